This is an optimization exercise on Yosys and OpenROAD, whose aim is small area and a short achievable clock period, not a production implementation.
RTL that was checked went through simulation tests only; none was proved equivalent to the original.
The runs stand in the order in which they began. Some may have run side by side, so a run need not build on the results above it, and the first need not be the original design.
The series may have gaps, and a smaller design here may also do less where the tests do not look.
No functional check of the RTL was part of runs 2 to 10.

`flow/config.mk`:
```
export PLATFORM = sky130hd
export DESIGN_NAME = FIR
export DESIGN_NICKNAME = FIR
export VERILOG_FILES = /design/flow/design.v
export SDC_FILE = /design/flow/constraint.sdc
export NUM_CORES = 4
export LEC_CHECK = 0
export CAP_MARGIN = 20
export CORE_MARGIN = 2
export CORE_UTILIZATION = 40
export SLEW_MARGIN = 20
```
`flow/constraint.sdc`:
```
create_clock -name core_clock -period 19.0 [get_ports {clk}]
set_input_delay 3.8000 -clock core_clock [delete_from_list [all_inputs] [get_ports {clk}]]
set_output_delay 3.8000 -clock core_clock [all_outputs]
set_load 0.01 [all_outputs]
```
`flow/design.v`:
```
module FIR(
input clk, 
input reset_p, 
input  [9:0]data_in, 
output [9:0]fir_data 
);
wire [31:0] mul_data_1;
wire [31:0] mul_data_2;
wire [31:0] mul_data_3;
wire [31:0] mul_data_4;
wire [31:0]add_data;
reg  [9:0] shift_data_0;
reg  [9:0] shift_data_1;
reg  [9:0] shift_data_2;
reg  [9:0] shift_data_3;
reg  [9:0] shift_data_4;
reg  [9:0] shift_data_5;
reg  [9:0] shift_data_6;
reg  [9:0] shift_data_7;
assign mul_data_1=9*(shift_data_0+shift_data_7); 
assign mul_data_2=48*(shift_data_1+shift_data_6);
assign mul_data_3=164*(shift_data_2+shift_data_5);
assign mul_data_4=279*(shift_data_3+shift_data_4); 
assign add_data=(mul_data_1+mul_data_2+mul_data_3+mul_data_4)/1000; 
assign fir_data=add_data[9:0]; 
always @(posedge clk or posedge reset_p)
    begin
        if(reset_p)
        begin
            shift_data_0<=10'd0;
            shift_data_1<=10'd0;
            shift_data_2<=10'd0;
            shift_data_3<=10'd0;
            shift_data_4<=10'd0;
            shift_data_5<=10'd0;
            shift_data_6<=10'd0;
            shift_data_7<=10'd0;
        end
        else
        begin
			shift_data_0<=data_in;
            shift_data_1<=shift_data_0;
            shift_data_2<=shift_data_1;
            shift_data_3<=shift_data_2;
            shift_data_4<=shift_data_3;
            shift_data_5<=shift_data_4;
            shift_data_6<=shift_data_5;
            shift_data_7<=shift_data_6;
        end
    end
endmodule
```
`flow/run.sh`:
```
#!/bin/bash
# synth_recipe.tcl (not shown) runs the flow's synth.tcl, then flattens the netlist and writes it again
# the make line also repeats each setting of config.mk as NAME=value (left out here)
make -C /OpenROAD-flow-scripts/flow DESIGN_CONFIG=/design/flow/config.mk WORK_HOME=/design/flow/orfs CLKGATE_MAP_FILE= SYNTH_SCRIPT=/design/flow/synth_recipe.tcl finish
```
==> results of run 1 <==
-- layer usage --
layer	up-vias	GRT usage, %
li1	4892	-
met1	4825	24.6
met2	156	31.7
met3	21	1.34
met4	0	2.97
met5	-	0
-- state kept, by name (all words and copies together) (netlist names) --
signal and flops:
shift_data_5 10, shift_data_4 10, shift_data_7 10, shift_data_6 10, shift_data_3 10, shift_data_1 10, shift_data_2 10, shift_data_0 10
-- what timing repair did --
item	4_1_cts	5_1_grt
endpoints found under the hold margin	0	0
cloned	0	1
pin swaps	13	107
gates resized for setup	28	154
setup buffers	6	43
endpoints found under the setup margin	2	3
-- logic make-up (layout without fill, tap and decap cells) --
family | count (synthesis) | count (layout)
AOI/OAI and AO/OA | 357 | 357
adders and majority gates | 256 | 256
and+or+nand+nor | 250 | 251
buffers and inverters | 201 | 454
DFF | 80 | 80
xor gates and xnor gates | 79 | 79
muxes | 12 | 12
-- layout make-up --
| class | count | area (um2) | area share, % |
|---|---|---|---|
| clock buffers | 11 | 243 | 1.62 |
| inverters | 183 | 691 | 4.61 |
| well taps | 378 | 473 | 3.16 |
| repair buffers | 255 | 1980 | 13.2 |
| multi-input cells | 955 | 9540 | 63.7 |
| clock inverters | 5 | 56.3 | 0.376 |
| flip-flops and latches | 80 | 2000 | 13.4 |
-- worst min path at each step --
stage | from | slack (ns) | to
2_1_floorplan | shift_data_4[0] | 0.36 | shift_data_5[0]
3_3_place_gp | shift_data_4[5] | 0.36 | shift_data_5[5]
3_5_place_dp | shift_data_4[6] | 0.36 | shift_data_5[6]
4_1_cts | shift_data_1[2] | 0.37 | shift_data_2[2]
5_1_grt | shift_data_1[2] | 0.39 | shift_data_2[2]
6_report | shift_data_1[2] | 0.37 | shift_data_2[2]
-- placed cells by master, fill, tap and decap left out, types with 38 or more instances in the layout --
| master | synthesis | routed |
|---|---|---|
| nor2_1 | 57 | 52 |
| buf_4 | 2 | 229 |
| inv_1 | 180 | 170 |
| nand2_1 | 66 | 57 |
| o21bai_1 | 39 | 38 |
| ha_1 | 171 | 153 |
| a21oi_1 | 84 | 62 |
| xnor2_1 | 67 | 59 |
| fa_1 | 83 | 78 |
| dfrtp_1 | 80 | 80 |
-- stage by stage --
step           instance area, um2  worst slack [ns]  utilization, %
3_5_place_dp                13400           -0.0992            48.0
3_3_place_gp                13400            0.0553            48.0
6_report                    15000             0.520            53.5
2_1_floorplan               11500             0.993               -
4_1_cts                     13900           0.00428            49.6
5_1_grt                     15000            -0.168            53.5
==> results.toml, run 1 <==
[sta]
tns_ns = 0
fin_worst_hold_slack_ns = 0.374
final.period_utilization_pct = 97.3
timing.final.crit_period_ns = 18.48
slew_headroom_pct = 37.1
final_hold_viol_count = 0
clock-skew-final_ns = 0.00592
setup_viol = 0
worst_slew_pin_slew_ns = 0.943
drv_slew = 0
clock.fmax_ghz = 0.0541

[synth]
adder_cell_area_share_of_the_yosys_netlist_pct = 33.3
number_of_flops_mapped_to_enable_cells_by_yosys = 0
yosys.cell_count.top_type = "inv_1"
leading_cell_types_by_total_area_after_synthesis = "ha_1 (19%), dfrtp_1 (17%), fa_1 (14%), inv_1 (5.9%), xnor2_1 (5.1%)"
synth_fp_nets = 1501
synth_area_leader_cell = "ha_1"
synth_top_area_share_pct = 18.7
post_synth_mux_area_share_pct = 1.15
netlist_instances = 1235
synth_top_family_by_area = "adder cells"
synth_compound_gate_area_share_pct = 23.7
synth_xor_xnor_area_share_pct = 6.17
synth_warnings = 1
synthDistinctLibCells = 103
postSynthRegisterBits = 80
synth-seq-area-share_pct = 17.5
asyncSetResetFlopFracSynth_pct = 100
netlist_area_mm2 = 0.0115
synth-main-ff-cell = "dfrtp_1"
yosys.area_share.simple_pct = 11.2
synth.top_cells.by_count = "inv_1 (180), ha_1 (171), a21oi_1 (84), fa_1 (83), dfrtp_1 (80)"
post_synth.cell_area_avg_um2 = 9.28

[worst_setup_path]
kind_of_end_point_of_the_critical_path = "output port"
worst_path_max_delay_cell = "fa_1"
worst_path_dominant_cell_family = "compound AO/OA/AOI/OAI gates"
cp.arrival_ns = 14.68
critical_path.max_fanout = 6
critical_path.startpoint = "shift_data_2[0]"
setup.worst_path.start_class = "register"
crit_path_end = "fir_data[0]"
reg2regPathDepth = 0
slowest_delay_ns = 0.53
r2r-start = "shift_data_2[1]"
worstPathBufferInverterCount = 14
critical_path.reg2reg.endpoint = "shift_data_3[1]"
crit_path_depth = 63
timing.reg2reg.setup_slack_ns = 18.42
path_common_cell = "fa_1"
cp_data_required_time_ns = 15.20
criticalPathCategory = "register to output port"

[placement]
place_congestion = 0.854
io_buffer_count = 21
placed_cells_incl_taps = 1802
post-dp-hpwl_mm = 22.8

[cells_and_area]
final_nets = 1750
antennaDiodeCount = 0
final_layout_size_suffix_gt1_share_pct = 30.0
layout.cells.non_filler = 1867
area_growth_syn_to_layout_pct = 30.7
filler_cell_count = 2520

[global_routing]
grt_max_degree = 81
number_of_antenna_violations_at_the_first_check_in_global_routing = 0
global_route_wire_length_before_repair_mm = 45.8
grt_util_all_layers_pct = 18.0
globalRoute.totalOverflow = 0
first_global_vias = 9661

[cts]
cts.htree.levels = 3
clock_insertion_delay_worst_skew_ns = 0.33
tritoncts_clock_tree = "built"
cts_hold_fix_bufs = 0
cts.clk_slew.worst_paths_ns = 0.06
cts_buffers = 9
cts_buffer_depth = 2
cts_root_buffer = "clkbuf_16"
cts.sinks = 80

[route]
firstDrtPassIters = 5
remaining_drc_errors = 0
average_vias_per_placed_instance = 5.30
met3_length_um = 689
route.layer.met1.wl_mm = 13.5
wl_per_cell_um = 15.4
drtAntennaViolNets = 0
routed_wl_mm = 28.7
detail_route.iter0.violations = 429
met2_length_mm = 14.3
num_vias = 9894
dr.max_layer_used = "met4"

[die]
chipHeight_um = 173
initial_cell_density_of_the_core_pct = 40.9
std_cell_rows = 61
core_area_mm2 = 0.0280
area_of_the_die_mm2 = 0.0300
die-width_um = 173
io_pins = 22

[flow_run]
max-cap-violations = 0

[status]
outcome = "finished clean"

[min_path]
holdPathStages = 0
holdCritPathClass = "register to register"
Power of run 1 is left out: the tool's default activity adds up to more than one toggle a clock period on the data nets, which glitch-free logic cannot reach.
==> run 2, diff against run 1 <==
==> flow/design.v (replaced) <==
module FIR(
input clk,
input reset_p,
input  [9:0]data_in,
output [9:0]fir_data
);
reg  [9:0] x1, x2, x3, x4, x5, x6, x7;
reg  [9:0] y;
wire [10:0] p1 = x1 + x6;
wire [10:0] p2 = x2 + x5;
wire [10:0] p3 = x3 + x4;
wire [19:0] s  = 48*p1 + 164*p2 + 279*p3 + 9*x7;
wire [9:0]  h  = s[19:10];
wire [14:0] t  = 24*h + s[9:0];
wire [4:0]  h2 = t[14:10];
wire [9:0]  q0 = h + h2;
wire [10:0] r0 = 24*h2 + t[9:0];
wire [13:0] v  = r0 + 9*data_in;
wire [3:0]  inc = (v >= 14'd10000) ? 4'd10 :
                  (v >= 14'd9000)  ? 4'd9  :
                  (v >= 14'd8000)  ? 4'd8  :
                  (v >= 14'd7000)  ? 4'd7  :
                  (v >= 14'd6000)  ? 4'd6  :
                  (v >= 14'd5000)  ? 4'd5  :
                  (v >= 14'd4000)  ? 4'd4  :
                  (v >= 14'd3000)  ? 4'd3  :
                  (v >= 14'd2000)  ? 4'd2  :
                  (v >= 14'd1000)  ? 4'd1  : 4'd0;
assign fir_data = y;
always @(posedge clk or posedge reset_p)
    begin
        if(reset_p)
        begin
            x1 <= 10'd0;
            x2 <= 10'd0;
            x3 <= 10'd0;
            x4 <= 10'd0;
            x5 <= 10'd0;
            x6 <= 10'd0;
            x7 <= 10'd0;
            y  <= 10'd0;
        end
        else
        begin
            x1 <= data_in;
            x2 <= x1;
            x3 <= x2;
            x4 <= x3;
            x5 <= x4;
            x6 <= x5;
            x7 <= x6;
            y  <= q0 + inc;
        end
    end
endmodule
==> results.toml, run 2 <==
[global_routing]
first_global_vias = 7574
grt_max_degree = 54
number_of_antenna_violations_at_the_first_check_in_global_routing = 0
global_route_wire_length_before_repair_mm = 37.7
globalRoute.totalOverflow = 0
grt_util_all_layers_pct = 17.0

[worst_setup_path]
slowest_delay_ns = 0.57
timing.reg2reg.setup_slack_ns = 1.81
critical_path.startpoint = "x2[0]"
r2r-start = "x2[0]"
cp.arrival_ns = 17.45
criticalPathCategory = "register to register"
path_common_cell = "fa_1"
cp_data_required_time_ns = 19.26
worst_path_max_delay_cell = "o31ai_1"
critical_path.max_fanout = 7
setup.worst_path.start_class = "register"
kind_of_end_point_of_the_critical_path = "register"

[cells_and_area]
final_layout_size_suffix_gt1_share_pct = 2.90
antennaDiodeCount = 0
final_nets = 1424
area_growth_syn_to_layout_pct = 8.92
filler_cell_count = 2482
final_cell_mix = "inv_1 (251), ha_1 (210), fa_1 (102)"
most_common_library_cell_in_the_layout_ignoring_fill_and_taps = "inv_1"
layout.core_utilization_pct = 44.0

[route]
routed_wl_mm = 21.9
remaining_drc_errors = 0
wl_per_cell_um = 15.2
firstDrtPassIters = 4
drtAntennaViolNets = 0
num_vias = 7122
average_vias_per_placed_instance = 4.95
detail_route.iter0.violations = 230

[sta]
slew_headroom_pct = 43.0
tns_ns = 0
fin_worst_hold_slack_ns = 0.379
clock.fmax_ghz = 0.0582
final_hold_viol_count = 0
setup_viol = 0
clock-skew-final_ns = 0.00812
drv_slew = 0
rsz_0062_raised_after_global_routing = "no"
timing.final.crit_period_ns = 17.19
worst_slew_pin_slew_ns = 0.849
final.period_utilization_pct = 90.5

[cts]
cts.clk_slew.worst_paths_ns = 0.07
clock_insertion_delay_worst_skew_ns = 0.34
post_cts_resize_count = 0
cts_buffer_depth = 2
cts.htree.levels = 3
cts.sinks = 80
tritoncts_clock_tree = "built"
postCtsSetupBuffers = 0
cts_root_buffer = "clkbuf_16"
cts_hold_fix_bufs = 0
cts_buffers = 9

[synth]
number_of_flops_mapped_to_enable_cells_by_yosys = 0
netlist_instances = 1071
synth-seq-area-share_pct = 19.1
yosys.area_share.simple_pct = 6.81
asyncSetResetFlopFracSynth_pct = 100
synth_top_area_share_pct = 25.1
yosys.cell_count.top_type = "inv_1"
synth-main-ff-cell = "dfrtp_1"
synth_xor_xnor_area_share_pct = 8.31
post_synth_mux_area_share_pct = 0.191
synth_area_leader_cell = "ha_1"
synth_fp_nets = 1395
synth_compound_gate_area_share_pct = 11.6
adder_cell_area_share_of_the_yosys_netlist_pct = 44.8
synth_top_family_by_area = "adder cells"
post_synth.cell_area_avg_um2 = 9.78
synth.top_cells.by_count = "inv_1 (252), ha_1 (210), fa_1 (102), dfrtp_1 (80), xnor2_1 (66)"
synthDistinctLibCells = 64
leading_cell_types_by_total_area_after_synthesis = "ha_1 (25%), fa_1 (19%), dfrtp_1 (19%), inv_1 (9.0%), xnor2_1 (5.5%)"
netlist_area_mm2 = 0.0105
synth_warnings = 1
postSynthRegisterBits = 80

[placement]
io_buffer_count = 21
place_congestion = 0.879
post-dp-hpwl_mm = 19.2

[die]
io_pins = 22
core_area_mm2 = 0.0259
die-width_um = 166
area_of_the_die_mm2 = 0.0275
chipHeight_um = 166
initial_cell_density_of_the_core_pct = 40.4
std_cell_rows = 59

[flow_run]
max-cap-violations = 0

[min_path]
hp-start = "x4[2]"
holdCritPathClass = "register to register"

[status]
outcome = "finished clean"
==> run 2: changes by cell type after synthesis, sizes merged, moves of 13 or more <==
cell / delta
buf: -15
xor2: +14
inv: +69
nor2: -13
ha: +39
o21bai: -16
fa: +19
a211oi: -15
o211ai: -18
a21oi: -25
nand2: -42
==> run 2: logic make-up (layout without fill, tap and decap cells) <==
family,Yosys count,after routing
adders and majority gates,314,314
buffers and inverters,256,290
AOI/OAI and AO/OA,184,184
and+or+nand+nor,141,141
xor gates and xnor gates,94,94
DFF,80,80
muxes,2,2
==> run 2: final cells by class <==
cell class / count / area (um2) / area share (%)
timing repair buffer: 22 / 218 / 1.91
sequential: 80 / 2000 / 17.5
clock buffer: 10 / 239 / 2.09
multi-input combinational: 735 / 7510 / 65.8
inverter: 252 / 947 / 8.30
tap: 335 / 419 / 3.67
clock inverter: 6 / 76.3 / 0.669
==> run 2: worst paths after layout <==
path,cells past startpoint,endpoint
min in group asynchronous,2,x1[2]
setup reg to reg,65,y[9]
hold reg to reg,0,x5[2]
setup / recovery,65,y[9]
hold / removal,0,x5[2]
max in group asynchronous,3,y[9]
==> run 2: metrics by stage <==
stage / instance area (um2) / cells / setup WS (ns)
global placement: 11100 / 1424 / 1.93
CTS: 11400 / 1440 / 1.66
detailed placement: 11100 / 1424 / 1.70
finish: 11400 / 1440 / 1.81
global route: 11400 / 1440 / 0.357
floorplan: 10500 / 1071 / 3.26
==> run 2: metal layers <==
metal / wire length, um / track usage (%)
met2: 10500 / 28.6
met5: 0 / 0
met3: 736 / 2.43
met4: 199 / 2.61
met1: 10500 / 24.0
==> run 2: critical path, delay by kind of cell (launching register included) <==
family / cells / cell delay [ns]
compound gates: 17 / 3.63
xor+xnor: 7 / 1.65
fa+ha+maj: 25 / 9.96
buf+inv: 6 / 0.30
flops: 1 / 0.38
simple gates: 10 / 1.18
Power of run 2 is left out for the same reason.
==> run 3, diff against run 2 <==
==> flow/design.v (replaced) <==
module FIR(
input clk,
input reset_p,
input  [9:0]data_in,
output [9:0]fir_data
);
reg  [9:0] x1, x2, x3, x4, x5, x6, x7;
reg  [9:0] y;
wire n1 = x1[0] ^ x6[0];
wire n2 = x1[0] & x6[0];
wire n3 = x1[1] ^ x6[1] ^ n2;
wire n4 = (x1[1] & x6[1]) | (x1[1] & n2) | (x6[1] & n2);
wire n5 = x1[2] ^ x6[2] ^ n4;
wire n6 = (x1[2] & x6[2]) | (x1[2] & n4) | (x6[2] & n4);
wire n7 = x1[3] ^ x6[3] ^ n6;
wire n8 = (x1[3] & x6[3]) | (x1[3] & n6) | (x6[3] & n6);
wire n9 = x1[4] ^ x6[4] ^ n8;
wire n10 = (x1[4] & x6[4]) | (x1[4] & n8) | (x6[4] & n8);
wire n11 = x1[5] ^ x6[5] ^ n10;
wire n12 = (x1[5] & x6[5]) | (x1[5] & n10) | (x6[5] & n10);
wire n13 = x1[6] ^ x6[6] ^ n12;
wire n14 = (x1[6] & x6[6]) | (x1[6] & n12) | (x6[6] & n12);
wire n15 = x1[7] ^ x6[7] ^ n14;
wire n16 = (x1[7] & x6[7]) | (x1[7] & n14) | (x6[7] & n14);
wire n17 = x1[8] ^ x6[8] ^ n16;
wire n18 = (x1[8] & x6[8]) | (x1[8] & n16) | (x6[8] & n16);
wire n19 = x1[9] ^ x6[9] ^ n18;
wire n20 = (x1[9] & x6[9]) | (x1[9] & n18) | (x6[9] & n18);
wire n21 = x2[0] ^ x5[0];
wire n22 = x2[0] & x5[0];
wire n23 = x2[1] ^ x5[1] ^ n22;
wire n24 = (x2[1] & x5[1]) | (x2[1] & n22) | (x5[1] & n22);
wire n25 = x2[2] ^ x5[2] ^ n24;
wire n26 = (x2[2] & x5[2]) | (x2[2] & n24) | (x5[2] & n24);
wire n27 = x2[3] ^ x5[3] ^ n26;
wire n28 = (x2[3] & x5[3]) | (x2[3] & n26) | (x5[3] & n26);
wire n29 = x2[4] ^ x5[4] ^ n28;
wire n30 = (x2[4] & x5[4]) | (x2[4] & n28) | (x5[4] & n28);
wire n31 = x2[5] ^ x5[5] ^ n30;
wire n32 = (x2[5] & x5[5]) | (x2[5] & n30) | (x5[5] & n30);
wire n33 = x2[6] ^ x5[6] ^ n32;
wire n34 = (x2[6] & x5[6]) | (x2[6] & n32) | (x5[6] & n32);
wire n35 = x2[7] ^ x5[7] ^ n34;
wire n36 = (x2[7] & x5[7]) | (x2[7] & n34) | (x5[7] & n34);
wire n37 = x2[8] ^ x5[8] ^ n36;
wire n38 = (x2[8] & x5[8]) | (x2[8] & n36) | (x5[8] & n36);
wire n39 = x2[9] ^ x5[9] ^ n38;
wire n40 = (x2[9] & x5[9]) | (x2[9] & n38) | (x5[9] & n38);
wire n41 = x3[0] ^ x4[0];
wire n42 = x3[0] & x4[0];
wire n43 = x3[1] ^ x4[1] ^ n42;
wire n44 = (x3[1] & x4[1]) | (x3[1] & n42) | (x4[1] & n42);
wire n45 = x3[2] ^ x4[2] ^ n44;
wire n46 = (x3[2] & x4[2]) | (x3[2] & n44) | (x4[2] & n44);
wire n47 = x3[3] ^ x4[3] ^ n46;
wire n48 = (x3[3] & x4[3]) | (x3[3] & n46) | (x4[3] & n46);
wire n49 = x3[4] ^ x4[4] ^ n48;
wire n50 = (x3[4] & x4[4]) | (x3[4] & n48) | (x4[4] & n48);
wire n51 = x3[5] ^ x4[5] ^ n50;
wire n52 = (x3[5] & x4[5]) | (x3[5] & n50) | (x4[5] & n50);
wire n53 = x3[6] ^ x4[6] ^ n52;
wire n54 = (x3[6] & x4[6]) | (x3[6] & n52) | (x4[6] & n52);
wire n55 = x3[7] ^ x4[7] ^ n54;
wire n56 = (x3[7] & x4[7]) | (x3[7] & n54) | (x4[7] & n54);
wire n57 = x3[8] ^ x4[8] ^ n56;
wire n58 = (x3[8] & x4[8]) | (x3[8] & n56) | (x4[8] & n56);
wire n59 = x3[9] ^ x4[9] ^ n58;
wire n60 = (x3[9] & x4[9]) | (x3[9] & n58) | (x4[9] & n58);
wire n61 = x7[0] ^ n41;
wire n62 = x7[0] & n41;
wire n63 = x7[1] ^ n41 ^ n62;
wire n64 = (x7[1] & n41) | (x7[1] & n62) | (n41 & n62);
wire n65 = n43 ^ n63;
wire n66 = n43 & n63;
wire n67 = x7[2] ^ n21 ^ n41;
wire n68 = (x7[2] & n21) | (x7[2] & n41) | (n21 & n41);
wire n69 = n43 ^ n67 ^ n64;
wire n70 = (n43 & n67) | (n43 & n64) | (n67 & n64);
wire n71 = n45 ^ n66 ^ n69;
wire n72 = (n45 & n66) | (n45 & n69) | (n66 & n69);
wire n73 = x7[3] ^ x7[0] ^ n68;
wire n74 = (x7[3] & x7[0]) | (x7[3] & n68) | (x7[0] & n68);
wire n75 = n23 ^ n43 ^ n45;
wire n76 = (n23 & n43) | (n23 & n45) | (n43 & n45);
wire n77 = n73 ^ n70 ^ n47;
wire n78 = (n73 & n70) | (n73 & n47) | (n70 & n47);
wire n79 = n75 ^ n72 ^ n77;
wire n80 = (n75 & n72) | (n75 & n77) | (n72 & n77);
wire n81 = x7[4] ^ x7[1] ^ n1;
wire n82 = (x7[4] & x7[1]) | (x7[4] & n1) | (x7[1] & n1);
wire n83 = n41 ^ n81 ^ n74;
wire n84 = (n41 & n81) | (n41 & n74) | (n81 & n74);
wire n85 = n25 ^ n45 ^ n47;
wire n86 = (n25 & n45) | (n25 & n47) | (n45 & n47);
wire n87 = n83 ^ n76 ^ n49;
wire n88 = (n83 & n76) | (n83 & n49) | (n76 & n49);
wire n89 = n78 ^ n85 ^ n80;
wire n90 = (n78 & n85) | (n78 & n80) | (n85 & n80);
wire n91 = n87 ^ n89;
wire n92 = n87 & n89;
wire n93 = x7[5] ^ x7[2] ^ n1;
wire n94 = (x7[5] & x7[2]) | (x7[5] & n1) | (x7[2] & n1);
wire n95 = n21 ^ n82 ^ n3;
wire n96 = (n21 & n82) | (n21 & n3) | (n82 & n3);
wire n97 = n43 ^ n93 ^ n95;
wire n98 = (n43 & n93) | (n43 & n95) | (n93 & n95);
wire n99 = n84 ^ n27 ^ n47;
wire n100 = (n84 & n27) | (n84 & n47) | (n27 & n47);
wire n101 = n97 ^ n49 ^ n86;
wire n102 = (n97 & n49) | (n97 & n86) | (n49 & n86);
wire n103 = n99 ^ n51 ^ n88;
wire n104 = (n99 & n51) | (n99 & n88) | (n51 & n88);
wire n105 = n101 ^ n90 ^ n103;
wire n106 = (n101 & n90) | (n101 & n103) | (n90 & n103);
wire n107 = n92 ^ n105;
wire n108 = n92 & n105;
wire n109 = x7[6] ^ x7[3] ^ n94;
wire n110 = (x7[6] & x7[3]) | (x7[6] & n94) | (x7[3] & n94);
wire n111 = n3 ^ n23 ^ n5;
wire n112 = (n3 & n23) | (n3 & n5) | (n23 & n5);
wire n113 = n45 ^ n109 ^ n96;
wire n114 = (n45 & n109) | (n45 & n96) | (n109 & n96);
wire n115 = n98 ^ n111 ^ n113;
wire n116 = (n98 & n111) | (n98 & n113) | (n111 & n113);
wire n117 = n29 ^ n49 ^ n100;
wire n118 = (n29 & n49) | (n29 & n100) | (n49 & n100);
wire n119 = n115 ^ n51 ^ n102;
wire n120 = (n115 & n51) | (n115 & n102) | (n51 & n102);
wire n121 = n117 ^ n53 ^ n104;
wire n122 = (n117 & n53) | (n117 & n104) | (n53 & n104);
wire n123 = n119 ^ n106 ^ n121;
wire n124 = (n119 & n106) | (n119 & n121) | (n106 & n121);
wire n125 = n108 ^ n123;
wire n126 = n108 & n123;
wire n127 = x7[7] ^ x7[4] ^ n21;
wire n128 = (x7[7] & x7[4]) | (x7[7] & n21) | (x7[4] & n21);
wire n129 = n127 ^ n110 ^ n5;
wire n130 = (n127 & n110) | (n127 & n5) | (n110 & n5);
wire n131 = n25 ^ n7 ^ n47;
wire n132 = (n25 & n7) | (n25 & n47) | (n7 & n47);
wire n133 = n112 ^ n114 ^ n129;
wire n134 = (n112 & n114) | (n112 & n129) | (n114 & n129);
wire n135 = n131 ^ n116 ^ n133;
wire n136 = (n131 & n116) | (n131 & n133) | (n116 & n133);
wire n137 = n31 ^ n51 ^ n118;
wire n138 = (n31 & n51) | (n31 & n118) | (n51 & n118);
wire n139 = n135 ^ n53 ^ n120;
wire n140 = (n135 & n53) | (n135 & n120) | (n53 & n120);
wire n141 = n137 ^ n55 ^ n122;
wire n142 = (n137 & n55) | (n137 & n122) | (n55 & n122);
wire n143 = n139 ^ n124 ^ n141;
wire n144 = (n139 & n124) | (n139 & n141) | (n124 & n141);
wire n145 = n126 ^ n143;
wire n146 = n126 & n143;
wire n147 = x7[8] ^ x7[5] ^ n41;
wire n148 = (x7[8] & x7[5]) | (x7[8] & n41) | (x7[5] & n41);
wire n149 = n128 ^ n23 ^ n147;
wire n150 = (n128 & n23) | (n128 & n147) | (n23 & n147);
wire n151 = n149 ^ n7 ^ n27;
wire n152 = (n149 & n7) | (n149 & n27) | (n7 & n27);
wire n153 = n130 ^ n9 ^ n49;
wire n154 = (n130 & n9) | (n130 & n49) | (n9 & n49);
wire n155 = n132 ^ n134 ^ n151;
wire n156 = (n132 & n134) | (n132 & n151) | (n134 & n151);
wire n157 = n153 ^ n136 ^ n155;
wire n158 = (n153 & n136) | (n153 & n155) | (n136 & n155);
wire n159 = n33 ^ n53 ^ n138;
wire n160 = (n33 & n53) | (n33 & n138) | (n53 & n138);
wire n161 = n157 ^ n55 ^ n140;
wire n162 = (n157 & n55) | (n157 & n140) | (n55 & n140);
wire n163 = n159 ^ n57 ^ n142;
wire n164 = (n159 & n57) | (n159 & n142) | (n57 & n142);
wire n165 = n161 ^ n144 ^ n163;
wire n166 = (n161 & n144) | (n161 & n163) | (n144 & n163);
wire n167 = n146 ^ n165;
wire n168 = n146 & n165;
wire n169 = x7[9] ^ x7[6] ^ n148;
wire n170 = (x7[9] & x7[6]) | (x7[9] & n148) | (x7[6] & n148);
wire n171 = n43 ^ n25 ^ n169;
wire n172 = (n43 & n25) | (n43 & n169) | (n25 & n169);
wire n173 = n150 ^ n171 ^ n9;
wire n174 = (n150 & n171) | (n150 & n9) | (n171 & n9);
wire n175 = n29 ^ n152 ^ n11;
wire n176 = (n29 & n152) | (n29 & n11) | (n152 & n11);
wire n177 = n51 ^ n154 ^ n156;
wire n178 = (n51 & n154) | (n51 & n156) | (n154 & n156);
wire n179 = n173 ^ n175 ^ n158;
wire n180 = (n173 & n175) | (n173 & n158) | (n175 & n158);
wire n181 = n177 ^ n35 ^ n55;
wire n182 = (n177 & n35) | (n177 & n55) | (n35 & n55);
wire n183 = n160 ^ n179 ^ n57;
wire n184 = (n160 & n179) | (n160 & n57) | (n179 & n57);
wire n185 = n162 ^ n181 ^ n59;
wire n186 = (n162 & n181) | (n162 & n59) | (n181 & n59);
wire n187 = n164 ^ n183 ^ n185;
wire n188 = (n164 & n183) | (n164 & n185) | (n183 & n185);
wire n189 = n166 ^ n168 ^ n187;
wire n190 = (n166 & n168) | (n166 & n187) | (n168 & n187);
wire n191 = x7[7] ^ n170 ^ n45;
wire n192 = (x7[7] & n170) | (x7[7] & n45) | (n170 & n45);
wire n193 = n27 ^ n172 ^ n191;
wire n194 = (n27 & n172) | (n27 & n191) | (n172 & n191);
wire n195 = n193 ^ n11 ^ n31;
wire n196 = (n193 & n11) | (n193 & n31) | (n11 & n31);
wire n197 = n174 ^ n13 ^ n53;
wire n198 = (n174 & n13) | (n174 & n53) | (n13 & n53);
wire n199 = n176 ^ n178 ^ n195;
wire n200 = (n176 & n178) | (n176 & n195) | (n178 & n195);
wire n201 = n197 ^ n180 ^ n199;
wire n202 = (n197 & n180) | (n197 & n199) | (n180 & n199);
wire n203 = n37 ^ n57 ^ n182;
wire n204 = (n37 & n57) | (n37 & n182) | (n57 & n182);
wire n205 = n201 ^ n60 ^ n59;
wire n206 = (n201 & n60) | (n201 & n59) | (n60 & n59);
wire n207 = n184 ^ n203 ^ n186;
wire n208 = (n184 & n203) | (n184 & n186) | (n203 & n186);
wire n209 = n205 ^ n188 ^ n207;
wire n210 = (n205 & n188) | (n205 & n207) | (n188 & n207);
wire n211 = n190 ^ n209;
wire n212 = n190 & n209;
wire n213 = x7[8] ^ n47 ^ n192;
wire n214 = (x7[8] & n47) | (x7[8] & n192) | (n47 & n192);
wire n215 = n29 ^ n194 ^ n213;
wire n216 = (n29 & n194) | (n29 & n213) | (n194 & n213);
wire n217 = n215 ^ n13 ^ n33;
wire n218 = (n215 & n13) | (n215 & n33) | (n13 & n33);
wire n219 = n196 ^ n15 ^ n55;
wire n220 = (n196 & n15) | (n196 & n55) | (n15 & n55);
wire n221 = n198 ^ n200 ^ n217;
wire n222 = (n198 & n200) | (n198 & n217) | (n200 & n217);
wire n223 = n219 ^ n202 ^ n221;
wire n224 = (n219 & n202) | (n219 & n221) | (n202 & n221);
wire n225 = n60 ^ n39 ^ n59;
wire n226 = (n60 & n39) | (n60 & n59) | (n39 & n59);
wire n227 = n204 ^ n223 ^ n206;
wire n228 = (n204 & n223) | (n204 & n206) | (n223 & n206);
wire n229 = n225 ^ n208 ^ n227;
wire n230 = (n225 & n208) | (n225 & n227) | (n208 & n227);
wire n231 = n210 ^ n229 ^ n212;
wire n232 = (n210 & n229) | (n210 & n212) | (n229 & n212);
wire n233 = x7[9] ^ n49 ^ n214;
wire n234 = (x7[9] & n49) | (x7[9] & n214) | (n49 & n214);
wire n235 = n31 ^ n216 ^ n233;
wire n236 = (n31 & n216) | (n31 & n233) | (n216 & n233);
wire n237 = n235 ^ n15 ^ n35;
wire n238 = (n235 & n15) | (n235 & n35) | (n15 & n35);
wire n239 = n218 ^ n17 ^ n57;
wire n240 = (n218 & n17) | (n218 & n57) | (n17 & n57);
wire n241 = n220 ^ n222 ^ n237;
wire n242 = (n220 & n222) | (n220 & n237) | (n222 & n237);
wire n243 = n40 ^ n60 ^ n239;
wire n244 = (n40 & n60) | (n40 & n239) | (n60 & n239);
wire n245 = n241 ^ n224 ^ n226;
wire n246 = (n241 & n224) | (n241 & n226) | (n224 & n226);
wire n247 = n243 ^ n228 ^ n245;
wire n248 = (n243 & n228) | (n243 & n245) | (n228 & n245);
wire n249 = n230 ^ n247 ^ n232;
wire n250 = (n230 & n247) | (n230 & n232) | (n247 & n232);
wire n251 = n51 ^ n234 ^ n33;
wire n252 = (n51 & n234) | (n51 & n33) | (n234 & n33);
wire n253 = n236 ^ n251 ^ n17;
wire n254 = (n236 & n251) | (n236 & n17) | (n251 & n17);
wire n255 = n37 ^ n238 ^ n19;
wire n256 = (n37 & n238) | (n37 & n19) | (n238 & n19);
wire n257 = n59 ^ n240 ^ n242;
wire n258 = (n59 & n240) | (n59 & n242) | (n240 & n242);
wire n259 = n253 ^ n255 ^ n244;
wire n260 = (n253 & n255) | (n253 & n244) | (n255 & n244);
wire n261 = n257 ^ n246 ^ n259;
wire n262 = (n257 & n246) | (n257 & n259) | (n246 & n259);
wire n263 = n248 ^ n261 ^ n250;
wire n264 = (n248 & n261) | (n248 & n250) | (n261 & n250);
wire n265 = n53 ^ n35 ^ n252;
wire n266 = (n53 & n35) | (n53 & n252) | (n35 & n252);
wire n267 = n265 ^ n20 ^ n60;
wire n268 = (n265 & n20) | (n265 & n60) | (n20 & n60);
wire n269 = n19 ^ n39 ^ n254;
wire n270 = (n19 & n39) | (n19 & n254) | (n39 & n254);
wire n271 = n256 ^ n267 ^ n258;
wire n272 = (n256 & n267) | (n256 & n258) | (n267 & n258);
wire n273 = n269 ^ n260 ^ n271;
wire n274 = (n269 & n260) | (n269 & n271) | (n260 & n271);
wire n275 = n262 ^ n273 ^ n264;
wire n276 = (n262 & n273) | (n262 & n264) | (n273 & n264);
wire n277 = n55 ^ n37 ^ n266;
wire n278 = (n55 & n37) | (n55 & n266) | (n37 & n266);
wire n279 = n20 ^ n40 ^ n277;
wire n280 = (n20 & n40) | (n20 & n277) | (n40 & n277);
wire n281 = n268 ^ n270 ^ n279;
wire n282 = (n268 & n270) | (n268 & n279) | (n270 & n279);
wire n283 = n272 ^ n281 ^ n274;
wire n284 = (n272 & n281) | (n272 & n274) | (n281 & n274);
wire n285 = n283 ^ n276;
wire n286 = n283 & n276;
wire n287 = n57 ^ n39 ^ n278;
wire n288 = (n57 & n39) | (n57 & n278) | (n39 & n278);
wire n289 = n280 ^ n287 ^ n282;
wire n290 = (n280 & n287) | (n280 & n282) | (n287 & n282);
wire n291 = n289 ^ n284 ^ n286;
wire n292 = (n289 & n284) | (n289 & n286) | (n284 & n286);
wire n293 = n40 ^ n59 ^ n288;
wire n294 = (n40 & n59) | (n40 & n288) | (n59 & n288);
wire n295 = n293 ^ n290 ^ n292;
wire n296 = (n293 & n290) | (n293 & n292) | (n290 & n292);
wire n297 = n60 ^ n294 ^ n296;
wire n298 = (n60 & n294) | (n60 & n296) | (n294 & n296);
wire n299 = n79 ^ n211;
wire n300 = n79 & n211;
wire n301 = n91 ^ n211 ^ n300;
wire n302 = (n91 & n211) | (n91 & n300) | (n211 & n300);
wire n303 = n231 ^ n301;
wire n304 = n231 & n301;
wire n305 = n107 ^ n231 ^ n302;
wire n306 = (n107 & n231) | (n107 & n302) | (n231 & n302);
wire n307 = n249 ^ n304 ^ n305;
wire n308 = (n249 & n304) | (n249 & n305) | (n304 & n305);
wire n309 = n125 ^ n249 ^ n306;
wire n310 = (n125 & n249) | (n125 & n306) | (n249 & n306);
wire n311 = n263 ^ n308 ^ n309;
wire n312 = (n263 & n308) | (n263 & n309) | (n308 & n309);
wire n313 = n145 ^ n263 ^ n310;
wire n314 = (n145 & n263) | (n145 & n310) | (n263 & n310);
wire n315 = n275 ^ n312 ^ n313;
wire n316 = (n275 & n312) | (n275 & n313) | (n312 & n313);
wire n317 = n167 ^ n275 ^ n285;
wire n318 = (n167 & n275) | (n167 & n285) | (n275 & n285);
wire n319 = n314 ^ n316 ^ n317;
wire n320 = (n314 & n316) | (n314 & n317) | (n316 & n317);
wire n321 = n189 ^ n285 ^ n318;
wire n322 = (n189 & n285) | (n189 & n318) | (n285 & n318);
wire n323 = n291 ^ n321 ^ n320;
wire n324 = (n291 & n321) | (n291 & n320) | (n321 & n320);
wire n325 = n291 ^ n322 ^ n295;
wire n326 = (n291 & n322) | (n291 & n295) | (n322 & n295);
wire n327 = n324 ^ n325;
wire n328 = n324 & n325;
wire n329 = n295 ^ n297 ^ n326;
wire n330 = (n295 & n297) | (n295 & n326) | (n297 & n326);
wire n331 = n328 ^ n329;
wire n332 = n328 & n329;
wire n333 = n298 ^ n297 ^ n330;
wire n334 = (n298 & n297) | (n298 & n330) | (n297 & n330);
wire n335 = n332 ^ n333;
wire n336 = n332 & n333;
wire n337 = n298 ^ n334 ^ n336;
wire n338 = (n298 & n334) | (n298 & n336) | (n334 & n336);
wire n339 = n211 ^ n327;
wire n340 = n211 & n327;
wire n341 = n231 ^ n340 ^ n331;
wire n342 = (n231 & n340) | (n231 & n331) | (n340 & n331);
wire n343 = n249 ^ n335 ^ n342;
wire n344 = (n249 & n335) | (n249 & n342) | (n335 & n342);
wire n345 = n263 ^ n344 ^ n337;
wire n346 = (n263 & n344) | (n263 & n337) | (n344 & n337);
wire n347 = n275 ^ n338 ^ n346;
wire n348 = (n275 & n338) | (n275 & n346) | (n338 & n346);
wire n349 = n285 ^ n348;
wire n350 = n285 & n348;
wire n351 = n291 ^ n350;
wire n352 = n291 & n350;
wire n353 = n295 ^ n352;
wire n354 = n295 & n352;
wire n355 = n297 ^ n354;
wire n356 = n297 & n354;
wire n357 = n298 ^ n356;
wire n358 = n298 & n356;
wire n359 = n299 ^ n327;
wire n360 = n299 & n327;
wire n361 = n303 ^ n327 ^ n360;
wire n362 = (n303 & n327) | (n303 & n360) | (n327 & n360);
wire n363 = n331 ^ n361;
wire n364 = n331 & n361;
wire n365 = n307 ^ n331 ^ n362;
wire n366 = (n307 & n331) | (n307 & n362) | (n331 & n362);
wire n367 = n335 ^ n364 ^ n365;
wire n368 = (n335 & n364) | (n335 & n365) | (n364 & n365);
wire n369 = n311 ^ n335 ^ n366;
wire n370 = (n311 & n335) | (n311 & n366) | (n335 & n366);
wire n371 = n337 ^ n368 ^ n369;
wire n372 = (n337 & n368) | (n337 & n369) | (n368 & n369);
wire n373 = n315 ^ n338 ^ n337;
wire n374 = (n315 & n338) | (n315 & n337) | (n338 & n337);
wire n375 = n370 ^ n373 ^ n372;
wire n376 = (n370 & n373) | (n370 & n372) | (n373 & n372);
wire n377 = n319 ^ n338 ^ n374;
wire n378 = (n319 & n338) | (n319 & n374) | (n338 & n374);
wire n379 = n377 ^ n376;
wire n380 = n377 & n376;
wire n381 = n323 ^ n378 ^ n380;
wire n382 = (n323 & n378) | (n323 & n380) | (n378 & n380);
wire [9:0] q0 = {n357, n355, n353, n351, n349, n347, n345, n343, n341, n339};
wire [10:0] r0 = {n382, n381, n379, n375, n371, n367, n363, n359, n71, n65, n61};
wire [13:0] v = r0 + 9*data_in;
wire [3:0]  inc = (v >= 14'd10000) ? 4'd10 :
                  (v >= 14'd9000)  ? 4'd9  :
                  (v >= 14'd8000)  ? 4'd8  :
                  (v >= 14'd7000)  ? 4'd7  :
                  (v >= 14'd6000)  ? 4'd6  :
                  (v >= 14'd5000)  ? 4'd5  :
                  (v >= 14'd4000)  ? 4'd4  :
                  (v >= 14'd3000)  ? 4'd3  :
                  (v >= 14'd2000)  ? 4'd2  :
                  (v >= 14'd1000)  ? 4'd1  : 4'd0;
wire [9:0] y_next = q0 + inc;
assign fir_data = y;
always @(posedge clk or posedge reset_p)
    begin
        if(reset_p)
        begin
            x1 <= 10'd0;
            x2 <= 10'd0;
            x3 <= 10'd0;
            x4 <= 10'd0;
            x5 <= 10'd0;
            x6 <= 10'd0;
            x7 <= 10'd0;
            y  <= 10'd0;
        end
        else
        begin
            x1 <= data_in;
            x2 <= x1;
            x3 <= x2;
            x4 <= x3;
            x5 <= x4;
            x6 <= x5;
            x7 <= x6;
            y  <= y_next;
        end
    end
endmodule
==> results.toml, run 3 <==
[worst_setup_path]
critical_path.reg2reg.endpoint = "y[7]"
cp.arrival_ns = 16.44
critical_path.max_fanout = 9
slowest_delay_ns = 0.58
kind_of_end_point_of_the_critical_path = "register"
reg2regPathDepth = 65
path_common_cell = "fa_1"
worst_path_dominant_cell_family = "adder cells"
worstPathBufferInverterCount = 19
cp_data_required_time_ns = 19.20
setup.worst_path.start_class = "register"
r2r-start = "x3[0]"
criticalPathCategory = "register to register"
worst_path_max_delay_cell = "fa_1"
timing.reg2reg.setup_slack_ns = 2.76

[cells_and_area]
final_layout_size_suffix_gt1_share_pct = 4.13
antennaDiodeCount = 0
area_growth_syn_to_layout_pct = 10.3
final_nets = 982
most_common_library_cell_in_the_layout_ignoring_fill_and_taps = "inv_1"
layout.cells.non_filler = 1020
final_cell_mix = "inv_1 (243), fa_1 (169), dfrtp_1 (80)"
filler_cell_count = 1925

[global_routing]
top_usage_layer = "met2"
grt_util_all_layers_pct = 16.5
global_route_wire_length_before_repair_mm = 27.4
met2_layer_usage_reported_by_global_route_pct = 27.9
met1_usage_pct = 22.5
number_of_antenna_violations_at_the_first_check_in_global_routing = 0
grt_max_degree = 81
globalRouteMet3Util_pct = 2.52
globalRoute.totalOverflow = 0
first_global_vias = 5395

[synth]
synth.top_cells.by_count = "inv_1 (244), fa_1 (169), dfrtp_1 (80), ha_1 (56), nor2_1 (22)"
yosys.cell_count.top_type = "inv_1"
netlist_area_mm2 = 0.00822
leading_cell_types_by_total_area_after_synthesis = "fa_1 (41%), dfrtp_1 (24%), inv_1 (11%), ha_1 (8.5%), xor2_1 (1.2%)"
netlist_instances = 719
synth_xor_xnor_area_share_pct = 1.90
asyncSetResetFlopFracSynth_pct = 100
synth_top_family_by_area = "adder cells"
number_of_flops_mapped_to_enable_cells_by_yosys = 0
synth_top_area_share_pct = 41.2
synth_compound_gate_area_share_pct = 7.08
adder_cell_area_share_of_the_yosys_netlist_pct = 49.8
yosys.area_share.simple_pct = 4.84
synth_fp_nets = 956
synth_warnings = 1
synth-main-ff-cell = "dfrtp_1"
synth-seq-area-share_pct = 24.4
post_synth_mux_area_share_pct = 0.244
synthDistinctLibCells = 64
postSynthRegisterBits = 80
post_synth.cell_area_avg_um2 = 11.4
synth_area_leader_cell = "fa_1"

[route]
average_vias_per_placed_instance = 4.58
drtAntennaViolNets = 0
wl_per_cell_um = 15.3
num_vias = 4673
routed_wl_mm = 15.6
remaining_drc_errors = 0
detail_route.iter0.violations = 155
firstDrtPassIters = 4

[cts]
tritoncts_clock_tree = "built"
clock_insertion_delay_worst_skew_ns = 0.35
cts.htree.levels = 3
cts_hold_fix_bufs = 0
cts.sinks = 80
post_cts_resize_count = 0
cts_root_buffer = "clkbuf_16"
postCtsSetupBuffers = 0
cts.clk_slew.worst_paths_ns = 0.07
cts_buffer_depth = 2
cts_buffers = 9

[sta]
drv_slew = 0
post-route-worst-setup-slack_ns = 2.76
final.period_utilization_pct = 85.5
final_hold_viol_count = 0
setup_viol = 0
rsz_0062_raised_after_global_routing = "no"
worst_slew_pin_slew_ns = 0.735
clock.fmax_ghz = 0.0616
clock-skew-final_ns = 0.0138
fin_worst_hold_slack_ns = 0.365
timing.final.crit_period_ns = 16.24
slew_headroom_pct = 51.0
tns_ns = 0

[placement]
placed_cells_incl_taps = 1004
post-dp-hpwl_mm = 13.7
place_congestion = 0.850
io_buffer_count = 21
place_worst_setup_slack_ns = 2.74

[die]
std_cell_rows = 52
area_of_the_die_mm2 = 0.0217
io_pins = 22
chipHeight_um = 147
core_area_mm2 = 0.0202
initial_cell_density_of_the_core_pct = 40.7
die-width_um = 147

[min_path]
holdPathStages = 0
min_delay_worst_endpoint = "x4[2]"
holdCritPathClass = "register to register"
hp-start = "x3[2]"

[flow_run]
max-cap-violations = 0

[status]
outcome = "finished clean"
run 3: cell count changes in the layout (fill, tap and decap cells not counted), moves of 21 or more:
cell      before  now
xnor2_1       66    5
a21o_1        28    3
nor2_1        45   22
o21bai_1      23    2
a21oi_1       63   14
fa_1         102  169
ha_1         210   56
run 3: through the flow:
| step | instance area, um2 | util, % |
|---|---|---|
| finish | 9060 | 44.9 |
| global route | 9060 | 44.9 |
| CTS | 9060 | 44.9 |
| detailed placement | 8720 | 43.3 |
| global placement | 8720 | 43.3 |
| floorplan | 8220 | - |
run 3: logic make-up after synthesis:
kind of cell / Yosys count
adders and majority gates: 226
buffers and inverters: 251
muxes: 2
AOI/OAI and AO/OA: 75
xor gates and xnor gates: 17
and+or+nand+nor: 68
DFF: 80
run 3: area by class of cell:
class / instances / area, um2 / share of cell area [%]
clock buffers: 9 / 225 / 2.49
well taps: 270 / 338 / 3.73
clock inverters: 7 / 106 / 1.17
flip-flops and latches: 80 / 2000 / 22.1
inverters: 244 / 917 / 10.1
repair buffers: 22 / 221 / 2.44
multi-input cells: 388 / 5250 / 57.9
run 3: how the worst max path moves through the flow:
stage           from    to  slack, ns  depth (start not counted)
2_1_floorplan  x3[0]  y[7]       3.61                         65
3_3_place_gp   x3[0]  y[8]       2.83                         64
3_5_place_dp   x1[0]  y[7]       2.74                         61
4_1_cts        x3[0]  y[7]       2.65                         63
5_1_grt        x3[0]  y[7]       1.85                         65
6_report       x3[0]  y[7]       2.76                         65
run 3: layer usage:
layer / vias up / part of all wire (%)
met5: - / 0
met4: 0 / 1.6
met3: 15 / 2.0
met2: 46 / 50
met1: 2416 / 47
li1: 2196 / -
Power of run 3 is left out for the same reason.
==> run 4, diff against run 3 <==
==> flow/design.v (replaced) <==
module FIR(
input clk,
input reset_p,
input  [9:0]data_in,
output [9:0]fir_data
);
reg  [9:0] x1, x2, x3, x4, x5;
reg  [11:0] t3;
reg  [10:0] qp;
reg  [19:0] b;
reg  [9:0] qa;
reg  [14:0] ra;
reg  [9:0] q;
reg  [3:0] i;
wire n1, n2;
fir_ha u_n1 (.a(data_in[1]), .b(data_in[0]), .s(n1), .co(n2));
wire n3, n4;
fir_ha u_n3 (.a(data_in[2]), .b(data_in[1]), .s(n3), .co(n4));
wire n5, n6;
fir_ha u_n5 (.a(data_in[3]), .b(data_in[2]), .s(n5), .co(n6));
wire n7, n8;
fir_ha u_n7 (.a(data_in[4]), .b(data_in[3]), .s(n7), .co(n8));
wire n9, n10;
fir_ha u_n9 (.a(data_in[5]), .b(data_in[4]), .s(n9), .co(n10));
wire n11, n12;
fir_ha u_n11 (.a(data_in[6]), .b(data_in[5]), .s(n11), .co(n12));
wire n13, n14;
fir_ha u_n13 (.a(data_in[7]), .b(data_in[6]), .s(n13), .co(n14));
wire n15, n16;
fir_ha u_n15 (.a(data_in[8]), .b(data_in[7]), .s(n15), .co(n16));
wire n17, n18;
fir_ha u_n17 (.a(data_in[9]), .b(data_in[8]), .s(n17), .co(n18));
wire n19 = n1 & data_in[0];
wire n20 = n6 | (n5 & n4);
wire n21 = n5 & n3;
wire n22 = n10 | (n9 & n8);
wire n23 = n9 & n7;
wire n24 = n14 | (n13 & n12);
wire n25 = n13 & n11;
wire n26 = n18 | (n17 & n16);
wire n27 = n17 & n15;
wire n28 = n4 | (n3 & n2);
wire n29 = n3 & n19;
wire n30 = n20 | (n21 & n2);
wire n31 = n21 & n19;
wire n32 = n12 | (n11 & n22);
wire n33 = n11 & n23;
wire n34 = n24 | (n25 & n22);
wire n35 = n25 & n23;
wire n36 = data_in[9] & n26;
wire n37 = data_in[9] & n27;
wire n38 = n8 | (n7 & n30);
wire n39 = n7 & n31;
wire n40 = n22 | (n23 & n30);
wire n41 = n23 & n31;
wire n42 = n32 | (n33 & n30);
wire n43 = n33 & n31;
wire n44 = n34 | (n35 & n30);
wire n45 = n35 & n31;
wire n46 = n16 | (n15 & n44);
wire n47 = n15 & n45;
wire n48 = n26 | (n27 & n44);
wire n49 = n27 & n45;
wire n50 = n36 | (n37 & n44);
wire n51 = n37 & n45;
wire n52 = n3 ^ n2;
wire n53 = n5 ^ n28;
wire n54 = n7 ^ n30;
wire n55 = n9 ^ n38;
wire n56 = n11 ^ n40;
wire n57 = n13 ^ n42;
wire n58 = n15 ^ n44;
wire n59 = n17 ^ n46;
wire n60 = data_in[9] ^ n48;
wire [11:0] t3_next = {n50, n60, n59, n58, n57, n56, n55, n54, n53, n52, n1, data_in[0]};
wire n61, n62;
fir_ha u_n61 (.a(x3[0]), .b(data_in[0]), .s(n61), .co(n62));
wire n63, n64;
fir_ha u_n63 (.a(x3[1]), .b(data_in[1]), .s(n63), .co(n64));
wire n65, n66;
fir_ha u_n65 (.a(x3[2]), .b(data_in[2]), .s(n65), .co(n66));
wire n67, n68;
fir_ha u_n67 (.a(x3[3]), .b(data_in[3]), .s(n67), .co(n68));
wire n69, n70;
fir_ha u_n69 (.a(x3[4]), .b(data_in[4]), .s(n69), .co(n70));
wire n71, n72;
fir_ha u_n71 (.a(x3[5]), .b(data_in[5]), .s(n71), .co(n72));
wire n73, n74;
fir_ha u_n73 (.a(x3[6]), .b(data_in[6]), .s(n73), .co(n74));
wire n75, n76;
fir_ha u_n75 (.a(x3[7]), .b(data_in[7]), .s(n75), .co(n76));
wire n77, n78;
fir_ha u_n77 (.a(x3[8]), .b(data_in[8]), .s(n77), .co(n78));
wire n79, n80;
fir_ha u_n79 (.a(x3[9]), .b(data_in[9]), .s(n79), .co(n80));
wire n81 = n64 | (n63 & n62);
wire n82 = n63 & n61;
wire n83 = n68 | (n67 & n66);
wire n84 = n67 & n65;
wire n85 = n72 | (n71 & n70);
wire n86 = n71 & n69;
wire n87 = n76 | (n75 & n74);
wire n88 = n75 & n73;
wire n89 = n80 | (n79 & n78);
wire n90 = n79 & n77;
wire n91 = n66 | (n65 & n81);
wire n92 = n65 & n82;
wire n93 = n83 | (n84 & n81);
wire n94 = n84 & n82;
wire n95 = n74 | (n73 & n85);
wire n96 = n73 & n86;
wire n97 = n87 | (n88 & n85);
wire n98 = n88 & n86;
wire n99 = n70 | (n69 & n93);
wire n100 = n69 & n94;
wire n101 = n85 | (n86 & n93);
wire n102 = n86 & n94;
wire n103 = n95 | (n96 & n93);
wire n104 = n96 & n94;
wire n105 = n97 | (n98 & n93);
wire n106 = n98 & n94;
wire n107 = n78 | (n77 & n105);
wire n108 = n77 & n106;
wire n109 = n89 | (n90 & n105);
wire n110 = n90 & n106;
wire n111 = n63 ^ n62;
wire n112 = n65 ^ n81;
wire n113 = n67 ^ n91;
wire n114 = n69 ^ n93;
wire n115 = n71 ^ n99;
wire n116 = n73 ^ n101;
wire n117 = n75 ^ n103;
wire n118 = n77 ^ n105;
wire n119 = n79 ^ n107;
wire [10:0] qp_next = {n109, n119, n118, n117, n116, n115, n114, n113, n112, n111, n61};
wire n120, n121;
fir_ha u_n120 (.a(x1[0]), .b(x2[0]), .s(n120), .co(n121));
wire n122, n123;
fir_ha u_n122 (.a(x1[1]), .b(x2[1]), .s(n122), .co(n123));
wire n124, n125;
fir_ha u_n124 (.a(x1[2]), .b(x2[2]), .s(n124), .co(n125));
wire n126, n127;
fir_ha u_n126 (.a(x1[3]), .b(x2[3]), .s(n126), .co(n127));
wire n128, n129;
fir_ha u_n128 (.a(x1[4]), .b(x2[4]), .s(n128), .co(n129));
wire n130, n131;
fir_ha u_n130 (.a(x1[5]), .b(x2[5]), .s(n130), .co(n131));
wire n132, n133;
fir_ha u_n132 (.a(x1[6]), .b(x2[6]), .s(n132), .co(n133));
wire n134, n135;
fir_ha u_n134 (.a(x1[7]), .b(x2[7]), .s(n134), .co(n135));
wire n136, n137;
fir_ha u_n136 (.a(x1[8]), .b(x2[8]), .s(n136), .co(n137));
wire n138, n139;
fir_ha u_n138 (.a(x1[9]), .b(x2[9]), .s(n138), .co(n139));
wire n140 = n123 | (n122 & n121);
wire n141 = n122 & n120;
wire n142 = n127 | (n126 & n125);
wire n143 = n126 & n124;
wire n144 = n131 | (n130 & n129);
wire n145 = n130 & n128;
wire n146 = n135 | (n134 & n133);
wire n147 = n134 & n132;
wire n148 = n139 | (n138 & n137);
wire n149 = n138 & n136;
wire n150 = n125 | (n124 & n140);
wire n151 = n124 & n141;
wire n152 = n142 | (n143 & n140);
wire n153 = n143 & n141;
wire n154 = n133 | (n132 & n144);
wire n155 = n132 & n145;
wire n156 = n146 | (n147 & n144);
wire n157 = n147 & n145;
wire n158 = n129 | (n128 & n152);
wire n159 = n128 & n153;
wire n160 = n144 | (n145 & n152);
wire n161 = n145 & n153;
wire n162 = n154 | (n155 & n152);
wire n163 = n155 & n153;
wire n164 = n156 | (n157 & n152);
wire n165 = n157 & n153;
wire n166 = n137 | (n136 & n164);
wire n167 = n136 & n165;
wire n168 = n148 | (n149 & n164);
wire n169 = n149 & n165;
wire n170 = n122 ^ n121;
wire n171 = n124 ^ n140;
wire n172 = n126 ^ n150;
wire n173 = n128 ^ n152;
wire n174 = n130 ^ n158;
wire n175 = n132 ^ n160;
wire n176 = n134 ^ n162;
wire n177 = n136 ^ n164;
wire n178 = n138 ^ n166;
wire n179, n180;
fir_fa u_n179 (.a(x5[1]), .b(n120), .c(n170), .s(n179), .co(n180));
wire n181, n182;
fir_fa u_n181 (.a(x5[2]), .b(n120), .c(n170), .s(n181), .co(n182));
wire n183, n184;
fir_fa u_n183 (.a(n171), .b(n180), .c(n181), .s(n183), .co(n184));
wire n185, n186;
fir_fa u_n185 (.a(x5[3]), .b(x5[0]), .c(n170), .s(n185), .co(n186));
wire n187, n188;
fir_fa u_n187 (.a(n171), .b(n172), .c(n182), .s(n187), .co(n188));
wire n189, n190;
fir_fa u_n189 (.a(n185), .b(n184), .c(n187), .s(n189), .co(n190));
wire n191, n192;
fir_fa u_n191 (.a(x4[0]), .b(x5[4]), .c(x5[1]), .s(n191), .co(n192));
wire n193, n194;
fir_fa u_n193 (.a(n120), .b(n191), .c(n171), .s(n193), .co(n194));
wire n195, n196;
fir_fa u_n195 (.a(n173), .b(n172), .c(n186), .s(n195), .co(n196));
wire n197, n198;
fir_fa u_n197 (.a(n193), .b(n188), .c(n195), .s(n197), .co(n198));
wire n199, n200;
fir_fa u_n199 (.a(x4[1]), .b(x4[0]), .c(x5[5]), .s(n199), .co(n200));
wire n201, n202;
fir_fa u_n201 (.a(x5[2]), .b(n192), .c(n199), .s(n201), .co(n202));
wire n203, n204;
fir_fa u_n203 (.a(n170), .b(n173), .c(n172), .s(n203), .co(n204));
wire n205, n206;
fir_fa u_n205 (.a(n201), .b(n174), .c(n194), .s(n205), .co(n206));
wire n207, n208;
fir_fa u_n207 (.a(n196), .b(n203), .c(n205), .s(n207), .co(n208));
wire n209, n210;
fir_fa u_n209 (.a(x4[2]), .b(x4[1]), .c(x5[6]), .s(n209), .co(n210));
wire n211, n212;
fir_fa u_n211 (.a(x5[3]), .b(n200), .c(n209), .s(n211), .co(n212));
wire n213, n214;
fir_fa u_n213 (.a(n171), .b(n173), .c(n202), .s(n213), .co(n214));
wire n215, n216;
fir_fa u_n215 (.a(n211), .b(n175), .c(n174), .s(n215), .co(n216));
wire n217, n218;
fir_fa u_n217 (.a(n204), .b(n213), .c(n206), .s(n217), .co(n218));
wire n219, n220;
fir_fa u_n219 (.a(n215), .b(n208), .c(n217), .s(n219), .co(n220));
wire n221, n222;
fir_fa u_n221 (.a(x4[3]), .b(x4[2]), .c(x5[7]), .s(n221), .co(n222));
wire n223, n224;
fir_fa u_n223 (.a(x5[4]), .b(n210), .c(n221), .s(n223), .co(n224));
wire n225, n226;
fir_fa u_n225 (.a(n172), .b(n212), .c(n223), .s(n225), .co(n226));
wire n227, n228;
fir_fa u_n227 (.a(n176), .b(n175), .c(n174), .s(n227), .co(n228));
wire n229, n230;
fir_fa u_n229 (.a(n214), .b(n216), .c(n225), .s(n229), .co(n230));
wire n231, n232;
fir_fa u_n231 (.a(n227), .b(n218), .c(n229), .s(n231), .co(n232));
wire n233, n234;
fir_fa u_n233 (.a(x4[4]), .b(x4[3]), .c(x5[8]), .s(n233), .co(n234));
wire n235, n236;
fir_fa u_n235 (.a(x5[5]), .b(n120), .c(n222), .s(n235), .co(n236));
wire n237, n238;
fir_fa u_n237 (.a(n233), .b(n173), .c(n224), .s(n237), .co(n238));
wire n239, n240;
fir_fa u_n239 (.a(n235), .b(n177), .c(n176), .s(n239), .co(n240));
wire n241, n242;
fir_fa u_n241 (.a(n175), .b(n226), .c(n237), .s(n241), .co(n242));
wire n243, n244;
fir_fa u_n243 (.a(n228), .b(n239), .c(n230), .s(n243), .co(n244));
wire n245, n246;
fir_fa u_n245 (.a(n241), .b(n232), .c(n243), .s(n245), .co(n246));
wire n247, n248;
fir_fa u_n247 (.a(x4[5]), .b(x4[4]), .c(x5[9]), .s(n247), .co(n248));
wire n249, n250;
fir_fa u_n249 (.a(x5[6]), .b(n234), .c(n247), .s(n249), .co(n250));
wire n251, n252;
fir_fa u_n251 (.a(n170), .b(n236), .c(n249), .s(n251), .co(n252));
wire n253, n254;
fir_fa u_n253 (.a(n177), .b(n176), .c(n174), .s(n253), .co(n254));
wire n255, n256;
fir_fa u_n255 (.a(n178), .b(n238), .c(n240), .s(n255), .co(n256));
wire n257, n258;
fir_fa u_n257 (.a(n251), .b(n253), .c(n242), .s(n257), .co(n258));
wire n259, n260;
fir_fa u_n259 (.a(n255), .b(n244), .c(n257), .s(n259), .co(n260));
wire n261, n262;
fir_fa u_n261 (.a(x4[6]), .b(x4[5]), .c(x5[7]), .s(n261), .co(n262));
wire n263, n264;
fir_fa u_n263 (.a(n248), .b(n261), .c(n171), .s(n263), .co(n264));
wire n265, n266;
fir_fa u_n265 (.a(n250), .b(n168), .c(n177), .s(n265), .co(n266));
wire n267, n268;
fir_fa u_n267 (.a(n175), .b(n263), .c(n178), .s(n267), .co(n268));
wire n269, n270;
fir_fa u_n269 (.a(n252), .b(n254), .c(n265), .s(n269), .co(n270));
wire n271, n272;
fir_fa u_n271 (.a(n267), .b(n256), .c(n269), .s(n271), .co(n272));
wire n273, n274;
fir_fa u_n273 (.a(n258), .b(n271), .c(n260), .s(n273), .co(n274));
wire n275, n276;
fir_fa u_n275 (.a(x4[7]), .b(x4[6]), .c(x5[8]), .s(n275), .co(n276));
wire n277, n278;
fir_fa u_n277 (.a(n262), .b(n275), .c(n172), .s(n277), .co(n278));
wire n279, n280;
fir_fa u_n279 (.a(n168), .b(n176), .c(n264), .s(n279), .co(n280));
wire n281, n282;
fir_fa u_n281 (.a(n178), .b(n277), .c(n266), .s(n281), .co(n282));
wire n283, n284;
fir_fa u_n283 (.a(n279), .b(n268), .c(n270), .s(n283), .co(n284));
wire n285, n286;
fir_fa u_n285 (.a(n281), .b(n272), .c(n283), .s(n285), .co(n286));
wire n287, n288;
fir_fa u_n287 (.a(x4[8]), .b(x4[7]), .c(x5[9]), .s(n287), .co(n288));
wire n289, n290;
fir_fa u_n289 (.a(n276), .b(n287), .c(n173), .s(n289), .co(n290));
wire n291, n292;
fir_fa u_n291 (.a(n168), .b(n177), .c(n278), .s(n291), .co(n292));
wire n293, n294;
fir_fa u_n293 (.a(n289), .b(n280), .c(n291), .s(n293), .co(n294));
wire n295, n296;
fir_fa u_n295 (.a(n282), .b(n293), .c(n284), .s(n295), .co(n296));
wire n297, n298;
fir_fa u_n297 (.a(x4[9]), .b(x4[8]), .c(n288), .s(n297), .co(n298));
wire n299, n300;
fir_fa u_n299 (.a(n297), .b(n174), .c(n178), .s(n299), .co(n300));
wire n301, n302;
fir_fa u_n301 (.a(n290), .b(n292), .c(n299), .s(n301), .co(n302));
wire n303, n304;
fir_fa u_n303 (.a(n294), .b(n301), .c(n296), .s(n303), .co(n304));
wire n305, n306;
fir_fa u_n305 (.a(x4[9]), .b(n298), .c(n168), .s(n305), .co(n306));
wire n307, n308;
fir_fa u_n307 (.a(n175), .b(n305), .c(n300), .s(n307), .co(n308));
wire n309, n310;
fir_fa u_n309 (.a(n302), .b(n307), .c(n304), .s(n309), .co(n310));
wire n311, n312;
fir_fa u_n311 (.a(n176), .b(n306), .c(n308), .s(n311), .co(n312));
wire n313, n314;
fir_ha u_n313 (.a(x5[0]), .b(n120), .s(n313), .co(n314));
wire n315, n316;
fir_ha u_n315 (.a(n190), .b(n197), .s(n315), .co(n316));
wire n317, n318;
fir_ha u_n317 (.a(n198), .b(n207), .s(n317), .co(n318));
wire n319, n320;
fir_ha u_n319 (.a(n220), .b(n231), .s(n319), .co(n320));
wire n321, n322;
fir_ha u_n321 (.a(n246), .b(n259), .s(n321), .co(n322));
wire n323, n324;
fir_ha u_n323 (.a(n274), .b(n285), .s(n323), .co(n324));
wire n325, n326;
fir_ha u_n325 (.a(n286), .b(n295), .s(n325), .co(n326));
wire n327, n328;
fir_ha u_n327 (.a(n310), .b(n311), .s(n327), .co(n328));
wire n329, n330;
fir_ha u_n329 (.a(n177), .b(n312), .s(n329), .co(n330));
wire n331 = n179 & n314;
wire n332 = n179 & n313;
wire n333 = n189 & n183;
wire n334 = n318 | (n317 & n316);
wire n335 = n317 & n315;
wire n336 = n319 & n219;
wire n337 = n321 & n245;
wire n338 = n323 & n273;
wire n339 = n303 & n326;
wire n340 = n303 & n325;
wire n341 = n327 & n309;
wire n342 = n178 & n330;
wire n343 = n178 & n329;
wire n344 = n183 & n331;
wire n345 = n183 & n332;
wire n346 = n333 & n331;
wire n347 = n333 & n332;
wire n348 = n219 & n334;
wire n349 = n219 & n335;
wire n350 = n320 | (n336 & n334);
wire n351 = n336 & n335;
wire n352 = n273 & n322;
wire n353 = n273 & n337;
wire n354 = n324 | (n338 & n322);
wire n355 = n338 & n337;
wire n356 = n309 & n339;
wire n357 = n309 & n340;
wire n358 = n328 | (n341 & n339);
wire n359 = n341 & n340;
wire n360 = n168 & n342;
wire n361 = n168 & n343;
wire n362 = n316 | (n315 & n346);
wire n363 = n315 & n347;
wire n364 = n334 | (n335 & n346);
wire n365 = n335 & n347;
wire n366 = n348 | (n349 & n346);
wire n367 = n349 & n347;
wire n368 = n350 | (n351 & n346);
wire n369 = n351 & n347;
wire n370 = n326 | (n325 & n354);
wire n371 = n325 & n355;
wire n372 = n339 | (n340 & n354);
wire n373 = n340 & n355;
wire n374 = n356 | (n357 & n354);
wire n375 = n357 & n355;
wire n376 = n358 | (n359 & n354);
wire n377 = n359 & n355;
wire n378 = n245 & n368;
wire n379 = n245 & n369;
wire n380 = n322 | (n337 & n368);
wire n381 = n337 & n369;
wire n382 = n352 | (n353 & n368);
wire n383 = n353 & n369;
wire n384 = n354 | (n355 & n368);
wire n385 = n355 & n369;
wire n386 = n370 | (n371 & n368);
wire n387 = n371 & n369;
wire n388 = n372 | (n373 & n368);
wire n389 = n373 & n369;
wire n390 = n374 | (n375 & n368);
wire n391 = n375 & n369;
wire n392 = n376 | (n377 & n368);
wire n393 = n377 & n369;
wire n394 = n330 | (n329 & n392);
wire n395 = n329 & n393;
wire n396 = n342 | (n343 & n392);
wire n397 = n343 & n393;
wire n398 = n360 | (n361 & n392);
wire n399 = n361 & n393;
wire n400 = n179 ^ n314;
wire n401 = n183 ^ n331;
wire n402 = n189 ^ n344;
wire n403 = n315 ^ n346;
wire n404 = n317 ^ n362;
wire n405 = n219 ^ n364;
wire n406 = n319 ^ n366;
wire n407 = n245 ^ n368;
wire n408 = n321 ^ n378;
wire n409 = n273 ^ n380;
wire n410 = n323 ^ n382;
wire n411 = n325 ^ n384;
wire n412 = n303 ^ n386;
wire n413 = n309 ^ n388;
wire n414 = n327 ^ n390;
wire n415 = n329 ^ n392;
wire n416 = n178 ^ n394;
wire n417 = n168 ^ n396;
wire [19:0] b_next = {n398, n417, n416, n415, n414, n413, n412, n411, n410, n409, n408, n407, n406, n405, n404, n403, n402, n401, n400, n313};
wire n418, n419;
fir_fa u_n418 (.a(b[5]), .b(qp[3]), .c(qp[0]), .s(n418), .co(n419));
wire n420, n421;
fir_fa u_n420 (.a(b[6]), .b(qp[4]), .c(qp[1]), .s(n420), .co(n421));
wire n422, n423;
fir_fa u_n422 (.a(b[7]), .b(qp[5]), .c(qp[2]), .s(n422), .co(n423));
wire n424, n425;
fir_fa u_n424 (.a(qp[0]), .b(n421), .c(n422), .s(n424), .co(n425));
wire n426, n427;
fir_fa u_n426 (.a(b[8]), .b(qp[6]), .c(qp[3]), .s(n426), .co(n427));
wire n428, n429;
fir_fa u_n428 (.a(qp[1]), .b(n423), .c(n426), .s(n428), .co(n429));
wire n430, n431;
fir_fa u_n430 (.a(b[9]), .b(qp[7]), .c(qp[4]), .s(n430), .co(n431));
wire n432, n433;
fir_fa u_n432 (.a(qp[2]), .b(n427), .c(n430), .s(n432), .co(n433));
wire n434, n435;
fir_fa u_n434 (.a(b[10]), .b(qp[8]), .c(qp[5]), .s(n434), .co(n435));
wire n436, n437;
fir_fa u_n436 (.a(qp[3]), .b(n431), .c(n434), .s(n436), .co(n437));
wire n438, n439;
fir_fa u_n438 (.a(b[11]), .b(qp[9]), .c(qp[6]), .s(n438), .co(n439));
wire n440, n441;
fir_fa u_n440 (.a(qp[4]), .b(n435), .c(n438), .s(n440), .co(n441));
wire n442, n443;
fir_fa u_n442 (.a(b[12]), .b(qp[10]), .c(qp[7]), .s(n442), .co(n443));
wire n444, n445;
fir_fa u_n444 (.a(qp[5]), .b(n439), .c(n442), .s(n444), .co(n445));
wire n446, n447;
fir_fa u_n446 (.a(b[13]), .b(qp[8]), .c(qp[6]), .s(n446), .co(n447));
wire n448, n449;
fir_fa u_n448 (.a(n443), .b(n446), .c(n445), .s(n448), .co(n449));
wire n450, n451;
fir_fa u_n450 (.a(b[14]), .b(qp[9]), .c(qp[7]), .s(n450), .co(n451));
wire n452, n453;
fir_fa u_n452 (.a(n447), .b(n450), .c(n449), .s(n452), .co(n453));
wire n454, n455;
fir_fa u_n454 (.a(b[15]), .b(qp[10]), .c(qp[8]), .s(n454), .co(n455));
wire n456, n457;
fir_fa u_n456 (.a(n451), .b(n454), .c(n453), .s(n456), .co(n457));
wire n458, n459;
fir_fa u_n458 (.a(b[16]), .b(qp[9]), .c(n455), .s(n458), .co(n459));
wire n460, n461;
fir_fa u_n460 (.a(b[17]), .b(qp[10]), .c(n459), .s(n460), .co(n461));
wire n462, n463;
fir_ha u_n462 (.a(b[2]), .b(qp[0]), .s(n462), .co(n463));
wire n464, n465;
fir_ha u_n464 (.a(b[3]), .b(qp[1]), .s(n464), .co(n465));
wire n466, n467;
fir_ha u_n466 (.a(b[4]), .b(qp[2]), .s(n466), .co(n467));
wire n468, n469;
fir_ha u_n468 (.a(n419), .b(n420), .s(n468), .co(n469));
wire n470, n471;
fir_ha u_n470 (.a(n425), .b(n428), .s(n470), .co(n471));
wire n472, n473;
fir_ha u_n472 (.a(n429), .b(n432), .s(n472), .co(n473));
wire n474, n475;
fir_ha u_n474 (.a(n433), .b(n436), .s(n474), .co(n475));
wire n476, n477;
fir_ha u_n476 (.a(n437), .b(n440), .s(n476), .co(n477));
wire n478, n479;
fir_ha u_n478 (.a(n441), .b(n444), .s(n478), .co(n479));
wire n480, n481;
fir_ha u_n480 (.a(n457), .b(n458), .s(n480), .co(n481));
wire n482, n483;
fir_ha u_n482 (.a(b[18]), .b(n461), .s(n482), .co(n483));
wire n484 = b[1] & b[0];
wire n485 = n465 | (n464 & n463);
wire n486 = n464 & n462;
wire n487 = n418 & n467;
wire n488 = n418 & n466;
wire n489 = n424 & n469;
wire n490 = n424 & n468;
wire n491 = n473 | (n472 & n471);
wire n492 = n472 & n470;
wire n493 = n477 | (n476 & n475);
wire n494 = n476 & n474;
wire n495 = n448 & n479;
wire n496 = n448 & n478;
wire n497 = n456 & n452;
wire n498 = n460 & n481;
wire n499 = n460 & n480;
wire n500 = b[19] & n483;
wire n501 = b[19] & n482;
wire n502 = n462 & n484;
wire n503 = n486 & n484;
wire n504 = n469 | (n468 & n487);
wire n505 = n468 & n488;
wire n506 = n489 | (n490 & n487);
wire n507 = n490 & n488;
wire n508 = n475 | (n474 & n491);
wire n509 = n474 & n492;
wire n510 = n493 | (n494 & n491);
wire n511 = n494 & n492;
wire n512 = n452 & n495;
wire n513 = n452 & n496;
wire n514 = n497 & n495;
wire n515 = n497 & n496;
wire n516 = n483 | (n482 & n498);
wire n517 = n482 & n499;
wire n518 = n500 | (n501 & n498);
wire n519 = n501 & n499;
wire n520 = n467 | (n466 & n485);
wire n521 = n466 & n503;
wire n522 = n487 | (n488 & n485);
wire n523 = n488 & n503;
wire n524 = n504 | (n505 & n485);
wire n525 = n505 & n503;
wire n526 = n506 | (n507 & n485);
wire n527 = n507 & n503;
wire n528 = n479 | (n478 & n510);
wire n529 = n478 & n511;
wire n530 = n495 | (n496 & n510);
wire n531 = n496 & n511;
wire n532 = n512 | (n513 & n510);
wire n533 = n513 & n511;
wire n534 = n514 | (n515 & n510);
wire n535 = n515 & n511;
wire n536 = n471 | (n470 & n526);
wire n537 = n470 & n527;
wire n538 = n491 | (n492 & n526);
wire n539 = n492 & n527;
wire n540 = n508 | (n509 & n526);
wire n541 = n509 & n527;
wire n542 = n510 | (n511 & n526);
wire n543 = n511 & n527;
wire n544 = n528 | (n529 & n526);
wire n545 = n529 & n527;
wire n546 = n530 | (n531 & n526);
wire n547 = n531 & n527;
wire n548 = n532 | (n533 & n526);
wire n549 = n533 & n527;
wire n550 = n534 | (n535 & n526);
wire n551 = n535 & n527;
wire n552 = n481 | (n480 & n550);
wire n553 = n480 & n551;
wire n554 = n498 | (n499 & n550);
wire n555 = n499 & n551;
wire n556 = n516 | (n517 & n550);
wire n557 = n517 & n551;
wire n558 = n518 | (n519 & n550);
wire n559 = n519 & n551;
wire n560 = n464 ^ n463;
wire n561 = n466 ^ n485;
wire n562 = n418 ^ n520;
wire n563 = n468 ^ n522;
wire n564 = n424 ^ n524;
wire n565 = n470 ^ n526;
wire n566 = n472 ^ n536;
wire n567 = n474 ^ n538;
wire n568 = n476 ^ n540;
wire n569 = n478 ^ n542;
wire n570 = n448 ^ n544;
wire n571 = n452 ^ n546;
wire n572 = n456 ^ n548;
wire n573 = n480 ^ n550;
wire n574 = n460 ^ n552;
wire n575 = n482 ^ n554;
wire n576 = b[19] ^ n556;
wire n577, n578;
fir_fa u_n577 (.a(n561), .b(n567), .c(n568), .s(n577), .co(n578));
wire n579, n580;
fir_fa u_n579 (.a(n562), .b(n569), .c(n568), .s(n579), .co(n580));
wire n581, n582;
fir_fa u_n581 (.a(n563), .b(n569), .c(n570), .s(n581), .co(n582));
wire n583, n584;
fir_fa u_n583 (.a(n564), .b(n571), .c(n570), .s(n583), .co(n584));
wire n585, n586;
fir_fa u_n585 (.a(n565), .b(n571), .c(n572), .s(n585), .co(n586));
wire n587, n588;
fir_fa u_n587 (.a(n566), .b(n572), .c(n586), .s(n587), .co(n588));
wire n589, n590;
fir_fa u_n589 (.a(n573), .b(n574), .c(n588), .s(n589), .co(n590));
wire n591, n592;
fir_fa u_n591 (.a(n575), .b(n574), .c(n590), .s(n591), .co(n592));
wire n593, n594;
fir_fa u_n593 (.a(n576), .b(n575), .c(n592), .s(n593), .co(n594));
wire n595, n596;
fir_ha u_n595 (.a(n560), .b(n567), .s(n595), .co(n596));
wire n597, n598;
fir_ha u_n597 (.a(n578), .b(n579), .s(n597), .co(n598));
wire n599, n600;
fir_ha u_n599 (.a(n580), .b(n581), .s(n599), .co(n600));
wire n601, n602;
fir_ha u_n601 (.a(n582), .b(n583), .s(n601), .co(n602));
wire n603, n604;
fir_ha u_n603 (.a(n584), .b(n585), .s(n603), .co(n604));
wire n605, n606;
fir_ha u_n605 (.a(n573), .b(n587), .s(n605), .co(n606));
wire n607, n608;
fir_ha u_n607 (.a(n576), .b(n594), .s(n607), .co(n608));
wire n609 = b[1] & b[0];
wire n610 = n595 & n462;
wire n611 = n597 & n577;
wire n612 = n602 | (n601 & n600);
wire n613 = n601 & n599;
wire n614 = n606 | (n605 & n604);
wire n615 = n605 & n603;
wire n616 = n591 & n589;
wire n617 = n607 & n593;
wire n618 = n462 & n609;
wire n619 = n610 & n609;
wire n620 = n600 | (n599 & n598);
wire n621 = n599 & n611;
wire n622 = n612 | (n613 & n598);
wire n623 = n613 & n611;
wire n624 = n589 & n614;
wire n625 = n589 & n615;
wire n626 = n616 & n614;
wire n627 = n616 & n615;
wire n628 = n577 & n596;
wire n629 = n577 & n619;
wire n630 = n598 | (n611 & n596);
wire n631 = n611 & n619;
wire n632 = n620 | (n621 & n596);
wire n633 = n621 & n619;
wire n634 = n622 | (n623 & n596);
wire n635 = n623 & n619;
wire n636 = n593 & n626;
wire n637 = n593 & n627;
wire n638 = n608 | (n617 & n626);
wire n639 = n617 & n627;
wire n640 = n604 | (n603 & n634);
wire n641 = n603 & n635;
wire n642 = n614 | (n615 & n634);
wire n643 = n615 & n635;
wire n644 = n624 | (n625 & n634);
wire n645 = n625 & n635;
wire n646 = n626 | (n627 & n634);
wire n647 = n627 & n635;
wire n648 = n636 | (n637 & n634);
wire n649 = n637 & n635;
wire n650 = n638 | (n639 & n634);
wire n651 = n639 & n635;
wire n652 = n577 ^ n596;
wire n653 = n597 ^ n628;
wire n654 = n599 ^ n630;
wire n655 = n601 ^ n632;
wire n656 = n603 ^ n634;
wire n657 = n605 ^ n640;
wire n658 = n589 ^ n642;
wire n659 = n591 ^ n644;
wire n660 = n593 ^ n646;
wire n661 = n607 ^ n648;
wire [9:0] qa_next = {n576, n575, n574, n573, n572, n571, n570, n569, n568, n567};
wire [14:0] ra_next = {n650, n661, n660, n659, n658, n657, n656, n655, n654, n653, n652, n595, n462, b[1], b[0]};
wire n662, n663;
fir_fa u_n662 (.a(ra[3]), .b(ra[10]), .c(t3[6]), .s(n662), .co(n663));
wire n664, n665;
fir_fa u_n664 (.a(ra[4]), .b(ra[11]), .c(ra[10]), .s(n664), .co(n665));
wire n666, n667;
fir_fa u_n666 (.a(t3[0]), .b(t3[7]), .c(t3[6]), .s(n666), .co(n667));
wire n668, n669;
fir_fa u_n668 (.a(n663), .b(n664), .c(n666), .s(n668), .co(n669));
wire n670, n671;
fir_fa u_n670 (.a(ra[5]), .b(ra[12]), .c(ra[11]), .s(n670), .co(n671));
wire n672, n673;
fir_fa u_n672 (.a(t3[1]), .b(t3[8]), .c(t3[7]), .s(n672), .co(n673));
wire n674, n675;
fir_fa u_n674 (.a(n665), .b(n667), .c(n670), .s(n674), .co(n675));
wire n676, n677;
fir_fa u_n676 (.a(n672), .b(n669), .c(n674), .s(n676), .co(n677));
wire n678, n679;
fir_fa u_n678 (.a(ra[6]), .b(ra[13]), .c(ra[12]), .s(n678), .co(n679));
wire n680, n681;
fir_fa u_n680 (.a(t3[2]), .b(t3[9]), .c(t3[8]), .s(n680), .co(n681));
wire n682, n683;
fir_fa u_n682 (.a(n671), .b(n673), .c(n678), .s(n682), .co(n683));
wire n684, n685;
fir_fa u_n684 (.a(n680), .b(n675), .c(n682), .s(n684), .co(n685));
wire n686, n687;
fir_fa u_n686 (.a(ra[7]), .b(ra[14]), .c(ra[13]), .s(n686), .co(n687));
wire n688, n689;
fir_fa u_n688 (.a(t3[3]), .b(t3[10]), .c(t3[9]), .s(n688), .co(n689));
wire n690, n691;
fir_fa u_n690 (.a(n679), .b(n681), .c(n686), .s(n690), .co(n691));
wire n692, n693;
fir_fa u_n692 (.a(n688), .b(n683), .c(n690), .s(n692), .co(n693));
wire n694, n695;
fir_fa u_n694 (.a(ra[8]), .b(ra[14]), .c(t3[4]), .s(n694), .co(n695));
wire n696, n697;
fir_fa u_n696 (.a(t3[11]), .b(t3[10]), .c(n687), .s(n696), .co(n697));
wire n698, n699;
fir_fa u_n698 (.a(n689), .b(n694), .c(n691), .s(n698), .co(n699));
wire n700, n701;
fir_fa u_n700 (.a(n696), .b(n693), .c(n698), .s(n700), .co(n701));
wire n702, n703;
fir_fa u_n702 (.a(ra[9]), .b(t3[5]), .c(t3[11]), .s(n702), .co(n703));
wire n704, n705;
fir_fa u_n704 (.a(n695), .b(n702), .c(n697), .s(n704), .co(n705));
wire n706, n707;
fir_fa u_n706 (.a(n699), .b(n704), .c(n701), .s(n706), .co(n707));
wire n708, n709;
fir_fa u_n708 (.a(n703), .b(n705), .c(n707), .s(n708), .co(n709));
wire n710, n711;
fir_ha u_n710 (.a(n677), .b(n684), .s(n710), .co(n711));
wire n712, n713;
fir_ha u_n712 (.a(n685), .b(n692), .s(n712), .co(n713));
wire n714 = ra[1] & ra[0];
wire n715 = n662 & ra[2];
wire n716 = n676 & n668;
wire n717 = n713 | (n712 & n711);
wire n718 = n712 & n710;
wire n719 = n706 & n700;
wire n720 = n709 & n708;
wire n721 = ra[2] & n714;
wire n722 = n715 & n714;
wire n723 = n710 & n716;
wire n724 = n718 & n716;
wire n725 = n708 & n719;
wire n726 = n720 & n719;
wire n727 = n668 & n722;
wire n728 = n716 & n722;
wire n729 = n723 & n722;
wire n730 = n724 & n722;
wire n731 = n700 & n717;
wire n732 = n700 & n730;
wire n733 = n719 & n717;
wire n734 = n719 & n730;
wire n735 = n725 & n717;
wire n736 = n725 & n730;
wire n737 = n726 & n717;
wire n738 = n726 & n730;
wire n739 = n712 ^ n711;
wire n740 = n700 ^ n717;
wire n741 = n706 ^ n731;
wire n742 = n708 ^ n733;
wire n743 = n709 ^ n735;
wire n744, n745;
fir_fa u_n744 (.a(qa[0]), .b(ra[10]), .c(t3[6]), .s(n744), .co(n745));
wire n746, n747;
fir_fa u_n746 (.a(qa[1]), .b(ra[11]), .c(t3[7]), .s(n746), .co(n747));
wire n748, n749;
fir_ha u_n748 (.a(n745), .b(n746), .s(n748), .co(n749));
wire n750, n751;
fir_fa u_n750 (.a(qa[2]), .b(ra[12]), .c(t3[8]), .s(n750), .co(n751));
wire n752, n753;
fir_fa u_n752 (.a(n747), .b(n750), .c(n749), .s(n752), .co(n753));
wire n754, n755;
fir_fa u_n754 (.a(qa[3]), .b(ra[13]), .c(t3[9]), .s(n754), .co(n755));
wire n756, n757;
fir_fa u_n756 (.a(n751), .b(n754), .c(n753), .s(n756), .co(n757));
wire n758, n759;
fir_fa u_n758 (.a(qa[4]), .b(ra[14]), .c(t3[10]), .s(n758), .co(n759));
wire n760, n761;
fir_fa u_n760 (.a(n755), .b(n758), .c(n757), .s(n760), .co(n761));
wire n762, n763;
fir_fa u_n762 (.a(qa[5]), .b(t3[11]), .c(n759), .s(n762), .co(n763));
wire n764, n765;
fir_ha u_n764 (.a(n761), .b(n762), .s(n764), .co(n765));
wire n766, n767;
fir_fa u_n766 (.a(qa[6]), .b(n763), .c(n765), .s(n766), .co(n767));
wire n768, n769;
fir_ha u_n768 (.a(qa[7]), .b(n767), .s(n768), .co(n769));
wire n770, n771;
fir_ha u_n770 (.a(qa[8]), .b(n769), .s(n770), .co(n771));
wire n772, n773;
fir_ha u_n772 (.a(qa[9]), .b(n771), .s(n772), .co(n773));
wire [9:0] q_next = {n772, n770, n768, n766, n764, n760, n756, n752, n748, n744};
wire n774, n775;
fir_fa u_n774 (.a(n662), .b(data_in[3]), .c(data_in[0]), .s(n774), .co(n775));
wire n776, n777;
fir_fa u_n776 (.a(n668), .b(data_in[4]), .c(data_in[1]), .s(n776), .co(n777));
wire n778, n779;
fir_fa u_n778 (.a(n676), .b(data_in[5]), .c(data_in[2]), .s(n778), .co(n779));
wire n780, n781;
fir_fa u_n780 (.a(n710), .b(data_in[6]), .c(data_in[3]), .s(n780), .co(n781));
wire n782, n783;
fir_fa u_n782 (.a(n739), .b(data_in[7]), .c(data_in[4]), .s(n782), .co(n783));
wire n784, n785;
fir_fa u_n784 (.a(n740), .b(data_in[8]), .c(data_in[5]), .s(n784), .co(n785));
wire n786, n787;
fir_fa u_n786 (.a(n741), .b(data_in[9]), .c(data_in[6]), .s(n786), .co(n787));
wire n788, n789;
fir_fa u_n788 (.a(n742), .b(data_in[7]), .c(n787), .s(n788), .co(n789));
wire n790, n791;
fir_fa u_n790 (.a(n743), .b(data_in[8]), .c(n789), .s(n790), .co(n791));
wire n792, n793;
fir_ha u_n792 (.a(ra[0]), .b(data_in[0]), .s(n792), .co(n793));
wire n794, n795;
fir_ha u_n794 (.a(ra[1]), .b(data_in[1]), .s(n794), .co(n795));
wire n796, n797;
fir_ha u_n796 (.a(ra[2]), .b(data_in[2]), .s(n796), .co(n797));
wire n798, n799;
fir_ha u_n798 (.a(n775), .b(n776), .s(n798), .co(n799));
wire n800, n801;
fir_ha u_n800 (.a(n777), .b(n778), .s(n800), .co(n801));
wire n802, n803;
fir_ha u_n802 (.a(n779), .b(n780), .s(n802), .co(n803));
wire n804, n805;
fir_ha u_n804 (.a(n781), .b(n782), .s(n804), .co(n805));
wire n806, n807;
fir_ha u_n806 (.a(n783), .b(n784), .s(n806), .co(n807));
wire n808, n809;
fir_ha u_n808 (.a(n785), .b(n786), .s(n808), .co(n809));
wire n810, n811;
fir_ha u_n810 (.a(data_in[9]), .b(n791), .s(n810), .co(n811));
wire n812 = n795 | (n794 & n793);
wire n813 = n794 & n792;
wire n814 = n774 & n797;
wire n815 = n774 & n796;
wire n816 = n801 | (n800 & n799);
wire n817 = n800 & n798;
wire n818 = n805 | (n804 & n803);
wire n819 = n804 & n802;
wire n820 = n809 | (n808 & n807);
wire n821 = n808 & n806;
wire n822 = n790 & n788;
wire n823 = n797 | (n796 & n812);
wire n824 = n796 & n813;
wire n825 = n814 | (n815 & n812);
wire n826 = n815 & n813;
wire n827 = n803 | (n802 & n816);
wire n828 = n802 & n817;
wire n829 = n818 | (n819 & n816);
wire n830 = n819 & n817;
wire n831 = n788 & n820;
wire n832 = n788 & n821;
wire n833 = n822 & n820;
wire n834 = n822 & n821;
wire n835 = n799 | (n798 & n825);
wire n836 = n798 & n826;
wire n837 = n816 | (n817 & n825);
wire n838 = n817 & n826;
wire n839 = n827 | (n828 & n825);
wire n840 = n828 & n826;
wire n841 = n829 | (n830 & n825);
wire n842 = n830 & n826;
wire n843 = n811 | (n810 & n833);
wire n844 = n810 & n834;
wire n845 = n807 | (n806 & n841);
wire n846 = n806 & n842;
wire n847 = n820 | (n821 & n841);
wire n848 = n821 & n842;
wire n849 = n831 | (n832 & n841);
wire n850 = n832 & n842;
wire n851 = n833 | (n834 & n841);
wire n852 = n834 & n842;
wire n853 = n843 | (n844 & n841);
wire n854 = n844 & n842;
wire n855 = n794 ^ n793;
wire n856 = n796 ^ n812;
wire n857 = n774 ^ n823;
wire n858 = n798 ^ n825;
wire n859 = n800 ^ n835;
wire n860 = n802 ^ n837;
wire n861 = n804 ^ n839;
wire n862 = n806 ^ n841;
wire n863 = n808 ^ n845;
wire n864 = n788 ^ n847;
wire n865 = n790 ^ n849;
wire n866 = n810 ^ n851;
wire [13:0] v = {n853, n866, n865, n864, n863, n862, n861, n860, n859, n858, n857, n856, n855, n792};
wire n867, n868;
fir_ha u_n867 (.a(q[0]), .b(i[0]), .s(n867), .co(n868));
wire n869, n870;
fir_ha u_n869 (.a(q[1]), .b(i[1]), .s(n869), .co(n870));
wire n871, n872;
fir_ha u_n871 (.a(q[2]), .b(i[2]), .s(n871), .co(n872));
wire n873, n874;
fir_ha u_n873 (.a(q[3]), .b(i[3]), .s(n873), .co(n874));
wire n875 = n870 | (n869 & n868);
wire n876 = n869 & n867;
wire n877 = n874 | (n873 & n872);
wire n878 = n873 & n871;
wire n879 = q[5] & q[4];
wire n880 = q[7] & q[6];
wire n881 = q[9] & q[8];
wire n882 = n872 | (n871 & n875);
wire n883 = n871 & n876;
wire n884 = n877 | (n878 & n875);
wire n885 = n878 & n876;
wire n886 = q[6] & n879;
wire n887 = n880 & n879;
wire n888 = q[4] & n884;
wire n889 = q[4] & n885;
wire n890 = n879 & n884;
wire n891 = n879 & n885;
wire n892 = n886 & n884;
wire n893 = n886 & n885;
wire n894 = n887 & n884;
wire n895 = n887 & n885;
wire n896 = q[8] & n894;
wire n897 = q[8] & n895;
wire n898 = n881 & n894;
wire n899 = n881 & n895;
wire n900 = n869 ^ n868;
wire n901 = n871 ^ n875;
wire n902 = n873 ^ n882;
wire n903 = q[4] ^ n884;
wire n904 = q[5] ^ n888;
wire n905 = q[6] ^ n890;
wire n906 = q[7] ^ n892;
wire n907 = q[8] ^ n894;
wire n908 = q[9] ^ n896;
wire [9:0] y = {n908, n907, n906, n905, n904, n903, n902, n901, n900, n867};
wire t1 = v >= 14'd1000;
wire t2 = v >= 14'd2000;
wire t3_ = v >= 14'd3000;
wire t4 = v >= 14'd4000;
wire t5 = v >= 14'd5000;
wire t6 = v >= 14'd6000;
wire t7 = v >= 14'd7000;
wire t8 = v >= 14'd8000;
wire t9 = v >= 14'd9000;
wire t10 = v >= 14'd10000;
wire t11 = v >= 14'd11000;
wire t12 = v >= 14'd12000;
wire [3:0] i_next;
assign i_next[3] = t8;
assign i_next[2] = (t4 & ~t8) | t12;
assign i_next[1] = (t2 & ~t4) | (t6 & ~t8) | (t10 & ~t12);
assign i_next[0] = (t1 & ~t2) | (t3_ & ~t4) | (t5 & ~t6) | (t7 & ~t8) | (t9 & ~t10) | (t11 & ~t12);
assign fir_data = y;
always @(posedge clk or posedge reset_p)
    begin
        if(reset_p)
        begin
            x1 <= 10'd0;
            x2 <= 10'd0;
            x3 <= 10'd0;
            x4 <= 10'd0;
            x5 <= 10'd0;
            t3 <= 12'd0;
            qp <= 11'd0;
            b  <= 20'd0;
            qa <= 10'd0;
            ra <= 15'd0;
            q  <= 10'd0;
            i  <= 4'd0;
        end
        else
        begin
            x1 <= data_in;
            x2 <= x1;
            x3 <= x2;
            x4 <= x3;
            x5 <= x4;
            t3 <= t3_next;
            qp <= qp_next;
            b  <= b_next;
            qa <= qa_next;
            ra <= ra_next;
            q  <= q_next;
            i  <= i_next;
        end
    end
endmodule
module fir_fa(input a, input b, input c, output s, output co);
assign s = a ^ b ^ c;
assign co = (a & b) | (a & c) | (b & c);
endmodule
module fir_ha(input a, input b, output s, output co);
assign s = a ^ b;
assign co = a & b;
endmodule
--- a/flow/config.mk
+++ b/flow/config.mk
@@ -10,2 +10,3 @@
 export CORE_UTILIZATION = 40
 export SLEW_MARGIN = 20
+export SYNTH_HIERARCHICAL = 1
==> results.toml, run 4 <==
[cells_and_area]
final-seq-area_mm2 = 0.00328
final_design_area_no_fill_mm2 = 0.0107
antennaDiodeCount = 0
most_common_library_cell_in_the_layout_ignoring_fill_and_taps = "fa_1"
largest_reg_flops = 20
final_layout_size_suffix_gt1_share_pct = 6.80
final_nets = 999
final_cell_mix = "fa_1 (141), dfrtp_1 (131), ha_1 (109)"
largest_register = "b"
area_growth_syn_to_layout_pct = 11.5
biggestRegsByFlops = "b: 20 flops, ra: 15 flops, t3: 12 flops"
filler_cell_count = 2077
multi_input_area_mm2 = 0.00613

[synth]
asyncSetResetFlopFracSynth_pct = 100
synth.top_cells.by_count = "fa_1 (141), dfrtp_1 (131), ha_1 (109), nor2_1 (49), xnor2_1 (37)"
yosys.cell_count.top_type = "fa_1"
synth_fp_nets = 974
synth_area_leader_cell = "dfrtp_1"
synth_warnings = 7
number_of_flops_mapped_to_enable_cells_by_yosys = 0
synth-seq-area-share_pct = 34.3
synth_top_area_share_pct = 34.3
netlist_area_mm2 = 0.00957
synth-main-ff-cell = "dfrtp_1"
leading_cell_types_by_total_area_after_synthesis = "dfrtp_1 (34%), fa_1 (29%), ha_1 (14%), xnor2_1 (3.4%), nor2_1 (1.9%)"
postSynthRegisterBits = 131
netlist_instances = 712
post_synth.cell_area_avg_um2 = 13.4
synthDistinctLibCells = 62

[worst_setup_path]
cp.arrival_ns = 8.01
setup.worst_path.start_class = "input pin"
cp_data_required_time_ns = 19.31
critical_path.max_fanout = 12
criticalPathCategory = "input pin to register"
reg2regPathDepth = 24
kind_of_end_point_of_the_critical_path = "register"

[cts]
post_cts_resize_count = 0
cts.htree.levels = 4
tritoncts_clock_tree = "built"
cts.clk_slew.worst_paths_ns = 0.06
cts_root_buffer = "clkbuf_16"
cts_buffer_depth = 2
cts_hold_fix_bufs = 0
cts_buffers = 17
postCtsSetupBuffers = 0
cts.sinks = 131
clock_insertion_delay_worst_skew_ns = 0.42

[global_routing]
global_route_wire_length_before_repair_mm = 31.6
grt_util_all_layers_pct = 16.7
first_global_vias = 6262
grt_max_degree = 76
number_of_antenna_violations_at_the_first_check_in_global_routing = 0
globalRoute.totalOverflow = 0

[die]
core_area_mm2 = 0.0235
die-width_um = 159
initial_cell_density_of_the_core_pct = 40.8
io_pins = 22
area_of_the_die_mm2 = 0.0252
std_cell_rows = 56
chipHeight_um = 159

[route]
routed_wl_mm = 18.9
detail_route.iter0.violations = 212
wl_per_cell_um = 17.7
num_vias = 5540
average_vias_per_placed_instance = 5.18
firstDrtPassIters = 6
remaining_drc_errors = 0
drtAntennaViolNets = 0

[sta]
drv_slew = 0
worst_slew_pin_slew_ns = 0.974
tns_ns = 0
setup_viol = 0
rsz_0062_raised_after_global_routing = "no"
final.period_utilization_pct = 40.5
timing.final.crit_period_ns = 7.70
final_hold_viol_count = 0
slew_headroom_pct = 34.6
clock-skew-final_ns = 0.00730
clock.fmax_ghz = 0.130

[status]
outcome = "finished clean"

[placement]
place_congestion = 0.808
post-dp-hpwl_mm = 15.3
io_buffer_count = 21
post_dp_cell_area_mm2 = 0.0101

[min_path]
holdPathStages = 0
holdCritPathClass = "register to register"

[flow_run]
max-cap-violations = 0
## run 4: cell count changes in the layout (fill, tap and decap cells not counted), moves of 27 or more
cell and change:
dfrtp_1 +51, fa_1 -28, ha_1 +53, inv_1 -230, nor2_1 +27, xnor2_1 +32
## run 4: final cells by class
| type | instances | share of cell area (%) |
|---|---|---|
| multi-input cells | 550 | 57.5 |
| flip-flops and latches | 131 | 30.7 |
| clock buffers | 20 | 4.28 |
| well taps | 319 | 3.74 |
| repair buffers | 23 | 2.11 |
| clock inverters | 12 | 1.14 |
| inverters | 14 | 0.516 |
## run 4: kinds of logic after synthesis
| group | synth area share (%) |
|---|---|
| xor+xnor | 5.03 |
| fa+ha+maj | 43.9 |
| compound gates | 8.24 |
| buf+inv | 1.67 |
| flops | 34.3 |
| simple gates | 6.62 |
| mux | 0.327 |
## run 4: path summary, 6_finish.rpt
kind,start,to,slack [ns]
worst max-delay path,data_in[4],i[1],11.30
worst min-delay path,b[1],ra[1],0.36
worst max register to register,t3[0],b[17],12.27
worst min register to register,b[1],ra[1],0.36
max in group asynchronous,reset_p,x4[3],13.74
min in group asynchronous,reset_p,q[8],3.85
## run 4: stage by stage
step           hold WS (ns)  setup WS (ns)  instances  util (%)
2_1_floorplan         0.331          11.70        712         -
3_3_place_gp          0.344          11.02       1037      43.0
6_report              0.357          11.30       1069      45.5
3_5_place_dp          0.343          10.90       1037      43.0
4_1_cts               0.358          11.38       1069      45.4
5_1_grt               0.365          11.05       1069      45.5
## run 4: critical path, cell delays in order
cell,delay [ns]
clkdlybuf4s50_1,0.74
fa_1,0.50
ha_1,0.23
or4_4,0.56
nand4_1,0.23
nand2_1,0.09
ha_1,0.18
nor2_1,0.11
xnor2_1,0.17
nand2_1,0.32
nor3_1,0.39
maj3_1,0.24
a21oi_1,0.08
a221o_1,0.35
## run 4: Yosys stat by module, one instance, submodules excluded
module	flip-flops and latches	copies in the design	cells	area (um2)
FIR	131	1	494	5780
fir_ha	0	77	1	12.5
fir_fa	0	141	1	20.0
## run 4: metal layers
layer	track usage, %	part of all wire, %
met3	4.27	3.3
met5	0	0
met4	5.28	2.4
met2	29.2	52
met1	20.2	42
Power of run 4 is left out for the same reason.
==> run 5, diff against run 4 <==
--- a/flow/design.v
+++ b/flow/design.v
@@ -12,5 +12,5 @@
 reg  [14:0] ra;
 reg  [9:0] q;
-reg  [3:0] i;
+reg  [13:0] vr;
 wire n1, n2;
 fir_ha u_n1 (.a(data_in[1]), .b(data_in[0]), .s(n1), .co(n2));
@@ -886,65 +886,23 @@
 wire n866 = n810 ^ n851;
 wire [13:0] v = {n853, n866, n865, n864, n863, n862, n861, n860, n859, n858, n857, n856, n855, n792};
-wire n867, n868;
-fir_ha u_n867 (.a(q[0]), .b(i[0]), .s(n867), .co(n868));
-wire n869, n870;
-fir_ha u_n869 (.a(q[1]), .b(i[1]), .s(n869), .co(n870));
-wire n871, n872;
-fir_ha u_n871 (.a(q[2]), .b(i[2]), .s(n871), .co(n872));
-wire n873, n874;
-fir_ha u_n873 (.a(q[3]), .b(i[3]), .s(n873), .co(n874));
-wire n875 = n870 | (n869 & n868);
-wire n876 = n869 & n867;
-wire n877 = n874 | (n873 & n872);
-wire n878 = n873 & n871;
-wire n879 = q[5] & q[4];
-wire n880 = q[7] & q[6];
-wire n881 = q[9] & q[8];
-wire n882 = n872 | (n871 & n875);
-wire n883 = n871 & n876;
-wire n884 = n877 | (n878 & n875);
-wire n885 = n878 & n876;
-wire n886 = q[6] & n879;
-wire n887 = n880 & n879;
-wire n888 = q[4] & n884;
-wire n889 = q[4] & n885;
-wire n890 = n879 & n884;
-wire n891 = n879 & n885;
-wire n892 = n886 & n884;
-wire n893 = n886 & n885;
-wire n894 = n887 & n884;
-wire n895 = n887 & n885;
-wire n896 = q[8] & n894;
-wire n897 = q[8] & n895;
-wire n898 = n881 & n894;
-wire n899 = n881 & n895;
-wire n900 = n869 ^ n868;
-wire n901 = n871 ^ n875;
-wire n902 = n873 ^ n882;
-wire n903 = q[4] ^ n884;
-wire n904 = q[5] ^ n888;
-wire n905 = q[6] ^ n890;
-wire n906 = q[7] ^ n892;
-wire n907 = q[8] ^ n894;
-wire n908 = q[9] ^ n896;
-wire [9:0] y = {n908, n907, n906, n905, n904, n903, n902, n901, n900, n867};
-wire t1 = v >= 14'd1000;
-wire t2 = v >= 14'd2000;
-wire t3_ = v >= 14'd3000;
-wire t4 = v >= 14'd4000;
-wire t5 = v >= 14'd5000;
-wire t6 = v >= 14'd6000;
-wire t7 = v >= 14'd7000;
-wire t8 = v >= 14'd8000;
-wire t9 = v >= 14'd9000;
-wire t10 = v >= 14'd10000;
-wire t11 = v >= 14'd11000;
-wire t12 = v >= 14'd12000;
-wire [3:0] i_next;
-assign i_next[3] = t8;
-assign i_next[2] = (t4 & ~t8) | t12;
-assign i_next[1] = (t2 & ~t4) | (t6 & ~t8) | (t10 & ~t12);
-assign i_next[0] = (t1 & ~t2) | (t3_ & ~t4) | (t5 & ~t6) | (t7 & ~t8) | (t9 & ~t10) | (t11 & ~t12);
-assign fir_data = y;
+wire [12:1] tk;
+assign tk[1]  = vr >= 14'd1000;
+assign tk[2]  = vr >= 14'd2000;
+assign tk[3]  = vr >= 14'd3000;
+assign tk[4]  = vr >= 14'd4000;
+assign tk[5]  = vr >= 14'd5000;
+assign tk[6]  = vr >= 14'd6000;
+assign tk[7]  = vr >= 14'd7000;
+assign tk[8]  = vr >= 14'd8000;
+assign tk[9]  = vr >= 14'd9000;
+assign tk[10] = vr >= 14'd10000;
+assign tk[11] = vr >= 14'd11000;
+assign tk[12] = vr >= 14'd12000;
+wire [3:0] i_enc;
+assign i_enc[3] = tk[8];
+assign i_enc[2] = (tk[4] & ~tk[8]) | tk[12];
+assign i_enc[1] = (tk[2] & ~tk[4]) | (tk[6] & ~tk[8]) | (tk[10] & ~tk[12]);
+assign i_enc[0] = (tk[1] & ~tk[2]) | (tk[3] & ~tk[4]) | (tk[5] & ~tk[6]) | (tk[7] & ~tk[8]) | (tk[9] & ~tk[10]) | (tk[11] & ~tk[12]);
+assign fir_data = q + i_enc;
 always @(posedge clk or posedge reset_p)
     begin
@@ -962,5 +920,5 @@
             ra <= 15'd0;
             q  <= 10'd0;
-            i  <= 4'd0;
+            vr <= 14'd0;
         end
         else
@@ -977,5 +935,5 @@
             ra <= ra_next;
             q  <= q_next;
-            i  <= i_next;
+            vr <= v;
         end
     end
==> results.toml, run 5 <==
[worst_setup_path]
timing.reg2reg.setup_slack_ns = 12.92
reg2regPathDepth = 20
criticalPathCategory = "register to output port"
slowest_delay_ns = 0.56
critical_path.max_fanout = 6
worst_path_max_delay_cell = "clkdlybuf4s50_1"
worstPathBufferInverterCount = 1
kind_of_end_point_of_the_critical_path = "output port"
timing.critical_path.cells = "o21ai_0, a21oi_1, mux4_1, a31oi_1, o221a_1, a21oi_1, ha_1, fa_1, a21o_1, a21oi_1, nor2b_1, nand4_1, xnor2_1, clkdlybuf4s50_1"
worst_path_dominant_cell_family = "compound AO/OA/AOI/OAI gates"
path_common_cell = "a21oi_1"
cp.arrival_ns = 4.28
cp_data_required_time_ns = 15.20
setup.worst_path.start_class = "register"
crit_path_depth = 14

[synth]
synth_top_area_share_pct = 36.0
number_of_flops_mapped_to_enable_cells_by_yosys = 0
synth_top_family_by_area = "adder cells"
adder_cell_area_share_of_the_yosys_netlist_pct = 43.3
postSynthRegisterBits = 138
synth_fp_nets = 954
synth.top_cells.by_count = "fa_1 (142), dfrtp_1 (138), ha_1 (105), xnor2_1 (48), nor2_1 (46)"
synthDistinctLibCells = 51
synth_compound_gate_area_share_pct = 7.76
synth_area_leader_cell = "dfrtp_1"
asyncSetResetFlopFracSynth_pct = 100
yosys.cell_count.top_type = "fa_1"
leading_cell_types_by_total_area_after_synthesis = "dfrtp_1 (36%), fa_1 (30%), ha_1 (14%), xnor2_1 (4.4%), nor2_1 (1.8%)"
yosys.area_share.simple_pct = 5.96
post_synth_mux_area_share_pct = 0.274
post_synth.cell_area_avg_um2 = 13.8
netlist_instances = 695
synth-main-ff-cell = "dfrtp_1"
synth-seq-area-share_pct = 36.0
netlist_area_mm2 = 0.00959
synth_xor_xnor_area_share_pct = 5.66
synth_warnings = 7

[cts]
cts.clk_slew.worst_paths_ns = 0.06
cts.sinks = 138
postCtsSetupBuffers = 0
cts_root_buffer = "clkbuf_16"
cts_buffer_depth = 2
clock_insertion_delay_worst_skew_ns = 0.43
cts_hold_fix_bufs = 0
post_cts_resize_count = 0
cts_buffers = 17
cts.htree.levels = 4
tritoncts_clock_tree = "built"

[placement]
post-dp-hpwl_mm = 15.1
place_congestion = 0.896
io_buffer_count = 21
place_worst_setup_slack_ns = 11.44

[die]
area_of_the_die_mm2 = 0.0252
initial_cell_density_of_the_core_pct = 40.8
chipHeight_um = 159
core_area_mm2 = 0.0235
std_cell_rows = 56
die-width_um = 159
io_pins = 22

[sta]
post-route-worst-setup-slack_ns = 10.92
drv_slew = 0
fin_worst_hold_slack_ns = 0.355
clock.fmax_ghz = 0.124
final.period_utilization_pct = 42.5
slew_headroom_pct = 37.6
worst_slew_pin_slew_ns = 0.937
setup_viol = 0
clock-skew-final_ns = 0.0104
final_hold_viol_count = 0
timing.final.crit_period_ns = 8.08
tns_ns = 0
rsz_0062_raised_after_global_routing = "no"

[global_routing]
global_route_wire_length_before_repair_mm = 31.3
first_global_vias = 6142
grt_util_all_layers_pct = 16.0
number_of_antenna_violations_at_the_first_check_in_global_routing = 0
grt_max_degree = 78
globalRoute.totalOverflow = 0

[status]
outcome = "finished clean"

[route]
dr.max_layer_used = "met4"
route.layer.met1.wl_mm = 7.95
firstDrtPassIters = 6
average_vias_per_placed_instance = 5.12
drtAntennaViolNets = 0
met2_length_mm = 9.52
routed_wl_mm = 18.4
met3_length_um = 446
remaining_drc_errors = 0
detail_route.iter0.violations = 394
wl_per_cell_um = 17.3
num_vias = 5456

[cells_and_area]
biggestRegsByFlops = "b: 20 flops, ra: 15 flops, t3: 12 flops"
filler_cell_count = 2086
final_nets = 992
largest_reg_flops = 20
most_common_library_cell_in_the_layout_ignoring_fill_and_taps = "fa_1"
final_cell_mix = "fa_1 (142), dfrtp_1 (138), ha_1 (105)"
largest_register = "b"
antennaDiodeCount = 0
area_growth_syn_to_layout_pct = 12.3
layout.core_utilization_pct = 45.8
final_layout_size_suffix_gt1_share_pct = 6.03

[flow_run]
max-cap-violations = 0

[min_path]
holdPathStages = 0
holdCritPathClass = "register to register"
==> run 5: layer usage <==
| metal | global-route usage, % | vias up |
|---|---|---|
| li1 | - | 2481 |
| met1 | 20.2 | 2814 |
| met2 | 27.5 | 121 |
| met3 | 2.72 | 40 |
| met4 | 5.99 | 0 |
| met5 | 0 | - |
==> run 5: path summary, 6_finish.rpt <==
kind | from | to
setup / recovery | vr[4] | fir_data[8]
hold / removal | b[0] | ra[0]
setup reg to reg | x1[1] | b[17]
hold reg to reg | b[0] | ra[0]
max in group asynchronous | reset_p | x3[1]
min in group asynchronous | reset_p | q[7]
==> run 5: metrics by stage <==
step	std cells	instance area [um2]
after floorplan	695	9590
after global placement	1033	10200
after detailed placement	1033	10200
after CTS	1065	10800
after global routing	1065	10800
final	1065	10800
==> run 5: cell type report <==
class	count	area, um2	share of cell area (%)
multi-input combinational	538	6040	56.1
sequential	138	3450	32.0
tap	319	399	3.70
timing repair buffer	24	233	2.16
clock buffer	17	425	3.95
inverter	14	57.6	0.534
clock inverter	15	165	1.53
==> run 5: per-module statistics from Yosys, one instance, submodules excluded <==
| module | flops+latches | area, um2 | copies in the design | cells inside |
|---|---|---|---|---|
| fir_ha | 0 | 12.5 | 73 | 1 |
| fir_fa | 0 | 20.0 | 141 | 1 |
| FIR | 138 | 5860 | 1 | 481 |
==> run 5: logic make-up after synthesis <==
kind of cell | after synthesis
adder cells (fa/ha/maj) | 247
AO/OA/AOI/OAI | 108
AND/OR/NAND/NOR | 120
flip-flops | 138
XOR/XNOR | 62
multiplexers | 1
buffers and inverters | 19
==> run 5: worst register-to-register path, stage by stage (launching register included) <==
cell and delay (ns):
dfrtp_1 0.38, ha_1 0.30, ha_1 0.19, o21a_1 0.19, o211ai_1 0.17, a21boi_1 0.19
o31ai_1 0.39, a21boi_1 0.76, fa_1 0.57, fa_1 0.51, fa_1 0.40, fa_1 0.37
ha_1 0.34, a31oi_1 0.23, nor2b_1 0.07, nor2_1 0.13, a21oi_1 0.13, a21o_1 0.21
ha_1 0.17, nor2_1 0.11, xnor2_1 0.16
Power of run 5 is left out for the same reason.
==> run 6, diff against run 5 <==
==> flow/flow/run.sh (new file) <==
#!/bin/bash
# Standard layout flow, with port buffers of a faster cell than the
# default (every input and output port still gets its own buffer).
set -o pipefail
export BUFFER_PORTS_ARGS="-buffer_cell sky130_fd_sc_hd__buf_2"
echo "BUFFER_PORTS_ARGS=$BUFFER_PORTS_ARGS" > run.log
bash standard.sh > standard.log 2>&1
rc=$?
echo "standard.sh exit $rc" >> run.log
exit $rc
==> flow/standard.sh (new file) <==
#!/bin/bash
# synth_recipe.tcl (not shown) runs the flow's synth.tcl, then flattens the netlist and writes it again
# the make line also repeats each setting of config.mk as NAME=value (left out here)
make -C /OpenROAD-flow-scripts/flow DESIGN_CONFIG=/design/flow/config.mk WORK_HOME=/design/flow/orfs CLKGATE_MAP_FILE= SYNTH_SCRIPT=/design/flow/synth_recipe.tcl "${@:-finish}"
removed: flow/run.sh
==> results.toml, run 6 <==
[cells_and_area]
layout.core_utilization_pct = 45.3
area_growth_syn_to_layout_pct = 11.2
largest_register = "b"
final_cell_mix = "fa_1 (142), dfrtp_1 (138), ha_1 (105)"
final_nets = 992
most_common_library_cell_in_the_layout_ignoring_fill_and_taps = "fa_1"
final_layout_size_suffix_gt1_share_pct = 8.85
largest_reg_flops = 20
antennaDiodeCount = 0
biggestRegsByFlops = "b: 20 flops, ra: 15 flops, t3: 12 flops"

[cts]
clock_insertion_delay_worst_skew_ns = 0.41
cts_buffers = 17
cts_root_buffer = "clkbuf_16"
cts.clk_slew.worst_paths_ns = 0.06
cts_hold_fix_bufs = 0
cts.sinks = 138
cts.htree.levels = 4
postCtsSetupBuffers = 0
post_cts_resize_count = 0
cts_buffer_depth = 2
tritoncts_clock_tree = "built"

[synth]
synth-seq-area-share_pct = 36.0
synth_fp_nets = 954
synth.top_cells.by_count = "fa_1 (142), dfrtp_1 (138), ha_1 (105), xnor2_1 (48), nor2_1 (46)"
postSynthRegisterBits = 138
synth_warnings = 7
asyncSetResetFlopFracSynth_pct = 100
netlist_instances = 695
synthDistinctLibCells = 51
leading_cell_types_by_total_area_after_synthesis = "dfrtp_1 (36%), fa_1 (30%), ha_1 (14%), xnor2_1 (4.4%), nor2_1 (1.8%)"
synth_area_leader_cell = "dfrtp_1"
number_of_flops_mapped_to_enable_cells_by_yosys = 0
post_synth.cell_area_avg_um2 = 13.8
synth_top_area_share_pct = 36.0
synth-main-ff-cell = "dfrtp_1"
netlist_area_mm2 = 0.00959
yosys.cell_count.top_type = "fa_1"

[sta]
final.period_utilization_pct = 40.1
timing.final.crit_period_ns = 7.63
slew_headroom_pct = 35.5
setup_viol = 0
tns_ns = 0
rsz_0062_raised_after_global_routing = "no"
clock-skew-final_ns = 0.0135
drv_slew = 0
worst_slew_pin_slew_ns = 0.968
clock.fmax_ghz = 0.131
final_hold_viol_count = 0

[global_routing]
grt_max_degree = 78
globalRoute.totalOverflow = 0
number_of_antenna_violations_at_the_first_check_in_global_routing = 0
first_global_vias = 6044
global_route_wire_length_before_repair_mm = 30.6
grt_util_all_layers_pct = 15.6

[die]
chipHeight_um = 159
core_area_mm2 = 0.0235
std_cell_rows = 56
io_pins = 22
initial_cell_density_of_the_core_pct = 40.8
area_of_the_die_mm2 = 0.0252
die-width_um = 159

[worst_setup_path]
setup.worst_path.start_class = "register"
critical_path.reg2reg.endpoint = "b[17]"
timing.reg2reg.setup_slack_ns = 12.88
r2r-start = "x2[1]"
crit_path_end = "fir_data[8]"
criticalPathCategory = "register to output port"
reg2regPathDepth = 19
critical_path.startpoint = "vr[6]"
cp.arrival_ns = 3.83
critical_path.max_fanout = 9
cp_data_required_time_ns = 15.20
kind_of_end_point_of_the_critical_path = "output port"

[min_path]
holdCritPathClass = "register to register"
hp-start = "b[1]"

[route]
drtAntennaViolNets = 0
wl_per_cell_um = 17.4
firstDrtPassIters = 6
remaining_drc_errors = 0
routed_wl_mm = 18.5
detail_route.iter0.violations = 349
num_vias = 5411
average_vias_per_placed_instance = 5.08

[placement]
io_buffer_count = 21
place_congestion = 0.896
post-dp-hpwl_mm = 15.2

[status]
outcome = "finished clean"

[flow_run]
max-cap-violations = 0
==> run 6: cell counts after synthesis <==
Identical to the previous run, type by type.
==> run 6: how the worst min path moves through the flow <==
stage	end	slack [ns]	depth (start not counted)
after floorplan	ra[0]	0.33	0
after global placement	ra[0]	0.34	0
after detailed placement	ra[1]	0.34	0
after CTS	ra[1]	0.36	0
after global routing	ra[1]	0.36	0
final	ra[1]	0.35	0
==> run 6: critical path: stages, from the launching register on <==
cell	delay (ns)
dfrtp_1	0.52
nand4_1	0.17
and2_1	0.20
mux4_1	0.47
a31oi_1	0.30
o221a_1	0.23
a21oi_1	0.05
ha_1	0.23
fa_1	0.40
a21o_1	0.17
a21oi_1	0.21
nor2b_1	0.10
nand4_1	0.11
xnor2_1	0.11
buf_2	0.14
==> run 6: modules after synthesis, one instance, submodules excluded <==
module,area [um2],copies in the design,flops+latches,cells inside
FIR,5860,1,138,481
fir_fa,20.0,141,0,1
fir_ha,12.5,73,0,1
==> run 6: cell type report <==
class                           instances  area, um2
Inverter                               14       57.6
Timing Repair Buffer                   24        128
Sequential cell                       138       3450
Tap cell                              319        399
Fill cell                            2114      12900
Clock inverter                         15        164
Clock buffer                           17        425
Multi-Input combinational cell        538       6040
==> run 6: through the flow <==
stage / setup slack, ns / instances / hold WS (ns) / instance area, um2
floorplan: 11.50 / 695 / 0.331 / 9590
global placement: 12.02 / 1033 / 0.336 / 10100
detailed placement: 11.90 / 1033 / 0.342 / 10100
CTS: 11.45 / 1065 / 0.356 / 10700
global route: 11.19 / 1065 / 0.357 / 10700
finish: 11.37 / 1065 / 0.354 / 10700
==> run 6: per-layer routing <==
metal / wire (um) / global-route usage (%)
met1: 7910 / 19.2
met2: 9910 / 27.9
met3: 399 / 2.46
met4: 264 / 5.25
met5: 0 / 0
==> run 6: kinds of logic (layout without fill, tap and decap cells) <==
kind of cell	Yosys count	in the layout	share of synthesized area (%)
AND/OR/NAND/NOR	120	120	5.96
buffers and inverters	19	70	1.03
multiplexers	1	1	0.274
XOR/XNOR	62	62	5.66
flip-flops	138	138	36.0
adder cells (fa/ha/maj)	247	247	43.3
AO/OA/AOI/OAI	108	108	7.76
Power of run 6 is left out for the same reason.
==> run 7, diff against run 6 <==
--- a/flow/design.v
+++ b/flow/design.v
@@ -8,4 +8,5 @@
 reg  [11:0] t3;
 reg  [10:0] qp;
+reg  [10:0] pp;
 reg  [19:0] b;
 reg  [9:0] qa;
@@ -135,23 +136,23 @@
 wire [10:0] qp_next = {n109, n119, n118, n117, n116, n115, n114, n113, n112, n111, n61};
 wire n120, n121;
-fir_ha u_n120 (.a(x1[0]), .b(x2[0]), .s(n120), .co(n121));
+fir_ha u_n120 (.a(x1[0]), .b(data_in[0]), .s(n120), .co(n121));
 wire n122, n123;
-fir_ha u_n122 (.a(x1[1]), .b(x2[1]), .s(n122), .co(n123));
+fir_ha u_n122 (.a(x1[1]), .b(data_in[1]), .s(n122), .co(n123));
 wire n124, n125;
-fir_ha u_n124 (.a(x1[2]), .b(x2[2]), .s(n124), .co(n125));
+fir_ha u_n124 (.a(x1[2]), .b(data_in[2]), .s(n124), .co(n125));
 wire n126, n127;
-fir_ha u_n126 (.a(x1[3]), .b(x2[3]), .s(n126), .co(n127));
+fir_ha u_n126 (.a(x1[3]), .b(data_in[3]), .s(n126), .co(n127));
 wire n128, n129;
-fir_ha u_n128 (.a(x1[4]), .b(x2[4]), .s(n128), .co(n129));
+fir_ha u_n128 (.a(x1[4]), .b(data_in[4]), .s(n128), .co(n129));
 wire n130, n131;
-fir_ha u_n130 (.a(x1[5]), .b(x2[5]), .s(n130), .co(n131));
+fir_ha u_n130 (.a(x1[5]), .b(data_in[5]), .s(n130), .co(n131));
 wire n132, n133;
-fir_ha u_n132 (.a(x1[6]), .b(x2[6]), .s(n132), .co(n133));
+fir_ha u_n132 (.a(x1[6]), .b(data_in[6]), .s(n132), .co(n133));
 wire n134, n135;
-fir_ha u_n134 (.a(x1[7]), .b(x2[7]), .s(n134), .co(n135));
+fir_ha u_n134 (.a(x1[7]), .b(data_in[7]), .s(n134), .co(n135));
 wire n136, n137;
-fir_ha u_n136 (.a(x1[8]), .b(x2[8]), .s(n136), .co(n137));
+fir_ha u_n136 (.a(x1[8]), .b(data_in[8]), .s(n136), .co(n137));
 wire n138, n139;
-fir_ha u_n138 (.a(x1[9]), .b(x2[9]), .s(n138), .co(n139));
+fir_ha u_n138 (.a(x1[9]), .b(data_in[9]), .s(n138), .co(n139));
 wire n140 = n123 | (n122 & n121);
 wire n141 = n122 & n120;
@@ -193,54 +194,55 @@
 wire n177 = n136 ^ n164;
 wire n178 = n138 ^ n166;
+wire [10:0] pp_next = {n168, n178, n177, n176, n175, n174, n173, n172, n171, n170, n120};
 wire n179, n180;
-fir_fa u_n179 (.a(x5[1]), .b(n120), .c(n170), .s(n179), .co(n180));
+fir_fa u_n179 (.a(pp[1]), .b(pp[0]), .c(x5[1]), .s(n179), .co(n180));
 wire n181, n182;
-fir_fa u_n181 (.a(x5[2]), .b(n120), .c(n170), .s(n181), .co(n182));
+fir_fa u_n181 (.a(pp[2]), .b(pp[1]), .c(pp[0]), .s(n181), .co(n182));
 wire n183, n184;
-fir_fa u_n183 (.a(n171), .b(n180), .c(n181), .s(n183), .co(n184));
+fir_fa u_n183 (.a(x5[2]), .b(n180), .c(n181), .s(n183), .co(n184));
 wire n185, n186;
-fir_fa u_n185 (.a(x5[3]), .b(x5[0]), .c(n170), .s(n185), .co(n186));
+fir_fa u_n185 (.a(pp[3]), .b(pp[2]), .c(pp[1]), .s(n185), .co(n186));
 wire n187, n188;
-fir_fa u_n187 (.a(n171), .b(n172), .c(n182), .s(n187), .co(n188));
+fir_fa u_n187 (.a(x5[3]), .b(x5[0]), .c(n182), .s(n187), .co(n188));
 wire n189, n190;
 fir_fa u_n189 (.a(n185), .b(n184), .c(n187), .s(n189), .co(n190));
 wire n191, n192;
-fir_fa u_n191 (.a(x4[0]), .b(x5[4]), .c(x5[1]), .s(n191), .co(n192));
+fir_fa u_n191 (.a(pp[4]), .b(pp[3]), .c(pp[2]), .s(n191), .co(n192));
 wire n193, n194;
-fir_fa u_n193 (.a(n120), .b(n191), .c(n171), .s(n193), .co(n194));
+fir_fa u_n193 (.a(pp[0]), .b(x4[0]), .c(x5[4]), .s(n193), .co(n194));
 wire n195, n196;
-fir_fa u_n195 (.a(n173), .b(n172), .c(n186), .s(n195), .co(n196));
+fir_fa u_n195 (.a(x5[1]), .b(n186), .c(n191), .s(n195), .co(n196));
 wire n197, n198;
 fir_fa u_n197 (.a(n193), .b(n188), .c(n195), .s(n197), .co(n198));
 wire n199, n200;
-fir_fa u_n199 (.a(x4[1]), .b(x4[0]), .c(x5[5]), .s(n199), .co(n200));
+fir_fa u_n199 (.a(pp[5]), .b(pp[4]), .c(pp[3]), .s(n199), .co(n200));
 wire n201, n202;
-fir_fa u_n201 (.a(x5[2]), .b(n192), .c(n199), .s(n201), .co(n202));
+fir_fa u_n201 (.a(pp[1]), .b(x4[1]), .c(x4[0]), .s(n201), .co(n202));
 wire n203, n204;
-fir_fa u_n203 (.a(n170), .b(n173), .c(n172), .s(n203), .co(n204));
+fir_fa u_n203 (.a(x5[5]), .b(x5[2]), .c(n192), .s(n203), .co(n204));
 wire n205, n206;
-fir_fa u_n205 (.a(n201), .b(n174), .c(n194), .s(n205), .co(n206));
+fir_fa u_n205 (.a(n194), .b(n199), .c(n201), .s(n205), .co(n206));
 wire n207, n208;
 fir_fa u_n207 (.a(n196), .b(n203), .c(n205), .s(n207), .co(n208));
 wire n209, n210;
-fir_fa u_n209 (.a(x4[2]), .b(x4[1]), .c(x5[6]), .s(n209), .co(n210));
+fir_fa u_n209 (.a(pp[6]), .b(pp[5]), .c(pp[4]), .s(n209), .co(n210));
 wire n211, n212;
-fir_fa u_n211 (.a(x5[3]), .b(n200), .c(n209), .s(n211), .co(n212));
+fir_fa u_n211 (.a(pp[2]), .b(x4[2]), .c(x4[1]), .s(n211), .co(n212));
 wire n213, n214;
-fir_fa u_n213 (.a(n171), .b(n173), .c(n202), .s(n213), .co(n214));
+fir_fa u_n213 (.a(x5[6]), .b(x5[3]), .c(n200), .s(n213), .co(n214));
 wire n215, n216;
-fir_fa u_n215 (.a(n211), .b(n175), .c(n174), .s(n215), .co(n216));
+fir_fa u_n215 (.a(n202), .b(n209), .c(n211), .s(n215), .co(n216));
 wire n217, n218;
-fir_fa u_n217 (.a(n204), .b(n213), .c(n206), .s(n217), .co(n218));
+fir_fa u_n217 (.a(n204), .b(n206), .c(n213), .s(n217), .co(n218));
 wire n219, n220;
 fir_fa u_n219 (.a(n215), .b(n208), .c(n217), .s(n219), .co(n220));
 wire n221, n222;
-fir_fa u_n221 (.a(x4[3]), .b(x4[2]), .c(x5[7]), .s(n221), .co(n222));
+fir_fa u_n221 (.a(pp[7]), .b(pp[6]), .c(pp[5]), .s(n221), .co(n222));
 wire n223, n224;
-fir_fa u_n223 (.a(x5[4]), .b(n210), .c(n221), .s(n223), .co(n224));
+fir_fa u_n223 (.a(pp[3]), .b(x4[3]), .c(x4[2]), .s(n223), .co(n224));
 wire n225, n226;
-fir_fa u_n225 (.a(n172), .b(n212), .c(n223), .s(n225), .co(n226));
+fir_fa u_n225 (.a(x5[7]), .b(x5[4]), .c(n210), .s(n225), .co(n226));
 wire n227, n228;
-fir_fa u_n227 (.a(n176), .b(n175), .c(n174), .s(n227), .co(n228));
+fir_fa u_n227 (.a(n212), .b(n221), .c(n223), .s(n227), .co(n228));
 wire n229, n230;
 fir_fa u_n229 (.a(n214), .b(n216), .c(n225), .s(n229), .co(n230));
@@ -248,13 +250,13 @@
 fir_fa u_n231 (.a(n227), .b(n218), .c(n229), .s(n231), .co(n232));
 wire n233, n234;
-fir_fa u_n233 (.a(x4[4]), .b(x4[3]), .c(x5[8]), .s(n233), .co(n234));
+fir_fa u_n233 (.a(pp[8]), .b(pp[7]), .c(pp[6]), .s(n233), .co(n234));
 wire n235, n236;
-fir_fa u_n235 (.a(x5[5]), .b(n120), .c(n222), .s(n235), .co(n236));
+fir_fa u_n235 (.a(pp[4]), .b(pp[0]), .c(x4[4]), .s(n235), .co(n236));
 wire n237, n238;
-fir_fa u_n237 (.a(n233), .b(n173), .c(n224), .s(n237), .co(n238));
+fir_fa u_n237 (.a(x4[3]), .b(x5[8]), .c(x5[5]), .s(n237), .co(n238));
 wire n239, n240;
-fir_fa u_n239 (.a(n235), .b(n177), .c(n176), .s(n239), .co(n240));
+fir_fa u_n239 (.a(n222), .b(n224), .c(n233), .s(n239), .co(n240));
 wire n241, n242;
-fir_fa u_n241 (.a(n175), .b(n226), .c(n237), .s(n241), .co(n242));
+fir_fa u_n241 (.a(n235), .b(n237), .c(n226), .s(n241), .co(n242));
 wire n243, n244;
 fir_fa u_n243 (.a(n228), .b(n239), .c(n230), .s(n243), .co(n244));
@@ -262,49 +264,49 @@
 fir_fa u_n245 (.a(n241), .b(n232), .c(n243), .s(n245), .co(n246));
 wire n247, n248;
-fir_fa u_n247 (.a(x4[5]), .b(x4[4]), .c(x5[9]), .s(n247), .co(n248));
+fir_fa u_n247 (.a(pp[9]), .b(pp[8]), .c(pp[7]), .s(n247), .co(n248));
 wire n249, n250;
-fir_fa u_n249 (.a(x5[6]), .b(n234), .c(n247), .s(n249), .co(n250));
+fir_fa u_n249 (.a(pp[5]), .b(pp[1]), .c(x4[5]), .s(n249), .co(n250));
 wire n251, n252;
-fir_fa u_n251 (.a(n170), .b(n236), .c(n249), .s(n251), .co(n252));
+fir_fa u_n251 (.a(x4[4]), .b(x5[9]), .c(x5[6]), .s(n251), .co(n252));
 wire n253, n254;
-fir_fa u_n253 (.a(n177), .b(n176), .c(n174), .s(n253), .co(n254));
+fir_fa u_n253 (.a(n234), .b(n236), .c(n238), .s(n253), .co(n254));
 wire n255, n256;
-fir_fa u_n255 (.a(n178), .b(n238), .c(n240), .s(n255), .co(n256));
+fir_fa u_n255 (.a(n247), .b(n249), .c(n251), .s(n255), .co(n256));
 wire n257, n258;
-fir_fa u_n257 (.a(n251), .b(n253), .c(n242), .s(n257), .co(n258));
+fir_fa u_n257 (.a(n240), .b(n253), .c(n255), .s(n257), .co(n258));
 wire n259, n260;
-fir_fa u_n259 (.a(n255), .b(n244), .c(n257), .s(n259), .co(n260));
+fir_fa u_n259 (.a(n242), .b(n257), .c(n244), .s(n259), .co(n260));
 wire n261, n262;
-fir_fa u_n261 (.a(x4[6]), .b(x4[5]), .c(x5[7]), .s(n261), .co(n262));
+fir_fa u_n261 (.a(pp[10]), .b(pp[9]), .c(pp[8]), .s(n261), .co(n262));
 wire n263, n264;
-fir_fa u_n263 (.a(n248), .b(n261), .c(n171), .s(n263), .co(n264));
+fir_fa u_n263 (.a(pp[6]), .b(pp[2]), .c(x4[6]), .s(n263), .co(n264));
 wire n265, n266;
-fir_fa u_n265 (.a(n250), .b(n168), .c(n177), .s(n265), .co(n266));
+fir_fa u_n265 (.a(x4[5]), .b(x5[7]), .c(n248), .s(n265), .co(n266));
 wire n267, n268;
-fir_fa u_n267 (.a(n175), .b(n263), .c(n178), .s(n267), .co(n268));
+fir_fa u_n267 (.a(n250), .b(n252), .c(n261), .s(n267), .co(n268));
 wire n269, n270;
-fir_fa u_n269 (.a(n252), .b(n254), .c(n265), .s(n269), .co(n270));
+fir_fa u_n269 (.a(n263), .b(n254), .c(n256), .s(n269), .co(n270));
 wire n271, n272;
-fir_fa u_n271 (.a(n267), .b(n256), .c(n269), .s(n271), .co(n272));
+fir_fa u_n271 (.a(n265), .b(n267), .c(n258), .s(n271), .co(n272));
 wire n273, n274;
-fir_fa u_n273 (.a(n258), .b(n271), .c(n260), .s(n273), .co(n274));
+fir_fa u_n273 (.a(n269), .b(n271), .c(n260), .s(n273), .co(n274));
 wire n275, n276;
-fir_fa u_n275 (.a(x4[7]), .b(x4[6]), .c(x5[8]), .s(n275), .co(n276));
+fir_fa u_n275 (.a(pp[10]), .b(pp[9]), .c(pp[7]), .s(n275), .co(n276));
 wire n277, n278;
-fir_fa u_n277 (.a(n262), .b(n275), .c(n172), .s(n277), .co(n278));
+fir_fa u_n277 (.a(pp[3]), .b(x4[7]), .c(x4[6]), .s(n277), .co(n278));
 wire n279, n280;
-fir_fa u_n279 (.a(n168), .b(n176), .c(n264), .s(n279), .co(n280));
+fir_fa u_n279 (.a(x5[8]), .b(n262), .c(n264), .s(n279), .co(n280));
 wire n281, n282;
-fir_fa u_n281 (.a(n178), .b(n277), .c(n266), .s(n281), .co(n282));
+fir_fa u_n281 (.a(n275), .b(n277), .c(n266), .s(n281), .co(n282));
 wire n283, n284;
-fir_fa u_n283 (.a(n279), .b(n268), .c(n270), .s(n283), .co(n284));
+fir_fa u_n283 (.a(n268), .b(n279), .c(n270), .s(n283), .co(n284));
 wire n285, n286;
 fir_fa u_n285 (.a(n281), .b(n272), .c(n283), .s(n285), .co(n286));
 wire n287, n288;
-fir_fa u_n287 (.a(x4[8]), .b(x4[7]), .c(x5[9]), .s(n287), .co(n288));
+fir_fa u_n287 (.a(pp[10]), .b(pp[8]), .c(pp[4]), .s(n287), .co(n288));
 wire n289, n290;
-fir_fa u_n289 (.a(n276), .b(n287), .c(n173), .s(n289), .co(n290));
+fir_fa u_n289 (.a(x4[8]), .b(x4[7]), .c(x5[9]), .s(n289), .co(n290));
 wire n291, n292;
-fir_fa u_n291 (.a(n168), .b(n177), .c(n278), .s(n291), .co(n292));
+fir_fa u_n291 (.a(n276), .b(n278), .c(n287), .s(n291), .co(n292));
 wire n293, n294;
 fir_fa u_n293 (.a(n289), .b(n280), .c(n291), .s(n293), .co(n294));
@@ -312,21 +314,21 @@
 fir_fa u_n295 (.a(n282), .b(n293), .c(n284), .s(n295), .co(n296));
 wire n297, n298;
-fir_fa u_n297 (.a(x4[9]), .b(x4[8]), .c(n288), .s(n297), .co(n298));
+fir_fa u_n297 (.a(pp[9]), .b(pp[5]), .c(x4[9]), .s(n297), .co(n298));
 wire n299, n300;
-fir_fa u_n299 (.a(n297), .b(n174), .c(n178), .s(n299), .co(n300));
+fir_fa u_n299 (.a(x4[8]), .b(n288), .c(n290), .s(n299), .co(n300));
 wire n301, n302;
-fir_fa u_n301 (.a(n290), .b(n292), .c(n299), .s(n301), .co(n302));
+fir_fa u_n301 (.a(n297), .b(n292), .c(n299), .s(n301), .co(n302));
 wire n303, n304;
 fir_fa u_n303 (.a(n294), .b(n301), .c(n296), .s(n303), .co(n304));
 wire n305, n306;
-fir_fa u_n305 (.a(x4[9]), .b(n298), .c(n168), .s(n305), .co(n306));
+fir_fa u_n305 (.a(pp[10]), .b(pp[6]), .c(x4[9]), .s(n305), .co(n306));
 wire n307, n308;
-fir_fa u_n307 (.a(n175), .b(n305), .c(n300), .s(n307), .co(n308));
+fir_fa u_n307 (.a(n298), .b(n305), .c(n300), .s(n307), .co(n308));
 wire n309, n310;
 fir_fa u_n309 (.a(n302), .b(n307), .c(n304), .s(n309), .co(n310));
 wire n311, n312;
-fir_fa u_n311 (.a(n176), .b(n306), .c(n308), .s(n311), .co(n312));
+fir_fa u_n311 (.a(pp[7]), .b(n306), .c(n308), .s(n311), .co(n312));
 wire n313, n314;
-fir_ha u_n313 (.a(x5[0]), .b(n120), .s(n313), .co(n314));
+fir_ha u_n313 (.a(pp[0]), .b(x5[0]), .s(n313), .co(n314));
 wire n315, n316;
 fir_ha u_n315 (.a(n190), .b(n197), .s(n315), .co(n316));
@@ -344,5 +346,5 @@
 fir_ha u_n327 (.a(n310), .b(n311), .s(n327), .co(n328));
 wire n329, n330;
-fir_ha u_n329 (.a(n177), .b(n312), .s(n329), .co(n330));
+fir_ha u_n329 (.a(pp[8]), .b(n312), .s(n329), .co(n330));
 wire n331 = n179 & n314;
 wire n332 = n179 & n313;
@@ -356,6 +358,6 @@
 wire n340 = n303 & n325;
 wire n341 = n327 & n309;
-wire n342 = n178 & n330;
-wire n343 = n178 & n329;
+wire n342 = pp[9] & n330;
+wire n343 = pp[9] & n329;
 wire n344 = n183 & n331;
 wire n345 = n183 & n332;
@@ -374,6 +376,6 @@
 wire n358 = n328 | (n341 & n339);
 wire n359 = n341 & n340;
-wire n360 = n168 & n342;
-wire n361 = n168 & n343;
+wire n360 = pp[10] & n342;
+wire n361 = pp[10] & n343;
 wire n362 = n316 | (n315 & n346);
 wire n363 = n315 & n347;
@@ -430,6 +432,6 @@
 wire n414 = n327 ^ n390;
 wire n415 = n329 ^ n392;
-wire n416 = n178 ^ n394;
-wire n417 = n168 ^ n396;
+wire n416 = pp[9] ^ n394;
+wire n417 = pp[10] ^ n396;
 wire [19:0] b_next = {n398, n417, n416, n415, n414, n413, n412, n411, n410, n409, n408, n407, n406, n405, n404, n403, n402, n401, n400, n313};
 wire n418, n419;
@@ -904,5 +906,7 @@
 assign i_enc[1] = (tk[2] & ~tk[4]) | (tk[6] & ~tk[8]) | (tk[10] & ~tk[12]);
 assign i_enc[0] = (tk[1] & ~tk[2]) | (tk[3] & ~tk[4]) | (tk[5] & ~tk[6]) | (tk[7] & ~tk[8]) | (tk[9] & ~tk[10]) | (tk[11] & ~tk[12]);
-assign fir_data = q + i_enc;
+wire [4:0] y_lo = q[3:0] + i_enc;
+wire [5:0] q_hi1 = q[9:4] + 6'd1;
+assign fir_data = {y_lo[4] ? q_hi1 : q[9:4], y_lo[3:0]};
 always @(posedge clk or posedge reset_p)
     begin
@@ -916,4 +920,5 @@
             t3 <= 12'd0;
             qp <= 11'd0;
+            pp <= 11'd0;
             b  <= 20'd0;
             qa <= 10'd0;
@@ -931,4 +936,5 @@
             t3 <= t3_next;
             qp <= qp_next;
+            pp <= pp_next;
             b  <= b_next;
             qa <= qa_next;
==> results.toml, run 7 <==
[synth]
asyncSetResetFlopFracSynth_pct = 100
synthDistinctLibCells = 53
netlist_area_mm2 = 0.00986
synth_area_leader_cell = "dfrtp_1"
synth-main-ff-cell = "dfrtp_1"
synth-seq-area-share_pct = 37.8
synth_warnings = 7
netlist_instances = 703
post_synth.cell_area_avg_um2 = 14.0
synth_fp_nets = 963
number_of_flops_mapped_to_enable_cells_by_yosys = 0
synth.top_cells.by_count = "dfrtp_1 (149), fa_1 (142), ha_1 (106), xnor2_1 (45), nor2_1 (38)"
postSynthRegisterBits = 149
leading_cell_types_by_total_area_after_synthesis = "dfrtp_1 (38%), fa_1 (29%), ha_1 (13%), xnor2_1 (4.0%), nor2_1 (1.4%)"
synth_top_area_share_pct = 37.8
yosys.cell_count.top_type = "dfrtp_1"

[cts]
cts.clk_slew.worst_paths_ns = 0.07
cts_buffers = 17
postCtsSetupBuffers = 0
cts_hold_fix_bufs = 0
post_cts_resize_count = 0
cts.sinks = 149
cts_root_buffer = "clkbuf_16"
tritoncts_clock_tree = "built"
cts.htree.levels = 4
clock_insertion_delay_worst_skew_ns = 0.43
cts_buffer_depth = 2

[cells_and_area]
final_cell_mix = "dfrtp_1 (149), fa_1 (142), ha_1 (106)"
layout.core_utilization_pct = 45.2
most_common_library_cell_in_the_layout_ignoring_fill_and_taps = "dfrtp_1"
final_layout_size_suffix_gt1_share_pct = 9.30
largest_register = "b"
area_growth_syn_to_layout_pct = 11.3
largest_reg_flops = 20
biggestRegsByFlops = "b: 20 flops, ra: 15 flops, t3: 12 flops"
final_nets = 1000
filler_cell_count = 2202

[sta]
timing.final.crit_period_ns = 7.73
clock.fmax_ghz = 0.129
drv_slew = 0
rsz_0062_raised_after_global_routing = "no"
slew_headroom_pct = 41.5
tns_ns = 0
final_hold_viol_count = 0
final.period_utilization_pct = 40.7
clock-skew-final_ns = 0.0104
setup_viol = 0
worst_slew_pin_slew_ns = 0.878

[die]
std_cell_rows = 57
io_pins = 22
initial_cell_density_of_the_core_pct = 40.6
chipHeight_um = 161
area_of_the_die_mm2 = 0.0259
die-width_um = 161
core_area_mm2 = 0.0242

[status]
outcome = "finished clean"

[worst_setup_path]
kind_of_end_point_of_the_critical_path = "output port"
criticalPathCategory = "register to output port"
cp.arrival_ns = 3.93
critical_path.startpoint = "vr[10]"
critical_path.max_fanout = 10
setup.worst_path.start_class = "register"
r2r-start = "qp[7]"
cp_data_required_time_ns = 15.20

[route]
num_vias = 5416
average_vias_per_placed_instance = 5.02
routed_wl_mm = 18.6
remaining_drc_errors = 0
wl_per_cell_um = 17.2
firstDrtPassIters = 6
detail_route.iter0.violations = 238
drtAntennaViolNets = 0

[min_path]
hp-start = "x2[9]"
holdCritPathClass = "register to register"

[placement]
place_congestion = 0.858
io_buffer_count = 21
post-dp-hpwl_mm = 15.3

[global_routing]
grt_util_all_layers_pct = 16.3
number_of_antenna_violations_at_the_first_check_in_global_routing = 0
grt_max_degree = 80
globalRoute.totalOverflow = 0
global_route_wire_length_before_repair_mm = 32.1
first_global_vias = 6174

[flow_run]
max-cap-violations = 0
## run 7: layout make-up
type	count	area, um2	share of cell area [%]
diodes	1	2.50	0.0228
clock buffers	17	425	3.88
clock inverters	15	180	1.64
inverters	11	46.3	0.422
multi-input cells	539	6070	55.3
flip-flops and latches	149	3730	34.0
well taps	324	405	3.70
repair buffers	22	113	1.03
## run 7: kinds of logic after synthesis
| group | after synthesis | synth area share, % |
|---|---|---|
| compound gates | 103 | 7.36 |
| buf+inv | 15 | 0.609 |
| flops | 149 | 37.8 |
| mux | 2 | 0.216 |
| fa+ha+maj | 248 | 42.3 |
| xor+xnor | 60 | 5.33 |
| simple gates | 126 | 6.35 |
## run 7: metal layers
metal	global-route usage, %	up-vias	part of all wire (%)
met2	27.1	70	50
met3	2.70	27	2.2
met5	0	-	0
met1	21.8	2780	46
met4	5.60	0	2.0
li1	-	2539	-
## run 7: Yosys stat by module (local to each module, per instance)
module	times used	cells inside	flip-flops and latches
FIR	1	489	149
fir_fa	141	1	0
fir_ha	73	1	0
## run 7: stage by stage
stage          hold slack, ns  instance area [um2]  worst slack [ns]  cells
2_1_floorplan           0.331                 9860             11.19    703
3_3_place_gp            0.331                10400             11.86   1045
5_1_grt                 0.351                11000             10.97   1077
4_1_cts                 0.349                11000             11.29   1077
3_5_place_dp            0.335                10400             11.77   1045
6_report                0.350                11000             11.27   1078
## run 7: final timing paths
kind                          endpoint  slack, ns  cells after the start
min in group asynchronous        qa[7]       3.49                      2
hold reg to reg                  x3[9]       0.35                      0
max in group asynchronous        x5[5]      14.17                      3
hold / removal                   x3[9]       0.35                      0
setup reg to reg                ra[14]      13.39                     16
setup / recovery           fir_data[5]      11.27                     10
## run 7: critical path, stage by stage (launching register included)
cell and delay (ns):
dfrtp_1 0.52, nand3_1 0.16, o311ai_0 0.62, nand2_1 0.10, a2111o_1 0.44, ha_1 0.22
fa_1 0.41, a21o_1 0.18, a21oi_1 0.34, mux2_2 0.38, buf_2 0.14
Power of run 7 is left out for the same reason.
==> run 8, diff against run 7 <==
--- a/flow/design.v
+++ b/flow/design.v
@@ -888,25 +888,67 @@
 wire n866 = n810 ^ n851;
 wire [13:0] v = {n853, n866, n865, n864, n863, n862, n861, n860, n859, n858, n857, n856, n855, n792};
-wire [12:1] tk;
-assign tk[1]  = vr >= 14'd1000;
-assign tk[2]  = vr >= 14'd2000;
-assign tk[3]  = vr >= 14'd3000;
-assign tk[4]  = vr >= 14'd4000;
-assign tk[5]  = vr >= 14'd5000;
-assign tk[6]  = vr >= 14'd6000;
-assign tk[7]  = vr >= 14'd7000;
-assign tk[8]  = vr >= 14'd8000;
-assign tk[9]  = vr >= 14'd9000;
-assign tk[10] = vr >= 14'd10000;
-assign tk[11] = vr >= 14'd11000;
-assign tk[12] = vr >= 14'd12000;
-wire [3:0] i_enc;
-assign i_enc[3] = tk[8];
-assign i_enc[2] = (tk[4] & ~tk[8]) | tk[12];
-assign i_enc[1] = (tk[2] & ~tk[4]) | (tk[6] & ~tk[8]) | (tk[10] & ~tk[12]);
-assign i_enc[0] = (tk[1] & ~tk[2]) | (tk[3] & ~tk[4]) | (tk[5] & ~tk[6]) | (tk[7] & ~tk[8]) | (tk[9] & ~tk[10]) | (tk[11] & ~tk[12]);
-wire [4:0] y_lo = q[3:0] + i_enc;
-wire [5:0] q_hi1 = q[9:4] + 6'd1;
-assign fir_data = {y_lo[4] ? q_hi1 : q[9:4], y_lo[3:0]};
+wire n867, n868;
+fir_ha u_n867 (.a(q[0]), .b(vr[10]), .s(n867), .co(n868));
+wire n869, n870;
+fir_ha u_n869 (.a(q[1]), .b(vr[11]), .s(n869), .co(n870));
+wire n871, n872;
+fir_ha u_n871 (.a(q[2]), .b(vr[12]), .s(n871), .co(n872));
+wire n873, n874;
+fir_ha u_n873 (.a(q[3]), .b(vr[13]), .s(n873), .co(n874));
+wire n875 = n870 | (n869 & n868);
+wire n876 = n869 & n867;
+wire n877 = n874 | (n873 & n872);
+wire n878 = n873 & n871;
+wire n879 = q[5] & q[4];
+wire n880 = q[7] & q[6];
+wire n881 = q[9] & q[8];
+wire n882 = n872 | (n871 & n875);
+wire n883 = n871 & n876;
+wire n884 = n877 | (n878 & n875);
+wire n885 = n878 & n876;
+wire n886 = q[6] & n879;
+wire n887 = n880 & n879;
+wire n888 = q[4] & n884;
+wire n889 = q[4] & n885;
+wire n890 = n879 & n884;
+wire n891 = n879 & n885;
+wire n892 = n886 & n884;
+wire n893 = n886 & n885;
+wire n894 = n887 & n884;
+wire n895 = n887 & n885;
+wire n896 = q[8] & n894;
+wire n897 = q[8] & n895;
+wire n898 = n881 & n894;
+wire n899 = n881 & n895;
+wire n900 = n867 ^ c_out;
+wire n901 = n868 | (n867 & c_out);
+wire n902 = n869 ^ n901;
+wire n903 = n875 | (n876 & c_out);
+wire n904 = n871 ^ n903;
+wire n905 = n882 | (n883 & c_out);
+wire n906 = n873 ^ n905;
+wire n907 = n884 | (n885 & c_out);
+wire n908 = q[4] ^ n907;
+wire n909 = n888 | (n889 & c_out);
+wire n910 = q[5] ^ n909;
+wire n911 = n890 | (n891 & c_out);
+wire n912 = q[6] ^ n911;
+wire n913 = n892 | (n893 & c_out);
+wire n914 = q[7] ^ n913;
+wire n915 = n894 | (n895 & c_out);
+wire n916 = q[8] ^ n915;
+wire n917 = n896 | (n897 & c_out);
+wire n918 = q[9] ^ n917;
+wire [9:0] y = {n918, n916, n914, n912, n910, n908, n906, n904, n902, n900};
+wire [3:0] jv = vr[13:10];
+wire [9:0] lo = vr[9:0];
+wire c_out = (jv == 4'd0  & lo >= 10'd1000) | (jv == 4'd1  & lo >= 10'd976) |
+             (jv == 4'd2  & lo >= 10'd952)  | (jv == 4'd3  & lo >= 10'd928) |
+             (jv == 4'd4  & lo >= 10'd904)  | (jv == 4'd5  & lo >= 10'd880) |
+             (jv == 4'd6  & lo >= 10'd856)  | (jv == 4'd7  & lo >= 10'd832) |
+             (jv == 4'd8  & lo >= 10'd808)  | (jv == 4'd9  & lo >= 10'd784) |
+             (jv == 4'd10 & lo >= 10'd760)  | (jv == 4'd11 & lo >= 10'd736) |
+             (jv == 4'd12 & lo >= 10'd712);
+assign fir_data = y;
 always @(posedge clk or posedge reset_p)
     begin
==> results.toml, run 8 <==
[status]
outcome = "finished clean"

[global_routing]
first_global_vias = 6259
grt_util_all_layers_pct = 16.5
globalRoute.totalOverflow = 0
number_of_antenna_violations_at_the_first_check_in_global_routing = 0
grt_max_degree = 87
global_route_wire_length_before_repair_mm = 32.8

[cts]
cts_buffers = 17
cts_root_buffer = "clkbuf_16"
cts.clk_slew.worst_paths_ns = 0.07
cts.htree.levels = 4
tritoncts_clock_tree = "built"
cts_buffer_depth = 2
cts_hold_fix_bufs = 0
post_cts_resize_count = 0
clock_insertion_delay_worst_skew_ns = 0.43
cts.sinks = 149
postCtsSetupBuffers = 0

[min_path]
holdPathStages = 0
min_delay_worst_endpoint = "ra[0]"
holdCritPathClass = "register to register"
hp-start = "b[0]"

[placement]
io_buffer_count = 21
post-dp-hpwl_mm = 15.0
place_worst_setup_slack_ns = 12.52
place_congestion = 0.813

[synth]
post_synth.cell_area_avg_um2 = 14.1
leading_cell_types_by_total_area_after_synthesis = "dfrtp_1 (38%), fa_1 (29%), ha_1 (13%), xnor2_1 (3.9%), xor2_1 (1.8%)"
netlist_area_mm2 = 0.00984
asyncSetResetFlopFracSynth_pct = 100
synth.top_cells.by_count = "dfrtp_1 (149), fa_1 (141), ha_1 (106), nor2_1 (44), xnor2_1 (44)"
postSynthRegisterBits = 149
synth_warnings = 7
synth_area_leader_cell = "dfrtp_1"
synth-main-ff-cell = "dfrtp_1"
synth_fp_nets = 955
synth-seq-area-share_pct = 37.9
number_of_flops_mapped_to_enable_cells_by_yosys = 0
netlist_instances = 696
yosys.cell_count.top_type = "dfrtp_1"
synthDistinctLibCells = 51
synth_top_area_share_pct = 37.9

[cells_and_area]
final_cell_mix = "dfrtp_1 (149), fa_1 (141), ha_1 (106)"
area_growth_syn_to_layout_pct = 10.7
filler_cell_count = 2167
final_nets = 984
largest_reg_flops = 20
biggestRegsByFlops = "b: 20 flops, ra: 15 flops, t3: 12 flops"
largest_register = "b"
most_common_library_cell_in_the_layout_ignoring_fill_and_taps = "dfrtp_1"
final_layout_size_suffix_gt1_share_pct = 9.49
antennaDiodeCount = 0

[worst_setup_path]
cp.arrival_ns = 2.72
kind_of_end_point_of_the_critical_path = "output port"
reg2regPathDepth = 13
setup.worst_path.start_class = "register"
cp_data_required_time_ns = 15.20
timing.reg2reg.setup_slack_ns = 13.44
critical_path.reg2reg.endpoint = "ra[13]"
criticalPathCategory = "register to output port"
r2r-start = "qp[10]"
critical_path.max_fanout = 8

[sta]
final_hold_viol_count = 0
slew_headroom_pct = 49.2
clock.fmax_ghz = 0.153
worst_slew_pin_slew_ns = 0.762
drv_slew = 0
final.period_utilization_pct = 34.3
setup_viol = 0
rsz_0062_raised_after_global_routing = "no"
post-route-worst-setup-slack_ns = 12.48
clock-skew-final_ns = 0.00962
tns_ns = 0
timing.final.crit_period_ns = 6.52

[route]
detail_route.iter0.violations = 313
routed_wl_mm = 18.7
wl_per_cell_um = 17.6
firstDrtPassIters = 4
remaining_drc_errors = 0
drtAntennaViolNets = 0
average_vias_per_placed_instance = 5.03
num_vias = 5338

[die]
area_of_the_die_mm2 = 0.0259
chipHeight_um = 161
std_cell_rows = 57
core_area_mm2 = 0.0242
initial_cell_density_of_the_core_pct = 40.6
io_pins = 22
die-width_um = 161

[flow_run]
max-cap-violations = 0
-- run 8: changes by cell type in the layout (fill, tap and decap cells not counted), sizes merged, moves of 4 or more --
| cell | delta |
|---|---|
| clkinv | +4 |
| nor2 | +6 |
| nor2b | +5 |
| o21bai | -7 |
| a21oi | -14 |
| o31ai | -4 |
| nor3 | +4 |
| xor2 | +5 |
| and2 | -4 |
-- run 8: logic make-up (layout without fill, tap and decap cells) --
| logic type | after synthesis | count (layout) | synth area share, % |
|---|---|---|---|
| buffers and inverters | 23 | 65 | 1.35 |
| adder cells (fa/ha/maj) | 247 | 247 | 42.2 |
| AO/OA/AOI/OAI | 83 | 83 | 6.42 |
| flip-flops | 149 | 149 | 37.9 |
| AND/OR/NAND/NOR | 130 | 130 | 6.45 |
| XOR/XNOR | 64 | 64 | 5.70 |
-- run 8: worst max-delay path, stage by stage (launching register included) --
cell       delay [ns]
dfrtp_1          0.46
o21ai_0          0.32
a2111oi_2        0.15
a2111oi_2        0.39
nand4_2          0.20
a31oi_4          0.34
nor2_1           0.10
xor2_1           0.16
buf_2            0.16
-- run 8: per-module statistics from Yosys, one instance, submodules excluded --
module | cell area [um2] | copies in the design
fir_fa | 20.0 | 141
fir_ha | 12.5 | 77
FIR | 6050 | 1
-- run 8: worst max-delay path by stage --
stage,startpoint,endpoint,slack [ns],depth (start not counted)
after floorplan,reset_p,b[0],11.19,1
after global placement,data_in[1],pp[9],12.52,13
after detailed placement,data_in[1],pp[9],12.52,13
after CTS,vr[4],fir_data[9],12.47,8
after global routing,vr[13],fir_data[9],12.28,8
final,vr[4],fir_data[7],12.48,8
-- run 8: cell type report --
cell class	count	area [um2]	area share (%)
inverter	11	46.3	0.425
multi-input combinational	524	5980	54.9
clock inverter	15	194	1.78
tap	324	405	3.72
sequential	149	3730	34.2
clock buffer	17	425	3.91
timing repair buffer	22	116	1.07
-- run 8: metrics by stage --
step | std cells | utilization (%) | area [um2] | hold slack [ns]
after floorplan | 696 | - | 9840 | 0.331
after global placement | 1030 | 42.3 | 10300 | 0.332
after detailed placement | 1030 | 42.3 | 10300 | 0.336
after CTS | 1062 | 44.9 | 10900 | 0.353
after global routing | 1062 | 44.9 | 10900 | 0.361
final | 1062 | 44.9 | 10900 | 0.351
-- run 8: routing by layer --
metal  vias up  GRT usage, %  wire length [um]
li1       2437             -                 -
met1      2814          21.4              8210
met2        63          28.5              9730
met3        24          3.62               544
met4         0          3.69               251
met5         -             0                 0
Power of run 8 is left out for the same reason.
==> run 9, diff against run 8 <==
--- a/flow/config.mk
+++ b/flow/config.mk
@@ -9,4 +9,5 @@
 export CORE_MARGIN = 2
 export CORE_UTILIZATION = 40
+export CTS_BUF_LIST = sky130_fd_sc_hd__clkbuf_4 sky130_fd_sc_hd__clkbuf_8
 export SLEW_MARGIN = 20
 export SYNTH_HIERARCHICAL = 1
==> results.toml, run 9 <==
[synth]
yosys.cell_count.top_type = "dfrtp_1"
synth_area_leader_cell = "dfrtp_1"
post_synth.cell_area_avg_um2 = 14.1
synthDistinctLibCells = 51
netlist_instances = 696
postSynthRegisterBits = 149
synth.top_cells.by_count = "dfrtp_1 (149), fa_1 (141), ha_1 (106), nor2_1 (44), xnor2_1 (44)"
synth_fp_nets = 955
number_of_flops_mapped_to_enable_cells_by_yosys = 0
synth_warnings = 7
asyncSetResetFlopFracSynth_pct = 100
synth-main-ff-cell = "dfrtp_1"
synth-seq-area-share_pct = 37.9
synth_top_area_share_pct = 37.9
netlist_area_mm2 = 0.00984
leading_cell_types_by_total_area_after_synthesis = "dfrtp_1 (38%), fa_1 (29%), ha_1 (13%), xnor2_1 (3.9%), xor2_1 (1.8%)"

[placement]
io_buffer_count = 21
place_congestion = 0.813
post_dp_cell_area_mm2 = 0.0103
post-dp-hpwl_mm = 15.0

[cells_and_area]
final_design_area_no_fill_mm2 = 0.0107
largest_reg_flops = 20
filler_cell_count = 2193
layout.core_utilization_pct = 44.1
final_layout_size_suffix_gt1_share_pct = 9.49
final_nets = 984
most_common_library_cell_in_the_layout_ignoring_fill_and_taps = "dfrtp_1"
area_growth_syn_to_layout_pct = 8.78
largest_register = "b"
biggestRegsByFlops = "b: 20 flops, ra: 15 flops, t3: 12 flops"
antennaDiodeCount = 0
final_cell_mix = "dfrtp_1 (149), fa_1 (141), ha_1 (106)"

[worst_setup_path]
slowest_delay_ns = 0.47
timing.reg2reg.setup_slack_ns = 13.44
setup.worst_path.start_class = "register"
criticalPathCategory = "register to output port"
cp.arrival_ns = 2.74
kind_of_end_point_of_the_critical_path = "output port"
critical_path.reg2reg.endpoint = "ra[13]"
critical_path.max_fanout = 8
r2r-start = "qp[10]"
reg2regPathDepth = 13
critical_path.startpoint = "vr[4]"
worst_path_max_delay_cell = "dfrtp_1"
cp_data_required_time_ns = 15.20
timing.critical_path.cells = "o21ai_0, a2111oi_2, a2111oi_2, nand4_2, a31oi_4, nor2_1, xor2_1, buf_2"
path_common_cell = "a2111oi_2"
crit_path_end = "fir_data[7]"

[global_routing]
globalRoute.totalOverflow = 0
number_of_antenna_violations_at_the_first_check_in_global_routing = 0
globalRouteMet3Util_pct = 2.87
grt_util_all_layers_pct = 16.3
met1_usage_pct = 21.4
grt_max_degree = 87
met2_layer_usage_reported_by_global_route_pct = 28.1
top_usage_layer = "met2"
global_route_wire_length_before_repair_mm = 32.5
first_global_vias = 6237

[route]
detail_route.iter0.violations = 318
remaining_drc_errors = 0
drtAntennaViolNets = 0
num_vias = 5382
firstDrtPassIters = 7
average_vias_per_placed_instance = 5.07
routed_wl_mm = 18.5
wl_per_cell_um = 17.5

[cts]
cts.sinks = 149
cts_buffer_depth = 2
clock_insertion_delay_worst_skew_ns = 0.47
post_cts_resize_count = 0
cts_root_buffer = "clkbuf_8"
cts_hold_fix_bufs = 0
tritoncts_clock_tree = "built"
cts_buffers = 17
cts.htree.levels = 4
postCtsSetupBuffers = 0
cts.clk_slew.worst_paths_ns = 0.10

[sta]
tns_ns = 0
drv_slew = 0
slew_headroom_pct = 49.0
final.period_utilization_pct = 34.4
timing.final.crit_period_ns = 6.54
clock.fmax_ghz = 0.153
worst_slew_pin_slew_ns = 0.765
final_hold_viol_count = 0
clock-skew-final_ns = 0.0192
rsz_0062_raised_after_global_routing = "no"
setup_viol = 0

[die]
core_area_mm2 = 0.0242
die-width_um = 161
chipHeight_um = 161
initial_cell_density_of_the_core_pct = 40.6
io_pins = 22
area_of_the_die_mm2 = 0.0259
std_cell_rows = 57

[flow_run]
max-cap-violations = 0

[min_path]
holdCritPathClass = "register to register"

[status]
outcome = "finished clean"
[run 9: cell families (layout without fill, tap and decap cells)]
group	after synthesis	in the layout	share of synthesized area (%)
adders and majority gates	247	247	42.2
DFF	149	149	37.9
buffers and inverters	23	65	1.35
and+or+nand+nor	130	130	6.45
xor gates and xnor gates	64	64	5.70
AOI/OAI and AO/OA	83	83	6.42
[run 9: Yosys stat by module, one instance, submodules excluded]
module,copies in the design,flops+latches
fir_ha,77,0
FIR,1,149
fir_fa,141,0
[run 9: layer usage]
layer	vias to the layer above	routed length [um]
li1	2428	-
met1	2833	8150
met2	92	9550
met3	29	538
met4	0	303
met5	-	0
[run 9: layout make-up]
cell class,instances,area [um2],share of cell area [%]
Sequential cell,149,3730,34.8
Inverter,11,46.3,0.433
Multi-Input combinational cell,524,5980,55.8
Tap cell,324,405,3.79
Timing Repair Buffer,22,116,1.09
Clock buffer,17,234,2.19
Clock inverter,15,194,1.81
[run 9: critical path: cells and delay by family, from the launching register on]
family,cells,cell delay [ns]
AOI/OAI and AO/OA,4,1.19
DFF,1,0.47
and+or+nand+nor,2,0.30
xor gates and xnor gates,1,0.16
buffers and inverters,1,0.16
[run 9: worst min-delay path by stage]
stage / startpoint / endpoint / cells after the start
finish: x2[4] / x3[4] / 0
global route: x2[4] / x3[4] / 0
CTS: x2[4] / x3[4] / 0
detailed placement: b[0] / ra[0] / 0
global placement: x2[8] / x3[8] / 0
floorplan: b[0] / ra[0] / 0
[run 9: per-stage QoR]
stage	hold WS (ns)	cells	worst slack, ns
2_1_floorplan	0.331	696	11.19
3_3_place_gp	0.332	1030	12.52
3_5_place_dp	0.336	1030	12.52
4_1_cts	0.360	1062	12.41
5_1_grt	0.366	1062	12.23
6_report	0.357	1062	12.46
Power of run 9 is left out for the same reason.
==> run 10, diff against run 9 <==
--- a/flow/config.mk
+++ b/flow/config.mk
@@ -8,6 +8,5 @@
 export CAP_MARGIN = 20
 export CORE_MARGIN = 2
-export CORE_UTILIZATION = 40
-export CTS_BUF_LIST = sky130_fd_sc_hd__clkbuf_4 sky130_fd_sc_hd__clkbuf_8
+export CORE_UTILIZATION = 65
 export SLEW_MARGIN = 20
 export SYNTH_HIERARCHICAL = 1
==> results.toml, run 10 <==
[synth]
yosys.cell_count.top_type = "dfrtp_1"
netlist_instances = 696
synth.top_cells.by_count = "dfrtp_1 (149), fa_1 (141), ha_1 (106), nor2_1 (44), xnor2_1 (44)"
number_of_flops_mapped_to_enable_cells_by_yosys = 0
netlist_area_mm2 = 0.00984
synth-seq-area-share_pct = 37.9
synth_top_family_by_area = "adder cells"
synth_fp_nets = 955
postSynthRegisterBits = 149
post_synth_mux_area_share_pct = 0
yosys.area_share.simple_pct = 6.45
synth-main-ff-cell = "dfrtp_1"
synthDistinctLibCells = 51
asyncSetResetFlopFracSynth_pct = 100
leading_cell_types_by_total_area_after_synthesis = "dfrtp_1 (38%), fa_1 (29%), ha_1 (13%), xnor2_1 (3.9%), xor2_1 (1.8%)"
post_synth.cell_area_avg_um2 = 14.1
adder_cell_area_share_of_the_yosys_netlist_pct = 42.2
synth_area_leader_cell = "dfrtp_1"
synth_compound_gate_area_share_pct = 6.42
synth_xor_xnor_area_share_pct = 5.70
synth_top_area_share_pct = 37.9
synth_warnings = 7

[die]
std_cell_rows = 44
io_pins = 22
die-width_um = 127
core_area_mm2 = 0.0146
chipHeight_um = 127
area_of_the_die_mm2 = 0.0161
initial_cell_density_of_the_core_pct = 67.2

[placement]
place_congestion = 0.847
io_buffer_count = 21
place_worst_setup_slack_ns = 12.70
post-dp-hpwl_mm = 14.5

[cts]
clock_insertion_delay_worst_skew_ns = 0.42
cts.clk_slew.worst_paths_ns = 0.06
post_cts_resize_count = 0
cts_buffers = 17
postCtsSetupBuffers = 0
cts_buffer_depth = 2
tritoncts_clock_tree = "built"
cts.htree.levels = 4
cts_hold_fix_bufs = 0
cts_root_buffer = "clkbuf_16"
cts.sinks = 149

[worst_setup_path]
crit_path_depth = 8
critical_path.reg2reg.endpoint = "ra[13]"
reg2regPathDepth = 16
critical_path.startpoint = "vr[10]"
kind_of_end_point_of_the_critical_path = "output port"
worst_path_max_delay_cell = "dfrtp_1"
crit_path_end = "fir_data[9]"
setup.worst_path.start_class = "register"
timing.reg2reg.setup_slack_ns = 13.49
path_common_cell = "a2111oi_2"
slowest_delay_ns = 0.57
critical_path.max_fanout = 10
timing.critical_path.cells = "o21ai_0, a2111oi_2, a2111oi_2, nand4_2, a31oi_4, nor3_2, xor2_1, buf_2"
r2r-start = "qp[7]"
cp_data_required_time_ns = 15.20
worstPathBufferInverterCount = 1
criticalPathCategory = "register to output port"
cp.arrival_ns = 2.64
worst_path_dominant_cell_family = "compound AO/OA/AOI/OAI gates"

[cells_and_area]
layout.core_utilization_pct = 72.8
antennaDiodeCount = 0
final_cell_mix = "dfrtp_1 (149), fa_1 (141), ha_1 (106)"
area_growth_syn_to_layout_pct = 8.41
final_layout_size_suffix_gt1_share_pct = 9.21
biggestRegsByFlops = "b: 20 flops, ra: 15 flops, t3: 12 flops"
largest_reg_flops = 20
filler_cell_count = 974
final_nets = 984
most_common_library_cell_in_the_layout_ignoring_fill_and_taps = "dfrtp_1"
largest_register = "b"

[route]
num_vias = 5372
detail_route.iter0.violations = 257
wl_per_cell_um = 19.7
drtAntennaViolNets = 0
firstDrtPassIters = 4
routed_wl_mm = 18.2
remaining_drc_errors = 0
average_vias_per_placed_instance = 5.83

[sta]
clock-skew-final_ns = 0.00919
setup_viol = 0
drv_slew = 0
tns_ns = 0
worst_slew_pin_slew_ns = 0.795
clock.fmax_ghz = 0.155
final.period_utilization_pct = 33.9
fin_worst_hold_slack_ns = 0.351
post-route-worst-setup-slack_ns = 12.56
slew_headroom_pct = 47.0
final_hold_viol_count = 0
timing.final.crit_period_ns = 6.44
rsz_0062_raised_after_global_routing = "no"

[global_routing]
grt_max_degree = 87
grt_util_all_layers_pct = 26.5
global_route_wire_length_before_repair_mm = 32.0
first_global_vias = 6083
globalRoute.totalOverflow = 0
number_of_antenna_violations_at_the_first_check_in_global_routing = 0

[min_path]
holdCritPathClass = "register to register"
holdPathStages = 0

[flow_run]
max-cap-violations = 0

[status]
outcome = "finished clean"
[run 10: cell count changes in the layout (fill, tap and decap cells not counted)]
cell / previous run / this run
buf_4: 0 / 1
buf_6: 1 / 0
bufinv_16: 0 / 1
clkbuf_1: 0 / 2
clkbuf_16: 0 / 17
clkbuf_8: 17 / 1
clkinv_2: 0 / 1
clkinv_4: 1 / 6
clkinv_8: 5 / 0
clkinvlp_4: 0 / 1
inv_12: 2 / 0
inv_6: 4 / 3
inv_8: 4 / 1
[run 10: layer usage]
| layer | global-route usage (%) | vias to the layer above | wire [um] | share of wire, % |
|---|---|---|---|---|
| met1 | 39.3 | 2829 | 8400 | 46 |
| li1 | - | 2426 | - | - |
| met4 | 6.40 | 0 | 231 | 1.3 |
| met2 | 41.8 | 96 | 8950 | 49 |
| met5 | 0 | - | 0 | 0 |
| met3 | 4.65 | 21 | 613 | 3.4 |
[run 10: modules after synthesis, one instance, submodules excluded]
module,cells,flops+latches,copies in the design
FIR,478,149,1
fir_fa,1,0,141
fir_ha,1,0,77
[run 10: final cells by class]
cell class / count / area [um2] / area share (%)
multi-input combinational: 524 / 5980 / 56.0
timing repair buffer: 22 / 113 / 1.06
inverter: 11 / 46.3 / 0.434
tap: 184 / 230 / 2.16
clock buffer: 20 / 447 / 4.19
sequential: 149 / 3730 / 35.0
clock inverter: 12 / 124 / 1.16
[run 10: kinds of logic (layout without fill, tap and decap cells)]
logic type / Yosys count / count (layout)
flops: 149 / 149
buf+inv: 23 / 65
fa+ha+maj: 247 / 247
xor+xnor: 64 / 64
compound gates: 83 / 83
simple gates: 130 / 130
[run 10: worst min-delay path by stage]
stage | startpoint | end | slack [ns]
final | x2[7] | x3[7] | 0.35
after global routing | x2[6] | x3[6] | 0.36
after CTS | x2[7] | x3[7] | 0.35
after detailed placement | x2[1] | x3[1] | 0.34
after global placement | x2[7] | x3[7] | 0.33
after floorplan | b[0] | ra[0] | 0.33
[run 10: stage by stage]
step	cells	area, um2
after global placement	890	10100
final	922	10700
after CTS	922	10700
after floorplan	696	9840
after detailed placement	890	10100
after global routing	922	10700
Power of run 10 is left out for the same reason.
==> run 11, diff against run 10 <==
==> flow/design.v (replaced) <==
module FIR(
input clk,
input reset_p,
input  [9:0]data_in,
output [9:0]fir_data
);
reg  [9:0] x1, x2, x3, x4, x5;
reg  [11:0] t3;
reg  [10:0] qp;
reg  [10:0] pp;
reg  [19:0] b;
reg  [9:0] qa;
reg  [14:0] ra;
reg  [9:0] q;
reg  [13:0] vr;
wire [9:0] op1 = {data_in[9], data_in[8], data_in[7], data_in[6], data_in[5], data_in[4], data_in[3], data_in[2], data_in[1], data_in[0]};
wire [9:0] op2 = {data_in[9], data_in[8], data_in[7], data_in[6], data_in[5], data_in[4], data_in[3], data_in[2], data_in[1], data_in[0]};
wire [11:0] sum3 = op1 + {op2, 1'd0};
wire [11:0] t3_next = {sum3[11], sum3[10], sum3[9], sum3[8], sum3[7], sum3[6], sum3[5], sum3[4], sum3[3], sum3[2], sum3[1], sum3[0]};
wire [9:0] op4 = {data_in[9], data_in[8], data_in[7], data_in[6], data_in[5], data_in[4], data_in[3], data_in[2], data_in[1], data_in[0]};
wire [9:0] op5 = {x3[9], x3[8], x3[7], x3[6], x3[5], x3[4], x3[3], x3[2], x3[1], x3[0]};
wire [10:0] sum6 = op4 + op5;
wire [10:0] qp_next = {sum6[10], sum6[9], sum6[8], sum6[7], sum6[6], sum6[5], sum6[4], sum6[3], sum6[2], sum6[1], sum6[0]};
wire [9:0] op7 = {data_in[9], data_in[8], data_in[7], data_in[6], data_in[5], data_in[4], data_in[3], data_in[2], data_in[1], data_in[0]};
wire [9:0] op8 = {x1[9], x1[8], x1[7], x1[6], x1[5], x1[4], x1[3], x1[2], x1[1], x1[0]};
wire [10:0] sum9 = op7 + op8;
wire [10:0] pp_next = {sum9[10], sum9[9], sum9[8], sum9[7], sum9[6], sum9[5], sum9[4], sum9[3], sum9[2], sum9[1], sum9[0]};
wire n10, n11;
fir_fa u_n10 (.a(pp[1]), .b(pp[0]), .c(x5[1]), .s(n10), .co(n11));
wire n12, n13;
fir_fa u_n12 (.a(pp[2]), .b(pp[1]), .c(pp[0]), .s(n12), .co(n13));
wire n14, n15;
fir_fa u_n14 (.a(x5[2]), .b(n11), .c(n12), .s(n14), .co(n15));
wire n16, n17;
fir_fa u_n16 (.a(pp[3]), .b(pp[2]), .c(pp[1]), .s(n16), .co(n17));
wire n18, n19;
fir_fa u_n18 (.a(x5[3]), .b(x5[0]), .c(n13), .s(n18), .co(n19));
wire n20, n21;
fir_fa u_n20 (.a(n16), .b(n15), .c(n18), .s(n20), .co(n21));
wire n22, n23;
fir_fa u_n22 (.a(pp[4]), .b(pp[3]), .c(pp[2]), .s(n22), .co(n23));
wire n24, n25;
fir_fa u_n24 (.a(pp[0]), .b(x4[0]), .c(x5[4]), .s(n24), .co(n25));
wire n26, n27;
fir_fa u_n26 (.a(x5[1]), .b(n17), .c(n22), .s(n26), .co(n27));
wire n28, n29;
fir_fa u_n28 (.a(n24), .b(n19), .c(n26), .s(n28), .co(n29));
wire n30, n31;
fir_fa u_n30 (.a(pp[5]), .b(pp[4]), .c(pp[3]), .s(n30), .co(n31));
wire n32, n33;
fir_fa u_n32 (.a(pp[1]), .b(x4[1]), .c(x4[0]), .s(n32), .co(n33));
wire n34, n35;
fir_fa u_n34 (.a(x5[5]), .b(x5[2]), .c(n23), .s(n34), .co(n35));
wire n36, n37;
fir_fa u_n36 (.a(n25), .b(n30), .c(n32), .s(n36), .co(n37));
wire n38, n39;
fir_fa u_n38 (.a(n27), .b(n34), .c(n36), .s(n38), .co(n39));
wire n40, n41;
fir_fa u_n40 (.a(pp[6]), .b(pp[5]), .c(pp[4]), .s(n40), .co(n41));
wire n42, n43;
fir_fa u_n42 (.a(pp[2]), .b(x4[2]), .c(x4[1]), .s(n42), .co(n43));
wire n44, n45;
fir_fa u_n44 (.a(x5[6]), .b(x5[3]), .c(n31), .s(n44), .co(n45));
wire n46, n47;
fir_fa u_n46 (.a(n33), .b(n40), .c(n42), .s(n46), .co(n47));
wire n48, n49;
fir_fa u_n48 (.a(n35), .b(n37), .c(n44), .s(n48), .co(n49));
wire n50, n51;
fir_fa u_n50 (.a(n46), .b(n39), .c(n48), .s(n50), .co(n51));
wire n52, n53;
fir_fa u_n52 (.a(pp[7]), .b(pp[6]), .c(pp[5]), .s(n52), .co(n53));
wire n54, n55;
fir_fa u_n54 (.a(pp[3]), .b(x4[3]), .c(x4[2]), .s(n54), .co(n55));
wire n56, n57;
fir_fa u_n56 (.a(x5[7]), .b(x5[4]), .c(n41), .s(n56), .co(n57));
wire n58, n59;
fir_fa u_n58 (.a(n43), .b(n52), .c(n54), .s(n58), .co(n59));
wire n60, n61;
fir_fa u_n60 (.a(n45), .b(n47), .c(n56), .s(n60), .co(n61));
wire n62, n63;
fir_fa u_n62 (.a(n58), .b(n49), .c(n60), .s(n62), .co(n63));
wire n64, n65;
fir_fa u_n64 (.a(pp[8]), .b(pp[7]), .c(pp[6]), .s(n64), .co(n65));
wire n66, n67;
fir_fa u_n66 (.a(pp[4]), .b(pp[0]), .c(x4[4]), .s(n66), .co(n67));
wire n68, n69;
fir_fa u_n68 (.a(x4[3]), .b(x5[8]), .c(x5[5]), .s(n68), .co(n69));
wire n70, n71;
fir_fa u_n70 (.a(n53), .b(n55), .c(n64), .s(n70), .co(n71));
wire n72, n73;
fir_fa u_n72 (.a(n66), .b(n68), .c(n57), .s(n72), .co(n73));
wire n74, n75;
fir_fa u_n74 (.a(n59), .b(n70), .c(n61), .s(n74), .co(n75));
wire n76, n77;
fir_fa u_n76 (.a(n72), .b(n63), .c(n74), .s(n76), .co(n77));
wire n78, n79;
fir_fa u_n78 (.a(pp[9]), .b(pp[8]), .c(pp[7]), .s(n78), .co(n79));
wire n80, n81;
fir_fa u_n80 (.a(pp[5]), .b(pp[1]), .c(x4[5]), .s(n80), .co(n81));
wire n82, n83;
fir_fa u_n82 (.a(x4[4]), .b(x5[9]), .c(x5[6]), .s(n82), .co(n83));
wire n84, n85;
fir_fa u_n84 (.a(n65), .b(n67), .c(n69), .s(n84), .co(n85));
wire n86, n87;
fir_fa u_n86 (.a(n78), .b(n80), .c(n82), .s(n86), .co(n87));
wire n88, n89;
fir_fa u_n88 (.a(n71), .b(n84), .c(n86), .s(n88), .co(n89));
wire n90, n91;
fir_fa u_n90 (.a(n73), .b(n88), .c(n75), .s(n90), .co(n91));
wire n92, n93;
fir_fa u_n92 (.a(pp[10]), .b(pp[9]), .c(pp[8]), .s(n92), .co(n93));
wire n94, n95;
fir_fa u_n94 (.a(pp[6]), .b(pp[2]), .c(x4[6]), .s(n94), .co(n95));
wire n96, n97;
fir_fa u_n96 (.a(x4[5]), .b(x5[7]), .c(n79), .s(n96), .co(n97));
wire n98, n99;
fir_fa u_n98 (.a(n81), .b(n83), .c(n92), .s(n98), .co(n99));
wire n100, n101;
fir_fa u_n100 (.a(n94), .b(n85), .c(n87), .s(n100), .co(n101));
wire n102, n103;
fir_fa u_n102 (.a(n96), .b(n98), .c(n89), .s(n102), .co(n103));
wire n104, n105;
fir_fa u_n104 (.a(n100), .b(n102), .c(n91), .s(n104), .co(n105));
wire n106, n107;
fir_fa u_n106 (.a(pp[10]), .b(pp[9]), .c(pp[7]), .s(n106), .co(n107));
wire n108, n109;
fir_fa u_n108 (.a(pp[3]), .b(x4[7]), .c(x4[6]), .s(n108), .co(n109));
wire n110, n111;
fir_fa u_n110 (.a(x5[8]), .b(n93), .c(n95), .s(n110), .co(n111));
wire n112, n113;
fir_fa u_n112 (.a(n106), .b(n108), .c(n97), .s(n112), .co(n113));
wire n114, n115;
fir_fa u_n114 (.a(n99), .b(n110), .c(n101), .s(n114), .co(n115));
wire n116, n117;
fir_fa u_n116 (.a(n112), .b(n103), .c(n114), .s(n116), .co(n117));
wire n118, n119;
fir_fa u_n118 (.a(pp[10]), .b(pp[8]), .c(pp[4]), .s(n118), .co(n119));
wire n120, n121;
fir_fa u_n120 (.a(x4[8]), .b(x4[7]), .c(x5[9]), .s(n120), .co(n121));
wire n122, n123;
fir_fa u_n122 (.a(n107), .b(n109), .c(n118), .s(n122), .co(n123));
wire n124, n125;
fir_fa u_n124 (.a(n120), .b(n111), .c(n122), .s(n124), .co(n125));
wire n126, n127;
fir_fa u_n126 (.a(n113), .b(n124), .c(n115), .s(n126), .co(n127));
wire n128, n129;
fir_fa u_n128 (.a(pp[9]), .b(pp[5]), .c(x4[9]), .s(n128), .co(n129));
wire n130, n131;
fir_fa u_n130 (.a(x4[8]), .b(n119), .c(n121), .s(n130), .co(n131));
wire n132, n133;
fir_fa u_n132 (.a(n128), .b(n123), .c(n130), .s(n132), .co(n133));
wire n134, n135;
fir_fa u_n134 (.a(n125), .b(n132), .c(n127), .s(n134), .co(n135));
wire n136, n137;
fir_fa u_n136 (.a(pp[10]), .b(pp[6]), .c(x4[9]), .s(n136), .co(n137));
wire n138, n139;
fir_fa u_n138 (.a(n129), .b(n136), .c(n131), .s(n138), .co(n139));
wire n140, n141;
fir_fa u_n140 (.a(n133), .b(n138), .c(n135), .s(n140), .co(n141));
wire n142, n143;
fir_fa u_n142 (.a(pp[7]), .b(n137), .c(n139), .s(n142), .co(n143));
wire n144, n145;
fir_ha u_n144 (.a(pp[0]), .b(x5[0]), .s(n144), .co(n145));
wire n146, n147;
fir_ha u_n146 (.a(n21), .b(n28), .s(n146), .co(n147));
wire n148, n149;
fir_ha u_n148 (.a(n29), .b(n38), .s(n148), .co(n149));
wire n150, n151;
fir_ha u_n150 (.a(n51), .b(n62), .s(n150), .co(n151));
wire n152, n153;
fir_ha u_n152 (.a(n77), .b(n90), .s(n152), .co(n153));
wire n154, n155;
fir_ha u_n154 (.a(n105), .b(n116), .s(n154), .co(n155));
wire n156, n157;
fir_ha u_n156 (.a(n117), .b(n126), .s(n156), .co(n157));
wire n158, n159;
fir_ha u_n158 (.a(n141), .b(n142), .s(n158), .co(n159));
wire n160, n161;
fir_ha u_n160 (.a(pp[8]), .b(n143), .s(n160), .co(n161));
wire n162 = n10 & n145;
wire n163 = n10 & n144;
wire n164 = n20 & n14;
wire n165 = n149 | (n148 & n147);
wire n166 = n148 & n146;
wire n167 = n150 & n50;
wire n168 = n152 & n76;
wire n169 = n154 & n104;
wire n170 = n134 & n157;
wire n171 = n134 & n156;
wire n172 = n158 & n140;
wire n173 = pp[9] & n161;
wire n174 = pp[9] & n160;
wire n175 = n14 & n162;
wire n176 = n14 & n163;
wire n177 = n164 & n162;
wire n178 = n164 & n163;
wire n179 = n50 & n165;
wire n180 = n50 & n166;
wire n181 = n151 | (n167 & n165);
wire n182 = n167 & n166;
wire n183 = n104 & n153;
wire n184 = n104 & n168;
wire n185 = n155 | (n169 & n153);
wire n186 = n169 & n168;
wire n187 = n140 & n170;
wire n188 = n140 & n171;
wire n189 = n159 | (n172 & n170);
wire n190 = n172 & n171;
wire n191 = pp[10] & n173;
wire n192 = pp[10] & n174;
wire n193 = n147 | (n146 & n177);
wire n194 = n146 & n178;
wire n195 = n165 | (n166 & n177);
wire n196 = n166 & n178;
wire n197 = n179 | (n180 & n177);
wire n198 = n180 & n178;
wire n199 = n181 | (n182 & n177);
wire n200 = n182 & n178;
wire n201 = n157 | (n156 & n185);
wire n202 = n156 & n186;
wire n203 = n170 | (n171 & n185);
wire n204 = n171 & n186;
wire n205 = n187 | (n188 & n185);
wire n206 = n188 & n186;
wire n207 = n189 | (n190 & n185);
wire n208 = n190 & n186;
wire n209 = n76 & n199;
wire n210 = n76 & n200;
wire n211 = n153 | (n168 & n199);
wire n212 = n168 & n200;
wire n213 = n183 | (n184 & n199);
wire n214 = n184 & n200;
wire n215 = n185 | (n186 & n199);
wire n216 = n186 & n200;
wire n217 = n201 | (n202 & n199);
wire n218 = n202 & n200;
wire n219 = n203 | (n204 & n199);
wire n220 = n204 & n200;
wire n221 = n205 | (n206 & n199);
wire n222 = n206 & n200;
wire n223 = n207 | (n208 & n199);
wire n224 = n208 & n200;
wire n225 = n161 | (n160 & n223);
wire n226 = n160 & n224;
wire n227 = n173 | (n174 & n223);
wire n228 = n174 & n224;
wire n229 = n191 | (n192 & n223);
wire n230 = n192 & n224;
wire n231 = n10 ^ n145;
wire n232 = n14 ^ n162;
wire n233 = n20 ^ n175;
wire n234 = n146 ^ n177;
wire n235 = n148 ^ n193;
wire n236 = n50 ^ n195;
wire n237 = n150 ^ n197;
wire n238 = n76 ^ n199;
wire n239 = n152 ^ n209;
wire n240 = n104 ^ n211;
wire n241 = n154 ^ n213;
wire n242 = n156 ^ n215;
wire n243 = n134 ^ n217;
wire n244 = n140 ^ n219;
wire n245 = n158 ^ n221;
wire n246 = n160 ^ n223;
wire n247 = pp[9] ^ n225;
wire n248 = pp[10] ^ n227;
wire [19:0] b_next = {n229, n248, n247, n246, n245, n244, n243, n242, n241, n240, n239, n238, n237, n236, n235, n234, n233, n232, n231, n144};
wire n249, n250;
fir_fa u_n249 (.a(b[5]), .b(qp[3]), .c(qp[0]), .s(n249), .co(n250));
wire n251, n252;
fir_fa u_n251 (.a(b[6]), .b(qp[4]), .c(qp[1]), .s(n251), .co(n252));
wire n253, n254;
fir_fa u_n253 (.a(b[7]), .b(qp[5]), .c(qp[2]), .s(n253), .co(n254));
wire n255, n256;
fir_fa u_n255 (.a(qp[0]), .b(n252), .c(n253), .s(n255), .co(n256));
wire n257, n258;
fir_fa u_n257 (.a(b[8]), .b(qp[6]), .c(qp[3]), .s(n257), .co(n258));
wire n259, n260;
fir_fa u_n259 (.a(qp[1]), .b(n254), .c(n257), .s(n259), .co(n260));
wire n261, n262;
fir_fa u_n261 (.a(b[9]), .b(qp[7]), .c(qp[4]), .s(n261), .co(n262));
wire n263, n264;
fir_fa u_n263 (.a(qp[2]), .b(n258), .c(n261), .s(n263), .co(n264));
wire n265, n266;
fir_fa u_n265 (.a(b[10]), .b(qp[8]), .c(qp[5]), .s(n265), .co(n266));
wire n267, n268;
fir_fa u_n267 (.a(qp[3]), .b(n262), .c(n265), .s(n267), .co(n268));
wire n269, n270;
fir_fa u_n269 (.a(b[11]), .b(qp[9]), .c(qp[6]), .s(n269), .co(n270));
wire n271, n272;
fir_fa u_n271 (.a(qp[4]), .b(n266), .c(n269), .s(n271), .co(n272));
wire n273, n274;
fir_fa u_n273 (.a(b[12]), .b(qp[10]), .c(qp[7]), .s(n273), .co(n274));
wire n275, n276;
fir_fa u_n275 (.a(qp[5]), .b(n270), .c(n273), .s(n275), .co(n276));
wire n277, n278;
fir_fa u_n277 (.a(b[13]), .b(qp[8]), .c(qp[6]), .s(n277), .co(n278));
wire n279, n280;
fir_fa u_n279 (.a(n274), .b(n277), .c(n276), .s(n279), .co(n280));
wire n281, n282;
fir_fa u_n281 (.a(b[14]), .b(qp[9]), .c(qp[7]), .s(n281), .co(n282));
wire n283, n284;
fir_fa u_n283 (.a(n278), .b(n281), .c(n280), .s(n283), .co(n284));
wire n285, n286;
fir_fa u_n285 (.a(b[15]), .b(qp[10]), .c(qp[8]), .s(n285), .co(n286));
wire n287, n288;
fir_fa u_n287 (.a(n282), .b(n285), .c(n284), .s(n287), .co(n288));
wire n289, n290;
fir_fa u_n289 (.a(b[16]), .b(qp[9]), .c(n286), .s(n289), .co(n290));
wire n291, n292;
fir_fa u_n291 (.a(b[17]), .b(qp[10]), .c(n290), .s(n291), .co(n292));
wire n293, n294;
fir_ha u_n293 (.a(b[2]), .b(qp[0]), .s(n293), .co(n294));
wire n295, n296;
fir_ha u_n295 (.a(b[3]), .b(qp[1]), .s(n295), .co(n296));
wire n297, n298;
fir_ha u_n297 (.a(b[4]), .b(qp[2]), .s(n297), .co(n298));
wire n299, n300;
fir_ha u_n299 (.a(n250), .b(n251), .s(n299), .co(n300));
wire n301, n302;
fir_ha u_n301 (.a(n256), .b(n259), .s(n301), .co(n302));
wire n303, n304;
fir_ha u_n303 (.a(n260), .b(n263), .s(n303), .co(n304));
wire n305, n306;
fir_ha u_n305 (.a(n264), .b(n267), .s(n305), .co(n306));
wire n307, n308;
fir_ha u_n307 (.a(n268), .b(n271), .s(n307), .co(n308));
wire n309, n310;
fir_ha u_n309 (.a(n272), .b(n275), .s(n309), .co(n310));
wire n311, n312;
fir_ha u_n311 (.a(n288), .b(n289), .s(n311), .co(n312));
wire n313, n314;
fir_ha u_n313 (.a(b[18]), .b(n292), .s(n313), .co(n314));
wire n315 = b[1] & b[0];
wire n316 = n296 | (n295 & n294);
wire n317 = n295 & n293;
wire n318 = n249 & n298;
wire n319 = n249 & n297;
wire n320 = n255 & n300;
wire n321 = n255 & n299;
wire n322 = n304 | (n303 & n302);
wire n323 = n303 & n301;
wire n324 = n308 | (n307 & n306);
wire n325 = n307 & n305;
wire n326 = n279 & n310;
wire n327 = n279 & n309;
wire n328 = n287 & n283;
wire n329 = n291 & n312;
wire n330 = n291 & n311;
wire n331 = b[19] & n314;
wire n332 = b[19] & n313;
wire n333 = n293 & n315;
wire n334 = n317 & n315;
wire n335 = n300 | (n299 & n318);
wire n336 = n299 & n319;
wire n337 = n320 | (n321 & n318);
wire n338 = n321 & n319;
wire n339 = n306 | (n305 & n322);
wire n340 = n305 & n323;
wire n341 = n324 | (n325 & n322);
wire n342 = n325 & n323;
wire n343 = n283 & n326;
wire n344 = n283 & n327;
wire n345 = n328 & n326;
wire n346 = n328 & n327;
wire n347 = n314 | (n313 & n329);
wire n348 = n313 & n330;
wire n349 = n331 | (n332 & n329);
wire n350 = n332 & n330;
wire n351 = n298 | (n297 & n316);
wire n352 = n297 & n334;
wire n353 = n318 | (n319 & n316);
wire n354 = n319 & n334;
wire n355 = n335 | (n336 & n316);
wire n356 = n336 & n334;
wire n357 = n337 | (n338 & n316);
wire n358 = n338 & n334;
wire n359 = n310 | (n309 & n341);
wire n360 = n309 & n342;
wire n361 = n326 | (n327 & n341);
wire n362 = n327 & n342;
wire n363 = n343 | (n344 & n341);
wire n364 = n344 & n342;
wire n365 = n345 | (n346 & n341);
wire n366 = n346 & n342;
wire n367 = n302 | (n301 & n357);
wire n368 = n301 & n358;
wire n369 = n322 | (n323 & n357);
wire n370 = n323 & n358;
wire n371 = n339 | (n340 & n357);
wire n372 = n340 & n358;
wire n373 = n341 | (n342 & n357);
wire n374 = n342 & n358;
wire n375 = n359 | (n360 & n357);
wire n376 = n360 & n358;
wire n377 = n361 | (n362 & n357);
wire n378 = n362 & n358;
wire n379 = n363 | (n364 & n357);
wire n380 = n364 & n358;
wire n381 = n365 | (n366 & n357);
wire n382 = n366 & n358;
wire n383 = n312 | (n311 & n381);
wire n384 = n311 & n382;
wire n385 = n329 | (n330 & n381);
wire n386 = n330 & n382;
wire n387 = n347 | (n348 & n381);
wire n388 = n348 & n382;
wire n389 = n349 | (n350 & n381);
wire n390 = n350 & n382;
wire n391 = n295 ^ n294;
wire n392 = n297 ^ n316;
wire n393 = n249 ^ n351;
wire n394 = n299 ^ n353;
wire n395 = n255 ^ n355;
wire n396 = n301 ^ n357;
wire n397 = n303 ^ n367;
wire n398 = n305 ^ n369;
wire n399 = n307 ^ n371;
wire n400 = n309 ^ n373;
wire n401 = n279 ^ n375;
wire n402 = n283 ^ n377;
wire n403 = n287 ^ n379;
wire n404 = n311 ^ n381;
wire n405 = n291 ^ n383;
wire n406 = n313 ^ n385;
wire n407 = b[19] ^ n387;
wire n408, n409;
fir_fa u_n408 (.a(n392), .b(n398), .c(n399), .s(n408), .co(n409));
wire n410, n411;
fir_fa u_n410 (.a(n393), .b(n400), .c(n399), .s(n410), .co(n411));
wire n412, n413;
fir_fa u_n412 (.a(n394), .b(n400), .c(n401), .s(n412), .co(n413));
wire n414, n415;
fir_fa u_n414 (.a(n395), .b(n402), .c(n401), .s(n414), .co(n415));
wire n416, n417;
fir_fa u_n416 (.a(n396), .b(n402), .c(n403), .s(n416), .co(n417));
wire n418, n419;
fir_fa u_n418 (.a(n397), .b(n403), .c(n417), .s(n418), .co(n419));
wire n420, n421;
fir_fa u_n420 (.a(n404), .b(n405), .c(n419), .s(n420), .co(n421));
wire n422, n423;
fir_fa u_n422 (.a(n406), .b(n405), .c(n421), .s(n422), .co(n423));
wire n424, n425;
fir_fa u_n424 (.a(n407), .b(n406), .c(n423), .s(n424), .co(n425));
wire n426, n427;
fir_ha u_n426 (.a(n391), .b(n398), .s(n426), .co(n427));
wire n428, n429;
fir_ha u_n428 (.a(n409), .b(n410), .s(n428), .co(n429));
wire n430, n431;
fir_ha u_n430 (.a(n411), .b(n412), .s(n430), .co(n431));
wire n432, n433;
fir_ha u_n432 (.a(n413), .b(n414), .s(n432), .co(n433));
wire n434, n435;
fir_ha u_n434 (.a(n415), .b(n416), .s(n434), .co(n435));
wire n436, n437;
fir_ha u_n436 (.a(n404), .b(n418), .s(n436), .co(n437));
wire n438, n439;
fir_ha u_n438 (.a(n407), .b(n425), .s(n438), .co(n439));
wire n440 = b[1] & b[0];
wire n441 = n426 & n293;
wire n442 = n428 & n408;
wire n443 = n433 | (n432 & n431);
wire n444 = n432 & n430;
wire n445 = n437 | (n436 & n435);
wire n446 = n436 & n434;
wire n447 = n422 & n420;
wire n448 = n438 & n424;
wire n449 = n293 & n440;
wire n450 = n441 & n440;
wire n451 = n431 | (n430 & n429);
wire n452 = n430 & n442;
wire n453 = n443 | (n444 & n429);
wire n454 = n444 & n442;
wire n455 = n420 & n445;
wire n456 = n420 & n446;
wire n457 = n447 & n445;
wire n458 = n447 & n446;
wire n459 = n408 & n427;
wire n460 = n408 & n450;
wire n461 = n429 | (n442 & n427);
wire n462 = n442 & n450;
wire n463 = n451 | (n452 & n427);
wire n464 = n452 & n450;
wire n465 = n453 | (n454 & n427);
wire n466 = n454 & n450;
wire n467 = n424 & n457;
wire n468 = n424 & n458;
wire n469 = n439 | (n448 & n457);
wire n470 = n448 & n458;
wire n471 = n435 | (n434 & n465);
wire n472 = n434 & n466;
wire n473 = n445 | (n446 & n465);
wire n474 = n446 & n466;
wire n475 = n455 | (n456 & n465);
wire n476 = n456 & n466;
wire n477 = n457 | (n458 & n465);
wire n478 = n458 & n466;
wire n479 = n467 | (n468 & n465);
wire n480 = n468 & n466;
wire n481 = n469 | (n470 & n465);
wire n482 = n470 & n466;
wire n483 = n408 ^ n427;
wire n484 = n428 ^ n459;
wire n485 = n430 ^ n461;
wire n486 = n432 ^ n463;
wire n487 = n434 ^ n465;
wire n488 = n436 ^ n471;
wire n489 = n420 ^ n473;
wire n490 = n422 ^ n475;
wire n491 = n424 ^ n477;
wire n492 = n438 ^ n479;
wire [9:0] qa_next = {n407, n406, n405, n404, n403, n402, n401, n400, n399, n398};
wire [14:0] ra_next = {n481, n492, n491, n490, n489, n488, n487, n486, n485, n484, n483, n426, n293, b[1], b[0]};
wire n493, n494;
fir_fa u_n493 (.a(ra[3]), .b(ra[10]), .c(t3[6]), .s(n493), .co(n494));
wire n495, n496;
fir_fa u_n495 (.a(ra[4]), .b(ra[11]), .c(ra[10]), .s(n495), .co(n496));
wire n497, n498;
fir_fa u_n497 (.a(t3[0]), .b(t3[7]), .c(t3[6]), .s(n497), .co(n498));
wire n499, n500;
fir_fa u_n499 (.a(n494), .b(n495), .c(n497), .s(n499), .co(n500));
wire n501, n502;
fir_fa u_n501 (.a(ra[5]), .b(ra[12]), .c(ra[11]), .s(n501), .co(n502));
wire n503, n504;
fir_fa u_n503 (.a(t3[1]), .b(t3[8]), .c(t3[7]), .s(n503), .co(n504));
wire n505, n506;
fir_fa u_n505 (.a(n496), .b(n498), .c(n501), .s(n505), .co(n506));
wire n507, n508;
fir_fa u_n507 (.a(n503), .b(n500), .c(n505), .s(n507), .co(n508));
wire n509, n510;
fir_fa u_n509 (.a(ra[6]), .b(ra[13]), .c(ra[12]), .s(n509), .co(n510));
wire n511, n512;
fir_fa u_n511 (.a(t3[2]), .b(t3[9]), .c(t3[8]), .s(n511), .co(n512));
wire n513, n514;
fir_fa u_n513 (.a(n502), .b(n504), .c(n509), .s(n513), .co(n514));
wire n515, n516;
fir_fa u_n515 (.a(n511), .b(n506), .c(n513), .s(n515), .co(n516));
wire n517, n518;
fir_fa u_n517 (.a(ra[7]), .b(ra[14]), .c(ra[13]), .s(n517), .co(n518));
wire n519, n520;
fir_fa u_n519 (.a(t3[3]), .b(t3[10]), .c(t3[9]), .s(n519), .co(n520));
wire n521, n522;
fir_fa u_n521 (.a(n510), .b(n512), .c(n517), .s(n521), .co(n522));
wire n523, n524;
fir_fa u_n523 (.a(n519), .b(n514), .c(n521), .s(n523), .co(n524));
wire n525, n526;
fir_fa u_n525 (.a(ra[8]), .b(ra[14]), .c(t3[4]), .s(n525), .co(n526));
wire n527, n528;
fir_fa u_n527 (.a(t3[11]), .b(t3[10]), .c(n518), .s(n527), .co(n528));
wire n529, n530;
fir_fa u_n529 (.a(n520), .b(n525), .c(n522), .s(n529), .co(n530));
wire n531, n532;
fir_fa u_n531 (.a(n527), .b(n524), .c(n529), .s(n531), .co(n532));
wire n533, n534;
fir_fa u_n533 (.a(ra[9]), .b(t3[5]), .c(t3[11]), .s(n533), .co(n534));
wire n535, n536;
fir_fa u_n535 (.a(n526), .b(n533), .c(n528), .s(n535), .co(n536));
wire n537, n538;
fir_fa u_n537 (.a(n530), .b(n535), .c(n532), .s(n537), .co(n538));
wire n539, n540;
fir_fa u_n539 (.a(n534), .b(n536), .c(n538), .s(n539), .co(n540));
wire n541, n542;
fir_ha u_n541 (.a(n508), .b(n515), .s(n541), .co(n542));
wire n543, n544;
fir_ha u_n543 (.a(n516), .b(n523), .s(n543), .co(n544));
wire n545 = ra[1] & ra[0];
wire n546 = n493 & ra[2];
wire n547 = n507 & n499;
wire n548 = n544 | (n543 & n542);
wire n549 = n543 & n541;
wire n550 = n537 & n531;
wire n551 = n540 & n539;
wire n552 = ra[2] & n545;
wire n553 = n546 & n545;
wire n554 = n541 & n547;
wire n555 = n549 & n547;
wire n556 = n539 & n550;
wire n557 = n551 & n550;
wire n558 = n499 & n553;
wire n559 = n547 & n553;
wire n560 = n554 & n553;
wire n561 = n555 & n553;
wire n562 = n531 & n548;
wire n563 = n531 & n561;
wire n564 = n550 & n548;
wire n565 = n550 & n561;
wire n566 = n556 & n548;
wire n567 = n556 & n561;
wire n568 = n557 & n548;
wire n569 = n557 & n561;
wire n570 = n543 ^ n542;
wire n571 = n531 ^ n548;
wire n572 = n537 ^ n562;
wire n573 = n539 ^ n564;
wire n574 = n540 ^ n566;
wire n575, n576;
fir_fa u_n575 (.a(qa[0]), .b(ra[10]), .c(t3[6]), .s(n575), .co(n576));
wire n577, n578;
fir_fa u_n577 (.a(qa[1]), .b(ra[11]), .c(t3[7]), .s(n577), .co(n578));
wire n579, n580;
fir_ha u_n579 (.a(n576), .b(n577), .s(n579), .co(n580));
wire n581, n582;
fir_fa u_n581 (.a(qa[2]), .b(ra[12]), .c(t3[8]), .s(n581), .co(n582));
wire n583, n584;
fir_fa u_n583 (.a(n578), .b(n581), .c(n580), .s(n583), .co(n584));
wire n585, n586;
fir_fa u_n585 (.a(qa[3]), .b(ra[13]), .c(t3[9]), .s(n585), .co(n586));
wire n587, n588;
fir_fa u_n587 (.a(n582), .b(n585), .c(n584), .s(n587), .co(n588));
wire n589, n590;
fir_fa u_n589 (.a(qa[4]), .b(ra[14]), .c(t3[10]), .s(n589), .co(n590));
wire n591, n592;
fir_fa u_n591 (.a(n586), .b(n589), .c(n588), .s(n591), .co(n592));
wire n593, n594;
fir_fa u_n593 (.a(qa[5]), .b(t3[11]), .c(n590), .s(n593), .co(n594));
wire n595, n596;
fir_ha u_n595 (.a(n592), .b(n593), .s(n595), .co(n596));
wire n597, n598;
fir_fa u_n597 (.a(qa[6]), .b(n594), .c(n596), .s(n597), .co(n598));
wire n599, n600;
fir_ha u_n599 (.a(qa[7]), .b(n598), .s(n599), .co(n600));
wire n601, n602;
fir_ha u_n601 (.a(qa[8]), .b(n600), .s(n601), .co(n602));
wire n603, n604;
fir_ha u_n603 (.a(qa[9]), .b(n602), .s(n603), .co(n604));
wire [9:0] q_next = {n603, n601, n599, n597, n595, n591, n587, n583, n579, n575};
wire n605, n606;
fir_fa u_n605 (.a(n493), .b(data_in[3]), .c(data_in[0]), .s(n605), .co(n606));
wire n607, n608;
fir_fa u_n607 (.a(n499), .b(data_in[4]), .c(data_in[1]), .s(n607), .co(n608));
wire n609, n610;
fir_fa u_n609 (.a(n507), .b(data_in[5]), .c(data_in[2]), .s(n609), .co(n610));
wire n611, n612;
fir_fa u_n611 (.a(n541), .b(data_in[6]), .c(data_in[3]), .s(n611), .co(n612));
wire n613, n614;
fir_fa u_n613 (.a(n570), .b(data_in[7]), .c(data_in[4]), .s(n613), .co(n614));
wire n615, n616;
fir_fa u_n615 (.a(n571), .b(data_in[8]), .c(data_in[5]), .s(n615), .co(n616));
wire n617, n618;
fir_fa u_n617 (.a(n572), .b(data_in[9]), .c(data_in[6]), .s(n617), .co(n618));
wire n619, n620;
fir_fa u_n619 (.a(n573), .b(data_in[7]), .c(n618), .s(n619), .co(n620));
wire n621, n622;
fir_fa u_n621 (.a(n574), .b(data_in[8]), .c(n620), .s(n621), .co(n622));
wire n623, n624;
fir_ha u_n623 (.a(ra[0]), .b(data_in[0]), .s(n623), .co(n624));
wire n625, n626;
fir_ha u_n625 (.a(ra[1]), .b(data_in[1]), .s(n625), .co(n626));
wire n627, n628;
fir_ha u_n627 (.a(ra[2]), .b(data_in[2]), .s(n627), .co(n628));
wire n629, n630;
fir_ha u_n629 (.a(n606), .b(n607), .s(n629), .co(n630));
wire n631, n632;
fir_ha u_n631 (.a(n608), .b(n609), .s(n631), .co(n632));
wire n633, n634;
fir_ha u_n633 (.a(n610), .b(n611), .s(n633), .co(n634));
wire n635, n636;
fir_ha u_n635 (.a(n612), .b(n613), .s(n635), .co(n636));
wire n637, n638;
fir_ha u_n637 (.a(n614), .b(n615), .s(n637), .co(n638));
wire n639, n640;
fir_ha u_n639 (.a(n616), .b(n617), .s(n639), .co(n640));
wire n641, n642;
fir_ha u_n641 (.a(data_in[9]), .b(n622), .s(n641), .co(n642));
wire n643 = n626 | (n625 & n624);
wire n644 = n625 & n623;
wire n645 = n605 & n628;
wire n646 = n605 & n627;
wire n647 = n632 | (n631 & n630);
wire n648 = n631 & n629;
wire n649 = n636 | (n635 & n634);
wire n650 = n635 & n633;
wire n651 = n640 | (n639 & n638);
wire n652 = n639 & n637;
wire n653 = n621 & n619;
wire n654 = n628 | (n627 & n643);
wire n655 = n627 & n644;
wire n656 = n645 | (n646 & n643);
wire n657 = n646 & n644;
wire n658 = n634 | (n633 & n647);
wire n659 = n633 & n648;
wire n660 = n649 | (n650 & n647);
wire n661 = n650 & n648;
wire n662 = n619 & n651;
wire n663 = n619 & n652;
wire n664 = n653 & n651;
wire n665 = n653 & n652;
wire n666 = n630 | (n629 & n656);
wire n667 = n629 & n657;
wire n668 = n647 | (n648 & n656);
wire n669 = n648 & n657;
wire n670 = n658 | (n659 & n656);
wire n671 = n659 & n657;
wire n672 = n660 | (n661 & n656);
wire n673 = n661 & n657;
wire n674 = n642 | (n641 & n664);
wire n675 = n641 & n665;
wire n676 = n638 | (n637 & n672);
wire n677 = n637 & n673;
wire n678 = n651 | (n652 & n672);
wire n679 = n652 & n673;
wire n680 = n662 | (n663 & n672);
wire n681 = n663 & n673;
wire n682 = n664 | (n665 & n672);
wire n683 = n665 & n673;
wire n684 = n674 | (n675 & n672);
wire n685 = n675 & n673;
wire n686 = n625 ^ n624;
wire n687 = n627 ^ n643;
wire n688 = n605 ^ n654;
wire n689 = n629 ^ n656;
wire n690 = n631 ^ n666;
wire n691 = n633 ^ n668;
wire n692 = n635 ^ n670;
wire n693 = n637 ^ n672;
wire n694 = n639 ^ n676;
wire n695 = n619 ^ n678;
wire n696 = n621 ^ n680;
wire n697 = n641 ^ n682;
wire [13:0] v = {n684, n697, n696, n695, n694, n693, n692, n691, n690, n689, n688, n687, n686, n623};
wire n698, n699;
fir_ha u_n698 (.a(q[0]), .b(vr[10]), .s(n698), .co(n699));
wire n700, n701;
fir_ha u_n700 (.a(q[1]), .b(vr[11]), .s(n700), .co(n701));
wire n702, n703;
fir_ha u_n702 (.a(q[2]), .b(vr[12]), .s(n702), .co(n703));
wire n704, n705;
fir_ha u_n704 (.a(q[3]), .b(vr[13]), .s(n704), .co(n705));
wire n706 = n701 | (n700 & n699);
wire n707 = n700 & n698;
wire n708 = n705 | (n704 & n703);
wire n709 = n704 & n702;
wire n710 = q[5] & q[4];
wire n711 = q[7] & q[6];
wire n712 = q[9] & q[8];
wire n713 = n703 | (n702 & n706);
wire n714 = n702 & n707;
wire n715 = n708 | (n709 & n706);
wire n716 = n709 & n707;
wire n717 = q[6] & n710;
wire n718 = n711 & n710;
wire n719 = q[4] & n715;
wire n720 = q[4] & n716;
wire n721 = n710 & n715;
wire n722 = n710 & n716;
wire n723 = n717 & n715;
wire n724 = n717 & n716;
wire n725 = n718 & n715;
wire n726 = n718 & n716;
wire n727 = q[8] & n725;
wire n728 = q[8] & n726;
wire n729 = n712 & n725;
wire n730 = n712 & n726;
wire n731 = n698 ^ c_out;
wire n732 = n699 | (n698 & c_out);
wire n733 = n700 ^ n732;
wire n734 = n706 | (n707 & c_out);
wire n735 = n702 ^ n734;
wire n736 = n713 | (n714 & c_out);
wire n737 = n704 ^ n736;
wire n738 = n715 | (n716 & c_out);
wire n739 = q[4] ^ n738;
wire n740 = n719 | (n720 & c_out);
wire n741 = q[5] ^ n740;
wire n742 = n721 | (n722 & c_out);
wire n743 = q[6] ^ n742;
wire n744 = n723 | (n724 & c_out);
wire n745 = q[7] ^ n744;
wire n746 = n725 | (n726 & c_out);
wire n747 = q[8] ^ n746;
wire n748 = n727 | (n728 & c_out);
wire n749 = q[9] ^ n748;
wire [9:0] y = {n749, n747, n745, n743, n741, n739, n737, n735, n733, n731};
wire [3:0] jv = vr[13:10];
wire [9:0] lo = vr[9:0];
wire c_out = (jv == 4'd0  & lo >= 10'd1000) | (jv == 4'd1  & lo >= 10'd976) |
             (jv == 4'd2  & lo >= 10'd952)  | (jv == 4'd3  & lo >= 10'd928) |
             (jv == 4'd4  & lo >= 10'd904)  | (jv == 4'd5  & lo >= 10'd880) |
             (jv == 4'd6  & lo >= 10'd856)  | (jv == 4'd7  & lo >= 10'd832) |
             (jv == 4'd8  & lo >= 10'd808)  | (jv == 4'd9  & lo >= 10'd784) |
             (jv == 4'd10 & lo >= 10'd760)  | (jv == 4'd11 & lo >= 10'd736) |
             (jv == 4'd12 & lo >= 10'd712);
assign fir_data = y;
always @(posedge clk or posedge reset_p)
    begin
        if(reset_p)
        begin
            x1 <= 10'd0;
            x2 <= 10'd0;
            x3 <= 10'd0;
            x4 <= 10'd0;
            x5 <= 10'd0;
            t3 <= 12'd0;
            qp <= 11'd0;
            pp <= 11'd0;
            b  <= 20'd0;
            qa <= 10'd0;
            ra <= 15'd0;
            q  <= 10'd0;
            vr <= 14'd0;
        end
        else
        begin
            x1 <= data_in;
            x2 <= x1;
            x3 <= x2;
            x4 <= x3;
            x5 <= x4;
            t3 <= t3_next;
            qp <= qp_next;
            pp <= pp_next;
            b  <= b_next;
            qa <= qa_next;
            ra <= ra_next;
            q  <= q_next;
            vr <= v;
        end
    end
endmodule
module fir_fa(input a, input b, input c, output s, output co);
assign s = a ^ b ^ c;
assign co = (a & b) | (a & c) | (b & c);
endmodule
module fir_ha(input a, input b, output s, output co);
assign s = a ^ b;
assign co = a & b;
endmodule
--- a/flow/config.mk
+++ b/flow/config.mk
@@ -9,4 +9,5 @@
 export CORE_MARGIN = 2
 export CORE_UTILIZATION = 65
+export CTS_BUF_LIST = sky130_fd_sc_hd__clkbuf_4 sky130_fd_sc_hd__clkbuf_8
 export SLEW_MARGIN = 20
 export SYNTH_HIERARCHICAL = 1
==> results.toml, run 11 <==
[route]
average_vias_per_placed_instance = 5.82
remaining_drc_errors = 0
num_vias = 5635
wl_per_cell_um = 19.1
firstDrtPassIters = 5
detail_route.iter0.violations = 197
drtAntennaViolNets = 0
routed_wl_mm = 18.5

[synth]
synth-main-ff-cell = "dfrtp_1"
synth.top_cells.by_count = "dfrtp_1 (149), fa_1 (144), ha_1 (97), xnor2_1 (45), nor2_1 (34)"
yosys.cell_count.top_type = "dfrtp_1"
postSynthRegisterBits = 149
synth_fp_nets = 994
synthDistinctLibCells = 49
netlist_area_mm2 = 0.0100
synth_warnings = 7
post_synth.cell_area_avg_um2 = 13.5
synth_area_leader_cell = "dfrtp_1"
netlist_instances = 741
leading_cell_types_by_total_area_after_synthesis = "dfrtp_1 (37%), fa_1 (29%), ha_1 (12%), xnor2_1 (3.9%), xor2_1 (2.1%)"
synth-seq-area-share_pct = 37.2
asyncSetResetFlopFracSynth_pct = 100
number_of_flops_mapped_to_enable_cells_by_yosys = 0
synth_top_area_share_pct = 37.2

[cts]
post_cts_resize_count = 0
cts_hold_fix_bufs = 0
clock_insertion_delay_worst_skew_ns = 0.47
cts_buffer_depth = 2
cts.clk_slew.worst_paths_ns = 0.10
cts.sinks = 149
postCtsSetupBuffers = 0
tritoncts_clock_tree = "built"
cts.htree.levels = 4
cts_buffers = 17
cts_root_buffer = "clkbuf_8"

[global_routing]
global_route_wire_length_before_repair_mm = 31.2
grt_util_all_layers_pct = 25.5
number_of_antenna_violations_at_the_first_check_in_global_routing = 0
grt_max_degree = 99
globalRoute.totalOverflow = 0
first_global_vias = 6358

[cells_and_area]
biggestRegsByFlops = "b: 20 flops, ra: 15 flops, t3: 12 flops"
filler_cell_count = 1047
multi_input_area_mm2 = 0.00609
antennaDiodeCount = 0
final-seq-area_mm2 = 0.00373
final_nets = 1021
most_common_library_cell_in_the_layout_ignoring_fill_and_taps = "dfrtp_1"
area_growth_syn_to_layout_pct = 6.86
final_cell_mix = "dfrtp_1 (149), fa_1 (144), ha_1 (97)"
largest_reg_flops = 20
final_layout_size_suffix_gt1_share_pct = 8.45
largest_register = "b"

[die]
area_of_the_die_mm2 = 0.0164
core_area_mm2 = 0.0151
initial_cell_density_of_the_core_pct = 66.2
std_cell_rows = 45
chipHeight_um = 128
io_pins = 22
die-width_um = 128

[sta]
final.period_utilization_pct = 34.0
drv_slew = 0
tns_ns = 0
final_hold_viol_count = 0
clock.fmax_ghz = 0.155
rsz_0062_raised_after_global_routing = "no"
slew_headroom_pct = 43.9
setup_viol = 0
timing.final.crit_period_ns = 6.47
clock-skew-final_ns = 0.0121
worst_slew_pin_slew_ns = 0.841

[status]
outcome = "finished clean"

[worst_setup_path]
timing.critical_path.cells = "o21ai_0, a2111oi_0, o21ai_0, nand4_2, a21oi_2, nor3b_1, xor2_1, buf_2"
path_common_cell = "o21ai_0"
critical_path.reg2reg.endpoint = "ra[14]"
timing.reg2reg.setup_slack_ns = 13.45
slowest_delay_ns = 0.53
kind_of_end_point_of_the_critical_path = "output port"
worst_path_max_delay_cell = "dfrtp_1"
worstPathBufferInverterCount = 1
reg2regPathDepth = 15
cp_data_required_time_ns = 15.20
critical_path.max_fanout = 11
criticalPathCategory = "register to output port"
setup.worst_path.start_class = "register"
r2r-start = "qp[4]"
cp.arrival_ns = 2.67
worst_path_dominant_cell_family = "compound AO/OA/AOI/OAI gates"
crit_path_depth = 8

[min_path]
holdCritPathClass = "register to register"
hp-start = "x2[9]"
min_delay_worst_endpoint = "x3[9]"
holdPathStages = 0

[placement]
io_buffer_count = 21
post-dp-hpwl_mm = 15.3
place_congestion = 0.831

[flow_run]
max-cap-violations = 0
[run 11: cell types whose count changed in the layout (fill, tap and decap cells not counted), moves of 6 or more]
| cell | change |
|---|---|
| inv_1 | +20 |
| a21oi_1 | +19 |
| clkbuf_16 | -17 |
| clkbuf_8 | +16 |
| nor2_1 | -10 |
| o21ai_0 | +10 |
| ha_1 | -9 |
| a21o_1 | +8 |
| o21bai_1 | +6 |
[run 11: worst max-delay path by stage]
stage,start,end
after floorplan,reset_p,b[0]
after global placement,data_in[4],vr[13]
after detailed placement,data_in[4],vr[13]
after CTS,vr[5],fir_data[7]
after global routing,vr[5],fir_data[7]
final,vr[5],fir_data[7]
[run 11: area by class of cell]
class                   instances  area share, %
clock inverters                15           1.83
multi-input cells             547           56.8
well taps                     188           2.19
clock buffers                  17           2.18
flip-flops and latches        149           34.8
inverters                      31           1.13
repair buffers                 22           1.05
[run 11: Yosys stat by module, one instance, submodules excluded]
| module | cells | cell area [um2] | flip-flops and latches | copies in the design |
|---|---|---|---|---|
| FIR | 552 | 6610 | 149 | 1 |
| fir_fa | 1 | 20.0 | 0 | 141 |
| fir_ha | 1 | 12.5 | 0 | 48 |
[run 11: worst register-to-register path: cells and delay by family, from the launching register on]
| kind | cells | cell delay [ns] |
|---|---|---|
| compound gates | 5 | 1.10 |
| flops | 1 | 0.48 |
| xor+xnor | 1 | 0.22 |
| fa+ha+maj | 9 | 3.65 |
[run 11: logic make-up after synthesis]
group | share of synthesized area [%]
AO/OA/AOI/OAI | 7.73
buffers and inverters | 2.11
adder cells (fa/ha/maj) | 40.8
flip-flops | 37.2
XOR/XNOR | 6.03
AND/OR/NAND/NOR | 6.11
[run 11: routing by layer]
metal	up-vias	wire length (um)	track usage, %
li1	2588	-	-
met2	78	10100	46.2
met3	39	379	4.17
met4	0	581	10.2
met5	-	0	0
met1	2930	7380	30.6
[run 11: through the flow]
step / worst slack, ns / util [%] / cells / hold WS [ns] / area, um2
floorplan: 11.19 / - / 741 / 0.331 / 10000
global placement: 12.95 / 67.9 / 937 / 0.332 / 10300
detailed placement: 12.87 / 67.9 / 937 / 0.336 / 10300
CTS: 12.50 / 70.8 / 969 / 0.358 / 10700
global route: 12.27 / 70.8 / 969 / 0.364 / 10700
finish: 12.53 / 70.8 / 969 / 0.358 / 10700
Power of run 11 is left out for the same reason.

## static timing again, ports no longer ideal
The results above use ideal ports. As a check the final layouts listed here were re-extracted and re-timed, cells and wires unchanged.
Step 1 sets driving cells, clkbuf_16 on the clock port and buf_2 on the other inputs (assumed; they add their load-dependent delay and slew).
Step 2 also shifts input and output timing later by t, the mid clock arrival at the registers, as if the neighbouring blocks saw the same clock.
a / b / c = ideal / step 1 / step 2; a / b = the first two.
run | t, ns | setup slack, ns | worst setup path after step 2 | latest minus earliest clock arrival (ns) | cell pins on the clock port's net
run 1 | 0.362 | 0.520 / 0.486 / 0.848 | register to output | 0.007 / 0.008 | 1
run 2 | 0.385 | 1.809 / 1.809 / 1.809 | register to register | 0.008 / 0.008 | 1
run 3 | 0.381 | 2.763 / 2.763 / 2.763 | register to register | 0.014 / 0.014 | 1
run 4 | 0.463 | 11.296 / 11.315 / 10.852 | input to register | 0.009 / 0.009 | 1
run 5 | 0.468 | 10.921 / 10.877 / 11.344 | register to output | 0.010 / 0.011 | 1
run 6 | 0.450 | 11.373 / 11.330 / 11.780 | register to output | 0.013 / 0.013 | 1
run 7 | 0.469 | 11.270 / 11.223 / 11.692 | register to output | 0.012 / 0.012 | 1
run 8 | 0.472 | 12.482 / 12.440 / 12.349 | input to register | 0.012 / 0.012 | 1
run 9 | 0.495 | 12.462 / 12.424 / 12.402 | input to register | 0.021 / 0.021 | 1
run 10 | 0.458 | 12.560 / 12.520 / 12.590 | input to register | 0.010 / 0.009 | 1
run 11 | 0.502 | 12.533 / 12.495 / 12.863 | input to register | 0.012 / 0.012 | 1
After both steps every run listed still meets setup and hold. The setup slack of run 4, which loses most, moves by +0.019 ns with the drivers and by -0.444 ns with both steps.
